Source: an optimization exercise on an open RTL-to-GDS flow (aim: small area). Production flows keep margins and buffers that such runs may drop.
Function was checked by simulation only, so behaviour that the tests miss may differ from the original.
Order is by start time. A run may have started before the one above it ended, and the first run may already hold edits.
Not every run is shown, and edits may drop behaviour that the tests do not exercise.

[flow/design.v]
module ALU(
	input 			[15:0]	a,
	input 			[15:0]	b,
	input 			[3:0] 	opcode,
	output	reg 	[15:0]	out
);
always @(a, b, opcode) begin
	case (opcode)
		4'b0000: out <= b;			 
		4'b0001: out <= a + b;
		4'b0010: out <= a * b;
		4'b0011: out <= (b == 16'd0) ? 16'hFFFF : a / b;	 
		4'b0100: out <= a > b;
		4'b0101: out <= a == b;
		4'b0110: out <= a >> b;
		4'b0111: out <= a << b;
		4'b1000: out <= a - b;
		4'b1001: out <= a >>> b;	 
		4'b1010: out <= ~a;
		4'b1011: out <= a < b;		
		4'b1100: out <= a & b;		 
		4'b1101: out <= a | b;		 
		4'b1110: out <= a ^ b;		 
		4'b1111: out <= 16'd0;		 
		default: out <= 16'd0;
	endcase
end
endmodule 
module Mux_2(
	input 	 		select,
	input [15:0] 	a,
	input [15:0] 	b,
	output [15:0] 	out
);
assign out = select? b : a;
endmodule 
module Sign_ext_8(
	input 	[7:0] 	a,
	output 	[15:0] 	out
);
assign out = {{8{a[7]}}, a};
endmodule 
module Reg(
	input 						enable,
	input 						clk,
	input 						rst,
	input 			[15:0] 	D,
	output 	reg	[15:0] 	Q
);
always @(posedge clk) begin
	if (rst) Q <= 16'd0;
	else case (enable)
		1'b1:		Q <= D;
		1'b0:		Q <= Q;
		default: Q <= Q;
	endcase
end
endmodule 
module Register_file(
	input							clk,
	input							rst,
	input 						read_enable,
	input							write_enable,
	input 			[3:0]		reg1,
	input				[3:0]		reg2,
	input				[15:0] 	in_data,
	output	reg	[15:0]	out_data1,
	output	reg	[15:0]	out_data2
);
	reg [15:0]	enable;
	wire [15:0] r_out [0:15];
	Reg r0 (.enable(enable[0]), .clk(clk), .rst(rst), .D(in_data), .Q(r_out[0]));
	Reg r1 (.enable(enable[1]), .clk(clk), .rst(rst), .D(in_data), .Q(r_out[1]));
	Reg r2 (.enable(enable[2]), .clk(clk), .rst(rst), .D(in_data), .Q(r_out[2]));
	Reg r3 (.enable(enable[3]), .clk(clk), .rst(rst), .D(in_data), .Q(r_out[3]));
	Reg r4 (.enable(enable[4]), .clk(clk), .rst(rst), .D(in_data), .Q(r_out[4]));
	Reg r5 (.enable(enable[5]), .clk(clk), .rst(rst), .D(in_data), .Q(r_out[5]));
	Reg r6 (.enable(enable[6]), .clk(clk), .rst(rst), .D(in_data), .Q(r_out[6]));
	Reg r7 (.enable(enable[7]), .clk(clk), .rst(rst), .D(in_data), .Q(r_out[7]));
	Reg r8 (.enable(enable[8]), .clk(clk), .rst(rst), .D(in_data), .Q(r_out[8]));
	Reg r9 (.enable(enable[9]), .clk(clk), .rst(rst), .D(in_data), .Q(r_out[9]));
	Reg r10 (.enable(enable[10]), .clk(clk), .rst(rst), .D(in_data), .Q(r_out[10]));
	Reg r11 (.enable(enable[11]), .clk(clk), .rst(rst), .D(in_data), .Q(r_out[11]));
	Reg r12 (.enable(enable[12]), .clk(clk), .rst(rst), .D(in_data), .Q(r_out[12]));
	Reg r13 (.enable(enable[13]), .clk(clk), .rst(rst), .D(in_data), .Q(r_out[13]));
	Reg r14 (.enable(enable[14]), .clk(clk), .rst(rst), .D(in_data), .Q(r_out[14]));
	Reg r15 (.enable(enable[15]), .clk(clk), .rst(rst), .D(in_data), .Q(r_out[15]));
always @(*) begin
	case (read_enable)
		1'b1:	begin
			out_data1 = r_out[reg1];
			out_data2 = r_out[reg2];
		end
		default: begin
			out_data1 = 16'd0;
			out_data2 = 16'd0;
		end
	endcase
	case (write_enable)
		1'b1: enable = 16'd1 << reg1;
		default: enable = 16'd0;
	endcase
end
endmodule
module PC_counter(
	input 						replace,		 
	input 						increment,	 
	input 						add,			 
	input 						clk,
	input 						rst,
	input 			[15:0] 	D,
	output 	reg	[15:0] 	Q
);
always @(posedge clk) begin
	if (rst) begin
		Q <= 16'd0;
	end else if (replace) begin
		Q <= D;
	end else if (increment) begin
		Q <= Q + 1'b1;
	end else if (add) begin
		Q <= Q + D;
	end
end
endmodule 
module tick_FSM(
	input					clk,
	input					rst,
	output reg	[4:0]	tick
);
always @(posedge clk) begin
	if (rst) tick <= 5'b10000;
	else case (tick)
		5'b10000: 	tick <= 5'b01000;		 
		5'b01000: 	tick <= 5'b00100;		 
		5'b00100: 	tick <= 5'b00010;		 
		5'b00010: 	tick <= 5'b00001;		 
		5'b00001: 	tick <= 5'b10000;		 
		default: 	tick <= 5'b10000;
	endcase
end
endmodule 
module Control_unit(
	input 						clk,
	input 						rst,
	input							enable,
	input 			[15:0] 	instruction,
	input				[4:0]		tick,
	input 			[15:0]	alu_out,
	output			[3:0]		Reg_a,
	output			[3:0] 	Reg_b,
	output 			[7:0] 	Sign_ext_in,
	output	reg				Reg_r_enable,
	output	reg				Reg_w_enable,
	output 	reg				ALU_mux,				 
	output	reg				Sign_mux,			 
	output 	reg				write_data_mux,
	output 	reg				disp_enable,
	output 	reg	[2:0] 	PC_enables,
	output	reg	[3:0] 	ALU_op
);
assign Reg_a = instruction[11:8];
assign Reg_b = instruction[7:4];
assign Sign_ext_in = instruction[7:0];
reg				Reg_r_enable_q, Reg_w_enable_q, ALU_mux_q, Sign_mux_q, write_data_mux_q, disp_enable_q;
reg		[2:0]	PC_enables_q;
reg		[3:0]	ALU_op_q;
always @(posedge clk) begin
	if (rst) begin
		Reg_r_enable_q <= 1'b0;
		Reg_w_enable_q <= 1'b0;
		ALU_mux_q <= 1'b0;
		Sign_mux_q <= 1'b0;
		write_data_mux_q <= 1'b0;
		disp_enable_q <= 1'b0;
		PC_enables_q <= 3'b0;
		ALU_op_q <= 4'b0;
	end else begin
		Reg_r_enable_q <= Reg_r_enable;
		Reg_w_enable_q <= Reg_w_enable;
		ALU_mux_q <= ALU_mux;
		Sign_mux_q <= Sign_mux;
		write_data_mux_q <= write_data_mux;
		disp_enable_q <= disp_enable;
		PC_enables_q <= PC_enables;
		ALU_op_q <= ALU_op;
	end
end
always @(*) begin
	Reg_r_enable = Reg_r_enable_q;
	Reg_w_enable = Reg_w_enable_q;
	ALU_mux = ALU_mux_q;
	Sign_mux = Sign_mux_q;
	write_data_mux = write_data_mux_q;
	disp_enable = disp_enable_q;
	PC_enables = PC_enables_q;
	ALU_op = ALU_op_q;
	case (enable)
		1'b1: begin
			case (tick)
				5'b10000: begin
					Reg_w_enable = 1'b0;
					disp_enable = 1'b0;
					case (instruction[15:12])
						4'b0000: begin
						end
						4'b1111: begin
						end
						default: begin
						end
					endcase
				end
				5'b01000: begin
					Sign_mux = 1'b1;
					case (instruction[15:12])
						4'b0000: begin
							Reg_r_enable = 1'b1;
						end
						4'b1111: begin
						end
						default: begin
							Reg_r_enable = 1'b1;
						end
					endcase
				end
				5'b00100: begin
					Reg_r_enable = 1'b0;
					case (instruction[15:12])
						4'b0000: begin
							ALU_mux = 1'b0;					 
							ALU_op = instruction[3:0];		 
						end
						4'b1111: begin
						end
						default: begin
							ALU_mux = 1'b1;		 
							case (instruction[15:12])
								4'b0001: ALU_op = 4'b0001;	 
								4'b0010: ALU_op = 4'b0000;	 
								4'b0011: ALU_op = 4'b1100;	 
								4'b0100: ALU_op = 4'b1101;	 
								4'b0101: ALU_op = 4'b1110;	 
								4'b0110: ALU_op = 4'b0111;	 
								4'b0111: ALU_op = 4'b0110;	 
								4'b1000: ALU_op = 4'b1001;	 
								4'b1001: ALU_op = 4'b1010;	 
								4'b1010: begin 					 
									Sign_mux = 1'b0;
									ALU_op = 4'b0101;
								end
								4'b1011: begin						 
									Sign_mux = 1'b0;
									ALU_op = 4'b0100;	
								end
								4'b1100: begin						 
									Sign_mux = 1'b0;
									ALU_op = 4'b1011;	
								end
								4'b1101: ;	 
								4'b1110: ;	 
								default: ALU_op = 4'b0000;
							endcase
						end
					endcase
				end
				5'b00010: begin
					case (instruction[15:12])
						4'b0000: begin
						end
						4'b1111: begin
						end
						default: begin
						end
					endcase
				end
				5'b00001: begin
					case (instruction[15:12])
						4'b0000: begin
							write_data_mux = 1'b0;
							Reg_w_enable = 1'b1;
							PC_enables = 3'b010;
						end
						4'b1111: begin
						end
						default: begin
							case (instruction[15:12])
								4'b1001: disp_enable = 1'b1;	 
								4'b1010: begin 					 
									PC_enables = alu_out[0]? 3'b100 : 3'b010;
								end
								4'b1011: begin						 
									PC_enables = alu_out[0]? 3'b100 : 3'b010;
								end
								4'b1100: begin						 
									PC_enables = alu_out[0]? 3'b100 : 3'b010;
								end
								4'b1101: ;	 
								4'b1110: ;	 
								default: begin
									write_data_mux = 1'b0;
									Reg_w_enable = 1'b1;
									PC_enables = 3'b010;
								end
							endcase
						end
					endcase
				end
				default: begin	 
				end
			endcase
		end
		default: begin
			Reg_r_enable = 1'b0;
			Reg_w_enable = 1'b0;
			ALU_op = 4'b0;
		end
	endcase
end
endmodule 
module RISC_16(
	output	[15:0]		t_alu_in1, 
	output	[15:0]		t_alu_in2,
	output	[15:0]		t_alu_out,
	input 				clk,
	input 				rst,			 
	input 				enable,
	input 	[15:0] 	instruction,
	output 	[4:0] 	tick_out,
	output 	[15:0] 	display
);
assign 	t_alu_in1 = alu_in1; 
assign	t_alu_in2 = alu_in2;
assign 	t_alu_out = alu_out;
wire 	[15:0] 	alu_out;
wire 	[3:0]		reg_a, reg_b;
wire 	[3:0] 	alu_op;
wire	[2:0]		pc_enables;
wire 				reg_r_enable, reg_w_enable, alu_mux, w_data_mux, sign_mux, disp_enable; 
wire 	[15:0] 	alu_in1, alu_in2, reg_in1, reg_in2, reg_out2, reg_data_in, sign_out, sign_mux_out, pc_out;
wire 	[7:0] 	sign_in;
wire	[4:0]		tick;
assign tick_out = tick;
Control_unit C0 (
	.clk(clk),
	.rst(rst),
	.enable(enable),
	.instruction(instruction),
	.tick(tick),
	.alu_out(alu_out),
	.Reg_a(reg_a),
	.Reg_b(reg_b),
	.Sign_ext_in(sign_in),
	.Reg_r_enable(reg_r_enable),
	.Reg_w_enable(reg_w_enable),
	.ALU_mux(alu_mux),
	.Sign_mux(sign_mux),
	.write_data_mux(w_data_mux),
	.disp_enable(disp_enable),
	.PC_enables(pc_enables),
	.ALU_op(alu_op)
);
Register_file R0 (
	.clk(clk),
	.rst(rst),
	.read_enable(reg_r_enable),
	.write_enable(reg_w_enable),
	.reg1(reg_a),
	.reg2(reg_b),
	.in_data(reg_data_in),
	.out_data1(alu_in1),
	.out_data2(reg_out2)
);
PC_counter PC(
	.replace(pc_enables[0]),
	.increment(pc_enables[1]),
	.add(pc_enables[2]),
	.clk(clk),
	.rst(rst),
	.D(sign_out),
	.Q(pc_out)
);
ALU Alu (
	.a(alu_in1),
	.b(alu_in2),
	.opcode(alu_op),
	.out(alu_out)
);
tick_FSM Tick (
	.clk(clk),
	.rst(rst),
	.tick(tick)
);
Mux_2 ALU_mux (
	.select(alu_mux),
	.a(reg_out2),
	.b(sign_mux_out),
	.out(alu_in2)
);
Mux_2 Write_data_mux (
	.select(w_data_mux),
	.a(alu_out),
	.b(alu_out),		 
	.out(reg_data_in)
);
Mux_2 Sign_ext_mux(
	.select(sign_mux),
	.a(16'd0),
	.b(sign_out),		
	.out(sign_mux_out)
);
Sign_ext_8 sign_x (
	.a(sign_in),
	.out(sign_out)
);
Reg disp_register(
	.enable(disp_enable),
	.clk(clk),
	.rst(rst),
	.D(~alu_out),
	.Q(display)			 
);
endmodule 
[flow/run.sh]
#!/bin/bash
# synth_recipe.tcl (not shown) runs the flow's synth.tcl, then flattens the netlist and writes it again
# the make line also repeats each setting of config.mk as NAME=value (left out here)
make -C /OpenROAD-flow-scripts/flow DESIGN_CONFIG=/design/flow/config.mk WORK_HOME=/design/flow/orfs CLKGATE_MAP_FILE= SYNTH_SCRIPT=/design/flow/synth_recipe.tcl finish
[flow/config.mk]
export PLATFORM = sky130hd
export DESIGN_NAME = RISC_16
export DESIGN_NICKNAME = RISC_16
export VERILOG_FILES = /design/flow/design.v
export SDC_FILE = /design/flow/constraint.sdc
export NUM_CORES = 4
export LEC_CHECK = 0
export CAP_MARGIN = 20
export CORE_MARGIN = 2
export CORE_UTILIZATION = 40
export SLEW_MARGIN = 20
[flow/constraint.sdc]
create_clock -name core_clock -period 70.0 [get_ports {clk}]
set_input_delay 14.0000 -clock core_clock [delete_from_list [all_inputs] [get_ports {clk}]]
set_output_delay 14.0000 -clock core_clock [all_outputs]
set_load 0.01 [all_outputs]
==> results of run 1 <==
[per-stage QoR]
stage	cell area, um2	util [%]
2_1_floorplan	29800	-
3_3_place_gp	31700	42.7
3_5_place_dp	31700	42.8
4_1_cts	32700	44.2
5_1_grt	32800	44.2
6_report	32800	44.2
[per-layer routing]
metal / share of wire [%] / up-vias
li1: - / 14200
met1: 39 / 15100
met2: 43 / 2116
met3: 10 / 558
met4: 8.0 / 8
met5: 0.061 / -
[synthesized netlist by cell type (21+ instances only)]
cell type / number / area [um2]
mux2_2: 66 / 743
fa_1: 82 / 1640
a31oi_1: 41 / 257
o21ai_0: 245 / 1230
nand2b_1: 39 / 244
buf_2: 45 / 225
and3_1: 21 / 131
nor2b_1: 63 / 394
ha_1: 237 / 2970
a221oi_1: 42 / 368
a21o_1: 37 / 278
and2_1: 31 / 194
clkbuf_1: 156 / 586
dfxtp_1: 286 / 5730
nor3_1: 86 / 430
or2_2: 24 / 150
nand2_1: 533 / 2000
xor2_1: 29 / 254
a211oi_1: 42 / 315
nand3b_1: 102 / 766
xnor2_1: 66 / 578
nand3_1: 63 / 315
a21oi_1: 280 / 1400
o211ai_1: 27 / 203
a22oi_1: 51 / 383
nor2_1: 312 / 1170
nand4_1: 22 / 138
or3_1: 41 / 257
mux2i_1: 69 / 691
a22o_1: 51 / 447
inv_1: 210 / 788
o21a_1: 52 / 390
o22ai_1: 42 / 263
[worst min-delay path, delay by kind of cell, from the launching register on]
kind             cells  cell delay [ns]
AO/OA/AOI/OAI        1             0.05
flip-flops           1             0.32
AND/OR/NAND/NOR      1             0.06
[what timing repair did]
item,CTS,global route
hold endpoints to repair,0,0
endpoints found under the setup margin,0,1
gates resized for setup,0,0
[cells by family after synthesis]
kind of cell | count (synthesis)
AND/OR/NAND/NOR | 1429
flip-flops | 286
AO/OA/AOI/OAI | 1164
buffers and inverters | 474
multiplexers | 146
XOR/XNOR | 99
adder cells (fa/ha/maj) | 319
[worst paths after layout]
| path | start | to | slack, ns | depth (start not counted) |
|---|---|---|---|---|
| worst min register to register | R0.r8.Q[6] | R0.r8.Q[6] | 0.47 | 2 |
| worst min-delay path | R0.r8.Q[6] | R0.r8.Q[6] | 0.47 | 2 |
| worst max register to register | Tick.tick[1] | R0.r10.Q[0] | 32.10 | 156 |
| worst max-delay path | instruction[7] | t_alu_out[0] | 3.00 | 157 |
[final cells by class]
type | count | area, um2 | area share (%)
Sequential cell | 286 | 5730 | 17.5
Clock inverter | 15 | 174 | 0.531
Timing Repair Buffer | 214 | 1840 | 5.60
Antenna cell | 2 | 5.00 | 0.0153
Tap cell | 969 | 1210 | 3.70
Clock buffer | 38 | 830 | 2.53
Multi-Input combinational cell | 3158 | 22200 | 67.6
Inverter | 220 | 826 | 2.52
==> impl_results.md, run 1 <==
* Status: finished clean
* Initial antenna violation count at 6
* Met2 Use GR at 56.5%
* Synth warn at 6
* Final setup margin at 3.00 ns
* Layout Area Growth over Synthesis at 10.1%
* Total global routing overflow at 0
* Type of origin of the critical path: primary input
* Worst path slowest cell: nor2_1
* WL per Instance at 29.5 um
* Post-synthesis adder-cell area fraction at 15.5%
* GRT Max-Usage Layer: met2
* Post-route ant nets at 0
* CP bufs+invs at 11
* Post-synthesis cell area at 29,800 um2
* Dpl cells at 4,845
* Buffer count from post-CTS setup fixing at 0
* Endpoints failing hold at 0
* Post-Place Setup Slack at 3.94 ns
* Detailed Routing Iterations Pass 1 at 6
* Die Area at 76,600 um2
* DR vias/cell at 6.52
* Syn Area/Cell at 7.60 um2
* # rows at 100
* Share of flip-flops with an asynchronous set or reset at 0%
* Via count at 32,000
* Clock transition at path regs at 0.06 ns
* Final setup viols at 0
* Synthesized netlist cell count at 3,917
* Num Clock Sinks at 286
* Most common cell after layout, fill and taps aside: nand2_1
* Htree depth at 1
* CP endpoint kind: output pin
* Fin Setup TNS at 0 ns
* Tmin final at 67.00 ns
* Clock Tree Root: clkbuf_16
* Slew Limit Fails at 0
* Synth Flop Type: dfxtp_1
* Worst-path maximum fanout at 40
* Fraction of layout cells with a size suffix above 1 at 9.13%
* GR Layer Usage met1 at 45.8%
* Worst setup path class: in -> out
* Worst clock skew at 0.0389 ns
* Routing usage on met3 at 7.43%
* Port Buffers at 87
* Starting Density at 40.2%
* Hold Path Class: reg -> reg
* Seq/Total Area, Yosys at 19.2%
* Most frequent cells in the layout: nand2_1 (533), nor2_1 (312), dfxtp_1 (286)
* Remaining DRCs at 0
* CTS tree: done
* IO Count at 88
* Cts bufs inserted at 29
* Worst hold margin at 0.474 ns
* Die height at 277 um
* Final-stage net count at 4,247
* Non-filler instance count after layout at 4,902
* Worst slew pin tran at 1.21 ns
* Compound-Gate Fraction of Synth Area at 26.4%
* Largest net degree at the start of global routing at 111
* F_max at 0.0149 GHz
* Post-synthesis mux area share at 5.59%
* Drt total wl at 145,000 um
* Number of flops mapped to enable cells by yosys at 0
* Period utilization at 95.7%
* Max incr delay on CP at 0.90 ns
* Post-synthesis xor/xnor area fraction at 3.10%
* Hold buffer count at CTS at 0
* Final HPWL DP at 105,000 um
* Combinational family with the most area after synthesis: compound AO/OA/AOI/OAI gates
* RSZ-0062 raised after global routing: false
* RD Place Congestion at 1.08
* Flops & latches, synth at 286
* Max-cap violations at 0
* Slew headroom at 19.5%
* Worst skew pair latency at 0.61 ns
* Post-Synth Simple-Gate Area at 23.4%
* Fillers at 7,583
* CTS max path bufs at 3
* Total track usage at 36.4%
* CP top delay family: compound AO/OA/AOI/OAI gates
* Die X at 277 um
* Core ar. at 74,100 um2
* First-pass GRT wire length at 209,000 um
* Number of global-route vias before repair at 30,100
* Worst Path Arrival at 53.00 ns
* First-iteration detailed-routing DRC count at 4,495
* CP required at 56.00 ns
* Cell mode on critical path: o21a_1
* Count of cell types in the netlist at 112
* Mapped Nets at 4,255
Power of run 1 is left out: the tool's default activity adds up to more than one toggle a clock period on the data nets, which glitch-free logic cannot reach.
==> inputs of run 2 (changes only) <==
==> flow/design.v (replaced) <==
module mul8s(
	input [7:0] a,
	input [7:0] b,
	output [15:0] p
);
wire w1 = (a[0] & b[0]);
wire w2 = (a[0] & b[1]);
wire w3 = (a[1] & b[0]);
wire w4 = (a[0] & b[2]);
wire w5 = (a[1] & b[1]);
wire w6 = (a[2] & b[0]);
wire w7 = (a[0] & b[3]);
wire w8 = (a[1] & b[2]);
wire w9 = (a[2] & b[1]);
wire w10 = (a[3] & b[0]);
wire w11 = (a[0] & b[4]);
wire w12 = (a[1] & b[3]);
wire w13 = (a[2] & b[2]);
wire w14 = (a[3] & b[1]);
wire w15 = (a[4] & b[0]);
wire w16 = (a[0] & b[5]);
wire w17 = (a[1] & b[4]);
wire w18 = (a[2] & b[3]);
wire w19 = (a[3] & b[2]);
wire w20 = (a[4] & b[1]);
wire w21 = (a[5] & b[0]);
wire w22 = (a[0] & b[6]);
wire w23 = (a[1] & b[5]);
wire w24 = (a[2] & b[4]);
wire w25 = (a[3] & b[3]);
wire w26 = (a[4] & b[2]);
wire w27 = (a[5] & b[1]);
wire w28 = (a[6] & b[0]);
wire w29 = ~(a[0] & b[7]);
wire w30 = (a[1] & b[6]);
wire w31 = (a[2] & b[5]);
wire w32 = (a[3] & b[4]);
wire w33 = (a[4] & b[3]);
wire w34 = (a[5] & b[2]);
wire w35 = (a[6] & b[1]);
wire w36 = ~(a[7] & b[0]);
wire w37 = ~(a[1] & b[7]);
wire w38 = (a[2] & b[6]);
wire w39 = (a[3] & b[5]);
wire w40 = (a[4] & b[4]);
wire w41 = (a[5] & b[3]);
wire w42 = (a[6] & b[2]);
wire w43 = ~(a[7] & b[1]);
wire w44 = ~(a[2] & b[7]);
wire w45 = (a[3] & b[6]);
wire w46 = (a[4] & b[5]);
wire w47 = (a[5] & b[4]);
wire w48 = (a[6] & b[3]);
wire w49 = ~(a[7] & b[2]);
wire w50 = ~(a[3] & b[7]);
wire w51 = (a[4] & b[6]);
wire w52 = (a[5] & b[5]);
wire w53 = (a[6] & b[4]);
wire w54 = ~(a[7] & b[3]);
wire w55 = ~(a[4] & b[7]);
wire w56 = (a[5] & b[6]);
wire w57 = (a[6] & b[5]);
wire w58 = ~(a[7] & b[4]);
wire w59 = ~(a[5] & b[7]);
wire w60 = (a[6] & b[6]);
wire w61 = ~(a[7] & b[5]);
wire w62 = ~(a[6] & b[7]);
wire w63 = ~(a[7] & b[6]);
wire w64 = (a[7] & b[7]);
wire w65 = w22 ^ w23;
wire w66 = w22 & w23;
wire w67 = w29 ^ w30 ^ w31;
wire w68 = (w29 & w30) | (w29 & w31) | (w30 & w31);
wire w69 = w32 ^ w33;
wire w70 = w32 & w33;
wire w71 = w37 ^ w38 ^ w39;
wire w72 = (w37 & w38) | (w37 & w39) | (w38 & w39);
wire w73 = w40 ^ w41 ^ w42;
wire w74 = (w40 & w41) | (w40 & w42) | (w41 & w42);
wire w75 = w44 ^ w45 ^ w46;
wire w76 = (w44 & w45) | (w44 & w46) | (w45 & w46);
wire w77 = w11 ^ w12;
wire w78 = w11 & w12;
wire w79 = w16 ^ w17 ^ w18;
wire w80 = (w16 & w17) | (w16 & w18) | (w17 & w18);
wire w81 = w19 ^ w20;
wire w82 = w19 & w20;
wire w83 = w24 ^ w25 ^ w26;
wire w84 = (w24 & w25) | (w24 & w26) | (w25 & w26);
wire w85 = w27 ^ w28 ^ w65;
wire w86 = (w27 & w28) | (w27 & w65) | (w28 & w65);
wire w87 = w34 ^ w35 ^ w36;
wire w88 = (w34 & w35) | (w34 & w36) | (w35 & w36);
wire w89 = w66 ^ w67 ^ w69;
wire w90 = (w66 & w67) | (w66 & w69) | (w67 & w69);
wire w91 = w43 ^ 1'b1 ^ w68;
wire w92 = (w43 & 1'b1) | (w43 & w68) | (1'b1 & w68);
wire w93 = w70 ^ w71 ^ w73;
wire w94 = (w70 & w71) | (w70 & w73) | (w71 & w73);
wire w95 = w47 ^ w48 ^ w49;
wire w96 = (w47 & w48) | (w47 & w49) | (w48 & w49);
wire w97 = w72 ^ w74 ^ w75;
wire w98 = (w72 & w74) | (w72 & w75) | (w74 & w75);
wire w99 = w50 ^ w51 ^ w52;
wire w100 = (w50 & w51) | (w50 & w52) | (w51 & w52);
wire w101 = w53 ^ w54 ^ w76;
wire w102 = (w53 & w54) | (w53 & w76) | (w54 & w76);
wire w103 = w55 ^ w56 ^ w57;
wire w104 = (w55 & w56) | (w55 & w57) | (w56 & w57);
wire w105 = w7 ^ w8;
wire w106 = w7 & w8;
wire w107 = w13 ^ w14 ^ w15;
wire w108 = (w13 & w14) | (w13 & w15) | (w14 & w15);
wire w109 = w21 ^ w78 ^ w79;
wire w110 = (w21 & w78) | (w21 & w79) | (w78 & w79);
wire w111 = w80 ^ w82 ^ w83;
wire w112 = (w80 & w82) | (w80 & w83) | (w82 & w83);
wire w113 = w84 ^ w86 ^ w87;
wire w114 = (w84 & w86) | (w84 & w87) | (w86 & w87);
wire w115 = w88 ^ w90 ^ w91;
wire w116 = (w88 & w90) | (w88 & w91) | (w90 & w91);
wire w117 = w92 ^ w94 ^ w95;
wire w118 = (w92 & w94) | (w92 & w95) | (w94 & w95);
wire w119 = w96 ^ w98 ^ w99;
wire w120 = (w96 & w98) | (w96 & w99) | (w98 & w99);
wire w121 = w58 ^ w100 ^ w102;
wire w122 = (w58 & w100) | (w58 & w102) | (w100 & w102);
wire w123 = w59 ^ w60 ^ w61;
wire w124 = (w59 & w60) | (w59 & w61) | (w60 & w61);
wire w125 = w4 ^ w5;
wire w126 = w4 & w5;
wire w127 = w9 ^ w10 ^ w105;
wire w128 = (w9 & w10) | (w9 & w105) | (w10 & w105);
wire w129 = w77 ^ w106 ^ w107;
wire w130 = (w77 & w106) | (w77 & w107) | (w106 & w107);
wire w131 = w81 ^ w108 ^ w109;
wire w132 = (w81 & w108) | (w81 & w109) | (w108 & w109);
wire w133 = w85 ^ w110 ^ w111;
wire w134 = (w85 & w110) | (w85 & w111) | (w110 & w111);
wire w135 = w89 ^ w112 ^ w113;
wire w136 = (w89 & w112) | (w89 & w113) | (w112 & w113);
wire w137 = w93 ^ w114 ^ w115;
wire w138 = (w93 & w114) | (w93 & w115) | (w114 & w115);
wire w139 = w97 ^ w116 ^ w117;
wire w140 = (w97 & w116) | (w97 & w117) | (w116 & w117);
wire w141 = w101 ^ w118 ^ w119;
wire w142 = (w101 & w118) | (w101 & w119) | (w118 & w119);
wire w143 = w103 ^ w120 ^ w121;
wire w144 = (w103 & w120) | (w103 & w121) | (w120 & w121);
wire w145 = w104 ^ w122 ^ w123;
wire w146 = (w104 & w122) | (w104 & w123) | (w122 & w123);
wire w147 = w62 ^ w63 ^ w124;
wire w148 = (w62 & w63) | (w62 & w124) | (w63 & w124);
wire w149 = w2 ^ w3;
wire w150 = w2 & w3;
wire w151 = w6 ^ w125 ^ w150;
wire w152 = (w6 & w125) | (w6 & w150) | (w125 & w150);
wire w153 = w126 ^ w127 ^ w152;
wire w154 = (w126 & w127) | (w126 & w152) | (w127 & w152);
wire w155 = w128 ^ w129 ^ w154;
wire w156 = (w128 & w129) | (w128 & w154) | (w129 & w154);
wire w157 = w130 ^ w131 ^ w156;
wire w158 = (w130 & w131) | (w130 & w156) | (w131 & w156);
wire w159 = w132 ^ w133 ^ w158;
wire w160 = (w132 & w133) | (w132 & w158) | (w133 & w158);
wire w161 = w134 ^ w135 ^ w160;
wire w162 = (w134 & w135) | (w134 & w160) | (w135 & w160);
wire w163 = w136 ^ w137 ^ w162;
wire w164 = (w136 & w137) | (w136 & w162) | (w137 & w162);
wire w165 = w138 ^ w139 ^ w164;
wire w166 = (w138 & w139) | (w138 & w164) | (w139 & w164);
wire w167 = w140 ^ w141 ^ w166;
wire w168 = (w140 & w141) | (w140 & w166) | (w141 & w166);
wire w169 = w142 ^ w143 ^ w168;
wire w170 = (w142 & w143) | (w142 & w168) | (w143 & w168);
wire w171 = w144 ^ w145 ^ w170;
wire w172 = (w144 & w145) | (w144 & w170) | (w145 & w170);
wire w173 = w146 ^ w147 ^ w172;
wire w174 = (w146 & w147) | (w146 & w172) | (w147 & w172);
wire w175 = w64 ^ w148 ^ w174;
wire w176 = (w64 & w148) | (w64 & w174) | (w148 & w174);
wire w177 = 1'b1 ^ w176;
wire w178 = 1'b1 & w176;
assign p = {w177, w175, w173, w171, w169, w167, w165, w163, w161, w159, w157, w155, w153, w151, w149, w1};
endmodule
module divrows(
	input [6:0] rem_in,	 
	input [7:0] bits,	 
	input [6:0] d,		 
	output [7:0] q,		 
	output [6:0] rem_out
);
wire [7:0] t0 = {rem_in, bits[7]};
wire [7:0] c0;
wire [6:0] s0;
assign c0[0] = 1'b1;
assign s0[0] = t0[0] ^ ~d[0] ^ c0[0];
assign c0[1] = (t0[0] & ~d[0]) | (t0[0] & c0[0]) | (~d[0] & c0[0]);
assign s0[1] = t0[1] ^ ~d[1] ^ c0[1];
assign c0[2] = (t0[1] & ~d[1]) | (t0[1] & c0[1]) | (~d[1] & c0[1]);
assign s0[2] = t0[2] ^ ~d[2] ^ c0[2];
assign c0[3] = (t0[2] & ~d[2]) | (t0[2] & c0[2]) | (~d[2] & c0[2]);
assign s0[3] = t0[3] ^ ~d[3] ^ c0[3];
assign c0[4] = (t0[3] & ~d[3]) | (t0[3] & c0[3]) | (~d[3] & c0[3]);
assign s0[4] = t0[4] ^ ~d[4] ^ c0[4];
assign c0[5] = (t0[4] & ~d[4]) | (t0[4] & c0[4]) | (~d[4] & c0[4]);
assign s0[5] = t0[5] ^ ~d[5] ^ c0[5];
assign c0[6] = (t0[5] & ~d[5]) | (t0[5] & c0[5]) | (~d[5] & c0[5]);
assign s0[6] = t0[6] ^ ~d[6] ^ c0[6];
assign c0[7] = (t0[6] & ~d[6]) | (t0[6] & c0[6]) | (~d[6] & c0[6]);
assign q[7] = t0[7] | c0[7];
wire [6:0] r0 = q[7] ? s0 : t0[6:0];
wire [7:0] t1 = {r0, bits[6]};
wire [7:0] c1;
wire [6:0] s1;
assign c1[0] = 1'b1;
assign s1[0] = t1[0] ^ ~d[0] ^ c1[0];
assign c1[1] = (t1[0] & ~d[0]) | (t1[0] & c1[0]) | (~d[0] & c1[0]);
assign s1[1] = t1[1] ^ ~d[1] ^ c1[1];
assign c1[2] = (t1[1] & ~d[1]) | (t1[1] & c1[1]) | (~d[1] & c1[1]);
assign s1[2] = t1[2] ^ ~d[2] ^ c1[2];
assign c1[3] = (t1[2] & ~d[2]) | (t1[2] & c1[2]) | (~d[2] & c1[2]);
assign s1[3] = t1[3] ^ ~d[3] ^ c1[3];
assign c1[4] = (t1[3] & ~d[3]) | (t1[3] & c1[3]) | (~d[3] & c1[3]);
assign s1[4] = t1[4] ^ ~d[4] ^ c1[4];
assign c1[5] = (t1[4] & ~d[4]) | (t1[4] & c1[4]) | (~d[4] & c1[4]);
assign s1[5] = t1[5] ^ ~d[5] ^ c1[5];
assign c1[6] = (t1[5] & ~d[5]) | (t1[5] & c1[5]) | (~d[5] & c1[5]);
assign s1[6] = t1[6] ^ ~d[6] ^ c1[6];
assign c1[7] = (t1[6] & ~d[6]) | (t1[6] & c1[6]) | (~d[6] & c1[6]);
assign q[6] = t1[7] | c1[7];
wire [6:0] r1 = q[6] ? s1 : t1[6:0];
wire [7:0] t2 = {r1, bits[5]};
wire [7:0] c2;
wire [6:0] s2;
assign c2[0] = 1'b1;
assign s2[0] = t2[0] ^ ~d[0] ^ c2[0];
assign c2[1] = (t2[0] & ~d[0]) | (t2[0] & c2[0]) | (~d[0] & c2[0]);
assign s2[1] = t2[1] ^ ~d[1] ^ c2[1];
assign c2[2] = (t2[1] & ~d[1]) | (t2[1] & c2[1]) | (~d[1] & c2[1]);
assign s2[2] = t2[2] ^ ~d[2] ^ c2[2];
assign c2[3] = (t2[2] & ~d[2]) | (t2[2] & c2[2]) | (~d[2] & c2[2]);
assign s2[3] = t2[3] ^ ~d[3] ^ c2[3];
assign c2[4] = (t2[3] & ~d[3]) | (t2[3] & c2[3]) | (~d[3] & c2[3]);
assign s2[4] = t2[4] ^ ~d[4] ^ c2[4];
assign c2[5] = (t2[4] & ~d[4]) | (t2[4] & c2[4]) | (~d[4] & c2[4]);
assign s2[5] = t2[5] ^ ~d[5] ^ c2[5];
assign c2[6] = (t2[5] & ~d[5]) | (t2[5] & c2[5]) | (~d[5] & c2[5]);
assign s2[6] = t2[6] ^ ~d[6] ^ c2[6];
assign c2[7] = (t2[6] & ~d[6]) | (t2[6] & c2[6]) | (~d[6] & c2[6]);
assign q[5] = t2[7] | c2[7];
wire [6:0] r2 = q[5] ? s2 : t2[6:0];
wire [7:0] t3 = {r2, bits[4]};
wire [7:0] c3;
wire [6:0] s3;
assign c3[0] = 1'b1;
assign s3[0] = t3[0] ^ ~d[0] ^ c3[0];
assign c3[1] = (t3[0] & ~d[0]) | (t3[0] & c3[0]) | (~d[0] & c3[0]);
assign s3[1] = t3[1] ^ ~d[1] ^ c3[1];
assign c3[2] = (t3[1] & ~d[1]) | (t3[1] & c3[1]) | (~d[1] & c3[1]);
assign s3[2] = t3[2] ^ ~d[2] ^ c3[2];
assign c3[3] = (t3[2] & ~d[2]) | (t3[2] & c3[2]) | (~d[2] & c3[2]);
assign s3[3] = t3[3] ^ ~d[3] ^ c3[3];
assign c3[4] = (t3[3] & ~d[3]) | (t3[3] & c3[3]) | (~d[3] & c3[3]);
assign s3[4] = t3[4] ^ ~d[4] ^ c3[4];
assign c3[5] = (t3[4] & ~d[4]) | (t3[4] & c3[4]) | (~d[4] & c3[4]);
assign s3[5] = t3[5] ^ ~d[5] ^ c3[5];
assign c3[6] = (t3[5] & ~d[5]) | (t3[5] & c3[5]) | (~d[5] & c3[5]);
assign s3[6] = t3[6] ^ ~d[6] ^ c3[6];
assign c3[7] = (t3[6] & ~d[6]) | (t3[6] & c3[6]) | (~d[6] & c3[6]);
assign q[4] = t3[7] | c3[7];
wire [6:0] r3 = q[4] ? s3 : t3[6:0];
wire [7:0] t4 = {r3, bits[3]};
wire [7:0] c4;
wire [6:0] s4;
assign c4[0] = 1'b1;
assign s4[0] = t4[0] ^ ~d[0] ^ c4[0];
assign c4[1] = (t4[0] & ~d[0]) | (t4[0] & c4[0]) | (~d[0] & c4[0]);
assign s4[1] = t4[1] ^ ~d[1] ^ c4[1];
assign c4[2] = (t4[1] & ~d[1]) | (t4[1] & c4[1]) | (~d[1] & c4[1]);
assign s4[2] = t4[2] ^ ~d[2] ^ c4[2];
assign c4[3] = (t4[2] & ~d[2]) | (t4[2] & c4[2]) | (~d[2] & c4[2]);
assign s4[3] = t4[3] ^ ~d[3] ^ c4[3];
assign c4[4] = (t4[3] & ~d[3]) | (t4[3] & c4[3]) | (~d[3] & c4[3]);
assign s4[4] = t4[4] ^ ~d[4] ^ c4[4];
assign c4[5] = (t4[4] & ~d[4]) | (t4[4] & c4[4]) | (~d[4] & c4[4]);
assign s4[5] = t4[5] ^ ~d[5] ^ c4[5];
assign c4[6] = (t4[5] & ~d[5]) | (t4[5] & c4[5]) | (~d[5] & c4[5]);
assign s4[6] = t4[6] ^ ~d[6] ^ c4[6];
assign c4[7] = (t4[6] & ~d[6]) | (t4[6] & c4[6]) | (~d[6] & c4[6]);
assign q[3] = t4[7] | c4[7];
wire [6:0] r4 = q[3] ? s4 : t4[6:0];
wire [7:0] t5 = {r4, bits[2]};
wire [7:0] c5;
wire [6:0] s5;
assign c5[0] = 1'b1;
assign s5[0] = t5[0] ^ ~d[0] ^ c5[0];
assign c5[1] = (t5[0] & ~d[0]) | (t5[0] & c5[0]) | (~d[0] & c5[0]);
assign s5[1] = t5[1] ^ ~d[1] ^ c5[1];
assign c5[2] = (t5[1] & ~d[1]) | (t5[1] & c5[1]) | (~d[1] & c5[1]);
assign s5[2] = t5[2] ^ ~d[2] ^ c5[2];
assign c5[3] = (t5[2] & ~d[2]) | (t5[2] & c5[2]) | (~d[2] & c5[2]);
assign s5[3] = t5[3] ^ ~d[3] ^ c5[3];
assign c5[4] = (t5[3] & ~d[3]) | (t5[3] & c5[3]) | (~d[3] & c5[3]);
assign s5[4] = t5[4] ^ ~d[4] ^ c5[4];
assign c5[5] = (t5[4] & ~d[4]) | (t5[4] & c5[4]) | (~d[4] & c5[4]);
assign s5[5] = t5[5] ^ ~d[5] ^ c5[5];
assign c5[6] = (t5[5] & ~d[5]) | (t5[5] & c5[5]) | (~d[5] & c5[5]);
assign s5[6] = t5[6] ^ ~d[6] ^ c5[6];
assign c5[7] = (t5[6] & ~d[6]) | (t5[6] & c5[6]) | (~d[6] & c5[6]);
assign q[2] = t5[7] | c5[7];
wire [6:0] r5 = q[2] ? s5 : t5[6:0];
wire [7:0] t6 = {r5, bits[1]};
wire [7:0] c6;
wire [6:0] s6;
assign c6[0] = 1'b1;
assign s6[0] = t6[0] ^ ~d[0] ^ c6[0];
assign c6[1] = (t6[0] & ~d[0]) | (t6[0] & c6[0]) | (~d[0] & c6[0]);
assign s6[1] = t6[1] ^ ~d[1] ^ c6[1];
assign c6[2] = (t6[1] & ~d[1]) | (t6[1] & c6[1]) | (~d[1] & c6[1]);
assign s6[2] = t6[2] ^ ~d[2] ^ c6[2];
assign c6[3] = (t6[2] & ~d[2]) | (t6[2] & c6[2]) | (~d[2] & c6[2]);
assign s6[3] = t6[3] ^ ~d[3] ^ c6[3];
assign c6[4] = (t6[3] & ~d[3]) | (t6[3] & c6[3]) | (~d[3] & c6[3]);
assign s6[4] = t6[4] ^ ~d[4] ^ c6[4];
assign c6[5] = (t6[4] & ~d[4]) | (t6[4] & c6[4]) | (~d[4] & c6[4]);
assign s6[5] = t6[5] ^ ~d[5] ^ c6[5];
assign c6[6] = (t6[5] & ~d[5]) | (t6[5] & c6[5]) | (~d[5] & c6[5]);
assign s6[6] = t6[6] ^ ~d[6] ^ c6[6];
assign c6[7] = (t6[6] & ~d[6]) | (t6[6] & c6[6]) | (~d[6] & c6[6]);
assign q[1] = t6[7] | c6[7];
wire [6:0] r6 = q[1] ? s6 : t6[6:0];
wire [7:0] t7 = {r6, bits[0]};
wire [7:0] c7;
wire [6:0] s7;
assign c7[0] = 1'b1;
assign s7[0] = t7[0] ^ ~d[0] ^ c7[0];
assign c7[1] = (t7[0] & ~d[0]) | (t7[0] & c7[0]) | (~d[0] & c7[0]);
assign s7[1] = t7[1] ^ ~d[1] ^ c7[1];
assign c7[2] = (t7[1] & ~d[1]) | (t7[1] & c7[1]) | (~d[1] & c7[1]);
assign s7[2] = t7[2] ^ ~d[2] ^ c7[2];
assign c7[3] = (t7[2] & ~d[2]) | (t7[2] & c7[2]) | (~d[2] & c7[2]);
assign s7[3] = t7[3] ^ ~d[3] ^ c7[3];
assign c7[4] = (t7[3] & ~d[3]) | (t7[3] & c7[3]) | (~d[3] & c7[3]);
assign s7[4] = t7[4] ^ ~d[4] ^ c7[4];
assign c7[5] = (t7[4] & ~d[4]) | (t7[4] & c7[4]) | (~d[4] & c7[4]);
assign s7[5] = t7[5] ^ ~d[5] ^ c7[5];
assign c7[6] = (t7[5] & ~d[5]) | (t7[5] & c7[5]) | (~d[5] & c7[5]);
assign s7[6] = t7[6] ^ ~d[6] ^ c7[6];
assign c7[7] = (t7[6] & ~d[6]) | (t7[6] & c7[6]) | (~d[6] & c7[6]);
assign q[0] = t7[7] | c7[7];
wire [6:0] r7 = q[0] ? s7 : t7[6:0];
assign rem_out = r7;
endmodule
module RISC_16(
	output	[15:0]		t_alu_in1,
	output	[15:0]		t_alu_in2,
	output	[15:0]		t_alu_out,
	input 				clk,
	input 				rst,
	input 				enable,
	input 	[15:0] 	instruction,
	output 	[4:0] 	tick_out,
	output 	[15:0] 	display
);
wire [3:0] op = instruction[15:12];
wire [3:0] ra = instruction[11:8];
wire [3:0] rb = instruction[7:4];
wire [7:0] imm = instruction[7:0];
reg [4:0] tick;
always @(posedge clk) begin
	if (rst) tick <= 5'b10000;
	else tick <= {tick[0], tick[4:1]};
end
assign tick_out = tick;
wire tF = tick[4], tD = tick[3], tE = tick[2], tW = tick[0];
reg alu_mux_q, sign_mux_q, disp_q;
reg [3:0] aluop_q;
wire op_j = (op == 4'hF);
wire op_r = (op == 4'h0);
wire op_br = (op == 4'hA) | (op == 4'hB) | (op == 4'hC);
wire op_ls = (op == 4'hD) | (op == 4'hE);
wire rd_en = enable & tD & ~op_j;
wire wr_en = enable & tW & (op_r | (~op[3] & |op[2:0]) | (op == 4'h8));
wire alu_mux = (enable & tE & ~op_j) ? ~op_r : alu_mux_q;
wire sign_mux = (enable & tD) ? 1'b1 : (enable & tE & op_br) ? 1'b0 : sign_mux_q;
wire disp_en = (enable & tF) ? 1'b0 : (enable & tW & (op == 4'h9)) ? 1'b1 : disp_q;
reg [3:0] imap;
always @(*) begin
	case (op)
		4'h1: imap = 4'h1;
		4'h2: imap = 4'h0;
		4'h3: imap = 4'hC;
		4'h4: imap = 4'hD;
		4'h5: imap = 4'hE;
		4'h6: imap = 4'h7;
		4'h7: imap = 4'h6;
		4'h8: imap = 4'h9;
		4'h9: imap = 4'hA;
		4'hA: imap = 4'h5;
		4'hB: imap = 4'h4;
		4'hC: imap = 4'hB;
		default: imap = 4'h0;
	endcase
end
wire [3:0] aluop = ~enable ? 4'h0 :
                   (tE & op_r) ? instruction[3:0] :
                   (tE & ~op_j & ~op_ls) ? imap : aluop_q;
always @(posedge clk) begin
	if (rst) begin
		alu_mux_q <= 1'b0;
		sign_mux_q <= 1'b0;
		disp_q <= 1'b0;
		aluop_q <= 4'h0;
	end else begin
		alu_mux_q <= alu_mux;
		sign_mux_q <= sign_mux;
		disp_q <= disp_en;
		aluop_q <= aluop;
	end
end
reg [7:0] rf [0:15];
wire [7:0] alu_lo;
wire [7:0] wdata = rst ? 8'd0 : alu_lo;
genvar gi;
generate
	for (gi = 0; gi < 16; gi = gi + 1) begin : g_rf
		always @(posedge clk)
			if (rst | (wr_en & (ra == gi))) rf[gi] <= wdata;
	end
endgenerate
wire [7:0] port = rf[tF ? rb : ra];
reg [7:0] breg;		 
always @(posedge clk) breg <= port;
wire [7:0] a = rd_en ? port : 8'd0;
wire [7:0] b = alu_mux ? (sign_mux ? imm : 8'd0) : (rd_en ? breg : 8'd0);
assign t_alu_in1 = {{8{a[7]}}, a};
assign t_alu_in2 = {{8{b[7]}}, b};
wire [6:0] d_f = alu_mux_q ? imm[6:0] : (op_j ? 7'd0 : port[6:0]);
wire [6:0] d = tF ? d_f : b[6:0];
wire [6:0] rem_in = rem_q & {7{tD & a[7]}};
wire [7:0] dbits = tF ? 8'hFF : a;
wire [7:0] q8;
wire [6:0] rem8;
divrows u_div(.rem_in(rem_in), .bits(dbits), .d(d), .q(q8), .rem_out(rem8));
reg [7:0] qh_q;
reg [6:0] rem_q;
always @(posedge clk) begin
	qh_q <= q8;
	rem_q <= rem8;
end
wire dz = (b[6:0] == 7'd0);
wire [15:0] quo = {a[7] ? qh_q : {8{dz}}, tF ? {8{dz}} : q8};
wire [8:0] sum = {a[7], a} + {b[7], b};
wire [8:0] dif = {a[7], a} - {b[7], b};
wire [15:0] prod;
mul8s u_mul(.a(a), .b(b), .p(prod));
wire [15:0] A = {{8{a[7]}}, a};
wire sh_ok = (b[7:4] == 4'd0);
wire [15:0] srl = sh_ok ? (A >> b[3:0]) : 16'd0;
wire [15:0] sll = sh_ok ? (A << b[3:0]) : 16'd0;
wire lt = a < b;
wire eq = a == b;
wire gt = ~lt & ~eq;
wire [15:0] div = b[7] ? {15'd0, a[7] & ~lt} : quo;
reg [15:0] y;
always @(*) begin
	case (aluop)
		4'h0: y = {{8{b[7]}}, b};
		4'h1: y = {{7{sum[8]}}, sum};
		4'h2: y = prod;
		4'h3: y = div;
		4'h4: y = {15'd0, gt};
		4'h5: y = {15'd0, eq};
		4'h6: y = srl;
		4'h7: y = sll;
		4'h8: y = {{7{dif[8]}}, dif};
		4'h9: y = srl;
		4'hA: y = ~A;
		4'hB: y = {15'd0, lt};
		4'hC: y = {{8{a[7] & b[7]}}, a & b};
		4'hD: y = {{8{a[7] | b[7]}}, a | b};
		4'hE: y = {{8{a[7] ^ b[7]}}, a ^ b};
		default: y = 16'd0;
	endcase
end
assign t_alu_out = y;
assign alu_lo = y[7:0];
reg [15:0] disp_r;
always @(posedge clk) begin
	if (rst) disp_r <= 16'd0;
	else if (disp_en) disp_r <= ~y;
end
assign display = disp_r;
endmodule
--- a/flow/config.mk
+++ b/flow/config.mk
@@ -6,6 +6,7 @@
 export NUM_CORES = 4
 export LEC_CHECK = 0
+export ABC_AREA = 1
 export CAP_MARGIN = 20
 export CORE_MARGIN = 2
-export CORE_UTILIZATION = 40
+export CORE_UTILIZATION = 50
 export SLEW_MARGIN = 20
==> run 2 against run 1 <==
Global-route usage shrank 3.8 points. Utilization grew 13 points. Via count shrank 63%. Largest cell class unchanged. Count of clock-buffer cells in the layout shrank 21. Cell count shrank 59%. First-iteration DRC count shrank 67%. Sequential share of layout area grew 14 points. Fmax grew 29%. Flip-flop and latch count shrank 107. Hold slack lost 0.034 ns. Critical endpoint unchanged. Wire length shrank 69%. Synthesized cell count shrank 59%.
==> impl_results.md, run 2 <==
* Status: finished clean
* Buffer count from post-CTS setup fixing at 0 (unchanged)
* Worst-path maximum fanout at 15 (-63%)
* Cts bufs inserted at 17 (-41%)
* Num Clock Sinks at 179 (-37%)
* N_diodes at 0 (-2)
* Critical Path Start: instruction[9]
* Clock Tree Root: clkbuf_16
* Seq/Total Area, Yosys at 35.6% (+16 points)
* Die X at 169 um (-39%)
* Max incr delay on CP at 0.52 ns (-0.38 ns)
* Layout Area Growth over Synthesis at 13.3%
* Number of global-route vias before repair at 11,500 (-62%)
* Mapped Nets at 1,757 (-59%)
* Fillers at 2,500 (-67%)
* # rows at 60 (-40%)
* Max reg flops at 128
* Fin Setup TNS at 0 ns (unchanged)
* Hold Path Class: reg -> reg
* Slew headroom at 26.9% (+7.5 points)
* First-iteration detailed-routing DRC count at 1,472 (-67%)
* Post-synthesis adder-cell area fraction at 18.1% (+2.6 points)
* Combinational family with the most area after synthesis: simple AND/OR/NAND/NOR gates
* Via count at 11,900 (-63%)
* Synth area leader: edfxtp_1
* Synthesized netlist cell count at 1,599 (-59%)
* Drt total wl at 45,500 um (-69%)
* Hold_sp: tick[1]
* Initial antenna violation count at 2 (-4)
* First-pass GRT wire length at 69,600 um (-67%)
* Worst Path Arrival at 38.05 ns (-14.95 ns)
* Most common cell in the netlist: nand2_1
* Top layer in use: met5
* Tmin final at 52.05 ns (-14.95 ns)
* Final HPWL DP at 34,700 um (-67%)
* RSZ-0062 raised after global routing: false
* Synth warn at 2 (-4)
* Worst setup path class: in -> out
* Final-stage net count at 1,835 (-57%)
* RD Place Congestion at 0.973 (-9.6%)
* Number of flops mapped to enable cells by yosys at 128 (+128)
* Clock transition at path regs at 0.09 ns (+0.03 ns)
* CP required at 56.00 ns (about the same)
* FF-to-FF Start: tick[4]
* Most common cell after layout, fill and taps aside: nand2_1
* Die Area at 28,700 um2 (-63%)
* Flops & latches, synth at 179 (-37%)
* CTS tree: done
* CP top delay family: adder cells
* Die height at 169 um (-39%)
* Cell mode on critical path: fa_1
* Total global routing overflow at 0 (unchanged)
* Max-cap violations at 0 (unchanged)
* Remaining DRCs at 0 (unchanged)
* Worst path slowest cell: nor2_1
* Core ar. at 26,900 um2 (-64%)
* IO Count at 88 (unchanged)
* Worst clock skew at 0.0252 ns (-0.0136 ns)
* Post-route ant nets at 0 (unchanged)
* Largest net degree at the start of global routing at 37 (-67%)
* Synth Flop Type: edfxtp_1
* Post-synth top area share at 28.1% (+8.9 points)
* Endpoints failing hold at 0 (unchanged)
* Dpl cell area at 14,800 um2 (-53%)
* Htree depth at 4 (+3)
* Hold buffer count at CTS at 0 (unchanged)
* WL per Instance at 22.4 um (-24%)
* Largest cells by area after synthesis: edfxtp_1 (28%), fa_1 (14%), nand2_1 (9.2%)
* Worst slew pin tran at 1.09 ns (-0.110 ns)
* CP endpoint kind: output pin
* Type of origin of the critical path: primary input
* Seq. cell area at 4860 um2 (-15%)
* Share of flip-flops with an asynchronous set or reset at 0% (unchanged)
* Most frequent cells in the layout: nand2_1 (334), inv_1 (252), nor2_1 (148)
* Post-synthesis cell area at 13,700 um2 (-54%)
* Post-cts resize count at 0 (unchanged)
* Port Buffers at 87 (unchanged)
* Period utilization at 74.4% (-21 points)
* F_max at 0.0192 GHz (+29%)
* Detailed Routing Iterations Pass 1 at 6 (unchanged)
* DR vias/cell at 5.88 (-9.9%)
* Met2 wire length at 19,900 um (-68%)
* Post-Synth Simple-Gate Area at 22.4% (-1.1 points)
* CP bufs+invs at 23 (+12)
* Post-synthesis xor/xnor area fraction at 0.256% (-2.8 points)
* Post-synthesis mux area share at 0.302% (-5.3 points)
* Starting Density at 50.8% (+11 points)
* Worst skew pair latency at 0.45 ns (-0.16 ns)
* CTS max path bufs at 2 (-1)
* Fraction of layout cells with a size suffix above 1 at 8.52% (-0.61 points)
* Met3 WL at 4720 um (-68%)
* Met1 WL at 19,900 um (-65%)
* Largest registers: rf: 128 flops, disp_r: 16 flops
* Compound-Gate Fraction of Synth Area at 13.4% (-13 points)
* Total track usage at 32.6% (-3.8 points)
* Count of cell types in the netlist at 63 (-44%)
* Commonest cells in the netlist: nand2_1 (334), inv_1 (252), nor2_1 (148)
* Fin area at 15,500 um2 (-53%)
* Slew Limit Fails at 0 (unchanged)
* Final setup viols at 0 (unchanged)
* Syn Area/Cell at 8.55 um2 (+12%)
* Largest register by flop count: rf
* Multi-input logic area at 7440 um2 (-66%)
[run 2: changes by cell type after synthesis, sizes merged, moves of 67 or more]
cell | before | now
o21ai | 255 | 107
nor3 | 87 | 8
dfxtp | 286 | 51
nand2 | 534 | 363
a21oi | 283 | 65
mux2 | 68 | 1
clkbuf | 156 | 24
nor2 | 314 | 163
edfxtp | 0 | 128
ha | 237 | 41
nand3b | 102 | 0
[run 2: logic make-up (layout without fill, tap and decap cells)]
kind of cell,after synthesis,in the layout
XOR/XNOR,4,4
multiplexers,4,4
flip-flops,179,179
adder cells (fa/ha/maj),139,139
buffers and inverters,325,416
AND/OR/NAND/NOR,662,662
AO/OA/AOI/OAI,286,286
[run 2: routing by layer]
metal	up-vias	GRT usage [%]
met2	621	49.0
met3	75	8.37
met4	4	8.36
met1	5808	47.1
met5	-	0
li1	5430	-
[run 2: worst register-to-register path: cells and delay by family (launching register included)]
family | cells | cell delay, ns
compound gates | 11 | 1.54
fa+ha+maj | 49 | 16.01
buf+inv | 23 | 2.51
flops | 1 | 1.05
simple gates | 21 | 3.50
[run 2: final timing paths]
path                       end  slack (ns)  cells past startpoint
hold / removal         tick[0]        0.44                      2
hold reg to reg        tick[0]        0.44                      2
setup reg to reg     rf[15][0]       45.17                    104
setup / recovery  t_alu_out[0]       17.95                    105
[run 2: final cells by class]
| class | count | share of cell area [%] |
|---|---|---|
| inverter | 266 | 6.47 |
| sequential | 179 | 31.4 |
| clock inverter | 15 | 1.41 |
| tap | 341 | 2.76 |
| multi-input combinational | 1095 | 48.1 |
| timing repair buffer | 118 | 7.13 |
| clock buffer | 17 | 2.75 |
[run 2: through the flow]
stage	setup WS (ns)	cells	util [%]	hold WS, ns
floorplan	20.48	1599	-	0.417
global placement	18.83	1999	55.2	0.415
detailed placement	18.09	1999	55.2	0.419
CTS	18.09	2031	57.6	0.440
global route	16.43	2031	57.6	0.471
finish	17.95	2031	57.6	0.440
Power of run 2 is left out for the same reason.
==> inputs of run 3 (changes only) <==
--- a/flow/design.v
+++ b/flow/design.v
@@ -452,6 +452,20 @@
 wire dz = (b[6:0] == 7'd0);
 wire [15:0] quo = {a[7] ? qh_q : {8{dz}}, tF ? {8{dz}} : q8};
-wire [8:0] sum = {a[7], a} + {b[7], b};
-wire [8:0] dif = {a[7], a} - {b[7], b};
+wire sm = (aluop != 4'h1);	 
+wire [7:0] bx = b ^ {8{sm}};
+wire [8:0] c;
+wire [7:0] s;
+assign c[0] = sm;
+generate
+	for (gi = 0; gi < 8; gi = gi + 1) begin : g_add
+		assign s[gi] = a[gi] ^ bx[gi] ^ c[gi];
+		assign c[gi+1] = (a[gi] & bx[gi]) | (a[gi] & c[gi]) | (bx[gi] & c[gi]);
+	end
+endgenerate
+wire s8 = a[7] ^ bx[7] ^ c[8];
+wire [7:0] x = a ^ b;
+wire eq = ~|x;
+wire lt = ~c[8];		 
+wire gt = c[8] & ~eq;
 wire [15:0] prod;
 mul8s u_mul(.a(a), .b(b), .p(prod));
@@ -460,7 +474,4 @@
 wire [15:0] srl = sh_ok ? (A >> b[3:0]) : 16'd0;
 wire [15:0] sll = sh_ok ? (A << b[3:0]) : 16'd0;
-wire lt = a < b;
-wire eq = a == b;
-wire gt = ~lt & ~eq;
 wire [15:0] div = b[7] ? {15'd0, a[7] & ~lt} : quo;
 reg [15:0] y;
@@ -468,5 +479,5 @@
 	case (aluop)
 		4'h0: y = {{8{b[7]}}, b};
-		4'h1: y = {{7{sum[8]}}, sum};
+		4'h1: y = {{8{s8}}, s};
 		4'h2: y = prod;
 		4'h3: y = div;
@@ -475,11 +486,11 @@
 		4'h6: y = srl;
 		4'h7: y = sll;
-		4'h8: y = {{7{dif[8]}}, dif};
+		4'h8: y = {{8{s8}}, s};
 		4'h9: y = srl;
-		4'hA: y = ~A;
+		4'hA: y = {{8{~a[7]}}, ~a};
 		4'hB: y = {15'd0, lt};
 		4'hC: y = {{8{a[7] & b[7]}}, a & b};
 		4'hD: y = {{8{a[7] | b[7]}}, a | b};
-		4'hE: y = {{8{a[7] ^ b[7]}}, a ^ b};
+		4'hE: y = {{8{x[7]}}, x};
 		default: y = 16'd0;
 	endcase
==> flow/flow/run.sh (new file) <==
#!/bin/bash
# Own layout flow: the standard flow (standard.sh), except that synthesis
# maps the combinational logic with an area-only ABC script (flow/synth.tcl).
set -euo pipefail
W=$(pwd)
export MY_ABC_SCRIPT=$W/flow/area.abc
# port buffers: the smallest buffer (the default picks a larger delay cell)
export BUFFER_PORTS_ARGS="-buffer_cell sky130_fd_sc_hd__buf_1"
sed "s#SYNTH_SCRIPT=[^ ]*#SYNTH_SCRIPT=$W/flow/synth.tcl#" standard.sh > $W/synth_area.sh
bash $W/synth_area.sh synth > $W/synth.log 2>&1
bash standard.sh > $W/layout.log 2>&1
==> flow/flow/area.abc (new file) <==
strash
&get -n
&fraig -x
&put
dc2
dch -f
map -a
strash
dch -f
map -a
topo
==> flow/flow/synth.tcl (new file) <==
# The standard flow's synthesis script (synth_recipe.tcl), with ABC's combinational mapping
# run with an area-only script (flow/area.abc) instead of ORFS's, which buffers
# and upsizes for delay. Registers are mapped before ABC, so they are the same.
proc synth {args} { yosys synth -nofsm -noshare {*}$args }
proc abc {args} {
  set i [lsearch -exact $args -script]
  if { $i >= 0 } { lset args [expr {$i + 1}] $::env(MY_ABC_SCRIPT) }
  yosys abc {*}$args
}
source $::env(SCRIPTS_DIR)/synth.tcl
# left out here: clear keep_hierarchy, flatten, clean up, hide names made inside functions, write 1_2_yosys.v
==> flow/standard.sh (new file) <==
#!/bin/bash
# synth_recipe.tcl (not shown) runs the flow's synth.tcl, then flattens the netlist and writes it again
# the make line also repeats each setting of config.mk as NAME=value (left out here)
make -C /OpenROAD-flow-scripts/flow DESIGN_CONFIG=/design/flow/config.mk WORK_HOME=/design/flow/orfs CLKGATE_MAP_FILE= SYNTH_SCRIPT=/design/flow/synth_recipe.tcl "${@:-finish}"
--- a/flow/config.mk
+++ b/flow/config.mk
@@ -9,4 +9,5 @@
 export CAP_MARGIN = 20
 export CORE_MARGIN = 2
-export CORE_UTILIZATION = 50
+export CORE_UTILIZATION = 70
+export CTS_BUF_LIST = sky130_fd_sc_hd__clkbuf_8
 export SLEW_MARGIN = 20
removed: flow/run.sh
==> run 3 against run 2 <==
First-iteration DRC count increased by 18%. Register-to-register slack worse by 2.5 ns. Cell count fell by 18%. Utilization rose by 20 points. Clock skew barely moved. Global-route usage rose by 11 points. Via count decreased by 7.3%. Fmax shrank 3.6%. Flip-flop and latch count is the same.
==> impl_results.md, run 3 <==
* Most common cell after layout, fill and taps aside: clkinv_1
* Number of flops mapped to enable cells by yosys at 128 (unchanged)
* Port Buffers at 87 (unchanged)
* Worst setup path class: in -> out
* Post-cts resize count at 0 (unchanged)
* Die height at 135 um (-20%)
* Via count at 11,100 (-7.3%)
* Reg2reg setup slack at 42.69 ns (-2.48 ns)
* GR Layer Usage met1 at 59.0% (+12 points)
* Core ar. at 17,100 um2 (-36%)
* CTS tree: done
* Critical path depth at 103 (-1.9%)
* Critical Path Start: instruction[15]
* GRT Max-Usage Layer: met2
* Commonest cells in the netlist: clkinv_1 (210), nand2_1 (192), nor2_1 (172)
* Compound-Gate Fraction of Synth Area at 16.8% (+3.4 points)
* Period utilization at 77.1% (+2.8 points)
* Layout Area Growth over Synthesis at 10.1%
* Largest register by flop count: rf
* Largest net degree at the start of global routing at 37 (unchanged)
* Type of origin of the critical path: primary input
* Cell mode on critical path: fa_1
* Detailed Routing Iterations Pass 1 at 6 (unchanged)
* Post-synthesis xor/xnor area fraction at 0.507% (+0.25 points)
* Final HPWL DP at 29,000 um (-16%)
* CP endpoint kind: output pin
* Die Area at 18,400 um2 (-36%)
* Combinational family with the most area after synthesis: adder cells
* Routing usage on met3 at 11.6% (+3.2 points)
* Reg2Reg Depth at 108 (+3.8%)
* Number of global-route vias before repair at 10,500 (-8.5%)
* WL per Instance at 23.5 um (+5.0%)
* F_max at 0.0185 GHz (-3.6%)
* RD Place Congestion at 1.02 (+5.3%)
* # rows at 48 (-20%)
* Remaining DRCs at 0 (unchanged)
* DR vias/cell at 6.66 (+13%)
* CTS max path bufs at 2 (unchanged)
* Most common cell in the netlist: clkinv_1
* Final setup viols at 0 (unchanged)
* Tmin final at 54.00 ns (+1.95 ns)
* Max incr delay on CP at 0.62 ns (+0.10 ns)
* Final-stage net count at 1,579 (-14%)
* Max-cap violations at 0 (unchanged)
* Worst clock skew at 0.0248 ns (-0.000450 ns)
* Synth area leader: edfxtp_1
* Flops & latches, synth at 179 (unchanged)
* Slew headroom at 14.7% (-12 points)
* Post-route ant nets at 0 (unchanged)
* Endpoints failing hold at 0 (unchanged)
* IO Count at 88 (unchanged)
* Post-synthesis adder-cell area fraction at 20.6% (+2.5 points)
* Post-synthesis cell area at 12,100 um2 (-11%)
* Slew Limit Fails at 0 (unchanged)
* FF-to-FF Start: tick[4]
* Hold Path Class: reg -> reg
* Worst path slowest cell: a22oi_1
* Critical R2R Capture: rf[2][0]
* Worst slew pin tran at 1.25 ns (+0.153 ns)
* Cts bufs inserted at 17 (unchanged)
* Worst setup endpoint: t_alu_out[0]
* CP top delay family: adder cells
* Fraction of layout cells with a size suffix above 1 at 6.27% (-2.3 points)
* Worst-path maximum fanout at 26 (+11)
* RSZ-0062 raised after global routing: false
* Seq/Total Area, Yosys at 40.2% (+4.6 points)
* Synthesized netlist cell count at 1,298 (-19%)
* Syn Area/Cell at 9.33 um2 (+9.1%)
* Worst Path Arrival at 40.00 ns (+1.95 ns)
* Status: finished clean
* Worst skew pair latency at 0.49 ns (+0.04 ns)
* Htree depth at 4 (unchanged)
* Post-synth top area share at 31.8% (+3.6 points)
* Share of flip-flops with an asynchronous set or reset at 0% (unchanged)
* Drt total wl at 39,100 um (-14%)
* Hold buffer count at CTS at 0 (unchanged)
* Fin Setup TNS at 0 ns (unchanged)
* Die X at 135 um (-20%)
* Total global routing overflow at 0 (unchanged)
* Mapped Nets at 1,454 (-17%)
* Largest registers: rf: 128 flops, disp_r: 16 flops
* CP required at 56.00 ns (about the same)
* Most frequent cells in the layout: clkinv_1 (210), nand2_1 (192), nor2_1 (172)
* Post-synthesis mux area share at 0.165% (-0.14 points)
* Met2 Use GR at 66.6% (+18 points)
* Buffer count from post-CTS setup fixing at 0 (unchanged)
* Synth warn at 2 (unchanged)
* First-pass GRT wire length at 58,600 um (-16%)
* Num Clock Sinks at 179 (unchanged)
* Post-Synth Simple-Gate Area at 14.0% (-8.4 points)
* Largest cells by area after synthesis: edfxtp_1 (32%), fa_1 (17%), dfxtp_1 (8.4%)
* Max reg flops at 128 (unchanged)
* First-iteration detailed-routing DRC count at 1,734 (+18%)
* Clock transition at path regs at 0.11 ns (+0.02 ns)
* CP bufs+invs at 19 (-17%)
* Total track usage at 43.3% (+11 points)
* Count of cell types in the netlist at 36 (-43%)
* Starting Density at 70.7% (+20 points)
* Clock Tree Root: clkbuf_8
* Initial antenna violation count at 1 (-1)
* Synth Flop Type: edfxtp_1
-- run 3: changes by cell type in the layout (fill, tap and decap cells not counted), moves of 14 or more --
cell / before / now
a22o_1: 14 / 0
nand3_1: 90 / 20
nor2_1: 148 / 172
inv_1: 252 / 0
buf_1: 0 / 87
nand2_1: 334 / 192
nand2_2: 15 / 0
clkbuf_16: 17 / 0
clkinv_1: 3 / 210
clkdlybuf4s50_1: 87 / 0
a22oi_1: 8 / 46
clkbuf_8: 0 / 17
-- run 3: layer usage --
metal | part of all wire [%] | wire (um) | vias up
met1 | 36 | 14100 | 5244
met4 | 4.5 | 1750 | 0
met5 | 0 | 0 | -
met2 | 45 | 17500 | 920
li1 | - | - | 4718
met3 | 15 | 5680 | 190
-- run 3: worst min-delay path by stage --
| stage | startpoint | to | slack (ns) | cells after the start |
|---|---|---|---|---|
| final | tick[1] | tick[0] | 0.43 | 2 |
| after global routing | tick[1] | tick[0] | 0.45 | 2 |
| after CTS | tick[1] | tick[0] | 0.43 | 2 |
| after detailed placement | tick[1] | tick[0] | 0.42 | 2 |
| after global placement | tick[1] | tick[0] | 0.40 | 2 |
| after floorplan | tick[3] | tick[2] | 0.41 | 2 |
-- run 3: area by class of cell --
cell class                 count  area (um2)
antenna                        1        2.50
clock buffer                  17         234
clock inverter                15         200
fill                        1156        3790
inverter                     210         788
multi-input combinational    889        6330
sequential                   179        4860
tap                          225         282
timing repair buffer         126         619
-- run 3: stage by stage --
stage / setup WS [ns] / util (%) / instances / hold WS [ns] / instance area [um2]
global placement: 17.45 / 75.1 / 1627 / 0.402 / 12900
detailed placement: 16.30 / 75.1 / 1627 / 0.416 / 12900
floorplan: 17.52 / - / 1298 / 0.413 / 12100
CTS: 16.30 / 77.7 / 1659 / 0.433 / 13300
finish: 16.00 / 77.8 / 1662 / 0.430 / 13300
global route: 14.21 / 77.8 / 1661 / 0.448 / 13300
-- run 3: cell families (layout without fill, tap and decap cells) --
| kind of cell | count (synthesis) | in the layout |
|---|---|---|
| compound gates | 320 | 320 |
| xor+xnor | 7 | 7 |
| fa+ha+maj | 137 | 137 |
| flops | 179 | 179 |
| buf+inv | 230 | 368 |
| other cells | 0 | 1 |
| mux | 2 | 2 |
| simple gates | 423 | 423 |
-- run 3: worst register-to-register path, delay by kind of cell (launching register included) --
kind,cells,cell delay [ns]
AOI/OAI and AO/OA,24,4.60
DFF,1,0.33
buffers and inverters,21,3.59
and+or+nand+nor,15,2.79
adders and majority gates,48,15.69
Power of run 3 is left out for the same reason.
==> inputs of run 4 (changes only) <==
==> flow/design.v (replaced) <==
module mul8s(
	input [7:0] a,
	input [7:0] b,
	output [15:0] p
);
wire w1 = ~(a[0] & b[0]);
wire w2 = ~(a[0] & b[1]);
wire w3 = ~(a[1] & b[0]);
wire w4 = ~(a[0] & b[2]);
wire w5 = ~(a[1] & b[1]);
wire w6 = ~(a[2] & b[0]);
wire w7 = ~(a[0] & b[3]);
wire w8 = ~(a[1] & b[2]);
wire w9 = ~(a[2] & b[1]);
wire w10 = ~(a[3] & b[0]);
wire w11 = ~(a[0] & b[4]);
wire w12 = ~(a[1] & b[3]);
wire w13 = ~(a[2] & b[2]);
wire w14 = ~(a[3] & b[1]);
wire w15 = ~(a[4] & b[0]);
wire w16 = ~(a[0] & b[5]);
wire w17 = ~(a[1] & b[4]);
wire w18 = ~(a[2] & b[3]);
wire w19 = ~(a[3] & b[2]);
wire w20 = ~(a[4] & b[1]);
wire w21 = ~(a[5] & b[0]);
wire w22 = ~(a[0] & b[6]);
wire w23 = ~(a[1] & b[5]);
wire w24 = ~(a[2] & b[4]);
wire w25 = ~(a[3] & b[3]);
wire w26 = ~(a[4] & b[2]);
wire w27 = ~(a[5] & b[1]);
wire w28 = ~(a[6] & b[0]);
wire w29 = (a[0] & b[7]);
wire w30 = ~(a[1] & b[6]);
wire w31 = ~(a[2] & b[5]);
wire w32 = ~(a[3] & b[4]);
wire w33 = ~(a[4] & b[3]);
wire w34 = ~(a[5] & b[2]);
wire w35 = ~(a[6] & b[1]);
wire w36 = (a[7] & b[0]);
wire w37 = (a[1] & b[7]);
wire w38 = ~(a[2] & b[6]);
wire w39 = ~(a[3] & b[5]);
wire w40 = ~(a[4] & b[4]);
wire w41 = ~(a[5] & b[3]);
wire w42 = ~(a[6] & b[2]);
wire w43 = (a[7] & b[1]);
wire w44 = (a[2] & b[7]);
wire w45 = ~(a[3] & b[6]);
wire w46 = ~(a[4] & b[5]);
wire w47 = ~(a[5] & b[4]);
wire w48 = ~(a[6] & b[3]);
wire w49 = (a[7] & b[2]);
wire w50 = (a[3] & b[7]);
wire w51 = ~(a[4] & b[6]);
wire w52 = ~(a[5] & b[5]);
wire w53 = ~(a[6] & b[4]);
wire w54 = (a[7] & b[3]);
wire w55 = (a[4] & b[7]);
wire w56 = ~(a[5] & b[6]);
wire w57 = ~(a[6] & b[5]);
wire w58 = (a[7] & b[4]);
wire w59 = (a[5] & b[7]);
wire w60 = ~(a[6] & b[6]);
wire w61 = (a[7] & b[5]);
wire w62 = (a[6] & b[7]);
wire w63 = (a[7] & b[6]);
wire w64 = ~(a[7] & b[7]);
wire w65 = ~(w22 ^ w23);
wire w66 = w22 | w23;
wire w67 = w29 ^ w30 ^ w31;
wire w68 = (w29 & w30) | (w29 & w31) | (w30 & w31);
wire w69 = ~(w32 ^ w33);
wire w70 = w32 | w33;
wire w71 = w37 ^ w38 ^ w39;
wire w72 = (w37 & w38) | (w37 & w39) | (w38 & w39);
wire w73 = w40 ^ w41 ^ w42;
wire w74 = (w40 & w41) | (w40 & w42) | (w41 & w42);
wire w75 = w44 ^ w45 ^ w46;
wire w76 = (w44 & w45) | (w44 & w46) | (w45 & w46);
wire w77 = ~(w11 ^ w12);
wire w78 = w11 | w12;
wire w79 = w16 ^ w17 ^ w18;
wire w80 = (w16 & w17) | (w16 & w18) | (w17 & w18);
wire w81 = ~(w19 ^ w20);
wire w82 = w19 | w20;
wire w83 = w24 ^ w25 ^ w26;
wire w84 = (w24 & w25) | (w24 & w26) | (w25 & w26);
wire w85 = w27 ^ w28 ^ w65;
wire w86 = (w27 & w28) | (w27 & w65) | (w28 & w65);
wire w87 = w34 ^ w35 ^ w36;
wire w88 = (w34 & w35) | (w34 & w36) | (w35 & w36);
wire w89 = w66 ^ w67 ^ w69;
wire w90 = (w66 & w67) | (w66 & w69) | (w67 & w69);
wire w91 = w43 ^ 1'b0 ^ w68;
wire w92 = (w43 & 1'b0) | (w43 & w68) | (1'b0 & w68);
wire w93 = w70 ^ w71 ^ w73;
wire w94 = (w70 & w71) | (w70 & w73) | (w71 & w73);
wire w95 = w47 ^ w48 ^ w49;
wire w96 = (w47 & w48) | (w47 & w49) | (w48 & w49);
wire w97 = w72 ^ w74 ^ w75;
wire w98 = (w72 & w74) | (w72 & w75) | (w74 & w75);
wire w99 = w50 ^ w51 ^ w52;
wire w100 = (w50 & w51) | (w50 & w52) | (w51 & w52);
wire w101 = w53 ^ w54 ^ w76;
wire w102 = (w53 & w54) | (w53 & w76) | (w54 & w76);
wire w103 = w55 ^ w56 ^ w57;
wire w104 = (w55 & w56) | (w55 & w57) | (w56 & w57);
wire w105 = ~(w7 ^ w8);
wire w106 = w7 | w8;
wire w107 = w13 ^ w14 ^ w15;
wire w108 = (w13 & w14) | (w13 & w15) | (w14 & w15);
wire w109 = w21 ^ w78 ^ w79;
wire w110 = (w21 & w78) | (w21 & w79) | (w78 & w79);
wire w111 = w80 ^ w82 ^ w83;
wire w112 = (w80 & w82) | (w80 & w83) | (w82 & w83);
wire w113 = w84 ^ w86 ^ w87;
wire w114 = (w84 & w86) | (w84 & w87) | (w86 & w87);
wire w115 = w88 ^ w90 ^ w91;
wire w116 = (w88 & w90) | (w88 & w91) | (w90 & w91);
wire w117 = w92 ^ w94 ^ w95;
wire w118 = (w92 & w94) | (w92 & w95) | (w94 & w95);
wire w119 = w96 ^ w98 ^ w99;
wire w120 = (w96 & w98) | (w96 & w99) | (w98 & w99);
wire w121 = w58 ^ w100 ^ w102;
wire w122 = (w58 & w100) | (w58 & w102) | (w100 & w102);
wire w123 = w59 ^ w60 ^ w61;
wire w124 = (w59 & w60) | (w59 & w61) | (w60 & w61);
wire w125 = ~(w4 ^ w5);
wire w126 = w4 | w5;
wire w127 = w9 ^ w10 ^ w105;
wire w128 = (w9 & w10) | (w9 & w105) | (w10 & w105);
wire w129 = w77 ^ w106 ^ w107;
wire w130 = (w77 & w106) | (w77 & w107) | (w106 & w107);
wire w131 = w81 ^ w108 ^ w109;
wire w132 = (w81 & w108) | (w81 & w109) | (w108 & w109);
wire w133 = w85 ^ w110 ^ w111;
wire w134 = (w85 & w110) | (w85 & w111) | (w110 & w111);
wire w135 = w89 ^ w112 ^ w113;
wire w136 = (w89 & w112) | (w89 & w113) | (w112 & w113);
wire w137 = w93 ^ w114 ^ w115;
wire w138 = (w93 & w114) | (w93 & w115) | (w114 & w115);
wire w139 = w97 ^ w116 ^ w117;
wire w140 = (w97 & w116) | (w97 & w117) | (w116 & w117);
wire w141 = w101 ^ w118 ^ w119;
wire w142 = (w101 & w118) | (w101 & w119) | (w118 & w119);
wire w143 = w103 ^ w120 ^ w121;
wire w144 = (w103 & w120) | (w103 & w121) | (w120 & w121);
wire w145 = w104 ^ w122 ^ w123;
wire w146 = (w104 & w122) | (w104 & w123) | (w122 & w123);
wire w147 = w62 ^ w63 ^ w124;
wire w148 = (w62 & w63) | (w62 & w124) | (w63 & w124);
wire w149 = ~(w2 ^ w3);
wire w150 = w2 | w3;
wire w151 = w6 ^ w125 ^ w150;
wire w152 = (w6 & w125) | (w6 & w150) | (w125 & w150);
wire w153 = w126 ^ w127 ^ w152;
wire w154 = (w126 & w127) | (w126 & w152) | (w127 & w152);
wire w155 = w128 ^ w129 ^ w154;
wire w156 = (w128 & w129) | (w128 & w154) | (w129 & w154);
wire w157 = w130 ^ w131 ^ w156;
wire w158 = (w130 & w131) | (w130 & w156) | (w131 & w156);
wire w159 = w132 ^ w133 ^ w158;
wire w160 = (w132 & w133) | (w132 & w158) | (w133 & w158);
wire w161 = w134 ^ w135 ^ w160;
wire w162 = (w134 & w135) | (w134 & w160) | (w135 & w160);
wire w163 = w136 ^ w137 ^ w162;
wire w164 = (w136 & w137) | (w136 & w162) | (w137 & w162);
wire w165 = w138 ^ w139 ^ w164;
wire w166 = (w138 & w139) | (w138 & w164) | (w139 & w164);
wire w167 = w140 ^ w141 ^ w166;
wire w168 = (w140 & w141) | (w140 & w166) | (w141 & w166);
wire w169 = w142 ^ w143 ^ w168;
wire w170 = (w142 & w143) | (w142 & w168) | (w143 & w168);
wire w171 = w144 ^ w145 ^ w170;
wire w172 = (w144 & w145) | (w144 & w170) | (w145 & w170);
wire w173 = w146 ^ w147 ^ w172;
wire w174 = (w146 & w147) | (w146 & w172) | (w147 & w172);
wire w175 = w64 ^ w148 ^ w174;
wire w176 = (w64 & w148) | (w64 & w174) | (w148 & w174);
wire w177 = ~(1'b0 ^ w176);
wire w178 = 1'b0 | w176;
assign p = ~{w177, w175, w173, w171, w169, w167, w165, w163, w161, w159, w157, w155, w153, w151, w149, w1};
endmodule
module divrows(
	input [6:0] rem_in,	 
	input [7:0] bits,	 
	input [6:0] d,		 
	output [7:0] q,		 
	output [6:0] rem_out
);
wire [6:0] nd = ~d;
wire [7:0] nbits = ~bits;
wire [7:0] t0 = {rem_in, bits[7]};
wire [7:0] c0;
wire [6:0] s0;
assign c0[0] = 1'b1;
assign s0[0] = t0[0] ^ nd[0] ^ c0[0];
assign c0[1] = (t0[0] & nd[0]) | (t0[0] & c0[0]) | (nd[0] & c0[0]);
assign s0[1] = t0[1] ^ nd[1] ^ c0[1];
assign c0[2] = (t0[1] & nd[1]) | (t0[1] & c0[1]) | (nd[1] & c0[1]);
assign s0[2] = t0[2] ^ nd[2] ^ c0[2];
assign c0[3] = (t0[2] & nd[2]) | (t0[2] & c0[2]) | (nd[2] & c0[2]);
assign s0[3] = t0[3] ^ nd[3] ^ c0[3];
assign c0[4] = (t0[3] & nd[3]) | (t0[3] & c0[3]) | (nd[3] & c0[3]);
assign s0[4] = t0[4] ^ nd[4] ^ c0[4];
assign c0[5] = (t0[4] & nd[4]) | (t0[4] & c0[4]) | (nd[4] & c0[4]);
assign s0[5] = t0[5] ^ nd[5] ^ c0[5];
assign c0[6] = (t0[5] & nd[5]) | (t0[5] & c0[5]) | (nd[5] & c0[5]);
assign s0[6] = t0[6] ^ nd[6] ^ c0[6];
assign c0[7] = (t0[6] & nd[6]) | (t0[6] & c0[6]) | (nd[6] & c0[6]);
assign q[7] = t0[7] | c0[7];
wire [6:0] r0 = ~(q[7] ? s0 : t0[6:0]);
wire [7:0] t1 = {r0, nbits[6]};
wire [7:0] c1;
wire [6:0] s1;
assign c1[0] = 1'b0;
assign s1[0] = t1[0] ^ d[0] ^ c1[0];
assign c1[1] = (t1[0] & d[0]) | (t1[0] & c1[0]) | (d[0] & c1[0]);
assign s1[1] = t1[1] ^ d[1] ^ c1[1];
assign c1[2] = (t1[1] & d[1]) | (t1[1] & c1[1]) | (d[1] & c1[1]);
assign s1[2] = t1[2] ^ d[2] ^ c1[2];
assign c1[3] = (t1[2] & d[2]) | (t1[2] & c1[2]) | (d[2] & c1[2]);
assign s1[3] = t1[3] ^ d[3] ^ c1[3];
assign c1[4] = (t1[3] & d[3]) | (t1[3] & c1[3]) | (d[3] & c1[3]);
assign s1[4] = t1[4] ^ d[4] ^ c1[4];
assign c1[5] = (t1[4] & d[4]) | (t1[4] & c1[4]) | (d[4] & c1[4]);
assign s1[5] = t1[5] ^ d[5] ^ c1[5];
assign c1[6] = (t1[5] & d[5]) | (t1[5] & c1[5]) | (d[5] & c1[5]);
assign s1[6] = t1[6] ^ d[6] ^ c1[6];
assign c1[7] = (t1[6] & d[6]) | (t1[6] & c1[6]) | (d[6] & c1[6]);
assign q[6] = ~(t1[7] & c1[7]);
wire [6:0] r1 = ~(q[6] ? s1 : t1[6:0]);
wire [7:0] t2 = {r1, bits[5]};
wire [7:0] c2;
wire [6:0] s2;
assign c2[0] = 1'b1;
assign s2[0] = t2[0] ^ nd[0] ^ c2[0];
assign c2[1] = (t2[0] & nd[0]) | (t2[0] & c2[0]) | (nd[0] & c2[0]);
assign s2[1] = t2[1] ^ nd[1] ^ c2[1];
assign c2[2] = (t2[1] & nd[1]) | (t2[1] & c2[1]) | (nd[1] & c2[1]);
assign s2[2] = t2[2] ^ nd[2] ^ c2[2];
assign c2[3] = (t2[2] & nd[2]) | (t2[2] & c2[2]) | (nd[2] & c2[2]);
assign s2[3] = t2[3] ^ nd[3] ^ c2[3];
assign c2[4] = (t2[3] & nd[3]) | (t2[3] & c2[3]) | (nd[3] & c2[3]);
assign s2[4] = t2[4] ^ nd[4] ^ c2[4];
assign c2[5] = (t2[4] & nd[4]) | (t2[4] & c2[4]) | (nd[4] & c2[4]);
assign s2[5] = t2[5] ^ nd[5] ^ c2[5];
assign c2[6] = (t2[5] & nd[5]) | (t2[5] & c2[5]) | (nd[5] & c2[5]);
assign s2[6] = t2[6] ^ nd[6] ^ c2[6];
assign c2[7] = (t2[6] & nd[6]) | (t2[6] & c2[6]) | (nd[6] & c2[6]);
assign q[5] = t2[7] | c2[7];
wire [6:0] r2 = ~(q[5] ? s2 : t2[6:0]);
wire [7:0] t3 = {r2, nbits[4]};
wire [7:0] c3;
wire [6:0] s3;
assign c3[0] = 1'b0;
assign s3[0] = t3[0] ^ d[0] ^ c3[0];
assign c3[1] = (t3[0] & d[0]) | (t3[0] & c3[0]) | (d[0] & c3[0]);
assign s3[1] = t3[1] ^ d[1] ^ c3[1];
assign c3[2] = (t3[1] & d[1]) | (t3[1] & c3[1]) | (d[1] & c3[1]);
assign s3[2] = t3[2] ^ d[2] ^ c3[2];
assign c3[3] = (t3[2] & d[2]) | (t3[2] & c3[2]) | (d[2] & c3[2]);
assign s3[3] = t3[3] ^ d[3] ^ c3[3];
assign c3[4] = (t3[3] & d[3]) | (t3[3] & c3[3]) | (d[3] & c3[3]);
assign s3[4] = t3[4] ^ d[4] ^ c3[4];
assign c3[5] = (t3[4] & d[4]) | (t3[4] & c3[4]) | (d[4] & c3[4]);
assign s3[5] = t3[5] ^ d[5] ^ c3[5];
assign c3[6] = (t3[5] & d[5]) | (t3[5] & c3[5]) | (d[5] & c3[5]);
assign s3[6] = t3[6] ^ d[6] ^ c3[6];
assign c3[7] = (t3[6] & d[6]) | (t3[6] & c3[6]) | (d[6] & c3[6]);
assign q[4] = ~(t3[7] & c3[7]);
wire [6:0] r3 = ~(q[4] ? s3 : t3[6:0]);
wire [7:0] t4 = {r3, bits[3]};
wire [7:0] c4;
wire [6:0] s4;
assign c4[0] = 1'b1;
assign s4[0] = t4[0] ^ nd[0] ^ c4[0];
assign c4[1] = (t4[0] & nd[0]) | (t4[0] & c4[0]) | (nd[0] & c4[0]);
assign s4[1] = t4[1] ^ nd[1] ^ c4[1];
assign c4[2] = (t4[1] & nd[1]) | (t4[1] & c4[1]) | (nd[1] & c4[1]);
assign s4[2] = t4[2] ^ nd[2] ^ c4[2];
assign c4[3] = (t4[2] & nd[2]) | (t4[2] & c4[2]) | (nd[2] & c4[2]);
assign s4[3] = t4[3] ^ nd[3] ^ c4[3];
assign c4[4] = (t4[3] & nd[3]) | (t4[3] & c4[3]) | (nd[3] & c4[3]);
assign s4[4] = t4[4] ^ nd[4] ^ c4[4];
assign c4[5] = (t4[4] & nd[4]) | (t4[4] & c4[4]) | (nd[4] & c4[4]);
assign s4[5] = t4[5] ^ nd[5] ^ c4[5];
assign c4[6] = (t4[5] & nd[5]) | (t4[5] & c4[5]) | (nd[5] & c4[5]);
assign s4[6] = t4[6] ^ nd[6] ^ c4[6];
assign c4[7] = (t4[6] & nd[6]) | (t4[6] & c4[6]) | (nd[6] & c4[6]);
assign q[3] = t4[7] | c4[7];
wire [6:0] r4 = ~(q[3] ? s4 : t4[6:0]);
wire [7:0] t5 = {r4, nbits[2]};
wire [7:0] c5;
wire [6:0] s5;
assign c5[0] = 1'b0;
assign s5[0] = t5[0] ^ d[0] ^ c5[0];
assign c5[1] = (t5[0] & d[0]) | (t5[0] & c5[0]) | (d[0] & c5[0]);
assign s5[1] = t5[1] ^ d[1] ^ c5[1];
assign c5[2] = (t5[1] & d[1]) | (t5[1] & c5[1]) | (d[1] & c5[1]);
assign s5[2] = t5[2] ^ d[2] ^ c5[2];
assign c5[3] = (t5[2] & d[2]) | (t5[2] & c5[2]) | (d[2] & c5[2]);
assign s5[3] = t5[3] ^ d[3] ^ c5[3];
assign c5[4] = (t5[3] & d[3]) | (t5[3] & c5[3]) | (d[3] & c5[3]);
assign s5[4] = t5[4] ^ d[4] ^ c5[4];
assign c5[5] = (t5[4] & d[4]) | (t5[4] & c5[4]) | (d[4] & c5[4]);
assign s5[5] = t5[5] ^ d[5] ^ c5[5];
assign c5[6] = (t5[5] & d[5]) | (t5[5] & c5[5]) | (d[5] & c5[5]);
assign s5[6] = t5[6] ^ d[6] ^ c5[6];
assign c5[7] = (t5[6] & d[6]) | (t5[6] & c5[6]) | (d[6] & c5[6]);
assign q[2] = ~(t5[7] & c5[7]);
wire [6:0] r5 = ~(q[2] ? s5 : t5[6:0]);
wire [7:0] t6 = {r5, bits[1]};
wire [7:0] c6;
wire [6:0] s6;
assign c6[0] = 1'b1;
assign s6[0] = t6[0] ^ nd[0] ^ c6[0];
assign c6[1] = (t6[0] & nd[0]) | (t6[0] & c6[0]) | (nd[0] & c6[0]);
assign s6[1] = t6[1] ^ nd[1] ^ c6[1];
assign c6[2] = (t6[1] & nd[1]) | (t6[1] & c6[1]) | (nd[1] & c6[1]);
assign s6[2] = t6[2] ^ nd[2] ^ c6[2];
assign c6[3] = (t6[2] & nd[2]) | (t6[2] & c6[2]) | (nd[2] & c6[2]);
assign s6[3] = t6[3] ^ nd[3] ^ c6[3];
assign c6[4] = (t6[3] & nd[3]) | (t6[3] & c6[3]) | (nd[3] & c6[3]);
assign s6[4] = t6[4] ^ nd[4] ^ c6[4];
assign c6[5] = (t6[4] & nd[4]) | (t6[4] & c6[4]) | (nd[4] & c6[4]);
assign s6[5] = t6[5] ^ nd[5] ^ c6[5];
assign c6[6] = (t6[5] & nd[5]) | (t6[5] & c6[5]) | (nd[5] & c6[5]);
assign s6[6] = t6[6] ^ nd[6] ^ c6[6];
assign c6[7] = (t6[6] & nd[6]) | (t6[6] & c6[6]) | (nd[6] & c6[6]);
assign q[1] = t6[7] | c6[7];
wire [6:0] r6 = ~(q[1] ? s6 : t6[6:0]);
wire [7:0] t7 = {r6, nbits[0]};
wire [7:0] c7;
wire [6:0] s7;
assign c7[0] = 1'b0;
assign s7[0] = t7[0] ^ d[0] ^ c7[0];
assign c7[1] = (t7[0] & d[0]) | (t7[0] & c7[0]) | (d[0] & c7[0]);
assign s7[1] = t7[1] ^ d[1] ^ c7[1];
assign c7[2] = (t7[1] & d[1]) | (t7[1] & c7[1]) | (d[1] & c7[1]);
assign s7[2] = t7[2] ^ d[2] ^ c7[2];
assign c7[3] = (t7[2] & d[2]) | (t7[2] & c7[2]) | (d[2] & c7[2]);
assign s7[3] = t7[3] ^ d[3] ^ c7[3];
assign c7[4] = (t7[3] & d[3]) | (t7[3] & c7[3]) | (d[3] & c7[3]);
assign s7[4] = t7[4] ^ d[4] ^ c7[4];
assign c7[5] = (t7[4] & d[4]) | (t7[4] & c7[4]) | (d[4] & c7[4]);
assign s7[5] = t7[5] ^ d[5] ^ c7[5];
assign c7[6] = (t7[5] & d[5]) | (t7[5] & c7[5]) | (d[5] & c7[5]);
assign s7[6] = t7[6] ^ d[6] ^ c7[6];
assign c7[7] = (t7[6] & d[6]) | (t7[6] & c7[6]) | (d[6] & c7[6]);
assign q[0] = ~(t7[7] & c7[7]);
wire [6:0] r7 = ~(q[0] ? s7 : t7[6:0]);
assign rem_out = r7;
endmodule
module RISC_16(
	output	[15:0]		t_alu_in1,
	output	[15:0]		t_alu_in2,
	output	[15:0]		t_alu_out,
	input 				clk,
	input 				rst,
	input 				enable,
	input 	[15:0] 	instruction,
	output 	[4:0] 	tick_out,
	output 	[15:0] 	display
);
wire [3:0] op = instruction[15:12];
wire [3:0] ra = instruction[11:8];
wire [3:0] rb = instruction[7:4];
wire [7:0] imm = instruction[7:0];
reg [4:0] tick;
always @(posedge clk) begin
	if (rst) tick <= 5'b10000;
	else tick <= {tick[0], tick[4:1]};
end
assign tick_out = tick;
wire tF = tick[4], tD = tick[3], tE = tick[2], tW = tick[0];
reg alu_mux_q, sign_mux_q, disp_q;
reg [3:0] aluop_q;
wire op_j = (op == 4'hF);
wire op_r = (op == 4'h0);
wire op_br = (op == 4'hA) | (op == 4'hB) | (op == 4'hC);
wire op_ls = (op == 4'hD) | (op == 4'hE);
wire rd_en = enable & tD & ~op_j;
wire wr_en = enable & tW & (op_r | (~op[3] & |op[2:0]) | (op == 4'h8));
wire alu_mux = (enable & tE & ~op_j) ? ~op_r : alu_mux_q;
wire sign_mux = (enable & tD) ? 1'b1 : (enable & tE & op_br) ? 1'b0 : sign_mux_q;
wire disp_en = (enable & tF) ? 1'b0 : (enable & tW & (op == 4'h9)) ? 1'b1 : disp_q;
reg [3:0] imap;
always @(*) begin
	case (op)
		4'h1: imap = 4'h1;
		4'h2: imap = 4'h0;
		4'h3: imap = 4'hC;
		4'h4: imap = 4'hD;
		4'h5: imap = 4'hE;
		4'h6: imap = 4'h7;
		4'h7: imap = 4'h6;
		4'h8: imap = 4'h9;
		4'h9: imap = 4'hA;
		4'hA: imap = 4'h5;
		4'hB: imap = 4'h4;
		4'hC: imap = 4'hB;
		default: imap = 4'h0;
	endcase
end
wire [3:0] aluop = ~enable ? 4'h0 :
                   (tE & op_r) ? instruction[3:0] :
                   (tE & ~op_j & ~op_ls) ? imap : aluop_q;
always @(posedge clk) begin
	if (rst) begin
		alu_mux_q <= 1'b0;
		sign_mux_q <= 1'b0;
		disp_q <= 1'b0;
		aluop_q <= 4'h0;
	end else begin
		alu_mux_q <= alu_mux;
		sign_mux_q <= sign_mux;
		disp_q <= disp_en;
		aluop_q <= aluop;
	end
end
reg [7:0] rf [0:15];
wire [7:0] alu_lo;
wire [7:0] wdata = rst ? 8'd0 : alu_lo;
genvar gi;
generate
	for (gi = 0; gi < 16; gi = gi + 1) begin : g_rf
		always @(posedge clk)
			if (rst | (wr_en & (ra == gi))) rf[gi] <= wdata;
	end
endgenerate
wire [7:0] port = rf[tF ? rb : ra];
reg [7:0] breg;		 
always @(posedge clk) breg <= port;
wire [7:0] a = rd_en ? port : 8'd0;
wire [7:0] b = alu_mux ? (sign_mux ? imm : 8'd0) : (rd_en ? breg : 8'd0);
assign t_alu_in1 = {{8{a[7]}}, a};
assign t_alu_in2 = {{8{b[7]}}, b};
wire [6:0] d_f = alu_mux_q ? imm[6:0] : (op_j ? 7'd0 : port[6:0]);
wire [6:0] d = tF ? d_f : b[6:0];
wire [6:0] rem_in = rem_q & {7{tD & a[7]}};
wire [7:0] dbits = tF ? 8'hFF : a;
wire [7:0] q8;
wire [6:0] rem8;
divrows u_div(.rem_in(rem_in), .bits(dbits), .d(d), .q(q8), .rem_out(rem8));
reg [7:0] qh_q;
reg [6:0] rem_q;
always @(posedge clk) begin
	qh_q <= q8;
	rem_q <= rem8;
end
wire dz = (b[6:0] == 7'd0);
wire [15:0] quo = {a[7] ? qh_q : {8{dz}}, tF ? {8{dz}} : q8};
wire sm = (aluop != 4'h1);	 
wire [7:0] bx = b ^ {8{sm}};
wire [8:0] c;
wire [7:0] s;
assign c[0] = sm;
generate
	for (gi = 0; gi < 8; gi = gi + 1) begin : g_add
		assign s[gi] = a[gi] ^ bx[gi] ^ c[gi];
		assign c[gi+1] = (a[gi] & bx[gi]) | (a[gi] & c[gi]) | (bx[gi] & c[gi]);
	end
endgenerate
wire s8 = a[7] ^ bx[7] ^ c[8];
wire [7:0] x = a ^ b;
wire eq = ~|x;
wire lt = ~c[8];		 
wire gt = c[8] & ~eq;
wire [15:0] prod;
mul8s u_mul(.a(a), .b(b), .p(prod));
wire [15:0] A = {{8{a[7]}}, a};
wire sh_ok = (b[7:4] == 4'd0);
wire [3:0] sa = b[3:0];
wire [15:0] sr16 = A >> sa[2:0];
wire [15:0] fill = {16{a[7]}} & (16'hFFFF >> sa);
wire [15:0] srl = sh_ok ? {fill[15:8], sa[3] ? fill[7:0] : sr16[7:0]} : 16'd0;
wire [15:0] sl16 = A << sa[2:0];
wire [15:0] sll = sh_ok ? (sa[3] ? {sl16[7:0], 8'd0} : sl16) : 16'd0;
wire [15:0] div = b[7] ? {15'd0, a[7] & ~lt} : quo;
reg [15:0] y;
always @(*) begin
	case (aluop)
		4'h0: y = {{8{b[7]}}, b};
		4'h1: y = {{8{s8}}, s};
		4'h2: y = prod;
		4'h3: y = div;
		4'h4: y = {15'd0, gt};
		4'h5: y = {15'd0, eq};
		4'h6: y = srl;
		4'h7: y = sll;
		4'h8: y = {{8{s8}}, s};
		4'h9: y = srl;
		4'hA: y = {{8{~a[7]}}, ~a};
		4'hB: y = {15'd0, lt};
		4'hC: y = {{8{a[7] & b[7]}}, a & b};
		4'hD: y = {{8{a[7] | b[7]}}, a | b};
		4'hE: y = {{8{x[7]}}, x};
		default: y = 16'd0;
	endcase
end
assign t_alu_out = y;
assign alu_lo = y[7:0];
reg [15:0] disp_r;
always @(posedge clk) begin
	if (rst) disp_r <= 16'd0;
	else if (disp_en) disp_r <= ~y;
end
assign display = disp_r;
endmodule
==> run 4 against run 3 <==
Flip-flop and latch count stayed put. Sequential share of layout area is 0.46 points higher. Utilization is 1.2 points higher. Critical endpoint unchanged. Clock skew is 0.0080 ns lower. First-iteration DRC count is 5.4% higher. Design area is 1.2% lower. Die area is 1.1% lower.
==> impl_results.md, run 4 <==
* Number of flops mapped to enable cells by yosys at 128 (unchanged)
* Die Area at 18,100 um2 (-1.1%)
* Reg2Reg Depth at 107 (-0.93%)
* Syn Area/Cell at 9.23 um2 (-1.0%)
* Port Buffers at 87 (unchanged)
* Post-synth top area share at 32.1% (+0.38 points)
* Clock Tree Root: clkbuf_8
* Layout Area Growth over Synthesis at 10.0% (about the same)
* Worst slew pin tran at 1.30 ns (+0.0530 ns)
* Worst-path maximum fanout at 21 (-19%)
* Final setup viols at 0 (unchanged)
* Clock transition at path regs at 0.12 ns (about the same)
* Final-stage net count at 1,569 (-0.63%)
* Initial antenna violation count at 1 (unchanged)
* Largest register by flop count: rf
* Num Clock Sinks at 179 (unchanged)
* Final HPWL DP at 28,900 um (-0.57%)
* Period utilization at 80.6% (+3.4 points)
* Commonest cells in the netlist: nand2_1 (219), nor2_1 (190), clkinv_1 (172)
* Number of global-route vias before repair at 10,400 (-1.2%)
* Post-Synth Simple-Gate Area at 16.1% (+2.1 points)
* Worst skew pair latency at 0.48 ns (about the same)
* Remaining DRCs at 0 (unchanged)
* Post-synthesis xor/xnor area fraction at 1.03% (+0.52 points)
* Largest cells by area after synthesis: edfxtp_1 (32%), fa_1 (16%), dfxtp_1 (8.5%)
* Slew Limit Fails at 0 (unchanged)
* Post-synthesis adder-cell area fraction at 19.7% (-0.92 points)
* FF-to-FF Start: tick[4]
* Hold_sp: tick[1]
* Cell mode on critical path: fa_1
* Max reg flops at 128 (unchanged)
* Synthesized netlist cell count at 1,296 (-0.15%)
* N_diodes at 0 (-1)
* Largest net degree at the start of global routing at 39 (+5.4%)
* Hold Path Depth at 2 (unchanged)
* Htree depth at 4 (unchanged)
* Max-cap violations at 0 (unchanged)
* Hold Path Class: reg -> reg
* Worst setup path class: in -> out
* Largest registers: rf: 128 flops, disp_r: 16 flops
* Compound-Gate Fraction of Synth Area at 15.7% (-1.1 points)
* Mapped Nets at 1,445 (-0.62%)
* CTS tree: done
* Most frequent cells in the layout: nand2_1 (219), nor2_1 (190), clkinv_1 (171)
* Synth area leader: edfxtp_1
* Reg2reg setup slack at 40.31 ns (-2.38 ns)
* Drt total wl at 39,700 um (+1.5%)
* Most common cell after layout, fill and taps aside: nand2_1
* Core ar. at 16,600 um2 (-2.8%)
* Flops & latches, synth at 179 (unchanged)
* Status: finished clean
* Max incr delay on CP at 0.53 ns (-0.09 ns)
* Share of flip-flops with an asynchronous set or reset at 0% (unchanged)
* # rows at 47 (-2.1%)
* Worst clock skew at 0.0168 ns (-0.00797 ns)
* Most common cell in the netlist: nand2_1
* Slew headroom at 11.0% (-3.6 points)
* Fin Setup TNS at 0 ns (unchanged)
* Die X at 135 um (-0.58%)
* WL per Instance at 24.0 um (+2.1%)
* Post-synthesis cell area at 12,000 um2 (-1.2%)
* Total global routing overflow at 0 (unchanged)
* Type of origin of the critical path: primary input
* Endpoints failing hold at 0 (unchanged)
* Core Util, Final at 79.1% (+1.2 points)
* First-iteration detailed-routing DRC count at 1,828 (+5.4%)
* Starting Density at 71.9% (+1.2 points)
* Count of cell types in the netlist at 39 (+8.3%)
* CTS max path bufs at 2 (unchanged)
* Tmin final at 56.40 ns (+2.40 ns)
* Worst Path Arrival at 42.40 ns (+2.40 ns)
* Critical R2R Capture: rf[6][0]
* Seq/Total Area, Yosys at 40.7% (+0.48 points)
* Hold buffer count at CTS at 0 (unchanged)
* F_max at 0.0177 GHz (-4.3%)
* Post-route ant nets at 0 (unchanged)
* Fraction of layout cells with a size suffix above 1 at 6.70% (+0.43 points)
* Hold Path End: tick[0]
* Detailed Routing Iterations Pass 1 at 6 (unchanged)
* CP required at 56.00 ns (about the same)
* Cts bufs inserted at 17 (unchanged)
* Combinational family with the most area after synthesis: adder cells
* Critical Path Start: instruction[15]
* Post-synthesis mux area share at 0.178% (+0.012 points)
* Synth Flop Type: edfxtp_1
* CP endpoint kind: output pin
* Total track usage at 44.5% (+1.3 points)
* RD Place Congestion at 1.05 (+2.6%)
* Die height at 135 um (-0.58%)
* First-pass GRT wire length at 59,400 um (+1.4%)
* RSZ-0062 raised after global routing: false
* Post-cts resize count at 0 (unchanged)
* Via count at 11,200 (+1.1%)
* Worst path slowest cell: a21oi_1
* Buffer count from post-CTS setup fixing at 0 (unchanged)
* Synth warn at 2 (unchanged)
* IO Count at 88 (unchanged)
* DR vias/cell at 6.77 (+1.6%)
## run 4: changes by cell type after synthesis, moves of 5 or more
cell      before  now
xnor2_1        0    5
a21oi_1       77   72
nor2_1       172  190
a22oi_1       47   55
fa_1         104   97
o21ai_0       90   95
nand2_1      192  219
clkinv_1     210  172
a221oi_1      23   10
o21a_1         6    1
## run 4: how the worst max path moves through the flow
| stage | cells after the start | endpoint | slack [ns] |
|---|---|---|---|
| after global placement | 110 | t_alu_out[0] | 15.58 |
| after global routing | 111 | t_alu_out[0] | 11.98 |
| after CTS | 110 | t_alu_out[0] | 14.10 |
| after floorplan | 105 | t_alu_out[0] | 16.38 |
| after detailed placement | 110 | t_alu_out[0] | 14.44 |
| final | 110 | t_alu_out[0] | 13.60 |
## run 4: cells by family after synthesis
kind of cell,Yosys count
mux,2
fa+ha+maj,130
compound gates,302
buf+inv,192
flops,179
xor+xnor,14
simple gates,477
## run 4: cell type report
class	count	area, um2
clock buffers	17	234
inverters	172	646
fillers	1093	3480
clock inverters	15	198
flip-flops and latches	179	4860
multi-input cells	925	6330
repair buffers	125	612
well taps	220	275
## run 4: worst max-delay path: cells and delay by family
family	cells	cell delay [ns]
xor gates and xnor gates	4	0.69
adders and majority gates	42	16.88
AOI/OAI and AO/OA	13	2.85
buffers and inverters	24	4.07
and+or+nand+nor	27	3.84
## run 4: stage by stage
stage	cell area, um2	cells	hold WS (ns)	worst slack (ns)
finish	13200	1653	0.434	13.60
global route	13200	1653	0.454	11.98
CTS	13100	1653	0.438	14.10
detailed placement	12700	1621	0.422	14.44
global placement	12700	1621	0.401	15.58
floorplan	12000	1296	0.426	16.38
## run 4: routing by layer
metal  share of wire [%]  vias up  wire length (um)  track usage, %
li1                    -     4708                 -               -
met1                  35     5215             13800            61.0
met2                  45     1036             17700            66.8
met3                  15      232              6030            13.3
met4                 5.4        2              2130            19.4
met5               0.033        -                13               0
Power of run 4 is left out for the same reason.
==> inputs of run 5 (changes only) <==
==> flow/flow/area.abc (replaced) <==
strash
&get -n
&fraig -x
&put
dc2
dch -f
amap
strash
dch -f
amap
topo
--- a/flow/config.mk
+++ b/flow/config.mk
@@ -11,3 +11,4 @@
 export CORE_UTILIZATION = 70
 export CTS_BUF_LIST = sky130_fd_sc_hd__clkbuf_8
+export GPL_TIMING_DRIVEN = 0
 export SLEW_MARGIN = 20
==> run 5 against run 4 <==
Still clean on timing, DRC and antenna. Design area is essentially flat. Non-clock buffer count grew 15. Flip-flop and latch count is the same. Wire length shrank 2.3%. Hold slack gained 0.048 ns. Cell count shrank 7.3%. Fmax shrank 3.5%. Via count shrank 3.5%. Count of clock-buffer cells in the layout is the same. Global-route usage grew 0.11 points. First-iteration DRC count shrank 7.0%. Sequential share of layout area is essentially flat. Critical endpoint unchanged.
==> impl_results.md, run 5 <==
* Status: finished clean
* Post-synth top area share at 32.9% (+0.78 points)
* Worst slew pin tran at 1.19 ns (-0.112 ns)
* CP required at 56.00 ns (about the same)
* Syn Area/Cell at 10.1 um2 (+9.0%)
* Seq/Total Area, Yosys at 41.7% (+0.98 points)
* Worst-path maximum fanout at 18 (-14%)
* CTS tree: done
* First-iteration detailed-routing DRC count at 1,700 (-7.0%)
* Starting Density at 70.9% (-0.95 points)
* Layout Area Growth over Synthesis at 12.7%
* Post-synthesis cell area at 11,700 um2 (-2.4%)
* Share of flip-flops with an asynchronous set or reset at 0% (unchanged)
* Fillers at 1,028 (-5.9%)
* CP bufs+invs at 15 (-38%)
* F_max at 0.0171 GHz (-3.5%)
* # rows at 47 (unchanged)
* Synth warn at 2 (unchanged)
* Count of cell types in the netlist at 43 (+10%)
* Cell mode on critical path: fa_1
* WL per Instance at 25.3 um (+5.4%)
* Clock Tree Root: clkbuf_8
* Largest registers: rf: 128 flops, disp_r: 16 flops
* Worst setup path class: in -> out
* Max reg flops at 128 (unchanged)
* Total track usage at 44.6% (+0.11 points)
* Core Util, Final at 79.9% (+0.83 points)
* Synthesized netlist cell count at 1,161 (-10%)
* Worst clock skew at 0.0208 ns (+0.00400 ns)
* Largest net degree at the start of global routing at 33 (-15%)
* Dpl cell area at 12,700 um2 (+0.24%)
* Slew headroom at 20.4% (+9.4 points)
* Fin Setup TNS at 0 ns (unchanged)
* Final HPWL DP at 28,500 um (-1.4%)
* Via count at 10,800 (-3.5%)
* Die X at 133 um (-1.2%)
* Hold buffer count at CTS at 0 (unchanged)
* Core ar. at 16,500 um2 (-1.1%)
* Total global routing overflow at 0 (unchanged)
* CP top delay family: adder cells
* Final-stage net count at 1,449 (-7.6%)
* Worst skew pair latency at 0.48 ns (about the same)
* Synth area leader: edfxtp_1
* Cts bufs inserted at 17 (unchanged)
* First-pass GRT wire length at 59,300 um (-0.21%)
* Max incr delay on CP at 1.12 ns (+0.59 ns)
* Remaining DRCs at 0 (unchanged)
* Met2 Use GR at 69.1% (+2.3 points)
* Initial antenna violation count at 0 (-1)
* Max-cap violations at 0 (unchanged)
* Most frequent cells in the layout: nor2_1 (187), clkinv_1 (146), edfxtp_1 (128)
* Worst path slowest cell: a22oi_1
* Type of origin of the critical path: primary input
* Routing usage on met3 at 13.4% (+0.18 points)
* GR Layer Usage met1 at 60.8% (-0.16 points)
* Mapped Nets at 1,310 (-9.3%)
* N_diodes at 0 (unchanged)
* Clock transition at path regs at 0.10 ns (-0.02 ns)
* Die height at 133 um (-1.2%)
* Synth Flop Type: edfxtp_1
* CP endpoint kind: output pin
* Period utilization at 83.5% (+3.0 points)
* Commonest cells in the netlist: nor2_1 (187), clkinv_1 (146), edfxtp_1 (128)
* Worst Path Arrival at 44.47 ns (+2.07 ns)
* IO Count at 88 (unchanged)
* Hold Path Class: reg -> reg
* CTS max path bufs at 2 (unchanged)
* Fraction of layout cells with a size suffix above 1 at 9.37% (+2.7 points)
* GRT Max-Usage Layer: met2
* Detailed Routing Iterations Pass 1 at 8 (+2)
* Number of flops mapped to enable cells by yosys at 128 (unchanged)
* RD Place Congestion at 0.963 (-8.4%)
* Post-cts resize count at 0 (unchanged)
* Port Buffers at 87 (unchanged)
* Most common cell after layout, fill and taps aside: nor2_1
* Htree depth at 4 (unchanged)
* Post-route ant nets at 0 (unchanged)
* Most common cell in the netlist: nor2_1
* RSZ-0062 raised after global routing: false
* Buffer count from post-CTS setup fixing at 0 (unchanged)
* Largest register by flop count: rf
* Largest cells by area after synthesis: edfxtp_1 (33%), fa_1 (17%), dfxtp_1 (8.7%)
* Endpoints failing hold at 0 (unchanged)
* Num Clock Sinks at 179 (unchanged)
* Number of global-route vias before repair at 10,400 (+0.38%)
* Slew Limit Fails at 0 (unchanged)
* DR vias/cell at 7.05 (+4.0%)
* Die Area at 17,700 um2 (-2.3%)
* Flops & latches, synth at 179 (unchanged)
* Drt total wl at 38,800 um (-2.3%)
* Fin area at 13,200 um2 (about the same)
* Tmin final at 58.47 ns (+2.07 ns)
* Final setup viols at 0 (unchanged)
## run 5: worst min-delay path, cell delays in order, from the launching register on
cell      delay [ns]
dfxtp_1         0.35
clkinv_1        0.06
nor2_1          0.04
## run 5: metal layers
metal	share of wire [%]	vias to the layer above	wire length, um
met5	0	-	0
met4	4.4	0	1700
met3	16	195	6190
met2	45	1016	17500
met1	35	5079	13400
li1	-	4510	-
## run 5: cells by family after synthesis
logic type | count (synthesis) | share of synthesized area (%)
flip-flops | 179 | 41.7
AO/OA/AOI/OAI | 329 | 18.9
adder cells (fa/ha/maj) | 130 | 20.2
AND/OR/NAND/NOR | 357 | 13.3
buffers and inverters | 166 | 5.98
## run 5: area by class of cell
type	count	area (um2)	area share (%)
multi-input cells	816	6350	48.2
flip-flops and latches	179	4870	37.0
repair buffers	120	581	4.41
inverters	146	548	4.17
well taps	220	275	2.09
clock buffers	17	234	1.78
clock inverters	15	156	1.19
plain buffers	20	150	1.14
## run 5: path summary, 6_finish.rpt
check | to | start | cells after the start | slack, ns
max | t_alu_out[0] | instruction[14] | 93 | 11.53
min | tick[2] | tick[3] | 2 | 0.48
max reg2reg | rf[5][0] | tick[4] | 92 | 37.17
min reg2reg | tick[2] | tick[3] | 2 | 0.48
## run 5: stage by stage
step                      setup WS, ns  std cells  hold WS [ns]
after floorplan                  16.99       1161         0.425
after global placement           12.24       1468         0.451
after detailed placement         12.70       1499         0.459
after CTS                        12.47       1531         0.475
after global routing             10.22       1533         0.504
final                            11.53       1533         0.482
Power of run 5 is not shown: the default activity estimate is doubtful for this run.
==> inputs of run 6 (changes only) <==
--- a/flow/config.mk
+++ b/flow/config.mk
@@ -9,6 +9,6 @@
 export CAP_MARGIN = 20
 export CORE_MARGIN = 2
-export CORE_UTILIZATION = 70
+export CORE_UTILIZATION = 80
 export CTS_BUF_LIST = sky130_fd_sc_hd__clkbuf_8
-export GPL_TIMING_DRIVEN = 0
+export PLACE_DENSITY = 0.9
 export SLEW_MARGIN = 20
==> run 6 against run 5 <==
Non-clock buffer count rose by 2. Cell count is 2.2% lower. Utilization is 10 points higher. Via count rose by 11%. Critical path type unchanged. Largest cell class unchanged. Critical endpoint unchanged. Highest routed layer is now met5.
==> impl_results.md, run 6 <==
* FF-to-FF Start: tick[4]
* Largest cells by area after synthesis: edfxtp_1 (33%), fa_1 (17%), dfxtp_1 (8.7%)
* Commonest cells in the netlist: nor2_1 (187), clkinv_1 (146), edfxtp_1 (128)
* # rows at 44 (-6.4%)
* Total global routing overflow at 0 (unchanged)
* Tmin final at 59.04 ns (+0.570 ns)
* Initial antenna violation count at 1 (+1)
* Worst skew pair latency at 0.51 ns (+0.03 ns)
* CP endpoint kind: output pin
* Mapped Nets at 1,310 (unchanged)
* Clock transition at path regs at 0.12 ns (+0.02 ns)
* Hold_sp: tick[1]
* Die Area at 15,600 um2 (-12%)
* Cts bufs inserted at 17 (unchanged)
* Die height at 125 um (-6.3%)
* Fraction of layout cells with a size suffix above 1 at 7.38% (-2.0 points)
* Worst clock skew at 0.0227 ns (+0.00192 ns)
* Largest net degree at the start of global routing at 33 (unchanged)
* Seq/Total Area, Yosys at 41.7% (unchanged)
* First-pass GRT wire length at 66,700 um (+12%)
* Max-cap violations at 0 (unchanged)
* RSZ-0062 raised after global routing: false
* Type of origin of the critical path: primary input
* CTS max path bufs at 2 (unchanged)
* Starting Density at 81.3% (+10 points)
* Flops & latches, synth at 179 (unchanged)
* Most common cell in the netlist: nor2_1
* Htree depth at 4 (unchanged)
* Met3 WL at 8780 um (+42%)
* Synth Flop Type: edfxtp_1
* Clock Tree Root: clkbuf_8
* Met1 WL at 13,100 um (-2.6%)
* Max incr delay on CP at 0.60 ns (-0.52 ns)
* Drt total wl at 45,800 um (+18%)
* Most frequent cells in the layout: nor2_1 (187), clkinv_1 (146), edfxtp_1 (128)
* Worst setup path class: in -> out
* DR vias/cell at 8.01 (+14%)
* Worst Path Arrival at 45.04 ns (+0.57 ns)
* Worst-path maximum fanout at 18 (unchanged)
* Critical Path Start: instruction[15]
* CTS tree: done
* Largest register by flop count: rf
* Post-cts resize count at 0 (unchanged)
* Post-synthesis cell area at 11,700 um2 (unchanged)
* Total track usage at 57.8% (+13 points)
* Max reg flops at 128 (unchanged)
* F_max at 0.0169 GHz (-0.97%)
* RD Place Congestion at 1.02 (+5.7%)
* Via count at 12,000 (+11%)
* Number of flops mapped to enable cells by yosys at 128 (unchanged)
* First-iteration detailed-routing DRC count at 3,030 (+78%)
* Status: finished clean
* Remaining DRCs at 0 (unchanged)
* Synth warn at 2 (unchanged)
* Core ar. at 14,400 um2 (-13%)
* Post-route ant nets at 0 (unchanged)
* Number of global-route vias before repair at 11,800 (+13%)
* Port Buffers at 87 (unchanged)
* Worst path slowest cell: a221oi_1
* CP required at 56.00 ns (about the same)
* Fin Setup TNS at 0 ns (unchanged)
* Cell mode on critical path: fa_1
* Buffer count from post-CTS setup fixing at 0 (unchanged)
* Synth area leader: edfxtp_1
* Final setup viols at 0 (unchanged)
* Final HPWL DP at 29,500 um (+3.6%)
* Num Clock Sinks at 179 (unchanged)
* Slew Limit Fails at 0 (unchanged)
* Share of flip-flops with an asynchronous set or reset at 0% (unchanged)
* IO Count at 88 (unchanged)
* Final-stage net count at 1,451 (+0.14%)
* Synthesized netlist cell count at 1,161 (unchanged)
* Syn Area/Cell at 10.1 um2 (unchanged)
* Layout Area Growth over Synthesis at 11.2%
* Die X at 125 um (-6.3%)
* Top layer in use: met5
* Endpoints failing hold at 0 (unchanged)
* Detailed Routing Iterations Pass 1 at 22 (+14)
* Post-synth top area share at 32.9% (unchanged)
* Largest registers: rf: 128 flops, disp_r: 16 flops
* Met2 wire length at 18,600 um (+6.3%)
* Most common cell after layout, fill and taps aside: nor2_1
* WL per Instance at 30.5 um (+21%)
* Hold Path Class: reg -> reg
* Hold buffer count at CTS at 0 (unchanged)
* Slew headroom at 21.1% (+0.70 points)
* Count of cell types in the netlist at 43 (unchanged)
* Period utilization at 84.3% (+0.81 points)
* Worst slew pin tran at 1.15 ns (-0.0359 ns)
==> run 6: cell count changes in the layout (fill, tap and decap cells not counted), moves of 7 or more <==
cell | before | now
buf_4 | 37 | 54
nor4_1 | 5 | 21
nor4_2 | 16 | 0
buf_2 | 12 | 0
o21ai_0 | 61 | 70
o21ai_1 | 15 | 7
o22ai_1 | 54 | 61
o22ai_2 | 7 | 0
==> run 6: final cells by class <==
type,instances,area [um2]
Clock inverter,15,208
Inverter,146,548
Antenna cell,1,2.50
Sequential cell,179,4860
Fill cell,592,1380
Tap cell,184,230
Clock buffer,17,234
Timing Repair Buffer,142,737
Multi-Input combinational cell,816,6160
==> run 6: per-stage QoR <==
stage,worst slack [ns],instances,hold slack (ns),util (%),cell area (um2)
after CTS,12.72,1497,0.475,90.2,13000
after global placement,16.26,1465,0.449,87.1,12500
final,10.96,1500,0.487,90.4,13000
after global routing,10.56,1500,0.512,90.4,13000
after floorplan,16.99,1161,0.425,-,11700
after detailed placement,13.82,1465,0.459,87.1,12500
==> run 6: critical path: cells and delay by family <==
kind            cells  cell delay, ns
fa+ha+maj          42           16.29
simple gates       20            5.37
buf+inv            17            4.41
compound gates     16            4.98
==> run 6: cells by family (layout without fill, tap and decap cells) <==
logic type	after synthesis	in the layout	share of synthesized area [%]
simple gates	357	357	13.3
compound gates	329	329	18.9
flops	179	179	41.7
buf+inv	166	320	5.98
fa+ha+maj	130	130	20.2
other cells	0	1	0
==> run 6: final timing paths <==
check            endpoint  slack [ns]  cells after the start
max          t_alu_out[0]       10.96                     95
min               tick[0]        0.49                      1
max reg2reg      rf[4][0]       38.00                     94
min reg2reg       tick[0]        0.49                      1
==> run 6: per-layer routing <==
metal | up-vias | GRT usage, %
met3 | 603 | 30.5
met2 | 1576 | 82.2
met4 | 2 | 43.0
met5 | - | 5.56
met1 | 5319 | 66.0
li1 | 4508 | -
Power of run 6 is not shown: default switching activity piles up to over one toggle a cycle in this logic, so the estimate is an artifact.
==> inputs of run 7 (changes only) <==
--- a/flow/config.mk
+++ b/flow/config.mk
@@ -9,6 +9,5 @@
 export CAP_MARGIN = 20
 export CORE_MARGIN = 2
-export CORE_UTILIZATION = 80
+export CORE_UTILIZATION = 85
 export CTS_BUF_LIST = sky130_fd_sc_hd__clkbuf_8
-export PLACE_DENSITY = 0.9
 export SLEW_MARGIN = 20
==> run 7 against run 6 <==
The flow now stops in global routing. Synthesized area stayed put. Synthesized cell count stayed put.
==> impl_results.md, run 7 <==
* Flops & latches, synth at 179 (unchanged)
* Port Buffers at 87 (unchanged)
* RD Place Congestion at 1.13 (+11%)
* Stop Error: [ERROR GRT-0116] Global routing finished with congestion. Check the congestion regions in the DRC Viewer.
* Dpl cells at 1,458 (-0.48%)
* Clock Tree Root: clkbuf_8
* Total global routing overflow at 129
* Largest net degree at the start of global routing at 33
* Share of flip-flops with an asynchronous set or reset at 0% (unchanged)
* Final HPWL DP at 30,400 um (+3.0%)
* Syn Area/Cell at 10.1 um2 (unchanged)
* Htree depth at 4 (unchanged)
* Post-cts resize count at 0 (unchanged)
* Count of cell types in the netlist at 43 (unchanged)
* Most common cell in the netlist: nor2_1
* Status: aborted with a tool error
* Number of global-route vias before repair at 14,300
* Number of flops mapped to enable cells by yosys at 128 (unchanged)
* Post-synth top area share at 32.9% (unchanged)
* # rows at 42 (-4.5%)
* Largest cells by area after synthesis: edfxtp_1 (33%), fa_1 (17%), dfxtp_1 (8.7%)
* Cts bufs inserted at 17 (unchanged)
* Total track usage at 78.2%
* Hold buffer count at CTS at 0 (unchanged)
* Die X at 121 um (-2.9%)
* Synth warn at 2 (unchanged)
* IO Count at 88 (unchanged)
* Synth area leader: edfxtp_1
* First-pass GRT wire length at 83,400 um
* Num Clock Sinks at 179 (unchanged)
* Synth Flop Type: edfxtp_1
* Die height at 121 um (-2.9%)
* Post-synthesis cell area at 11,700 um2 (unchanged)
* Synthesized netlist cell count at 1,161 (unchanged)
* Stop stage: global routing
* Starting Density at 87.5% (+6.2 points)
* Dpl cell area at 12,500 um2 (about the same)
* Seq/Total Area, Yosys at 41.7% (unchanged)
* CTS max path bufs at 2 (unchanged)
* Buffer count from post-CTS setup fixing at 0 (unchanged)
* Mapped Nets at 1,310 (unchanged)
* Commonest cells in the netlist: nor2_1 (187), clkinv_1 (146), edfxtp_1 (128)
==> run 7: cell counts after synthesis <==
Identical to the previous run, type by type.
==> run 7: how the worst max path moves through the flow <==
stage / from / to / cells after the start
detailed placement: instruction[15] / t_alu_out[0] / 95
floorplan: instruction[15] / t_alu_out[0] / 91
global placement: enable / t_alu_out[0] / 90
CTS: instruction[15] / t_alu_out[0] / 95
==> run 7: layer usage <==
metal | track usage [%] | GRT overflow
met1 | 80.5 | 2
met2 | 95.5 | 55
met3 | 60.1 | 2
met4 | 78.8 | 70
met5 | 10.7 | 0
==> run 7: through the flow <==
step	util [%]	setup WS [ns]	hold slack (ns)
after floorplan	-	16.99	0.425
after global placement	93.8	16.32	0.446
after detailed placement	93.8	13.79	0.465
after CTS	96.7	12.18	0.487
==> run 7: cell families after synthesis <==
kind of cell               synth area share, %
AOI/OAI and AO/OA                         18.9
adders and majority gates                 20.2
buffers and inverters                     5.98
DFF                                       41.7
and+or+nand+nor                           13.3
==> inputs of run 8 (changes only) <==
--- a/flow/config.mk
+++ b/flow/config.mk
@@ -9,5 +9,5 @@
 export CAP_MARGIN = 20
 export CORE_MARGIN = 2
-export CORE_UTILIZATION = 85
+export CORE_UTILIZATION = 70
 export CTS_BUF_LIST = sky130_fd_sc_hd__clkbuf_8
 export SLEW_MARGIN = 20
==> run 8 against run 7 <==
The run now finishes clean. Synthesized cell count is the same. Synthesized area is the same.
==> impl_results.md, run 8 <==
* Status: finished clean
* Seq/Total Area, Yosys at 41.7% (unchanged)
* IO Count at 88 (unchanged)
* Post-route ant nets at 0
* CTS max path bufs at 2 (unchanged)
* WL per Instance at 24.1 um
* Final setup viols at 0
* Die height at 133 um (+9.9%)
* Core ar. at 16,500 um2
* N_diodes at 0
* Most common cell after layout, fill and taps aside: nor2_1
* Flops & latches, synth at 179 (unchanged)
* Initial antenna violation count at 1
* Worst setup path class: in -> out
* Num Clock Sinks at 179 (unchanged)
* Total track usage at 42.8%
* # rows at 47 (+12%)
* Worst clock skew at 0.0249 ns
* Buffer count from post-CTS setup fixing at 0 (unchanged)
* Starting Density at 70.9% (-17 points)
* Die X at 133 um (+9.9%)
* Htree depth at 4 (unchanged)
* Remaining DRCs at 0
* Synth area leader: edfxtp_1
* Via count at 10,500
* Count of cell types in the netlist at 43 (unchanged)
* Hold Path Class: reg -> reg
* Clock Tree Root: clkbuf_8
* Max incr delay on CP at 0.48 ns
* First-pass GRT wire length at 56,600 um
* DR vias/cell at 6.84
* Largest net degree at the start of global routing at 33
* Clock transition at path regs at 0.10 ns
* CP endpoint kind: output pin
* Synthesized netlist cell count at 1,161 (unchanged)
* Detailed Routing Iterations Pass 1 at 8
* Slew headroom at 21.1%
* Hold buffer count at CTS at 0 (unchanged)
* Max-cap violations at 0
* Synth warn at 2 (unchanged)
* Cts bufs inserted at 17 (unchanged)
* CTS tree: done
* Number of flops mapped to enable cells by yosys at 128 (unchanged)
* F_max at 0.0182 GHz
* Post-cts resize count at 0 (unchanged)
* Largest register by flop count: rf
* Period utilization at 78.5%
* RSZ-0062 raised after global routing: false
* Layout Area Growth over Synthesis at 11.6%
* Final HPWL DP at 26,900 um (-11%)
* Cell mode on critical path: fa_1
* First-iteration detailed-routing DRC count at 1,838
* Most frequent cells in the layout: nor2_1 (187), clkinv_1 (146), edfxtp_1 (128)
* Total global routing overflow at 0
* Most common cell in the netlist: nor2_1
* Fin Setup TNS at 0 ns
* Largest registers: rf: 128 flops, disp_r: 16 flops
* Fillers at 1,119
* Worst skew pair latency at 0.49 ns
* Share of flip-flops with an asynchronous set or reset at 0% (unchanged)
* Die Area at 17,700 um2
* Synth Flop Type: edfxtp_1
* Final-stage net count at 1,450
* Port Buffers at 87 (unchanged)
* Type of origin of the critical path: primary input
* Slew Limit Fails at 0
* Post-synthesis cell area at 11,700 um2 (unchanged)
* Commonest cells in the netlist: nor2_1 (187), clkinv_1 (146), edfxtp_1 (128)
* Worst path slowest cell: fa_1
* Tmin final at 54.94 ns
* Worst slew pin tran at 1.17 ns
* Drt total wl at 36,900 um
* Syn Area/Cell at 10.1 um2 (unchanged)
* Number of global-route vias before repair at 10,100
* Mapped Nets at 1,310 (unchanged)
* Fraction of layout cells with a size suffix above 1 at 7.31%
* RD Place Congestion at 0.984 (-13%)
* Largest cells by area after synthesis: edfxtp_1 (33%), fa_1 (17%), dfxtp_1 (8.7%)
* Worst Path Arrival at 40.94 ns
* Worst-path maximum fanout at 18
* Endpoints failing hold at 0
* CP required at 56.00 ns
* Max reg flops at 128
* Post-synth top area share at 32.9% (unchanged)
[run 8: critical path, delay by kind of cell]
| kind | cells | cell delay (ns) |
|---|---|---|
| compound gates | 16 | 3.63 |
| fa+ha+maj | 42 | 14.91 |
| buf+inv | 19 | 3.99 |
| simple gates | 20 | 4.38 |
[run 8: per-stage QoR]
step	utilization [%]	setup slack (ns)	hold WS [ns]	instance area [um2]	std cells
4_1_cts	79.1	15.34	0.493	13000	1534
2_1_floorplan	-	16.99	0.425	11700	1161
3_5_place_dp	76.4	15.46	0.464	12600	1502
5_1_grt	79.2	13.14	0.515	13000	1534
6_report	79.2	15.06	0.498	13000	1534
3_3_place_gp	76.4	16.64	0.449	12600	1502
[run 8: final cells by class]
cell class | count | area [um2] | area share (%)
Tap cell | 220 | 275 | 2.11
Multi-Input combinational cell | 816 | 6170 | 47.3
Inverter | 146 | 548 | 4.20
Sequential cell | 179 | 4860 | 37.3
Clock buffer | 17 | 234 | 1.80
Clock inverter | 15 | 211 | 1.62
Timing Repair Buffer | 141 | 732 | 5.62
[run 8: worst paths after layout]
kind / start / endpoint / slack [ns] / depth (start not counted)
setup / recovery: instruction[15] / t_alu_out[0] / 15.06 / 97
hold / removal: tick[3] / tick[2] / 0.50 / 2
setup reg to reg: tick[4] / rf[14][0] / 41.25 / 96
hold reg to reg: tick[3] / tick[2] / 0.50 / 2
[run 8: metal layers]
metal / part of all wire (%) / vias up / track usage (%) / wire length [um]
met5: 0 / - / 0 / 0
met4: 4.0 / 0 / 15.6 / 1460
met3: 16 / 159 / 13.5 / 5950
met2: 44 / 896 / 63.1 / 16100
met1: 36 / 4936 / 60.7 / 13300
li1: - / 4503 / - / -
[run 8: logic make-up (layout without fill, tap and decap cells)]
group | count (synthesis) | count (layout) | share of synthesized area (%)
buffers and inverters | 166 | 319 | 5.98
AND/OR/NAND/NOR | 357 | 357 | 13.3
adder cells (fa/ha/maj) | 130 | 130 | 20.2
flip-flops | 179 | 179 | 41.7
AO/OA/AOI/OAI | 329 | 329 | 18.9
Power of run 8 is not shown: the default activity estimate is doubtful for this run.
==> inputs of run 9 (changes only) <==
--- a/flow/design.v
+++ b/flow/design.v
@@ -4,183 +4,134 @@
 	output [15:0] p
 );
-wire w1 = ~(a[0] & b[0]);
-wire w2 = ~(a[0] & b[1]);
-wire w3 = ~(a[1] & b[0]);
-wire w4 = ~(a[0] & b[2]);
-wire w5 = ~(a[1] & b[1]);
-wire w6 = ~(a[2] & b[0]);
-wire w7 = ~(a[0] & b[3]);
-wire w8 = ~(a[1] & b[2]);
-wire w9 = ~(a[2] & b[1]);
-wire w10 = ~(a[3] & b[0]);
-wire w11 = ~(a[0] & b[4]);
-wire w12 = ~(a[1] & b[3]);
-wire w13 = ~(a[2] & b[2]);
-wire w14 = ~(a[3] & b[1]);
-wire w15 = ~(a[4] & b[0]);
-wire w16 = ~(a[0] & b[5]);
-wire w17 = ~(a[1] & b[4]);
-wire w18 = ~(a[2] & b[3]);
-wire w19 = ~(a[3] & b[2]);
-wire w20 = ~(a[4] & b[1]);
-wire w21 = ~(a[5] & b[0]);
-wire w22 = ~(a[0] & b[6]);
-wire w23 = ~(a[1] & b[5]);
-wire w24 = ~(a[2] & b[4]);
-wire w25 = ~(a[3] & b[3]);
-wire w26 = ~(a[4] & b[2]);
-wire w27 = ~(a[5] & b[1]);
-wire w28 = ~(a[6] & b[0]);
-wire w29 = (a[0] & b[7]);
-wire w30 = ~(a[1] & b[6]);
-wire w31 = ~(a[2] & b[5]);
-wire w32 = ~(a[3] & b[4]);
-wire w33 = ~(a[4] & b[3]);
-wire w34 = ~(a[5] & b[2]);
-wire w35 = ~(a[6] & b[1]);
-wire w36 = (a[7] & b[0]);
-wire w37 = (a[1] & b[7]);
-wire w38 = ~(a[2] & b[6]);
-wire w39 = ~(a[3] & b[5]);
-wire w40 = ~(a[4] & b[4]);
-wire w41 = ~(a[5] & b[3]);
-wire w42 = ~(a[6] & b[2]);
-wire w43 = (a[7] & b[1]);
-wire w44 = (a[2] & b[7]);
-wire w45 = ~(a[3] & b[6]);
-wire w46 = ~(a[4] & b[5]);
-wire w47 = ~(a[5] & b[4]);
-wire w48 = ~(a[6] & b[3]);
-wire w49 = (a[7] & b[2]);
-wire w50 = (a[3] & b[7]);
-wire w51 = ~(a[4] & b[6]);
-wire w52 = ~(a[5] & b[5]);
-wire w53 = ~(a[6] & b[4]);
-wire w54 = (a[7] & b[3]);
-wire w55 = (a[4] & b[7]);
-wire w56 = ~(a[5] & b[6]);
-wire w57 = ~(a[6] & b[5]);
-wire w58 = (a[7] & b[4]);
-wire w59 = (a[5] & b[7]);
-wire w60 = ~(a[6] & b[6]);
-wire w61 = (a[7] & b[5]);
-wire w62 = (a[6] & b[7]);
-wire w63 = (a[7] & b[6]);
-wire w64 = ~(a[7] & b[7]);
-wire w65 = ~(w22 ^ w23);
-wire w66 = w22 | w23;
-wire w67 = w29 ^ w30 ^ w31;
-wire w68 = (w29 & w30) | (w29 & w31) | (w30 & w31);
-wire w69 = ~(w32 ^ w33);
-wire w70 = w32 | w33;
-wire w71 = w37 ^ w38 ^ w39;
-wire w72 = (w37 & w38) | (w37 & w39) | (w38 & w39);
-wire w73 = w40 ^ w41 ^ w42;
-wire w74 = (w40 & w41) | (w40 & w42) | (w41 & w42);
-wire w75 = w44 ^ w45 ^ w46;
-wire w76 = (w44 & w45) | (w44 & w46) | (w45 & w46);
-wire w77 = ~(w11 ^ w12);
-wire w78 = w11 | w12;
-wire w79 = w16 ^ w17 ^ w18;
-wire w80 = (w16 & w17) | (w16 & w18) | (w17 & w18);
-wire w81 = ~(w19 ^ w20);
-wire w82 = w19 | w20;
-wire w83 = w24 ^ w25 ^ w26;
-wire w84 = (w24 & w25) | (w24 & w26) | (w25 & w26);
-wire w85 = w27 ^ w28 ^ w65;
-wire w86 = (w27 & w28) | (w27 & w65) | (w28 & w65);
-wire w87 = w34 ^ w35 ^ w36;
-wire w88 = (w34 & w35) | (w34 & w36) | (w35 & w36);
-wire w89 = w66 ^ w67 ^ w69;
-wire w90 = (w66 & w67) | (w66 & w69) | (w67 & w69);
-wire w91 = w43 ^ 1'b0 ^ w68;
-wire w92 = (w43 & 1'b0) | (w43 & w68) | (1'b0 & w68);
-wire w93 = w70 ^ w71 ^ w73;
-wire w94 = (w70 & w71) | (w70 & w73) | (w71 & w73);
-wire w95 = w47 ^ w48 ^ w49;
-wire w96 = (w47 & w48) | (w47 & w49) | (w48 & w49);
-wire w97 = w72 ^ w74 ^ w75;
-wire w98 = (w72 & w74) | (w72 & w75) | (w74 & w75);
-wire w99 = w50 ^ w51 ^ w52;
-wire w100 = (w50 & w51) | (w50 & w52) | (w51 & w52);
-wire w101 = w53 ^ w54 ^ w76;
-wire w102 = (w53 & w54) | (w53 & w76) | (w54 & w76);
-wire w103 = w55 ^ w56 ^ w57;
-wire w104 = (w55 & w56) | (w55 & w57) | (w56 & w57);
-wire w105 = ~(w7 ^ w8);
-wire w106 = w7 | w8;
-wire w107 = w13 ^ w14 ^ w15;
-wire w108 = (w13 & w14) | (w13 & w15) | (w14 & w15);
-wire w109 = w21 ^ w78 ^ w79;
-wire w110 = (w21 & w78) | (w21 & w79) | (w78 & w79);
-wire w111 = w80 ^ w82 ^ w83;
-wire w112 = (w80 & w82) | (w80 & w83) | (w82 & w83);
-wire w113 = w84 ^ w86 ^ w87;
-wire w114 = (w84 & w86) | (w84 & w87) | (w86 & w87);
-wire w115 = w88 ^ w90 ^ w91;
-wire w116 = (w88 & w90) | (w88 & w91) | (w90 & w91);
-wire w117 = w92 ^ w94 ^ w95;
-wire w118 = (w92 & w94) | (w92 & w95) | (w94 & w95);
-wire w119 = w96 ^ w98 ^ w99;
-wire w120 = (w96 & w98) | (w96 & w99) | (w98 & w99);
-wire w121 = w58 ^ w100 ^ w102;
-wire w122 = (w58 & w100) | (w58 & w102) | (w100 & w102);
-wire w123 = w59 ^ w60 ^ w61;
-wire w124 = (w59 & w60) | (w59 & w61) | (w60 & w61);
-wire w125 = ~(w4 ^ w5);
-wire w126 = w4 | w5;
-wire w127 = w9 ^ w10 ^ w105;
-wire w128 = (w9 & w10) | (w9 & w105) | (w10 & w105);
-wire w129 = w77 ^ w106 ^ w107;
-wire w130 = (w77 & w106) | (w77 & w107) | (w106 & w107);
-wire w131 = w81 ^ w108 ^ w109;
-wire w132 = (w81 & w108) | (w81 & w109) | (w108 & w109);
-wire w133 = w85 ^ w110 ^ w111;
-wire w134 = (w85 & w110) | (w85 & w111) | (w110 & w111);
-wire w135 = w89 ^ w112 ^ w113;
-wire w136 = (w89 & w112) | (w89 & w113) | (w112 & w113);
-wire w137 = w93 ^ w114 ^ w115;
-wire w138 = (w93 & w114) | (w93 & w115) | (w114 & w115);
-wire w139 = w97 ^ w116 ^ w117;
-wire w140 = (w97 & w116) | (w97 & w117) | (w116 & w117);
-wire w141 = w101 ^ w118 ^ w119;
-wire w142 = (w101 & w118) | (w101 & w119) | (w118 & w119);
-wire w143 = w103 ^ w120 ^ w121;
-wire w144 = (w103 & w120) | (w103 & w121) | (w120 & w121);
-wire w145 = w104 ^ w122 ^ w123;
-wire w146 = (w104 & w122) | (w104 & w123) | (w122 & w123);
-wire w147 = w62 ^ w63 ^ w124;
-wire w148 = (w62 & w63) | (w62 & w124) | (w63 & w124);
-wire w149 = ~(w2 ^ w3);
-wire w150 = w2 | w3;
-wire w151 = w6 ^ w125 ^ w150;
-wire w152 = (w6 & w125) | (w6 & w150) | (w125 & w150);
-wire w153 = w126 ^ w127 ^ w152;
-wire w154 = (w126 & w127) | (w126 & w152) | (w127 & w152);
-wire w155 = w128 ^ w129 ^ w154;
-wire w156 = (w128 & w129) | (w128 & w154) | (w129 & w154);
-wire w157 = w130 ^ w131 ^ w156;
-wire w158 = (w130 & w131) | (w130 & w156) | (w131 & w156);
-wire w159 = w132 ^ w133 ^ w158;
-wire w160 = (w132 & w133) | (w132 & w158) | (w133 & w158);
-wire w161 = w134 ^ w135 ^ w160;
-wire w162 = (w134 & w135) | (w134 & w160) | (w135 & w160);
-wire w163 = w136 ^ w137 ^ w162;
-wire w164 = (w136 & w137) | (w136 & w162) | (w137 & w162);
-wire w165 = w138 ^ w139 ^ w164;
-wire w166 = (w138 & w139) | (w138 & w164) | (w139 & w164);
-wire w167 = w140 ^ w141 ^ w166;
-wire w168 = (w140 & w141) | (w140 & w166) | (w141 & w166);
-wire w169 = w142 ^ w143 ^ w168;
-wire w170 = (w142 & w143) | (w142 & w168) | (w143 & w168);
-wire w171 = w144 ^ w145 ^ w170;
-wire w172 = (w144 & w145) | (w144 & w170) | (w145 & w170);
-wire w173 = w146 ^ w147 ^ w172;
-wire w174 = (w146 & w147) | (w146 & w172) | (w147 & w172);
-wire w175 = w64 ^ w148 ^ w174;
-wire w176 = (w64 & w148) | (w64 & w174) | (w148 & w174);
-wire w177 = ~(1'b0 ^ w176);
-wire w178 = 1'b0 | w176;
-assign p = ~{w177, w175, w173, w171, w169, w167, w165, w163, w161, w159, w157, w155, w153, w151, w149, w1};
+wire [8:0] ax = {a[7], a};
+wire one0 = b[0] ^ 1'b0;
+wire two0 = (b[1] & ~b[0] & ~1'b0) | (~b[1] & b[0] & 1'b0);
+wire neg0 = b[1];
+wire w1 = ((one0 & ax[0]) | (two0 & 1'b0)) ^ neg0;
+wire w2 = ((one0 & ax[1]) | (two0 & ax[0])) ^ neg0;
+wire w3 = ((one0 & ax[2]) | (two0 & ax[1])) ^ neg0;
+wire w4 = ((one0 & ax[3]) | (two0 & ax[2])) ^ neg0;
+wire w5 = ((one0 & ax[4]) | (two0 & ax[3])) ^ neg0;
+wire w6 = ((one0 & ax[5]) | (two0 & ax[4])) ^ neg0;
+wire w7 = ((one0 & ax[6]) | (two0 & ax[5])) ^ neg0;
+wire w8 = ((one0 & ax[7]) | (two0 & ax[6])) ^ neg0;
+wire w9 = ~(((one0 & ax[8]) | (two0 & ax[7])) ^ neg0);
+wire one1 = b[2] ^ b[1];
+wire two1 = (b[3] & ~b[2] & ~b[1]) | (~b[3] & b[2] & b[1]);
+wire neg1 = b[3];
+wire w10 = ((one1 & ax[0]) | (two1 & 1'b0)) ^ neg1;
+wire w11 = ((one1 & ax[1]) | (two1 & ax[0])) ^ neg1;
+wire w12 = ((one1 & ax[2]) | (two1 & ax[1])) ^ neg1;
+wire w13 = ((one1 & ax[3]) | (two1 & ax[2])) ^ neg1;
+wire w14 = ((one1 & ax[4]) | (two1 & ax[3])) ^ neg1;
+wire w15 = ((one1 & ax[5]) | (two1 & ax[4])) ^ neg1;
+wire w16 = ((one1 & ax[6]) | (two1 & ax[5])) ^ neg1;
+wire w17 = ((one1 & ax[7]) | (two1 & ax[6])) ^ neg1;
+wire w18 = ~(((one1 & ax[8]) | (two1 & ax[7])) ^ neg1);
+wire one2 = b[4] ^ b[3];
+wire two2 = (b[5] & ~b[4] & ~b[3]) | (~b[5] & b[4] & b[3]);
+wire neg2 = b[5];
+wire w19 = ((one2 & ax[0]) | (two2 & 1'b0)) ^ neg2;
+wire w20 = ((one2 & ax[1]) | (two2 & ax[0])) ^ neg2;
+wire w21 = ((one2 & ax[2]) | (two2 & ax[1])) ^ neg2;
+wire w22 = ((one2 & ax[3]) | (two2 & ax[2])) ^ neg2;
+wire w23 = ((one2 & ax[4]) | (two2 & ax[3])) ^ neg2;
+wire w24 = ((one2 & ax[5]) | (two2 & ax[4])) ^ neg2;
+wire w25 = ((one2 & ax[6]) | (two2 & ax[5])) ^ neg2;
+wire w26 = ((one2 & ax[7]) | (two2 & ax[6])) ^ neg2;
+wire w27 = ~(((one2 & ax[8]) | (two2 & ax[7])) ^ neg2);
+wire one3 = b[6] ^ b[5];
+wire two3 = (b[7] & ~b[6] & ~b[5]) | (~b[7] & b[6] & b[5]);
+wire neg3 = b[7];
+wire w28 = ((one3 & ax[0]) | (two3 & 1'b0)) ^ neg3;
+wire w29 = ((one3 & ax[1]) | (two3 & ax[0])) ^ neg3;
+wire w30 = ((one3 & ax[2]) | (two3 & ax[1])) ^ neg3;
+wire w31 = ((one3 & ax[3]) | (two3 & ax[2])) ^ neg3;
+wire w32 = ((one3 & ax[4]) | (two3 & ax[3])) ^ neg3;
+wire w33 = ((one3 & ax[5]) | (two3 & ax[4])) ^ neg3;
+wire w34 = ((one3 & ax[6]) | (two3 & ax[5])) ^ neg3;
+wire w35 = ((one3 & ax[7]) | (two3 & ax[6])) ^ neg3;
+wire w36 = ~(((one3 & ax[8]) | (two3 & ax[7])) ^ neg3);
+wire w37 = w7 ^ w14;
+wire w38 = w7 & w14;
+wire w39 = w8 ^ w15;
+wire w40 = w8 & w15;
+wire w41 = w9 ^ w16 ^ w23;
+wire w42 = (w9 & w16) | (w9 & w23) | (w16 & w23);
+wire w43 = w17 ^ w24;
+wire w44 = w17 & w24;
+wire w45 = w5 ^ w12;
+wire w46 = w5 & w12;
+wire w47 = w6 ^ w13;
+wire w48 = w6 & w13;
+wire w49 = w21 ^ w28 ^ neg3;
+wire w50 = (w21 & w28) | (w21 & neg3) | (w28 & neg3);
+wire w51 = w22 ^ w29 ^ w38;
+wire w52 = (w22 & w29) | (w22 & w38) | (w29 & w38);
+wire w53 = w30 ^ 1'b1 ^ w40;
+wire w54 = (w30 & 1'b1) | (w30 & w40) | (1'b1 & w40);
+wire w55 = w31 ^ 1'b1 ^ w42;
+wire w56 = (w31 & 1'b1) | (w31 & w42) | (1'b1 & w42);
+wire w57 = w18 ^ w25 ^ w32;
+wire w58 = (w18 & w25) | (w18 & w32) | (w25 & w32);
+wire w59 = w26 ^ w33;
+wire w60 = w26 & w33;
+wire w61 = w3 ^ w10;
+wire w62 = w3 & w10;
+wire w63 = w4 ^ w11;
+wire w64 = w4 & w11;
+wire w65 = w19 ^ neg2 ^ w45;
+wire w66 = (w19 & neg2) | (w19 & w45) | (neg2 & w45);
+wire w67 = w20 ^ w46 ^ w47;
+wire w68 = (w20 & w46) | (w20 & w47) | (w46 & w47);
+wire w69 = w37 ^ w48 ^ w49;
+wire w70 = (w37 & w48) | (w37 & w49) | (w48 & w49);
+wire w71 = w39 ^ w50 ^ w51;
+wire w72 = (w39 & w50) | (w39 & w51) | (w50 & w51);
+wire w73 = w41 ^ w52 ^ w53;
+wire w74 = (w41 & w52) | (w41 & w53) | (w52 & w53);
+wire w75 = w43 ^ w54 ^ w55;
+wire w76 = (w43 & w54) | (w43 & w55) | (w54 & w55);
+wire w77 = w44 ^ w56 ^ w57;
+wire w78 = (w44 & w56) | (w44 & w57) | (w56 & w57);
+wire w79 = 1'b1 ^ w58 ^ w59;
+wire w80 = (1'b1 & w58) | (1'b1 & w59) | (w58 & w59);
+wire w81 = w27 ^ w34 ^ w60;
+wire w82 = (w27 & w34) | (w27 & w60) | (w34 & w60);
+wire w83 = w35 ^ 1'b1;
+wire w84 = w35 & 1'b1;
+wire w85 = w1 ^ neg0;
+wire w86 = w1 & neg0;
+wire w87 = w2 ^ w86;
+wire w88 = w2 & w86;
+wire w89 = neg1 ^ w61 ^ w88;
+wire w90 = (neg1 & w61) | (neg1 & w88) | (w61 & w88);
+wire w91 = w62 ^ w63 ^ w90;
+wire w92 = (w62 & w63) | (w62 & w90) | (w63 & w90);
+wire w93 = w64 ^ w65 ^ w92;
+wire w94 = (w64 & w65) | (w64 & w92) | (w65 & w92);
+wire w95 = w66 ^ w67 ^ w94;
+wire w96 = (w66 & w67) | (w66 & w94) | (w67 & w94);
+wire w97 = w68 ^ w69 ^ w96;
+wire w98 = (w68 & w69) | (w68 & w96) | (w69 & w96);
+wire w99 = w70 ^ w71 ^ w98;
+wire w100 = (w70 & w71) | (w70 & w98) | (w71 & w98);
+wire w101 = w72 ^ w73 ^ w100;
+wire w102 = (w72 & w73) | (w72 & w100) | (w73 & w100);
+wire w103 = w74 ^ w75 ^ w102;
+wire w104 = (w74 & w75) | (w74 & w102) | (w75 & w102);
+wire w105 = w76 ^ w77 ^ w104;
+wire w106 = (w76 & w77) | (w76 & w104) | (w77 & w104);
+wire w107 = w78 ^ w79 ^ w106;
+wire w108 = (w78 & w79) | (w78 & w106) | (w79 & w106);
+wire w109 = w80 ^ w81 ^ w108;
+wire w110 = (w80 & w81) | (w80 & w108) | (w81 & w108);
+wire w111 = w82 ^ w83 ^ w110;
+wire w112 = (w82 & w83) | (w82 & w110) | (w83 & w110);
+wire w113 = w36 ^ w84 ^ w112;
+wire w114 = (w36 & w84) | (w36 & w112) | (w84 & w112);
+wire w115 = 1'b1 ^ w114;
+wire w116 = 1'b1 & w114;
+assign p = {w115, w113, w111, w109, w107, w105, w103, w101, w99, w97, w95, w93, w91, w89, w87, w85};
 endmodule
 module divrows(
==> run 9 against run 8 <==
Count of clock-buffer cells in the layout stayed put. Critical path depth is 2 lower. Design area is 0.13% higher. Non-clock buffer count is 4 higher. Cell count is 2.3% higher. Global-route usage is 1.6 points higher. Synthesized area is 0.41% lower. Die area is 0.40% lower. Synthesized cell count is 2.8% higher. Critical endpoint unchanged. Highest routed layer unchanged.
==> impl_results.md, run 9 <==
* Number of flops mapped to enable cells by yosys at 128 (unchanged)
* Count of cell types in the netlist at 46 (+7.0%)
* Die Area at 17,700 um2 (-0.40%)
* Number of global-route vias before repair at 10,500 (+4.3%)
* F_max at 0.0174 GHz (-4.6%)
* IO Count at 88 (unchanged)
* Endpoints failing hold at 0 (unchanged)
* Post-route ant nets at 0 (unchanged)
* Post-synthesis cell area at 11,600 um2 (-0.41%)
* Final-stage net count at 1,468 (+1.2%)
* Fin Setup TNS at 0 ns (unchanged)
* Hold buffer count at CTS at 0 (unchanged)
* Hold Path Class: reg -> reg
* Cts bufs inserted at 17 (unchanged)
* Tmin final at 57.61 ns (+2.68 ns)
* First-iteration detailed-routing DRC count at 1,937 (+5.4%)
* Synthesized netlist cell count at 1,194 (+2.8%)
* Type of origin of the critical path: primary input
* Via count at 11,100 (+5.5%)
* Slew Limit Fails at 0 (unchanged)
* Final HPWL DP at 27,800 um (+3.3%)
* Fillers at 1,060 (-5.3%)
* Reg2reg setup slack at 39.79 ns (-1.46 ns)
* Final setup viols at 0 (unchanged)
* Commonest cells in the netlist: nor2_1 (190), clkinv_1 (151), edfxtp_1 (128)
* Max incr delay on CP at 0.84 ns (+0.36 ns)
* Buffer count from post-CTS setup fixing at 0 (unchanged)
* Worst skew pair latency at 0.50 ns (about the same)
* Worst-path maximum fanout at 20 (+2)
* Slew headroom at 21.6% (+0.44 points)
* Worst Path Arrival at 43.61 ns (+2.67 ns)
* N_diodes at 0 (unchanged)
* Die X at 133 um (-0.20%)
* Seq/Total Area, Yosys at 41.8% (+0.17 points)
* Initial antenna violation count at 0 (-1)
* Fin area at 13,100 um2 (+0.13%)
* Htree depth at 4 (unchanged)
* Syn Area/Cell at 9.74 um2 (-3.2%)
* Mapped Nets at 1,325 (+1.1%)
* Flops & latches, synth at 179 (unchanged)
* CP endpoint kind: output pin
* Total track usage at 44.4% (+1.6 points)
* # rows at 47 (unchanged)
* RD Place Congestion at 1.01 (+3.1%)
* Detailed Routing Iterations Pass 1 at 7 (-1)
* RSZ-0062 raised after global routing: false
* Worst setup path class: in -> out
* Worst clock skew at 0.0234 ns (-0.00149 ns)
* Max-cap violations at 0 (unchanged)
* Clock Tree Root: clkbuf_8
* Largest cells by area after synthesis: edfxtp_1 (33%), fa_1 (12%), dfxtp_1 (8.8%)
* Port Buffers at 87 (unchanged)
* DR vias/cell at 7.05 (+3.1%)
* Starting Density at 70.9% (about the same)
* Clock transition at path regs at 0.12 ns (+0.02 ns)
* Most frequent cells in the layout: nor2_1 (189), clkinv_1 (151), edfxtp_1 (128)
* Largest net degree at the start of global routing at 35 (+6.1%)
* Num Clock Sinks at 179 (unchanged)
* Layout Area Growth over Synthesis at 12.2%
* Remaining DRCs at 0 (unchanged)
* Status: finished clean
* Post-cts resize count at 0 (unchanged)
* First-pass GRT wire length at 59,100 um (+4.5%)
* Die height at 133 um (-0.20%)
* Most common cell after layout, fill and taps aside: nor2_1
* Synth Flop Type: edfxtp_1
* Largest registers: rf: 128 flops, disp_r: 16 flops
* Cell mode on critical path: fa_1
* Max reg flops at 128 (unchanged)
* Drt total wl at 38,700 um (+4.8%)
* Most common cell in the netlist: nor2_1
* CTS tree: done
* WL per Instance at 24.6 um (+2.4%)
* CP required at 56.00 ns (about the same)
* Total global routing overflow at 0 (unchanged)
* Share of flip-flops with an asynchronous set or reset at 0% (unchanged)
* Synth warn at 2 (unchanged)
* Synth area leader: edfxtp_1
* Period utilization at 82.3% (+3.8 points)
* Post-synth top area share at 33.1% (+0.13 points)
* Fraction of layout cells with a size suffix above 1 at 7.78% (+0.47 points)
* Worst path slowest cell: o22ai_1
* Largest register by flop count: rf
* Dpl cell area at 12,600 um2 (-0.12%)
* Core ar. at 16,400 um2 (-0.36%)
* Worst slew pin tran at 1.17 ns (-0.00214 ns)
* CTS max path bufs at 2 (unchanged)
[run 9: cell families (layout without fill, tap and decap cells)]
family / count (synthesis) / in the layout / synth area share (%)
AOI/OAI and AO/OA: 382 / 382 / 22.1
adders and majority gates: 112 / 112 / 16.7
buffers and inverters: 172 / 328 / 6.23
DFF: 179 / 179 / 41.8
and+or+nand+nor: 349 / 349 / 13.2
[run 9: per-stage QoR]
step / utilization, % / setup WS, ns / hold WS (ns) / std cells
2_1_floorplan: - / 16.53 / 0.425 / 1194
3_3_place_gp: 76.6 / 15.06 / 0.459 / 1537
3_5_place_dp: 76.6 / 13.42 / 0.460 / 1537
4_1_cts: 79.3 / 13.02 / 0.468 / 1569
5_1_grt: 79.5 / 10.67 / 0.479 / 1570
6_report: 79.5 / 12.39 / 0.466 / 1570
[run 9: worst paths after layout]
path              cells past startpoint      endpoint            start
setup / recovery                     95  t_alu_out[0]  instruction[14]
setup reg to reg                     96      rf[0][0]          tick[4]
hold reg to reg                       2       tick[2]          tick[3]
hold / removal                        2       tick[2]          tick[3]
[run 9: critical path: cells and delay by family]
family	cells	cell delay [ns]
fa+ha+maj	42	15.48
compound gates	18	5.09
simple gates	18	4.75
buf+inv	17	4.27
[run 9: per-layer routing]
metal	wire length, um	track usage [%]	up-vias
li1	-	-	4747
met2	16900	66.1	1014
met5	0	0	-
met4	1530	16.8	0
met3	6060	12.3	177
met1	14200	62.9	5137
[run 9: final cells by class]
cell class              instances  area, um2  share of cell area [%]
multi-input cells             843       6120                    46.9
clock inverters                15        211                    1.62
inverters                     151        567                    4.34
well taps                     220        275                    2.11
clock buffers                  17        234                    1.79
flip-flops and latches        179       4860                    37.3
repair buffers                145        782                    5.99
Power of run 9 is not shown: the default activity estimate is doubtful for this run.
==> inputs of run 10 (changes only) <==
--- a/flow/flow/run.sh
+++ b/flow/flow/run.sh
@@ -7,4 +7,7 @@
 # port buffers: the smallest buffer (the default picks a larger delay cell)
 export BUFFER_PORTS_ARGS="-buffer_cell sky130_fd_sc_hd__buf_1"
+# clock tree: ORFS's default arguments, with clkbuf_8 and without the dummy
+# loads that CTS adds to balance its clusters
+export CTS_ARGS="-sink_clustering_enable -repair_clock_nets -buf_list sky130_fd_sc_hd__clkbuf_8 -dont_use_dummy_load"
 sed "s#SYNTH_SCRIPT=[^ ]*#SYNTH_SCRIPT=$W/flow/synth.tcl#" standard.sh > $W/synth_area.sh
 bash $W/synth_area.sh synth > $W/synth.log 2>&1
==> run 10 against run 9 <==
Still clean on timing, DRC and antenna. Register-to-register slack better by 0.23 ns. Fmax rose by 0.32%. Utilization decreased by 1.3 points. Cell count decreased by 0.96%. Design area fell by 1.6%. Highest routed layer unchanged.
==> impl_results.md, run 10 <==
* Starting Density at 70.9% (unchanged)
* Core ar. at 16,400 um2 (unchanged)
* Post-Place Setup Slack at 13.42 ns (unchanged)
* Layout Area Growth over Synthesis at 10.4%
* Post-synth top area share at 33.1% (unchanged)
* Largest net degree at the start of global routing at 35 (unchanged)
* Htree depth at 4 (unchanged)
* Worst path slowest cell: o22ai_1
* Max reg flops at 128 (unchanged)
* Count of cell types in the netlist at 46 (unchanged)
* N_diodes at 0 (unchanged)
* Synth area leader: edfxtp_1
* Worst skew pair latency at 0.49 ns (about the same)
* Fraction of layout cells with a size suffix above 1 at 6.74% (-1.0 points)
* Final-stage net count at 1,468 (unchanged)
* Seq. cell area at 4860 um2 (unchanged)
* Worst clock skew at 0.0527 ns (+0.0293 ns)
* Number of flops mapped to enable cells by yosys at 128 (unchanged)
* Hold Path Class: reg -> reg
* Largest register by flop count: rf
* Worst Path Arrival at 43.43 ns (-0.18 ns)
* First-pass GRT wire length at 57,800 um (-2.2%)
* Synth Flop Type: edfxtp_1
* Core Util, Final at 78.3% (-1.3 points)
* Die Area at 17,700 um2 (unchanged)
* Reg2Reg Depth at 96 (unchanged)
* Largest cells by area after synthesis: edfxtp_1 (33%), fa_1 (12%), dfxtp_1 (8.8%)
* Type of origin of the critical path: primary input
* F_max at 0.0174 GHz (+0.32%)
* Most common cell after layout, fill and taps aside: nor2_1
* Final setup viols at 0 (unchanged)
* Most frequent cells in the layout: nor2_1 (189), clkinv_1 (151), edfxtp_1 (128)
* Flops & latches, synth at 179 (unchanged)
* Multi-input logic area at 6120 um2 (unchanged)
* Worst slew pin tran at 1.16 ns (-0.00795 ns)
* Tmin final at 57.43 ns (-0.186 ns)
* Detailed Routing Iterations Pass 1 at 7 (unchanged)
* Slew Limit Fails at 0 (unchanged)
* Hold Path Depth at 1 (-1)
* DR vias/cell at 7.03 (-0.39%)
* Post-route ant nets at 0 (unchanged)
* RSZ-0062 raised after global routing: false
* Share of flip-flops with an asynchronous set or reset at 0% (unchanged)
* Post-cts resize count at 0 (unchanged)
* Clock Tree Root: clkbuf_8
* Remaining DRCs at 0 (unchanged)
* Num Clock Sinks at 179 (unchanged)
* Post-synthesis cell area at 11,600 um2 (unchanged)
* Initial antenna violation count at 0 (unchanged)
* Max-cap violations at 0 (unchanged)
* Total track usage at 43.4% (-1.1 points)
* WL per Instance at 24.3 um (-1.3%)
* Met3 WL at 5890 um (-2.7%)
* Die X at 133 um (unchanged)
* Number of global-route vias before repair at 10,400 (-1.0%)
* Drt total wl at 37,800 um (-2.3%)
* Buffer count from post-CTS setup fixing at 0 (unchanged)
* # rows at 47 (unchanged)
* Port Buffers at 87 (unchanged)
* Syn Area/Cell at 9.74 um2 (unchanged)
* Worst-path maximum fanout at 20 (unchanged)
* IO Count at 88 (unchanged)
* CP required at 56.00 ns (about the same)
* Final HPWL DP at 27,800 um (unchanged)
* Cts bufs inserted at 17 (unchanged)
* Mapped Nets at 1,325 (unchanged)
* Largest registers: rf: 128 flops, disp_r: 16 flops
* Max incr delay on CP at 0.85 ns (about the same)
* Fillers at 1,112 (+4.9%)
* RD Place Congestion at 1.01 (unchanged)
* Final setup margin at 12.57 ns (+0.186 ns)
* Fin Setup TNS at 0 ns (unchanged)
* First-iteration detailed-routing DRC count at 1,839 (-5.1%)
* Met1 WL at 14,100 um (-1.0%)
* Top layer in use: met4
* Synth warn at 2 (unchanged)
* Met2 wire length at 16,400 um (-3.0%)
* Seq/Total Area, Yosys at 41.8% (unchanged)
* Commonest cells in the netlist: nor2_1 (190), clkinv_1 (151), edfxtp_1 (128)
* Die height at 133 um (unchanged)
* Hold buffer count at CTS at 0 (unchanged)
* Clock transition at path regs at 0.09 ns (-0.03 ns)
* Period utilization at 82.0% (-0.27 points)
* Most common cell in the netlist: nor2_1
* Endpoints failing hold at 0 (unchanged)
* Slew headroom at 22.1% (+0.53 points)
* Total global routing overflow at 0 (unchanged)
* Synthesized netlist cell count at 1,194 (unchanged)
* Via count at 10,900 (-1.3%)
* CTS max path bufs at 2 (unchanged)
* Cell mode on critical path: fa_1
* CTS tree: done
* CP endpoint kind: output pin
* Status: finished clean
* Worst setup path class: in -> out
==> run 10: cell counts after synthesis <==
Identical to the previous run, type by type.
==> run 10: kinds of logic after synthesis <==
family | share of synthesized area [%]
AOI/OAI and AO/OA | 22.1
DFF | 41.8
and+or+nand+nor | 13.2
adders and majority gates | 16.7
buffers and inverters | 6.23
==> run 10: worst max-delay path, delay by kind of cell <==
| family | cells | cell delay (ns) |
|---|---|---|
| and+or+nand+nor | 18 | 4.69 |
| adders and majority gates | 42 | 15.33 |
| buffers and inverters | 17 | 4.30 |
| AOI/OAI and AO/OA | 18 | 5.05 |
==> run 10: final timing paths <==
kind	from	to	slack, ns
max	instruction[14]	t_alu_out[0]	12.57
min	tick[1]	tick[0]	0.46
max reg2reg	tick[4]	rf[0][0]	40.02
min reg2reg	tick[1]	tick[0]	0.46
==> run 10: cell type report <==
class / instances / area share [%]
tap: 220 / 2.14
timing repair buffer: 145 / 6.09
sequential: 179 / 37.9
multi-input combinational: 843 / 47.6
inverter: 151 / 4.41
clock buffer: 17 / 1.82
==> run 10: per-layer routing <==
layer	track usage, %	vias to the layer above
li1	-	4721
met1	62.2	5083
met2	64.2	963
met3	11.7	159
met4	15.9	0
met5	0	-
==> run 10: stage by stage <==
stage	hold WS (ns)	instances	area, um2
finish	0.458	1555	12800
global route	0.461	1555	12800
CTS	0.452	1554	12800
detailed placement	0.460	1537	12600
global placement	0.459	1537	12600
floorplan	0.425	1194	11600
Power of run 10 is not shown: the default activity estimate is doubtful for this run.
==> inputs of run 11 (changes only) <==
==> flow/design.v: back to that of run 4 <==
==> run 11 against run 10 <==
Global-route usage decreased by 0.82 points. Flip-flop and latch count unchanged. Still clean on timing, DRC and antenna. Design area decreased by 0.14%. Die area increased by 0.40%. Setup slack improved by 2.5 ns. Count of clock-buffer cells in the layout unchanged. Via count decreased by 5.2%. Critical path depth increased by 2. Wire length decreased by 3.4%. Synthesized area increased by 0.41%. Synthesized cell count decreased by 2.8%. Sequential share of layout area increased by 0.052 points.
==> impl_results.md, run 11 <==
* Status: finished clean
* Worst clock skew at 0.0565 ns (+0.00379 ns)
* Most frequent cells in the layout: nor2_1 (187), clkinv_1 (146), edfxtp_1 (128)
* Synth warn at 2 (unchanged)
* Routing usage on met3 at 14.3% (+2.6 points)
* Worst skew pair latency at 0.49 ns (about the same)
* Fin Setup TNS at 0 ns (unchanged)
* Flops & latches, synth at 179 (unchanged)
* Count of cell types in the netlist at 43 (-6.5%)
* Combinational family with the most area after synthesis: adder cells
* CTS tree: done
* Syn Area/Cell at 10.1 um2 (+3.3%)
* Total global routing overflow at 0 (unchanged)
* Largest cells by area after synthesis: edfxtp_1 (33%), fa_1 (17%), dfxtp_1 (8.7%)
* N_diodes at 0 (unchanged)
* Detailed Routing Iterations Pass 1 at 8 (+1)
* Post-synthesis xor/xnor area fraction at 0% (unchanged)
* Endpoints failing hold at 0 (unchanged)
* Worst slew pin tran at 1.15 ns (-0.0114 ns)
* Die height at 133 um (+0.20%)
* Slew Limit Fails at 0 (unchanged)
* First-pass GRT wire length at 56,200 um (-2.9%)
* WL per Instance at 24.0 um (-1.1%)
* RD Place Congestion at 0.984 (-3.0%)
* Post-synthesis adder-cell area fraction at 20.2% (+3.5 points)
* Share of flip-flops with an asynchronous set or reset at 0% (unchanged)
* Clock transition at path regs at 0.06 ns (-0.03 ns)
* Most common cell in the netlist: nor2_1
* Largest registers: rf: 128 flops, disp_r: 16 flops
* Die Area at 17,700 um2 (+0.40%)
* Post-synthesis cell area at 11,700 um2 (+0.41%)
* Synth Flop Type: edfxtp_1
* Drt total wl at 36,500 um (-3.4%)
* Hold Path Class: reg -> reg
* Compound-Gate Fraction of Synth Area at 18.9% (-3.2 points)
* DR vias/cell at 6.82 (-2.9%)
* Number of global-route vias before repair at 10,100 (-3.1%)
* Worst setup path class: in -> out
* F_max at 0.0182 GHz (+4.6%)
* Clock Tree Root: clkbuf_8
* Largest net degree at the start of global routing at 33 (-5.7%)
* GRT Max-Usage Layer: met2
* Worst path slowest cell: fa_1
* Fillers at 1,150 (+3.4%)
* Num Clock Sinks at 179 (unchanged)
* # rows at 47 (unchanged)
* Via count at 10,400 (-5.2%)
* CTS max path bufs at 2 (unchanged)
* Post-synth top area share at 32.9% (-0.13 points)
* Remaining DRCs at 0 (unchanged)
* Buffer count from post-CTS setup fixing at 0 (unchanged)
* Max incr delay on CP at 0.47 ns (-0.38 ns)
* Synthesized netlist cell count at 1,161 (-2.8%)
* Met2 Use GR at 62.4% (-1.8 points)
* Period utilization at 78.5% (-3.6 points)
* Cts bufs inserted at 17 (unchanged)
* RSZ-0062 raised after global routing: false
* Type of origin of the critical path: primary input
* CP required at 56.00 ns (about the same)
* Commonest cells in the netlist: nor2_1 (187), clkinv_1 (146), edfxtp_1 (128)
* Max-cap violations at 0 (unchanged)
* Post-route ant nets at 0 (unchanged)
* IO Count at 88 (unchanged)
* Layout Area Growth over Synthesis at 9.80%
* CP endpoint kind: output pin
* Post-Synth Simple-Gate Area at 13.3% (+0.12 points)
* Number of flops mapped to enable cells by yosys at 128 (unchanged)
* Fraction of layout cells with a size suffix above 1 at 6.24% (-0.51 points)
* Synth area leader: edfxtp_1
* Hold buffer count at CTS at 0 (unchanged)
* Cell mode on critical path: fa_1
* Final setup viols at 0 (unchanged)
* Mapped Nets at 1,310 (-1.1%)
* GR Layer Usage met1 at 60.1% (-2.1 points)
* Post-synthesis mux area share at 0% (unchanged)
* Final HPWL DP at 26,900 um (-3.2%)
* Worst-path maximum fanout at 18 (-10%)
* Final-stage net count at 1,450 (-1.2%)
* Starting Density at 70.9% (about the same)
* Initial antenna violation count at 1 (+1)
* Die X at 133 um (+0.20%)
* Max reg flops at 128 (unchanged)
* First-iteration detailed-routing DRC count at 1,731 (-5.9%)
* Port Buffers at 87 (unchanged)
* Total track usage at 42.6% (-0.82 points)
* Worst Path Arrival at 40.92 ns (-2.51 ns)
* Htree depth at 4 (unchanged)
* Post-cts resize count at 0 (unchanged)
* Tmin final at 54.92 ns (-2.50 ns)
* Most common cell after layout, fill and taps aside: nor2_1
* Seq/Total Area, Yosys at 41.7% (-0.17 points)
* Core ar. at 16,500 um2 (+0.36%)
* Largest register by flop count: rf
* Slew headroom at 22.6% (+0.47 points)
-- run 11: changes by cell type after synthesis, moves of 4 or more --
cell | before | now
a22o_1 | 9 | 16
o21a_1 | 6 | 10
nor3_1 | 17 | 22
o22ai_1 | 80 | 61
clkinv_1 | 151 | 146
a221oi_1 | 15 | 10
a2111oi_0 | 8 | 2
nand4_1 | 7 | 11
ha_1 | 40 | 33
a21oi_1 | 78 | 53
fa_1 | 72 | 97
nand2_1 | 64 | 73
-- run 11: cells by family after synthesis --
logic type / Yosys count
buf+inv: 166
flops: 179
simple gates: 357
compound gates: 329
fa+ha+maj: 130
-- run 11: cell type report --
class,count,area (um2),share of cell area (%)
sequential,179,4860,37.9
tap,220,275,2.15
multi-input combinational,816,6170,48.1
clock buffer,17,234,1.82
inverter,146,548,4.27
timing repair buffer,141,732,5.71
-- run 11: metal layers --
layer | vias to the layer above | share of wire, %
li1 | 4490 | -
met1 | 4863 | 37
met2 | 869 | 44
met3 | 140 | 16
met4 | 0 | 3.8
met5 | - | 0
-- run 11: worst paths after layout --
| path | start | end | slack [ns] | cells after the start |
|---|---|---|---|---|
| max | instruction[15] | t_alu_out[0] | 15.08 | 97 |
| min | tick[3] | tick[2] | 0.48 | 2 |
| max reg2reg | tick[4] | rf[14][0] | 41.16 | 96 |
| min reg2reg | tick[3] | tick[2] | 0.48 | 2 |
-- run 11: stage by stage --
stage / utilization, % / std cells / area, um2 / hold slack [ns] / worst slack (ns)
6_report: 77.9 / 1519 / 12800 / 0.475 / 15.08
5_1_grt: 77.9 / 1519 / 12800 / 0.493 / 13.13
4_1_cts: 77.8 / 1519 / 12800 / 0.473 / 15.34
3_5_place_dp: 76.4 / 1502 / 12600 / 0.464 / 15.46
3_3_place_gp: 76.4 / 1502 / 12600 / 0.449 / 16.64
2_1_floorplan: - / 1161 / 11700 / 0.425 / 16.99
-- run 11: worst max-delay path, delay by kind of cell --
| family | cells | cell delay, ns |
|---|---|---|
| AO/OA/AOI/OAI | 16 | 3.64 |
| adder cells (fa/ha/maj) | 42 | 14.88 |
| buffers and inverters | 19 | 3.99 |
| AND/OR/NAND/NOR | 20 | 4.38 |
Power of run 11 is not shown: the default activity estimate is doubtful for this run.
==> inputs of run 12 (changes only) <==
--- a/flow/config.mk
+++ b/flow/config.mk
@@ -7,7 +7,7 @@
 export LEC_CHECK = 0
 export ABC_AREA = 1
-export CAP_MARGIN = 20
+export CAP_MARGIN = 10
 export CORE_MARGIN = 2
 export CORE_UTILIZATION = 70
 export CTS_BUF_LIST = sky130_fd_sc_hd__clkbuf_8
-export SLEW_MARGIN = 20
+export SLEW_MARGIN = 10
==> run 12 against run 11 <==
Critical path type unchanged. Critical path depth stayed put. Global-route usage did not move. Count of clock-buffer cells in the layout is the same. Highest routed layer unchanged. Flip-flop and latch count did not move. Die area is the same. Still clean. Hold slack improved by 0.0052 ns.
==> impl_results.md, run 12 <==
* Status: finished clean
* RSZ-0062 raised after global routing: false
* Non-filler instance count after layout at 1,520 (+0.066%)
* Seq/Total Area, Yosys at 41.7% (unchanged)
* Largest net degree at the start of global routing at 33 (unchanged)
* DR vias/cell at 6.84 (+0.30%)
* Final-stage net count at 1,451 (+0.069%)
* Layout Area Growth over Synthesis at 9.78% (about the same)
* Worst-path maximum fanout at 18 (unchanged)
* Die height at 133 um (unchanged)
* Fraction of layout cells with a size suffix above 1 at 6.00% (-0.24 points)
* Endpoints failing hold at 0 (unchanged)
* Synth area leader: edfxtp_1
* Synth warn at 2 (unchanged)
* Core Util, Final at 77.9% (about the same)
* Max incr delay on CP at 0.47 ns (about the same)
* Synthesized netlist cell count at 1,161 (unchanged)
* Worst hold margin at 0.480 ns (+0.00520 ns)
* First-iteration detailed-routing DRC count at 1,820 (+5.1%)
* Core ar. at 16,500 um2 (unchanged)
* Largest registers: rf: 128 flops, disp_r: 16 flops
* CTS max path bufs at 2 (unchanged)
* FF-to-FF Start: tick[4]
* Post-synth top area share at 32.9% (unchanged)
* Clock transition at path regs at 0.06 ns (about the same)
* Post-route ant nets at 0 (unchanged)
* Worst Path Arrival at 41.02 ns (+0.10 ns)
* Largest register by flop count: rf
* Max-cap violations at 0 (unchanged)
* N_diodes at 0 (unchanged)
* Largest cells by area after synthesis: edfxtp_1 (33%), fa_1 (17%), dfxtp_1 (8.7%)
* Cts bufs inserted at 17 (unchanged)
* Total track usage at 42.6% (unchanged)
* Most common cell in the netlist: nor2_1
* Port Buffers at 87 (unchanged)
* Slew Limit Fails at 0 (unchanged)
* F_max at 0.0182 GHz (-0.17%)
* Detailed Routing Iterations Pass 1 at 9 (+1)
* Flops & latches, synth at 179 (unchanged)
* Slew headroom at 13.9% (-8.7 points)
* IO Count at 88 (unchanged)
* Cell mode on critical path: fa_1
* Final setup viols at 0 (unchanged)
* Number of global-route vias before repair at 10,100 (unchanged)
* Number of flops mapped to enable cells by yosys at 128 (unchanged)
* Starting Density at 70.9% (unchanged)
* Initial antenna violation count at 1 (unchanged)
* Htree depth at 4 (unchanged)
* WL per Instance at 24.0 um (-0.10%)
* Worst setup path class: in -> out
* Via count at 10,400 (+0.37%)
* Worst skew pair latency at 0.49 ns (about the same)
* Hold buffer count at CTS at 0 (unchanged)
* Type of origin of the critical path: primary input
* Commonest cells in the netlist: nor2_1 (187), clkinv_1 (146), edfxtp_1 (128)
* Post-synthesis cell area at 11,700 um2 (unchanged)
* Synth Flop Type: edfxtp_1
* Critical Path Start: instruction[15]
* Worst clock skew at 0.0575 ns (+0.00105 ns)
* CTS tree: done
* Dpl cells at 1,502 (unchanged)
* First-pass GRT wire length at 56,200 um (unchanged)
* Final HPWL DP at 26,900 um (unchanged)
* CP endpoint kind: output pin
* Fin Setup TNS at 0 ns (unchanged)
* CP required at 56.00 ns (about the same)
* Total global routing overflow at 0 (unchanged)
* Remaining DRCs at 0 (unchanged)
* Buffer count from post-CTS setup fixing at 0 (unchanged)
* Die Area at 17,700 um2 (unchanged)
* Max reg flops at 128 (unchanged)
* Worst slew pin tran at 1.28 ns (+0.133 ns)
* Share of flip-flops with an asynchronous set or reset at 0% (unchanged)
* Drt total wl at 36,500 um (about the same)
* Mapped Nets at 1,310 (unchanged)
* Most frequent cells in the layout: nor2_1 (187), clkinv_1 (146), edfxtp_1 (128)
* Post-cts resize count at 0 (unchanged)
* RD Place Congestion at 0.984 (unchanged)
* Num Clock Sinks at 179 (unchanged)
* # rows at 47 (unchanged)
* Hold Path Class: reg -> reg
* Tmin final at 55.02 ns (+0.0956 ns)
* Period utilization at 78.6% (+0.14 points)
* Worst path slowest cell: fa_1
* Syn Area/Cell at 10.1 um2 (unchanged)
* Most common cell after layout, fill and taps aside: nor2_1
* Clock Tree Root: clkbuf_8
* Die X at 133 um (unchanged)
* Hold_sp: tick[3]
* Count of cell types in the netlist at 43 (unchanged)
[run 12: changes by cell type in the layout (fill, tap and decap cells not counted)]
cell,before,now
buf_6,0,1
nor2b_2,1,0
o21ai_2,3,0
o21ai_1,4,7
nor2b_1,16,17
[run 12: stage by stage]
step / area (um2) / worst slack, ns
after floorplan: 11700 / 16.99
after global placement: 12600 / 16.64
after detailed placement: 12600 / 15.46
after CTS: 12800 / 15.34
after global routing: 12800 / 13.13
final: 12800 / 14.98
[run 12: path summary, 6_finish.rpt]
| path | slack [ns] | depth (start not counted) | to |
|---|---|---|---|
| max | 14.98 | 97 | t_alu_out[0] |
| min | 0.48 | 2 | tick[2] |
| max reg2reg | 41.14 | 96 | rf[14][0] |
| min reg2reg | 0.48 | 2 | tick[2] |
[run 12: routing by layer]
layer	vias to the layer above	track usage [%]	wire, um
li1	4485	-	-
met1	4919	60.1	13500
met2	861	62.4	15900
met3	135	14.3	5740
met4	0	15.5	1350
met5	-	0	0
[run 12: logic make-up after synthesis]
group / count (synthesis) / synth area share (%)
AND/OR/NAND/NOR: 357 / 13.3
flip-flops: 179 / 41.7
AO/OA/AOI/OAI: 329 / 18.9
buffers and inverters: 166 / 5.98
adder cells (fa/ha/maj): 130 / 20.2
[run 12: cell type report]
| type | count | area [um2] |
|---|---|---|
| well taps | 220 | 275 |
| multi-input cells | 816 | 6150 |
| clock buffers | 17 | 234 |
| fillers | 1151 | 3650 |
| repair buffers | 142 | 743 |
| flip-flops and latches | 179 | 4860 |
| inverters | 146 | 548 |
[run 12: worst max-delay path: cells and delay by family]
family	cells	cell delay, ns
buf+inv	19	3.99
compound gates	16	3.69
simple gates	20	4.42
fa+ha+maj	42	14.92
Power of run 12 is not shown: the default activity estimate is doubtful for this run.
==> inputs of run 13 (changes only) <==
--- a/flow/config.mk
+++ b/flow/config.mk
@@ -7,7 +7,7 @@
 export LEC_CHECK = 0
 export ABC_AREA = 1
-export CAP_MARGIN = 10
+export CAP_MARGIN = 5
 export CORE_MARGIN = 2
 export CORE_UTILIZATION = 70
 export CTS_BUF_LIST = sky130_fd_sc_hd__clkbuf_8
-export SLEW_MARGIN = 10
+export SLEW_MARGIN = 5
==> run 13 against run 12 <==
Hold slack gained 0.00055 ns. Utilization shrank 0.068 points. Synthesized area is the same. First-iteration DRC count shrank 5.7%. Non-clock buffer count shrank 1.
==> impl_results.md, run 13 <==
* Status: finished clean
* Post-synthesis cell area at 11,700 um2 (unchanged)
* Reg2reg setup slack at 41.13 ns (about the same)
* Commonest cells in the netlist: nor2_1 (187), clkinv_1 (146), edfxtp_1 (128)
* Largest registers: rf: 128 flops, disp_r: 16 flops
* Worst clock skew at 0.0586 ns (+0.00105 ns)
* Period utilization at 78.4% (-0.16 points)
* Buffer count from post-CTS setup fixing at 0 (unchanged)
* Final-stage net count at 1,450 (-0.069%)
* Worst hold margin at 0.481 ns (+0.000545 ns)
* Num Clock Sinks at 179 (unchanged)
* Cts bufs inserted at 17 (unchanged)
* First-pass GRT wire length at 56,200 um (unchanged)
* Drt total wl at 36,700 um (+0.50%)
* Hold buffer count at CTS at 0 (unchanged)
* Worst-path maximum fanout at 18 (unchanged)
* Final HPWL DP at 26,900 um (unchanged)
* Core Util, Final at 77.8% (about the same)
* Final setup margin at 15.10 ns (+0.115 ns)
* Hold Path Class: reg -> reg
* CTS tree: done
* Via count at 10,400 (+0.36%)
* Multi-input logic area at 6150 um2 (unchanged)
* Die height at 133 um (unchanged)
* Worst slew pin tran at 1.33 ns (+0.0426 ns)
* Synthesized netlist cell count at 1,161 (unchanged)
* Die X at 133 um (unchanged)
* Fin Setup TNS at 0 ns (unchanged)
* Clock transition at path regs at 0.06 ns (about the same)
* Post-route ant nets at 0 (unchanged)
* CP endpoint kind: output pin
* Max reg flops at 128 (unchanged)
* Starting Density at 70.9% (unchanged)
* Worst Path Arrival at 40.90 ns (-0.12 ns)
* Share of flip-flops with an asynchronous set or reset at 0% (unchanged)
* Max incr delay on CP at 0.47 ns (about the same)
* Most frequent cells in the layout: nor2_1 (187), clkinv_1 (146), edfxtp_1 (128)
* Slew Limit Fails at 0 (unchanged)
* Tmin final at 54.90 ns (-0.115 ns)
* Synth area leader: edfxtp_1
* Max-cap violations at 0 (unchanged)
* IO Count at 88 (unchanged)
* Synth warn at 2 (unchanged)
* Total global routing overflow at 0 (unchanged)
* Synth Flop Type: edfxtp_1
* N_diodes at 0 (unchanged)
* Number of global-route vias before repair at 10,100 (unchanged)
* First-iteration detailed-routing DRC count at 1,716 (-5.7%)
* Detailed Routing Iterations Pass 1 at 8 (-1)
* Post-cts resize count at 0 (unchanged)
* Seq. cell area at 4860 um2 (unchanged)
* Worst setup path class: in -> out
* DR vias/cell at 6.87 (+0.42%)
* # rows at 47 (unchanged)
* Remaining DRCs at 0 (unchanged)
* Slew headroom at 11.0% (-2.9 points)
* Htree depth at 4 (unchanged)
* RD Place Congestion at 0.984 (unchanged)
* Final setup viols at 0 (unchanged)
* Worst path slowest cell: fa_1
* Cell mode on critical path: fa_1
* Most common cell after layout, fill and taps aside: nor2_1
* Seq/Total Area, Yosys at 41.7% (unchanged)
* Mapped Nets at 1,310 (unchanged)
* Port Buffers at 87 (unchanged)
* Clock Tree Root: clkbuf_8
* Worst skew pair latency at 0.49 ns (about the same)
* Fillers at 1,154 (+0.26%)
* Syn Area/Cell at 10.1 um2 (unchanged)
* RSZ-0062 raised after global routing: false
* Die Area at 17,700 um2 (unchanged)
* Fraction of layout cells with a size suffix above 1 at 5.93% (-0.072 points)
* Largest cells by area after synthesis: edfxtp_1 (33%), fa_1 (17%), dfxtp_1 (8.7%)
* CTS max path bufs at 2 (unchanged)
* Hold Path Depth at 2 (unchanged)
* Endpoints failing hold at 0 (unchanged)
* Largest register by flop count: rf
* CP required at 56.00 ns (about the same)
* Flops & latches, synth at 179 (unchanged)
* Count of cell types in the netlist at 43 (unchanged)
* Type of origin of the critical path: primary input
* F_max at 0.0182 GHz (+0.21%)
* Post-Place Setup Slack at 15.46 ns (unchanged)
* Initial antenna violation count at 1 (unchanged)
* Largest net degree at the start of global routing at 33 (unchanged)
* WL per Instance at 24.1 um (+0.57%)
* Number of flops mapped to enable cells by yosys at 128 (unchanged)
* Core ar. at 16,500 um2 (unchanged)
* Reg2Reg Depth at 96 (unchanged)
* Total track usage at 42.6% (unchanged)
* Post-synth top area share at 32.9% (unchanged)
* Most common cell in the netlist: nor2_1
* Layout Area Growth over Synthesis at 9.69% (about the same)
## run 13: critical path, delay by kind of cell
kind	cells	cell delay (ns)
compound gates	16	3.61
fa+ha+maj	42	14.87
simple gates	20	4.38
buf+inv	19	4.00
## run 13: path summary, 6_finish.rpt
kind,from,to
min reg2reg,tick[3],tick[2]
max reg2reg,tick[4],rf[14][0]
max,instruction[15],t_alu_out[0]
min,tick[3],tick[2]
## run 13: per-stage QoR
step / area (um2) / cells
6_report: 12800 / 1519
3_3_place_gp: 12600 / 1502
4_1_cts: 12800 / 1519
2_1_floorplan: 11700 / 1161
3_5_place_dp: 12600 / 1502
5_1_grt: 12800 / 1519
## run 13: cell type report
| cell class | count | share of cell area (%) |
|---|---|---|
| clock buffers | 17 | 1.83 |
| inverters | 146 | 4.28 |
| multi-input cells | 816 | 48.1 |
| flip-flops and latches | 179 | 38.0 |
| well taps | 220 | 2.15 |
| repair buffers | 141 | 5.71 |
## run 13: logic make-up (layout without fill, tap and decap cells)
| group | count (synthesis) | count (layout) | synth area share (%) |
|---|---|---|---|
| AO/OA/AOI/OAI | 329 | 329 | 18.9 |
| buffers and inverters | 166 | 304 | 5.98 |
| AND/OR/NAND/NOR | 357 | 357 | 13.3 |
| adder cells (fa/ha/maj) | 130 | 130 | 20.2 |
| flip-flops | 179 | 179 | 41.7 |
## run 13: per-layer routing
layer / track usage, % / share of wire [%] / wire [um] / up-vias
met3: 14.3 / 16 / 5950 / 146
met2: 62.4 / 43 / 16000 / 903
met1: 60.1 / 37 / 13400 / 4899
met4: 15.5 / 3.7 / 1370 / 0
met5: 0 / 0 / 0 / -
li1: - / - / - / 4489
Power of run 13 is not shown: the default activity estimate is doubtful for this run.
==> inputs of run 14 (changes only) <==
--- a/flow/flow/run.sh
+++ b/flow/flow/run.sh
@@ -9,5 +9,5 @@
 # clock tree: ORFS's default arguments, with clkbuf_8 and without the dummy
 # loads that CTS adds to balance its clusters
-export CTS_ARGS="-sink_clustering_enable -repair_clock_nets -buf_list sky130_fd_sc_hd__clkbuf_8 -dont_use_dummy_load"
+export CTS_ARGS="-sink_clustering_enable -repair_clock_nets -buf_list {sky130_fd_sc_hd__clkbuf_4 sky130_fd_sc_hd__clkbuf_8} -root_buf sky130_fd_sc_hd__clkbuf_16 -dont_use_dummy_load"
 sed "s#SYNTH_SCRIPT=[^ ]*#SYNTH_SCRIPT=$W/flow/synth.tcl#" standard.sh > $W/synth_area.sh
 bash $W/synth_area.sh synth > $W/synth.log 2>&1
--- a/flow/config.mk
+++ b/flow/config.mk
@@ -7,7 +7,7 @@
 export LEC_CHECK = 0
 export ABC_AREA = 1
-export CAP_MARGIN = 5
+export CAP_MARGIN = 20
 export CORE_MARGIN = 2
 export CORE_UTILIZATION = 70
 export CTS_BUF_LIST = sky130_fd_sc_hd__clkbuf_8
-export SLEW_MARGIN = 5
+export SLEW_MARGIN = 20
==> run 14 against run 13 <==
Still clean. Wire length fell by 0.37%. Setup slack got worse by 0.010 ns. Flip-flop and latch count did not move. Utilization rose by 0.15 points. Clock skew fell by 0.0031 ns. Cell count did not move. Design area rose by 0.20%. Via count fell by 0.58%. Fmax barely moved. Synthesized area did not move. Hold slack barely moved. Sequential share of layout area fell by 0.074 points. Largest cell class unchanged. Highest routed layer unchanged.
==> impl_results.md, run 14 <==
* First-pass GRT wire length at 56,300 um (+0.12%)
* IO Count at 88 (unchanged)
* Cell mode on critical path: fa_1
* GRT Max-Usage Layer: met2
* Slew headroom at 20.5% (+9.5 points)
* Post-cts resize count at 0 (unchanged)
* CP required at 56.00 ns (about the same)
* Core ar. at 16,500 um2 (unchanged)
* Worst skew pair latency at 0.41 ns (-0.08 ns)
* Period utilization at 78.4% (about the same)
* Worst hold margin at 0.481 ns (+0.000295 ns)
* RD Place Congestion at 0.984 (unchanged)
* Hold Path Depth at 2 (unchanged)
* Syn Area/Cell at 10.1 um2 (unchanged)
* Combinational family with the most area after synthesis: adder cells
* Die height at 133 um (unchanged)
* Initial antenna violation count at 1 (unchanged)
* Post-synthesis mux area share at 0% (unchanged)
* Synth Flop Type: edfxtp_1
* Largest net degree at the start of global routing at 33 (unchanged)
* Compound-Gate Fraction of Synth Area at 18.9% (unchanged)
* Layout Area Growth over Synthesis at 9.90%
* Final setup viols at 0 (unchanged)
* Share of flip-flops with an asynchronous set or reset at 0% (unchanged)
* Reg2Reg Depth at 96 (unchanged)
* Max reg flops at 128 (unchanged)
* Type of origin of the critical path: primary input
* Count of cell types in the netlist at 43 (unchanged)
* Starting Density at 70.9% (unchanged)
* Total track usage at 42.6% (unchanged)
* Buffer count from post-CTS setup fixing at 0 (unchanged)
* Drt total wl at 36,500 um (-0.37%)
* Hold_sp: tick[3]
* Worst path slowest cell: fa_1
* Num Clock Sinks at 179 (unchanged)
* RSZ-0062 raised after global routing: false
* Worst-path maximum fanout at 18 (unchanged)
* Largest cells by area after synthesis: edfxtp_1 (33%), fa_1 (17%), dfxtp_1 (8.7%)
* CTS tree: done
* Post-synthesis cell area at 11,700 um2 (unchanged)
* Routing usage on met3 at 13.6% (-0.72 points)
* GR Layer Usage met1 at 60.6% (+0.50 points)
* Synth warn at 2 (unchanged)
* Detailed Routing Iterations Pass 1 at 6 (-2)
* Die Area at 17,700 um2 (unchanged)
* DR vias/cell at 6.83 (-0.58%)
* Most common cell after layout, fill and taps aside: nor2_1
* Max-cap violations at 0 (unchanged)
* Post-synthesis adder-cell area fraction at 20.2% (unchanged)
* Critical Path Start: instruction[15]
* # rows at 47 (unchanged)
* Worst clock skew at 0.0555 ns (-0.00314 ns)
* Worst Path Arrival at 40.91 ns (about the same)
* Met2 Use GR at 62.6% (+0.23 points)
* Port Buffers at 87 (unchanged)
* Flops & latches, synth at 179 (unchanged)
* CTS max path bufs at 2 (unchanged)
* Mapped Nets at 1,310 (unchanged)
* Synth area leader: edfxtp_1
* Status: finished clean
* F_max at 0.0182 GHz (about the same)
* Number of flops mapped to enable cells by yosys at 128 (unchanged)
* Post-route ant nets at 0 (unchanged)
* Post-Synth Simple-Gate Area at 13.3% (unchanged)
* Remaining DRCs at 0 (unchanged)
* Cts bufs inserted at 17 (unchanged)
* Number of global-route vias before repair at 10,100 (+0.040%)
* Largest registers: rf: 128 flops, disp_r: 16 flops
* Htree depth at 4 (unchanged)
* Fin Setup TNS at 0 ns (unchanged)
* Most common cell in the netlist: nor2_1
* Clock transition at path regs at 0.06 ns (about the same)
* Hold buffer count at CTS at 0 (unchanged)
* Final-stage net count at 1,450 (unchanged)
* CP endpoint kind: output pin
* Reg2reg setup slack at 41.25 ns (+0.12 ns)
* Post-synth top area share at 32.9% (unchanged)
* FF-to-FF Start: tick[4]
* Seq/Total Area, Yosys at 41.7% (unchanged)
* Post-synthesis xor/xnor area fraction at 0% (unchanged)
* Hold Path Class: reg -> reg
* Die X at 133 um (unchanged)
* Hold Path End: tick[2]
* Dpl cell area at 12,600 um2 (unchanged)
* WL per Instance at 24.1 um (-0.37%)
* N_diodes at 0 (unchanged)
* Via count at 10,400 (-0.58%)
* Tmin final at 54.91 ns (+0.0100 ns)
* Critical R2R Capture: rf[14][0]
* Worst setup path class: in -> out
* Fin area at 12,800 um2 (+0.20%)
* Commonest cells in the netlist: nor2_1 (187), clkinv_1 (146), edfxtp_1 (128)
* Clock Tree Root: clkbuf_16
* Worst slew pin tran at 1.18 ns (-0.141 ns)
* Most frequent cells in the layout: nor2_1 (187), clkinv_1 (146), edfxtp_1 (128)
* Final HPWL DP at 26,900 um (unchanged)
* Slew Limit Fails at 0 (unchanged)
* Fraction of layout cells with a size suffix above 1 at 6.24% (+0.31 points)
* Endpoints failing hold at 0 (unchanged)
* Synthesized netlist cell count at 1,161 (unchanged)
* Largest register by flop count: rf
* Total global routing overflow at 0 (unchanged)
* Max incr delay on CP at 0.47 ns (about the same)
* First-iteration detailed-routing DRC count at 1,607 (-6.4%)
## run 14: per-stage QoR
step,instances,utilization [%],worst slack (ns)
after global placement,1502,76.4,16.64
after detailed placement,1502,76.4,15.46
after CTS,1519,77.9,15.34
after global routing,1519,77.9,13.13
after floorplan,1161,-,16.99
final,1519,77.9,15.09
## run 14: final cells by class
class / count / area (um2)
clock buffer: 17 / 245
fill: 1149 / 3630
inverter: 146 / 548
multi-input combinational: 816 / 6170
sequential: 179 / 4860
tap: 220 / 275
timing repair buffer: 141 / 732
## run 14: kinds of logic (layout without fill, tap and decap cells)
group | count (synthesis) | in the layout
fa+ha+maj | 130 | 130
simple gates | 357 | 357
buf+inv | 166 | 304
compound gates | 329 | 329
flops | 179 | 179
## run 14: worst max-delay path by stage
| stage | endpoint | slack, ns |
|---|---|---|
| 2_1_floorplan | t_alu_out[0] | 16.99 |
| 5_1_grt | t_alu_out[0] | 13.13 |
| 3_5_place_dp | t_alu_out[0] | 15.46 |
| 6_report | t_alu_out[0] | 15.09 |
| 3_3_place_gp | t_alu_out[0] | 16.64 |
| 4_1_cts | t_alu_out[0] | 15.34 |
## run 14: worst max-delay path, delay by kind of cell
family,cells,cell delay (ns)
compound gates,16,3.68
buf+inv,19,3.99
fa+ha+maj,42,14.88
simple gates,20,4.35
## run 14: metal layers
metal,vias to the layer above,wire length (um)
met4,0,1320
met2,867,16100
li1,4484,-
met5,-,0
met3,130,5550
met1,4895,13600
Power of run 14 is not shown: the default activity estimate is doubtful for this run.
==> inputs of run 15 (changes only) <==
--- a/flow/flow/run.sh
+++ b/flow/flow/run.sh
@@ -9,5 +9,9 @@
 # clock tree: ORFS's default arguments, with clkbuf_8 and without the dummy
 # loads that CTS adds to balance its clusters
-export CTS_ARGS="-sink_clustering_enable -repair_clock_nets -buf_list {sky130_fd_sc_hd__clkbuf_4 sky130_fd_sc_hd__clkbuf_8} -root_buf sky130_fd_sc_hd__clkbuf_16 -dont_use_dummy_load"
+export CTS_ARGS="-sink_clustering_enable -repair_clock_nets -buf_list sky130_fd_sc_hd__clkbuf_8 -dont_use_dummy_load"
+# buffer sizes the repairs may use (flow/small_bufs.tcl)
+for step in GLOBAL_PLACE RESIZE REPAIR_TIMING_POST_PLACE CTS GLOBAL_ROUTE; do
+  export PRE_${step}_TCL=$W/flow/small_bufs.tcl
+done
 sed "s#SYNTH_SCRIPT=[^ ]*#SYNTH_SCRIPT=$W/flow/synth.tcl#" standard.sh > $W/synth_area.sh
 bash $W/synth_area.sh synth > $W/synth.log 2>&1
==> flow/flow/small_bufs.tcl (new file) <==
# Sourced before the placement, resizing, clock tree and global routing steps:
# repairs use buffers of drive 1 and 2 only (or resize the driver instead).
set_dont_use {sky130_fd_sc_hd__buf_4 sky130_fd_sc_hd__buf_6 sky130_fd_sc_hd__buf_8 sky130_fd_sc_hd__buf_12 sky130_fd_sc_hd__buf_16}
==> run 15 against run 14 <==
Global-route usage rose by 0.63 points. Cell count rose by 0.13%. Synthesized cell count unchanged. Utilization is 0.40 points higher. Critical path depth shrank 2. Register-to-register slack worse by 1.2 ns. Flip-flop and latch count did not move. Highest routed layer is now met5. Die area stayed put. Wire length increased by 2.2%.
==> impl_results.md, run 15 <==
* Status: finished clean
* RSZ-0062 raised after global routing: false
* Critical R2R Capture: rf[11][0]
* Detailed Routing Iterations Pass 1 at 6 (unchanged)
* Reg2Reg Depth at 92 (-4.2%)
* Largest net degree at the start of global routing at 33 (unchanged)
* Remaining DRCs at 0 (unchanged)
* Die height at 133 um (unchanged)
* DR vias/cell at 7.01 (+2.6%)
* N_diodes at 0 (unchanged)
* Dpl cell area at 12,700 um2 (+0.63%)
* Post-synth top area share at 32.9% (unchanged)
* Worst-path maximum fanout at 18 (unchanged)
* Slew Limit Fails at 0 (unchanged)
* Worst skew pair latency at 0.48 ns (+0.07 ns)
* Hold Path Depth at 2 (unchanged)
* Core Util, Final at 78.3% (+0.40 points)
* Seq. cell area at 4860 um2 (unchanged)
* Hold buffer count at CTS at 0 (unchanged)
* Final setup viols at 0 (unchanged)
* Max reg flops at 128 (unchanged)
* Worst path slowest cell: a22oi_1
* Synth Flop Type: edfxtp_1
* First-iteration detailed-routing DRC count at 1,550 (-3.5%)
* Endpoints failing hold at 0 (unchanged)
* Syn Area/Cell at 10.1 um2 (unchanged)
* Synth area leader: edfxtp_1
* Mapped Nets at 1,310 (unchanged)
* CP endpoint kind: output pin
* Hold_sp: tick[3]
* FF-to-FF Start: tick[4]
* WL per Instance at 24.6 um (+2.1%)
* Starting Density at 70.9% (unchanged)
* Final-stage net count at 1,452 (+0.14%)
* Synth warn at 2 (unchanged)
* RD Place Congestion at 1.05 (+6.8%)
* Total track usage at 43.2% (+0.63 points)
* Commonest cells in the netlist: nor2_1 (187), clkinv_1 (146), edfxtp_1 (128)
* Total global routing overflow at 0 (unchanged)
* Post-synthesis adder-cell area fraction at 20.2% (unchanged)
* Synthesized netlist cell count at 1,161 (unchanged)
* Buffer count from post-CTS setup fixing at 0 (unchanged)
* First-pass GRT wire length at 57,100 um (+1.5%)
* Post-synthesis cell area at 11,700 um2 (unchanged)
* Hold Path End: tick[2]
* Post-synthesis xor/xnor area fraction at 0% (unchanged)
* Layout Area Growth over Synthesis at 10.5%
* Initial antenna violation count at 1 (unchanged)
* Worst hold margin at 0.449 ns (-0.0324 ns)
* Port Buffers at 87 (unchanged)
* Via count at 10,700 (+2.8%)
* Slew headroom at 25.1% (+4.6 points)
* Number of global-route vias before repair at 10,200 (+0.70%)
* Die Area at 17,700 um2 (unchanged)
* Post-route ant nets at 0 (unchanged)
* Multi-input logic area at 6170 um2 (about the same)
* # rows at 47 (unchanged)
* Clock transition at path regs at 0.09 ns (+0.03 ns)
* CTS tree: done
* Clock Tree Root: clkbuf_8
* Fraction of layout cells with a size suffix above 1 at 2.15% (-4.1 points)
* F_max at 0.0178 GHz (-2.5%)
* Most common cell in the netlist: nor2_1
* Compound-Gate Fraction of Synth Area at 18.9% (unchanged)
* Count of cell types in the netlist at 43 (unchanged)
* Largest register by flop count: rf
* Fin area at 12,900 um2 (+0.52%)
* Hold Path Class: reg -> reg
* Fin Setup TNS at 0 ns (unchanged)
* Die X at 133 um (unchanged)
* Core ar. at 16,500 um2 (unchanged)
* Most frequent cells in the layout: nor2_1 (187), clkinv_1 (146), edfxtp_1 (128)
* Combinational family with the most area after synthesis: adder cells
* Post-cts resize count at 0 (unchanged)
* Type of origin of the critical path: primary input
* Flops & latches, synth at 179 (unchanged)
* Max-cap violations at 0 (unchanged)
* Number of flops mapped to enable cells by yosys at 128 (unchanged)
* Worst Path Arrival at 42.33 ns (+1.42 ns)
* Worst clock skew at 0.0416 ns (-0.0139 ns)
* CP required at 56.00 ns (about the same)
* Period utilization at 80.5% (+2.0 points)
* Largest registers: rf: 128 flops, disp_r: 16 flops
* Most common cell after layout, fill and taps aside: nor2_1
* Htree depth at 4 (unchanged)
* Share of flip-flops with an asynchronous set or reset at 0% (unchanged)
* Critical Path Start: instruction[15]
* Post-Synth Simple-Gate Area at 13.3% (unchanged)
* Post-synthesis mux area share at 0% (unchanged)
* CTS max path bufs at 2 (unchanged)
* Cell mode on critical path: fa_1
* Seq/Total Area, Yosys at 41.7% (unchanged)
* Max incr delay on CP at 0.92 ns (+0.45 ns)
* Drt total wl at 37,400 um (+2.2%)
* Worst slew pin tran at 1.12 ns (-0.0686 ns)
* Cts bufs inserted at 17 (unchanged)
* Worst setup path class: in -> out
* Num Clock Sinks at 179 (unchanged)
* Tmin final at 56.33 ns (+1.42 ns)
* Reg2reg setup slack at 40.04 ns (-1.21 ns)
* Largest cells by area after synthesis: edfxtp_1 (33%), fa_1 (17%), dfxtp_1 (8.7%)
* Final HPWL DP at 28,100 um (+4.2%)
* IO Count at 88 (unchanged)
* Fillers at 1,088 (-5.3%)
[run 15: cell count changes in the layout (fill, tap and decap cells not counted), moves of 2 or more]
cell / delta
buf_4: -54
dlygate4sd1_1: +54
o21ai_0: +2
o21ai_2: -3
[run 15: cell type report]
cell class                      instances  area share (%)
Multi-Input combinational cell        816            47.8
Sequential cell                       179            37.7
Timing Repair Buffer                  143            6.29
Inverter                              146            4.25
Tap cell                              220            2.13
Clock buffer                           17            1.81
[run 15: worst max path at each step]
stage / to / slack, ns / cells past startpoint
floorplan: t_alu_out[0] / 16.99 / 91
global placement: t_alu_out[0] / 15.08 / 94
detailed placement: t_alu_out[0] / 13.87 / 94
CTS: t_alu_out[0] / 13.81 / 94
global route: t_alu_out[0] / 11.46 / 95
finish: t_alu_out[0] / 13.67 / 95
[run 15: metal layers]
layer	wire length, um	global-route usage [%]	part of all wire (%)	up-vias
li1	-	-	-	4494
met1	13600	60.5	37	5074
met2	16300	65.0	44	921
met3	5730	12.3	15	171
met4	1630	16.8	4.4	2
met5	13	0	0.035	-
[run 15: through the flow]
stage               worst slack (ns)  std cells
finish                         13.67       1521
CTS                            13.81       1519
global route                   11.46       1521
floorplan                      16.99       1161
detailed placement             13.87       1502
global placement               15.08       1502
[run 15: cells by family after synthesis]
group,count (synthesis)
DFF,179
and+or+nand+nor,357
buffers and inverters,166
adders and majority gates,130
AOI/OAI and AO/OA,329
[run 15: critical path: cells and delay by family]
family                     cells  cell delay (ns)
buffers and inverters         17             4.27
AOI/OAI and AO/OA             16             4.58
adders and majority gates     42            15.02
and+or+nand+nor               20             4.39
Power of run 15 is not shown: the default activity estimate is doubtful for this run.

[what the ideal ports hide]
Ports are ideal in the flow. The routed layouts listed here were re-timed in OpenROAD. Step 1 assumes that a clkbuf_16 drives the clock port and a buf_2 every other input. Step 2 times the ports against the registers' clock, not the clock port: input delays grow and output delays shrink by t, the midpoint of the rising clock arrivals with the driver on. Three values: ideal, step 1, step 2; two values: the first two.
run | shift t [ns] | slack for setup (ns) | latest minus earliest clock arrival (ns)
run 1 | 0.641 | 3.002 / 2.971 / 2.971 | 0.039 / 0.039
run 2 | 0.489 | 17.952 / 17.889 / 17.889 | 0.026 / 0.025
run 3 | 0.516 | 15.999 / 15.977 / 15.977 | 0.025 / 0.025
run 4 | 0.516 | 13.600 / 13.575 / 13.575 | 0.016 / 0.017
run 5 | 0.514 | 11.534 / 11.512 / 11.512 | 0.021 / 0.021
run 6 | 0.544 | 10.964 / 10.934 / 10.934 | 0.023 / 0.023
run 8 | 0.520 | 15.062 / 15.039 / 15.039 | 0.025 / 0.025
run 9 | 0.526 | 12.385 / 12.361 / 12.361 | 0.023 / 0.023
run 10 | 0.506 | 12.572 / 12.547 / 12.547 | 0.053 / 0.053
run 11 | 0.502 | 15.076 / 15.054 / 15.054 | 0.056 / 0.057
run 12 | 0.502 | 14.980 / 14.958 / 14.958 | 0.057 / 0.057
run 13 | 0.504 | 15.096 / 15.073 / 15.073 | 0.058 / 0.058
run 14 | 0.427 | 15.086 / 15.063 / 15.063 | 0.055 / 0.056
run 15 | 0.506 | 13.669 / 13.644 / 13.644 | 0.042 / 0.042
After both steps every run listed still meets setup and hold. For run 2, which loses most, drivers alone change the setup slack by -0.063 ns; drivers and shift together by -0.063 ns.
